This is an optimization exercise on Yosys and OpenROAD, whose aim is small area and a short achievable clock period, not a production implementation.
Where RTL was checked, it was by simulation tests only, not by an equivalence proof against the original.
The runs stand in the order in which they began. Some may have run side by side, so a run need not build on the results above it, and the first need not be the original design.
Some runs may be left out. An edit can pass the tests and still lose a function that they never use.
The RTL of runs 2 to 4, 7, 8, 10, 13, 14 and 19 was laid out without a check of its function.

==> design.v <==
module Memristor_Infra_Booth_4bit (
    input wire clk                      ,  
    input wire rst                      ,  
    input wire start                    ,  
    input wire top                      ,  
    input wire bottom                   ,  
    input wire signed [3:0] delta_m     ,  
    output wire signed [7:0] result         
);
reg signed [7:0] phi;
assign result = phi;
always @(posedge clk) begin
    if (rst) begin
        phi <= 0                        ;
    end
    else if (start) begin
        case({top,bottom})
            2'b00: phi <= phi >>> 1  ;
            2'b11: phi <= phi >>> 1  ;
            2'b10: phi <= $signed({( ({phi[7],phi[7:4]} - {delta_m[3],delta_m})),phi[3:0]}) >>> 1  ;
            2'b01: phi <= $signed({( ({phi[7],phi[7:4]} + {delta_m[3],delta_m})),phi[3:0]}) >>> 1  ;
        endcase
    end
end
endmodule
module Memristor_Infra_multiplier_4bit (
    input wire clk                          ,  
    input wire rst                          ,  
    input wire start                        ,  
    input wire signed [3:0] multiplier      ,  
    input wire signed [3:0] multiplicand    ,  
    output wire signed [7:0] result         ,  
    output wire done                           
);
wire top, bottom                            ;  
reg enable                                  ;  
reg [2:0] bit_counter                       ;  
reg [3:0] multiplier_reg                    ;  
reg [3:0] multiplicand_reg                  ;  
reg done_reg                                ;  
assign done = done_reg                      ;
assign bottom = (bit_counter == 0) ? 1'b0 : multiplier_reg[bit_counter-1];
assign top = (bit_counter >= 4) ? 1'b0 : multiplier_reg[bit_counter]     ; 
Memristor_Infra_Booth_4bit booth_instance (
    .clk(clk)                                                           ,
    .rst(rst)                                                           ,
    .start(enable)                                                      ,
    .top(top)                                                           ,
    .bottom(bottom)                                                     ,
    .delta_m(multiplicand_reg)                                          ,
    .result(result)
)                                                                       ;
always @(posedge clk) begin
    if (rst) begin
        enable <= 1'b0                                                  ;
        bit_counter <= 3'd0                                             ;
        multiplier_reg <= 4'd0                                          ;
        multiplicand_reg <= 4'd0                                        ;
        done_reg <= 1'b0                                                ;
    end
    else if (start) begin
        if (!done_reg) begin 
            if (bit_counter == 3'd0 && !enable) begin
                multiplier_reg   <= multiplier                          ;
                multiplicand_reg <= multiplicand                        ;
                enable <= 1'b1                                          ;
                bit_counter <= 3'd0                                     ; 
            end
            else if (bit_counter < 3'd3) begin
                bit_counter <= bit_counter + 1'b1                       ;
            end
            else if (bit_counter == 3'd3) begin   
                enable <= 1'b0                                          ;
                bit_counter <= 3'd0                                     ;
                done_reg <= 1'b1                                        ;  
            end
        end
    end
end
endmodule
module Tensor_Simple_Output_Adder(
    input wire clk,
    input wire rst,
    input wire start,
    input signed [7:0] ele_0,
    input signed [7:0] ele_1,
    input signed [7:0] ele_2,
    input signed [7:0] ele_3,
    input signed [3:0] ele_k,
    output wire signed [15:0] result
);
reg signed [15:0] result_temp;
reg done;
assign result = result_temp;
always @(posedge clk) begin
    if (rst) begin
        result_temp <= 16'd0;
        done <= 0;
    end
    else if (start && !done) begin
        result_temp <= ele_0 + ele_1 + ele_2 + ele_3 + ele_k;
        done <= 1;
    end
end
endmodule
module Tensor_Crossbar_Array_4m4n4k(
    input wire clk                          ,    
    input wire rst                          ,    
    input wire start                        ,    
    input wire [15:0] cin_M_0               ,    
    input wire [15:0] cin_M_1               ,    
    input wire [15:0] cin_M_2               ,    
    input wire [15:0] cin_M_3               ,    
    input wire [15:0] cin_N_0               ,    
    input wire [15:0] cin_N_1               ,    
    input wire [15:0] cin_N_2               ,    
    input wire [15:0] cin_N_3               ,    
    input wire [15:0] cin_K_0               ,    
    input wire [15:0] cin_K_1               ,    
    input wire [15:0] cin_K_2               ,    
    input wire [15:0] cin_K_3               ,    
    output reg [15:0] data_out_col_0        ,    
    output reg [15:0] data_out_col_1        ,    
    output reg [15:0] data_out_col_2        ,    
    output reg [15:0] data_out_col_3             
);
integer i, j, k                             ;    
genvar a, b, c, d, e                        ;    
reg [3:0]   STATE                           ;    
reg [3:0]   Array_M [0:3] [0:3]             ;    
reg [3:0]   Array_N [0:3] [0:3]             ;    
reg [3:0]   Array_K [0:3] [0:3]             ;    
reg [2:0]   FLAG_OUTPUT                     ;    
reg rst_mul                                 ;    
reg start_mul                               ;    
reg done_mul                                ;    
wire done_signal [0:3][0:3][0:3]            ;    
wire [7:0] multiplier_out [0:3][0:3][0:3]   ;    
reg rst_adder                               ;    
reg start_adder                             ;    
wire [15:0] Adder_Result [0:3] [0:3]        ;    
generate     
    for(d = 0; d < 4; d = d + 1) begin: floor
        for(e = 0; e < 4; e = e + 1) begin: row
            Tensor_Simple_Output_Adder adder_inst (
                .clk(clk)                           ,
                .rst(rst_adder)                     ,
                .start(start_adder)                 ,
                .ele_0(multiplier_out[d][e][0])     ,
                .ele_1(multiplier_out[d][e][1])     ,
                .ele_2(multiplier_out[d][e][2])     ,
                .ele_3(multiplier_out[d][e][3])     ,
                .ele_k(Array_K[d][e])               ,
                .result(Adder_Result[d][e])
            );
        end
    end
endgenerate 
generate     
    for(a = 0; a < 4; a = a + 1) begin: floor_mul
        for(b = 0; b < 4; b = b + 1) begin: column_mul
            for(c = 0; c < 4; c = c + 1) begin: row_mul
                Memristor_Infra_multiplier_4bit multiplier_inst (
                    .clk(clk)                                   ,
                    .rst(rst_mul)                               ,
                    .start(start_mul)                           ,
                    .multiplier(Array_N[a][c])                  ,    
                    .multiplicand(Array_M[b][c])                ,    
                    .result(multiplier_out[a][b][c])            ,    
                    .done(done_signal[a][b][c])
                );
            end
        end
    end
endgenerate
reg temp_done;
always@(*) begin
    temp_done = 1'b1;
    for(i = 0; i < 4; i = i + 1) begin
        for(j = 0; j < 4; j = j + 1) begin
            for(k = 0; k < 4; k = k + 1) begin
                temp_done = temp_done & done_signal[i][j][k];
            end
        end
    end
end
always@(posedge clk) begin
    done_mul <= temp_done;
end
always @(posedge clk) begin
    if(STATE == 1) begin
        for(j = 0; j < 4; j = j + 1) begin
            for(i = 0; i < 4; i = i + 1) begin
                case(j)
                    0: Array_M[i][j] <= cin_M_0[15-4*i -: 4]    ;
                    1: Array_M[i][j] <= cin_M_1[15-4*i -: 4]    ;
                    2: Array_M[i][j] <= cin_M_2[15-4*i -: 4]    ;
                    3: Array_M[i][j] <= cin_M_3[15-4*i -: 4]    ;
                endcase
            end
        end
        for(i = 0; i < 4; i = i + 1) begin
            for(j = 0; j < 4; j = j + 1) begin
                case(i)
                    0: Array_N[i][j] <= cin_N_0[15-4*j -: 4]    ;
                    1: Array_N[i][j] <= cin_N_1[15-4*j -: 4]    ;
                    2: Array_N[i][j] <= cin_N_2[15-4*j -: 4]    ;
                    3: Array_N[i][j] <= cin_N_3[15-4*j -: 4]    ;
                endcase
                case(i)
                    0: Array_K[i][j] <= cin_K_0[15-4*j -: 4]    ;
                    1: Array_K[i][j] <= cin_K_1[15-4*j -: 4]    ;
                    2: Array_K[i][j] <= cin_K_2[15-4*j -: 4]    ;
                    3: Array_K[i][j] <= cin_K_3[15-4*j -: 4]    ;
                endcase
            end
        end
    end
end
always @(posedge clk) begin
    if(rst) begin
        STATE <= 0                ;
        FLAG_OUTPUT <= 'd0                  ;
        rst_mul <= 'd1                      ;
        start_mul <= 'd0                    ;
        rst_adder <= 'd1                    ;
        start_adder <= 'd0                  ;
        data_out_col_0 <= 'd0               ;
        data_out_col_1 <= 'd0               ;
        data_out_col_2 <= 'd0               ;
        data_out_col_3 <= 'd0               ;
    end
    else begin
        case(STATE)
            0: begin
                data_out_col_0 <= 'd0                                   ;
                data_out_col_1 <= 'd0                                   ;
                data_out_col_2 <= 'd0                                   ;
                data_out_col_3 <= 'd0                                   ;
            end
            2: begin
                rst_mul <= 0;
                start_mul <= 1;
            end
            3: begin
                start_mul <= 0;
                rst_adder <= 0;
                start_adder <= 1;
            end
            4: begin
                case(FLAG_OUTPUT)
                    1: begin
                        data_out_col_0 <= Adder_Result[0][0]            ;
                        data_out_col_1 <= Adder_Result[0][1]            ;
                        data_out_col_2 <= Adder_Result[0][2]            ;
                        data_out_col_3 <= Adder_Result[0][3]            ;
                    end
                    2: begin
                        data_out_col_0 <= Adder_Result[1][0]            ;
                        data_out_col_1 <= Adder_Result[1][1]            ;
                        data_out_col_2 <= Adder_Result[1][2]            ;
                        data_out_col_3 <= Adder_Result[1][3]            ;
                    end
                    3: begin
                        data_out_col_0 <= Adder_Result[2][0]            ;
                        data_out_col_1 <= Adder_Result[2][1]            ;
                        data_out_col_2 <= Adder_Result[2][2]            ;
                        data_out_col_3 <= Adder_Result[2][3]            ;
                    end
                    4: begin
                        data_out_col_0 <= Adder_Result[3][0]            ;
                        data_out_col_1 <= Adder_Result[3][1]            ;
                        data_out_col_2 <= Adder_Result[3][2]            ;
                        data_out_col_3 <= Adder_Result[3][3]            ;
                    end
                    default: ;
                endcase
            end
            default: ;
        endcase
        if(start) begin
            case(STATE)
                0: begin
                    STATE <= 1;
                end
                1: begin
                    STATE <= 2;
                end
                2: begin
                    if(done_mul) begin
                        STATE <= 3;
                    end
                end
                3: begin
                    STATE <= 4;
                end
                4: begin
                    if(FLAG_OUTPUT < 'd4) begin
                        FLAG_OUTPUT  <= FLAG_OUTPUT + 1;
                    end
                    else if(FLAG_OUTPUT == 'd4) begin
                        FLAG_OUTPUT <= 'd0;
                        STATE <= 0;    
                        start_adder <= 0;        
                        rst_mul <= 1;            
                        rst_adder <= 1;          
                    end
                end
                default: begin
                    STATE <= 0;
                end
            endcase
        end
    end
end
endmodule
==> run.sh <==
#!/bin/bash
# synth_recipe.tcl (not shown) runs the flow's synth.tcl, then flattens the netlist and writes it again
# the make line also repeats each setting of config.mk as NAME=value (left out here)
make -C /OpenROAD-flow-scripts/flow DESIGN_CONFIG=/design/flow/config.mk WORK_HOME=/design/flow/orfs CLKGATE_MAP_FILE= SYNTH_SCRIPT=/design/flow/synth_recipe.tcl finish
==> config.mk <==
export PLATFORM = sky130hd
export DESIGN_NAME = Tensor_Crossbar_Array_4m4n4k
export DESIGN_NICKNAME = Tensor_Crossbar_Array_4m4n4k
export VERILOG_FILES = /design/flow/design.v
export SDC_FILE = /design/flow/constraint.sdc
export NUM_CORES = 4
export LEC_CHECK = 0
export CAP_MARGIN = 20
export CORE_MARGIN = 2
export CORE_UTILIZATION = 40
export SLEW_MARGIN = 20
==> constraint.sdc <==
create_clock -name core_clock -period 5.0 [get_ports {clk}]
set_input_delay 1.0000 -clock core_clock [delete_from_list [all_inputs] [get_ports {clk}]]
set_output_delay 1.0000 -clock core_clock [all_outputs]
set_load 0.01 [all_outputs]
==> flow_summary.toml, run 1 <==
[synth]
synth_nets = 14100
synth_top_area_frac = 0.298
synth.area.top_cells = "dfxtp_1 30%, ha_1 10%, mux2i_1 7.8%, fa_1 6.8%, nor2_1 6.3%"
synth_top_area_cell = "dfxtp_1"
synthDistinctLibCells = 73
synth_edf_count = 192
synthFlopType = "dfxtp_1"
postSynthAreaPerCell_um2 = 9.03
async_flop_share = 0
yosysWarnings = 10
synth_cells = 12600
ys_seq_area_frac = 0.349
synth.cell_area_um2 = 113000
ys_ff_latch = 1883

[die]
start_util = 0.402
die_w_um = 537
die_y_um = 537
dieArea_um2 = 288000
core-area_um2 = 282000
io_pins = 259
row_count = 195

[setup_path]
required_ns = 5.82
cp-start-kind = "flop"
end_kind = "flop"
r2r-end = "floor[3].row[3].adder_inst.result_temp[12]$_SDFFE_PP0P_"
r2r_cells = 17
r2r_slack_ns = 0.40
crit_type = "reg2reg"
worstPathArrival_ns = 5.43
crit_path_end = "floor[3].row[3].adder_inst.result_temp[12]$_SDFFE_PP0P_"
path_max_fanout = 6

[sta]
post-route-min-period_ns = 4.60
worst_pin_slew_ns = 1.15
fmax_mhz = 217
rsz0062_at_grt = "no"
post-route-period-util = 0.920
setup_viol = 0
slew_headroom = 0.231
hold_viol_final = 0
slew_violations = 0
setup_tns_ns = 0
clock_skew_ns = 0.0738

[route]
vias_per_cell = 5.25
routed_wl_um = 319000
dr.first_iter.drc_count = 6326
dr.pass1.iters = 5
ant_nets = 0
post-route-drc-count = 0
route.detailed.wl_per_inst_um = 19.2
route.vias.total = 87000

[clocking]
cts.sinks = 1883
clk_latency_ns = 0.91
cts_buffers = 223
tritoncts = "done"
cts.clk_slew.worst_paths_ns = 0.06
clock-root-buffer = "clkbuf_16"
post-cts-setup-buffers = 0
hold_buffers = 0
cts_resized = 0
htree_levels = 4
clockBufferDepth = 4

[place]
placedInstanceArea_um2 = 120000
place_inst = 16100
hpwl_um = 243000
io_buffers = 258
gp_congestion = 0.886

[grt]
grt_pass1_wl_um = 487000
antenna_found_initial = 20
grt_max_degree = 149
globalRouteTotalUtil = 0.217
first_global_vias = 80000
grt-ovfl-total = 0

[cells_and_area]
syn2layout_area_growth_pct = 12.1
final_cells = 16600
stdcell_area_um2 = 127000
final_core_util = 0.451
nNetsFinal = 14100
drive_above_1_share = 0.0575

[flow_run]
cap_violations = 0

[status]
status = "complete, no violations"

[worst_hold_path]
hp-class = "reg2reg"
-- cells in the final DEF (no fill, tap or decap), types with 47 or more instances in the layout --
cell type        count
a2111oi_0           47
a211oi_1           202
a21o_1             186
a21oi_1           1018
a221oi_1            66
a31oi_1             95
buf_4               91
clkbuf_16          229
clkdlybuf4s50_1    257
dfxtp_1           1685
edfxtp_1           192
fa_1               384
ha_1               929
inv_1             1009
mux2_2              72
mux2i_1            887
mux4_2             110
nand2_1            824
nand2b_1           135
nand3_1            205
nand4_1             54
nor2_1            1899
nor2b_1            163
nor3_1             156
nor4_1              55
nor4bb_1            64
o211ai_1            99
o21a_1              94
o21ai_0            491
xnor2_1            186
xor2_1             277
-- synthesized netlist by cell type, types with 27 or more instances --
| master | number |
|---|---|
| a2111oi_0 | 47 |
| a211oi_1 | 202 |
| a21o_1 | 186 |
| a21oi_1 | 1019 |
| a221oi_1 | 66 |
| a31oi_1 | 95 |
| a41oi_1 | 31 |
| buf_1 | 50 |
| buf_2 | 40 |
| buf_4 | 35 |
| clkbuf_1 | 395 |
| dfxtp_1 | 1691 |
| edfxtp_1 | 192 |
| fa_1 | 384 |
| ha_1 | 932 |
| inv_1 | 1009 |
| mux2_2 | 72 |
| mux2i_1 | 887 |
| mux4_2 | 110 |
| nand2_1 | 824 |
| nand2b_1 | 135 |
| nand3_1 | 205 |
| nand4_1 | 54 |
| nor2_1 | 1899 |
| nor2b_1 | 163 |
| nor3_1 | 162 |
| nor3b_1 | 33 |
| nor4_1 | 55 |
| nor4b_1 | 38 |
| nor4bb_1 | 64 |
| o211ai_1 | 99 |
| o21a_1 | 94 |
| o21ai_0 | 491 |
| o21ba_2 | 31 |
| or3_1 | 27 |
| xnor2_1 | 186 |
| xor2_1 | 277 |
-- cells by family after synthesis --
logic type | after synthesis | synth area share
xor+xnor | 463 | 0.0358
compound gates | 2531 | 0.137
mux | 1069 | 0.107
buf+inv | 1545 | 0.0532
fa+ha+maj | 1316 | 0.171
flops | 1883 | 0.349
simple gates | 3754 | 0.147
-- metrics by stage --
step                      setup slack [ns]  hold WS (ns)
after floorplan                     -0.721         0.425
after global placement               0.413         0.438
after detailed placement             0.393         0.444
after CTS                            0.406         0.452
after global routing                0.0717         0.471
final                                0.398         0.452
-- layer usage --
metal	up-vias	routed length (um)	GRT usage
met3	374	16700	0.0270
met4	2	9480	0.0624
li1	43600	-	-
met2	1839	136000	0.328
met1	41100	156000	0.322
met5	-	12	0
-- worst max-delay path: stages (launching register included) --
cell and delay (ns):
dfxtp_1 0.34, fa_1 0.48, ha_1 0.24, fa_1 0.41, a21o_1 0.18, a21oi_1 0.23, o21bai_1 0.09, a21oi_1 0.22
xor2_1 0.10, buf_4 0.17, fa_1 0.48, inv_1 0.04, ha_1 0.36, a211o_1 0.32, o31ai_1 0.39, nor2b_1 0.09
o2111a_1 0.26, nor3_1 0.17
-- area by class of cell --
| cell class | instances | area (um^2) |
|---|---|---|
| diodes | 4 | 10.0 |
| clock buffers | 305 | 6380 |
| clock inverters | 100 | 1180 |
| fillers | 27300 | 155000 |
| inverters | 1018 | 3820 |
| multi-input cells | 9133 | 67900 |
| flip-flops and latches | 1883 | 39600 |
| well taps | 3743 | 4680 |
| repair buffers | 368 | 3630 |
-- worst min-delay path by stage --
stage | from | end | slack [ns] | cells past startpoint
after global placement | floor[3].row[2].adder_inst.result_temp[3]$_SDFFE_PP0P_ | floor[3].row[2].adder_inst.result_temp[3]$_SDFFE_PP0P_ | 0.44 | 2
after floorplan | floor[3].row[3].adder_inst.result_temp[10]$_SDFFE_PP0P_ | floor[3].row[3].adder_inst.result_temp[10]$_SDFFE_PP0P_ | 0.42 | 2
after global routing | floor[3].row[2].adder_inst.result_temp[3]$_SDFFE_PP0P_ | floor[3].row[2].adder_inst.result_temp[3]$_SDFFE_PP0P_ | 0.47 | 2
after detailed placement | floor[1].row[2].adder_inst.result_temp[10]$_SDFFE_PP0P_ | floor[1].row[2].adder_inst.result_temp[10]$_SDFFE_PP0P_ | 0.44 | 2
after CTS | floor[0].row[3].adder_inst.result_temp[3]$_SDFFE_PP0P_ | floor[0].row[3].adder_inst.result_temp[3]$_SDFFE_PP0P_ | 0.45 | 2
final | floor[3].row[2].adder_inst.result_temp[3]$_SDFFE_PP0P_ | floor[3].row[2].adder_inst.result_temp[3]$_SDFFE_PP0P_ | 0.45 | 2
Power of run 1 is not shown: the default activity estimate is doubtful for this run.
==> run 2, diff against run 1 <==
==> design.v (replaced) <==
module Tensor_Crossbar_Array_4m4n4k(
    input wire clk,
    input wire rst,
    input wire start,
    input wire [15:0] cin_M_0, input wire [15:0] cin_M_1,
    input wire [15:0] cin_M_2, input wire [15:0] cin_M_3,
    input wire [15:0] cin_N_0, input wire [15:0] cin_N_1,
    input wire [15:0] cin_N_2, input wire [15:0] cin_N_3,
    input wire [15:0] cin_K_0, input wire [15:0] cin_K_1,
    input wire [15:0] cin_K_2, input wire [15:0] cin_K_3,
    output wire [15:0] data_out_col_0,
    output wire [15:0] data_out_col_1,
    output wire [15:0] data_out_col_2,
    output wire [15:0] data_out_col_3
);
localparam [2:0] S_IDLE = 3'd0, S_LOAD = 3'd1, S_MULT = 3'd2, S_ADD = 3'd3, S_OUT = 3'd4;
reg [2:0] state;
reg [2:0] f;         
reg [2:0] cnt;       
reg [15:0] M [0:3];  
reg [15:0] N [0:3];  
reg [15:0] K [0:3];  
reg signed [9:0] o0, o1, o2, o3;
assign data_out_col_0 = {{6{o0[9]}}, o0};
assign data_out_col_1 = {{6{o1[9]}}, o1};
assign data_out_col_2 = {{6{o2[9]}}, o2};
assign data_out_col_3 = {{6{o3[9]}}, o3};
function signed [3:0] el(input [15:0] w, input integer j);
    el = w[15-4*j -: 4];
endfunction
always @(posedge clk) begin
    if (state == S_LOAD) begin
        M[0] <= cin_M_0; M[1] <= cin_M_1; M[2] <= cin_M_2; M[3] <= cin_M_3;
        N[0] <= cin_N_0; N[1] <= cin_N_1; N[2] <= cin_N_2; N[3] <= cin_N_3;
        K[0] <= cin_K_0; K[1] <= cin_K_1; K[2] <= cin_K_2; K[3] <= cin_K_3;
    end
end
wire [1:0] rsel = f[1:0] - 2'd1;
wire [15:0] arow = N[rsel];
wire [15:0] crow = K[rsel];
function [9:0] dot(input [15:0] a, input [15:0] c, input integer col);
    reg [9:0] s;
    reg [3:0] x, y, k;
    integer t, i, j;
    begin
        k = el(c, col);
        s = 10'b1000111000 + {6'd0, ~k[3], k[2:0]} ;
        for (t = 0; t < 4; t = t + 1) begin
            x = el(a, t);
            y = el(M[t], col);
            for (i = 0; i < 4; i = i + 1)
                for (j = 0; j < 4; j = j + 1)
                    if ((i == 3) == (j == 3))
                        s = s + ({9'd0, x[i] & y[j]} << (i + j));
                    else
                        s = s + ({9'd0, ~(x[i] & y[j])} << (i + j));
        end
        dot = s;
    end
endfunction
wire signed [9:0] r0 = dot(arow, crow, 0);
wire signed [9:0] r1 = dot(arow, crow, 1);
wire signed [9:0] r2 = dot(arow, crow, 2);
wire signed [9:0] r3 = dot(arow, crow, 3);
always @(posedge clk) begin
    if (rst) begin
        state <= S_IDLE;
        f <= 3'd0;
        cnt <= 3'd0;
        o0 <= 10'd0; o1 <= 10'd0; o2 <= 10'd0; o3 <= 10'd0;
    end else begin
        if (state == S_IDLE) begin
            o0 <= 10'd0; o1 <= 10'd0; o2 <= 10'd0; o3 <= 10'd0;
        end else if (state == S_OUT && f != 3'd0) begin
            o0 <= r0; o1 <= r1; o2 <= r2; o3 <= r3;
        end
        if (state == S_MULT && cnt != 3'd7)
            cnt <= cnt + 3'd1;
        if (start) begin
            case (state)
                S_IDLE: state <= S_LOAD;
                S_LOAD: begin state <= S_MULT; cnt <= 3'd0; end
                S_MULT: if (cnt == 3'd7) state <= S_ADD;
                S_ADD:  begin state <= S_OUT; f <= 3'd0; end
                S_OUT:  if (f == 3'd4) begin f <= 3'd0; state <= S_IDLE; end
                        else f <= f + 3'd1;
                default: state <= S_IDLE;
            endcase
        end
    end
end
endmodule
==> run 2 against run 1 <==
Against the previous run: the layout now fails its checks (negative setup slack); die area shrank 84%; synthesized cell count decreased by 88%; first-iteration DRC count shrank 89%; worst setup slack lost 1.3 ns; via count fell by 87%; register-to-register slack got worse by 1.3 ns; hold slack barely moved; wire length shrank 86%; global-route usage decreased by 1.6 points; critical path depth increased by 3; highest routed layer unchanged.
==> flow_summary.toml, run 2 <==
[status]
so_faults = "negative setup slack"
status = "finished with violations"

[sta]
setup_viol = 28
fin_ws_ns = -0.932
holdWs_ns = 0.451
slew_headroom = 0.310
clock_skew_ns = 0.0229
hold_viol_final = 0
slew_violations = 0
setup_tns_ns = -19.40
rsz0062_at_grt = "yes"
worst_pin_slew_ns = 1.04
post-route-min-period_ns = 5.93
post-route-period-util = 1.19
fmax_mhz = 169

[clocking]
clk_latency_ns = 0.57
cts_buffers = 27
cts.sinks = 241
tritoncts = "done"
htree_levels = 1
cts.clk_slew.worst_paths_ns = 0.06
hold_buffers = 0
clockBufferDepth = 3
clock-root-buffer = "clkbuf_16"

[synth]
synth_edf_count = 192
yosysWarnings = 4
synth_nets = 2030
yosysMostFrequentCell = "fa_1"
postSynthAreaPerCell_um2 = 11.7
synth.cell_area_um2 = 17400
synth_common_cells = "223 x fa_1, 222 x inv_1, 193 x nand2_1, 192 x edfxtp_1, 120 x ha_1"
synth_top_area_frac = 0.331
ys_seq_area_frac = 0.388
synthDistinctLibCells = 50
async_flop_share = 0
synth_cells = 1492
synth_top_area_cell = "edfxtp_1"
synth.area.top_cells = "edfxtp_1 33%, fa_1 26%, ha_1 8.6%, dfxtp_1 5.6%, inv_1 4.8%"
ys_ff_latch = 241
synthFlopType = "edfxtp_1"

[cells_and_area]
reg_top3 = "K x64, M x64, N x64"
syn2layout_area_growth_pct = 33.1
nNetsFinal = 2365
final_core_util = 0.539
fillers = 3803
n_antenna_cell = 0
final_common_cell = "clkdlybuf4s50_1"
drive_above_1_share = 0.174
mostFrequentLayoutCells = "258 x clkdlybuf4s50_1, 205 x fa_1, 204 x inv_1"

[setup_path]
r2r_slack_ns = -0.93
required_ns = 5.44
regToRegStartpoint = "f[0]$_SDFFE_PP0P_"
worstSetupStartpoint = "f[0]$_SDFFE_PP0P_"
cp-start-kind = "flop"
worstPathArrival_ns = 6.37
end_kind = "flop"
crit_type = "reg2reg"
r2r-end = "o1[8]$_SDFFE_PP0P_"
path_max_fanout = 13
r2r_cells = 20

[route]
ant_nets = 0
post-route-drc-count = 0
dr.pass1.iters = 7
vias_per_cell = 4.81
dr.first_iter.drc_count = 673
routed_wl_um = 44500
route.vias.total = 11700
route.detailed.wl_per_inst_um = 18.3

[die]
die_w_um = 213
die_y_um = 213
dieArea_um2 = 45200
io_pins = 259
start_util = 0.405
core-area_um2 = 43000
row_count = 76

[place]
gp_congestion = 0.867
hpwl_um = 35400
dp_slack_ns = -0.991
io_buffers = 258

[grt]
grt_pass1_wl_um = 69800
globalRouteMet2Util = 0.322
gr-usage-met3 = 0.0436
grt_max_degree = 169
grt_use_met1 = 0.282
antenna_found_initial = 2
first_global_vias = 12400
grt-ovfl-total = 0
globalRouteTotalUtil = 0.201
grt-busiest-layer = "met2"

[worst_hold_path]
hold_depth = 2
hp-class = "reg2reg"
hold_path_end = "o2[3]$_SDFFE_PP0P_"
hp-start = "o2[3]$_SDFFE_PP0P_"

[flow_run]
cap_violations = 0
-- run 2: cell types whose count changed after synthesis, moves of 176 or more --
cell / before / now
mux2i_1: 887 / 4
a211oi_1: 202 / 22
xor2_1: 277 / 2
clkbuf_1: 395 / 37
inv_1: 1009 / 222
dfxtp_1: 1691 / 49
o21ai_0: 491 / 36
a21oi_1: 1019 / 47
a21o_1: 186 / 10
nand3_1: 205 / 7
nor2_1: 1899 / 57
nand2_1: 824 / 193
ha_1: 932 / 120
-- run 2: worst max-delay path by stage --
stage,end
global placement,o2[8]$_SDFFE_PP0P_
global route,o1[8]$_SDFFE_PP0P_
finish,o1[8]$_SDFFE_PP0P_
detailed placement,o2[8]$_SDFFE_PP0P_
CTS,o2[8]$_SDFFE_PP0P_
floorplan,K[0][0]$_DFFE_PN_
-- run 2: worst max-delay path, stage by stage, from the launching register on --
cell,delay (ns)
dfxtp_4,0.38
inv_4,0.06
ha_4,0.21
buf_4,0.16
a222oi_1,0.21
a21oi_1,0.13
buf_6,0.18
and2_1,0.18
fa_1,0.50
fa_1,0.52
inv_1,0.06
fa_1,0.57
inv_1,0.06
fa_2,0.53
fa_1,0.44
fa_1,0.55
ha_4,0.22
a211oi_2,0.21
o21ai_1,0.13
and4bb_2,0.24
a221o_1,0.25
-- run 2: cells by family (layout without fill, tap and decap cells) --
family          after synthesis  after routing  synth area share
compound gates              180            180            0.0722
xor+xnor                     14             14           0.00705
fa+ha+maj                   343            343             0.343
buf+inv                     292            647            0.0693
flops                       241            241             0.388
mux                           8              8           0.00489
simple gates                414            414             0.116
-- run 2: per-stage QoR --
stage | cells | cell area (um^2)
floorplan | 1492 | 18000
global placement | 2373 | 21900
detailed placement | 2373 | 21900
CTS | 2430 | 22900
global route | 2432 | 23200
finish | 2432 | 23200
-- run 2: cell type report --
cell class	instances	area [um^2]	share of cell area
clock inverter	20	176	0.00762
multi-input combinational	959	10200	0.440
tap	585	732	0.0316
inverter	223	843	0.0364
timing repair buffer	375	3770	0.163
sequential	241	6760	0.292
clock buffer	29	683	0.0295
-- run 2: repair_timing --
| item | in CTS | in global routing |
|---|---|---|
| endpoints found under the setup margin | 29 | 30 |
| setup buffers | 8 | 2 |
| pin swaps | 6 | 13 |
| gates resized for setup | 13 | 64 |
-- run 2: routing by layer --
layer  vias up  routed length (um)
met5         -                  13
met1      5711               20400
met2       342               20400
met4         2                 786
li1       5590                   -
met3        53                2910
Power of run 2 is not shown: default switching activity piles up to over one toggle a cycle in this logic, so the estimate is an artifact.
==> run 3, diff against run 2 <==
==> design.v (replaced) <==
module dot9_pipe (
    input wire clk,
    input wire [15:0] a,    
    input wire [15:0] b,    
    input wire [3:0] c,
    output wire [8:0] r     
);
reg [26:0] p1;
reg [13:0] p2;
wire n_1 = (a[0] & b[0]) ^ (a[4] & b[4]) ^ (a[8] & b[8]);
wire n_2 = ((a[0] & b[0]) & (a[4] & b[4])) | ((a[0] & b[0]) & (a[8] & b[8])) | ((a[4] & b[4]) & (a[8] & b[8]));
wire n_3 = (a[0] & b[1]) ^ (a[1] & b[0]) ^ (a[4] & b[5]);
wire n_4 = ((a[0] & b[1]) & (a[1] & b[0])) | ((a[0] & b[1]) & (a[4] & b[5])) | ((a[1] & b[0]) & (a[4] & b[5]));
wire n_5 = (a[5] & b[4]) ^ (a[8] & b[9]) ^ (a[9] & b[8]);
wire n_6 = ((a[5] & b[4]) & (a[8] & b[9])) | ((a[5] & b[4]) & (a[9] & b[8])) | ((a[8] & b[9]) & (a[9] & b[8]));
wire n_7 = (a[12] & b[13]) ^ (a[13] & b[12]) ^ c[1];
wire n_8 = ((a[12] & b[13]) & (a[13] & b[12])) | ((a[12] & b[13]) & c[1]) | ((a[13] & b[12]) & c[1]);
wire n_9 = (a[0] & b[2]) ^ (a[1] & b[1]) ^ (a[2] & b[0]);
wire n_10 = ((a[0] & b[2]) & (a[1] & b[1])) | ((a[0] & b[2]) & (a[2] & b[0])) | ((a[1] & b[1]) & (a[2] & b[0]));
wire n_11 = (a[4] & b[6]) ^ (a[5] & b[5]) ^ (a[6] & b[4]);
wire n_12 = ((a[4] & b[6]) & (a[5] & b[5])) | ((a[4] & b[6]) & (a[6] & b[4])) | ((a[5] & b[5]) & (a[6] & b[4]));
wire n_13 = (a[8] & b[10]) ^ (a[9] & b[9]) ^ (a[10] & b[8]);
wire n_14 = ((a[8] & b[10]) & (a[9] & b[9])) | ((a[8] & b[10]) & (a[10] & b[8])) | ((a[9] & b[9]) & (a[10] & b[8]));
wire n_15 = (a[12] & b[14]) ^ (a[13] & b[13]) ^ (a[14] & b[12]);
wire n_16 = ((a[12] & b[14]) & (a[13] & b[13])) | ((a[12] & b[14]) & (a[14] & b[12])) | ((a[13] & b[13]) & (a[14] & b[12]));
wire n_17 = ~(a[0] & b[3]) ^ (a[1] & b[2]) ^ (a[2] & b[1]);
wire n_18 = (~(a[0] & b[3]) & (a[1] & b[2])) | (~(a[0] & b[3]) & (a[2] & b[1])) | ((a[1] & b[2]) & (a[2] & b[1]));
wire n_19 = ~(a[3] & b[0]) ^ ~(a[4] & b[7]) ^ (a[5] & b[6]);
wire n_20 = (~(a[3] & b[0]) & ~(a[4] & b[7])) | (~(a[3] & b[0]) & (a[5] & b[6])) | (~(a[4] & b[7]) & (a[5] & b[6]));
wire n_21 = (a[6] & b[5]) ^ ~(a[7] & b[4]) ^ ~(a[8] & b[11]);
wire n_22 = ((a[6] & b[5]) & ~(a[7] & b[4])) | ((a[6] & b[5]) & ~(a[8] & b[11])) | (~(a[7] & b[4]) & ~(a[8] & b[11]));
wire n_23 = (a[9] & b[10]) ^ (a[10] & b[9]) ^ ~(a[11] & b[8]);
wire n_24 = ((a[9] & b[10]) & (a[10] & b[9])) | ((a[9] & b[10]) & ~(a[11] & b[8])) | ((a[10] & b[9]) & ~(a[11] & b[8]));
wire n_25 = ~(a[12] & b[15]) ^ (a[13] & b[14]) ^ (a[14] & b[13]);
wire n_26 = (~(a[12] & b[15]) & (a[13] & b[14])) | (~(a[12] & b[15]) & (a[14] & b[13])) | ((a[13] & b[14]) & (a[14] & b[13]));
wire n_27 = ~(a[15] & b[12]) ^ ~c[3] ^ 1'b1;
wire n_28 = (~(a[15] & b[12]) & ~c[3]) | (~(a[15] & b[12]) & 1'b1) | (~c[3] & 1'b1);
wire n_29 = ~(a[1] & b[3]) ^ (a[2] & b[2]) ^ ~(a[3] & b[1]);
wire n_30 = (~(a[1] & b[3]) & (a[2] & b[2])) | (~(a[1] & b[3]) & ~(a[3] & b[1])) | ((a[2] & b[2]) & ~(a[3] & b[1]));
wire n_31 = ~(a[5] & b[7]) ^ (a[6] & b[6]) ^ ~(a[7] & b[5]);
wire n_32 = (~(a[5] & b[7]) & (a[6] & b[6])) | (~(a[5] & b[7]) & ~(a[7] & b[5])) | ((a[6] & b[6]) & ~(a[7] & b[5]));
wire n_33 = ~(a[9] & b[11]) ^ (a[10] & b[10]) ^ ~(a[11] & b[9]);
wire n_34 = (~(a[9] & b[11]) & (a[10] & b[10])) | (~(a[9] & b[11]) & ~(a[11] & b[9])) | ((a[10] & b[10]) & ~(a[11] & b[9]));
wire n_35 = ~(a[13] & b[15]) ^ (a[14] & b[14]) ^ ~(a[15] & b[13]);
wire n_36 = (~(a[13] & b[15]) & (a[14] & b[14])) | (~(a[13] & b[15]) & ~(a[15] & b[13])) | ((a[14] & b[14]) & ~(a[15] & b[13]));
wire n_37 = ~(a[2] & b[3]) ^ ~(a[3] & b[2]) ^ ~(a[6] & b[7]);
wire n_38 = (~(a[2] & b[3]) & ~(a[3] & b[2])) | (~(a[2] & b[3]) & ~(a[6] & b[7])) | (~(a[3] & b[2]) & ~(a[6] & b[7]));
wire n_39 = ~(a[7] & b[6]) ^ ~(a[10] & b[11]) ^ ~(a[11] & b[10]);
wire n_40 = (~(a[7] & b[6]) & ~(a[10] & b[11])) | (~(a[7] & b[6]) & ~(a[11] & b[10])) | (~(a[10] & b[11]) & ~(a[11] & b[10]));
wire n_41 = ~(a[14] & b[15]) ^ ~(a[15] & b[14]) ^ 1'b1;
wire n_42 = (~(a[14] & b[15]) & ~(a[15] & b[14])) | (~(a[14] & b[15]) & 1'b1) | (~(a[15] & b[14]) & 1'b1);
wire n_43 = (a[3] & b[3]) ^ (a[7] & b[7]) ^ (a[11] & b[11]);
wire n_44 = ((a[3] & b[3]) & (a[7] & b[7])) | ((a[3] & b[3]) & (a[11] & b[11])) | ((a[7] & b[7]) & (a[11] & b[11]));
wire n_45 = n_1 ^ (a[12] & b[12]) ^ c[0];
wire n_46 = (n_1 & (a[12] & b[12])) | (n_1 & c[0]) | ((a[12] & b[12]) & c[0]);
wire n_47 = n_3 ^ n_5 ^ n_7;
wire n_48 = (n_3 & n_5) | (n_3 & n_7) | (n_5 & n_7);
wire n_49 = n_9 ^ n_11 ^ n_13;
wire n_50 = (n_9 & n_11) | (n_9 & n_13) | (n_11 & n_13);
wire n_51 = n_15 ^ c[2] ^ n_4;
wire n_52 = (n_15 & c[2]) | (n_15 & n_4) | (c[2] & n_4);
wire n_53 = n_17 ^ n_19 ^ n_21;
wire n_54 = (n_17 & n_19) | (n_17 & n_21) | (n_19 & n_21);
wire n_55 = n_23 ^ n_25 ^ n_27;
wire n_56 = (n_23 & n_25) | (n_23 & n_27) | (n_25 & n_27);
wire n_57 = n_10 ^ n_12 ^ n_14;
wire n_58 = (n_10 & n_12) | (n_10 & n_14) | (n_12 & n_14);
wire n_59 = n_29 ^ n_31 ^ n_33;
wire n_60 = (n_29 & n_31) | (n_29 & n_33) | (n_31 & n_33);
wire n_61 = n_35 ^ 1'b1 ^ n_18;
wire n_62 = (n_35 & 1'b1) | (n_35 & n_18) | (1'b1 & n_18);
wire n_63 = n_20 ^ n_22 ^ n_24;
wire n_64 = (n_20 & n_22) | (n_20 & n_24) | (n_22 & n_24);
wire n_65 = n_37 ^ n_39 ^ n_41;
wire n_66 = (n_37 & n_39) | (n_37 & n_41) | (n_39 & n_41);
wire n_67 = n_30 ^ n_32 ^ n_34;
wire n_68 = (n_30 & n_32) | (n_30 & n_34) | (n_32 & n_34);
wire n_69 = n_43 ^ (a[15] & b[15]) ^ n_38;
wire n_70 = (n_43 & (a[15] & b[15])) | (n_43 & n_38) | ((a[15] & b[15]) & n_38);
wire n_71 = n_47 ^ n_2 ^ n_46;
wire n_72 = (n_47 & n_2) | (n_47 & n_46) | (n_2 & n_46);
wire n_73 = n_49 ^ n_51 ^ n_6;
wire n_74 = (n_49 & n_51) | (n_49 & n_6) | (n_51 & n_6);
wire n_75 = n_53 ^ n_55 ^ n_57;
wire n_76 = (n_53 & n_55) | (n_53 & n_57) | (n_55 & n_57);
wire n_77 = n_16 ^ n_50 ^ n_52;
wire n_78 = (n_16 & n_50) | (n_16 & n_52) | (n_50 & n_52);
wire n_79 = n_59 ^ n_61 ^ n_63;
wire n_80 = (n_59 & n_61) | (n_59 & n_63) | (n_61 & n_63);
wire n_81 = n_26 ^ n_28 ^ n_54;
wire n_82 = (n_26 & n_28) | (n_26 & n_54) | (n_28 & n_54);
wire n_83 = n_65 ^ n_67 ^ n_36;
wire n_84 = (n_65 & n_67) | (n_65 & n_36) | (n_67 & n_36);
wire n_85 = n_60 ^ n_62 ^ n_64;
wire n_86 = (n_60 & n_62) | (n_60 & n_64) | (n_62 & n_64);
wire n_87 = n_69 ^ n_40 ^ n_42;
wire n_88 = (n_69 & n_40) | (n_69 & n_42) | (n_40 & n_42);
wire n_89 = p1[2] ^ p1[3] ^ p1[4];
wire n_90 = (p1[2] & p1[3]) | (p1[2] & p1[4]) | (p1[3] & p1[4]);
wire n_91 = p1[6] ^ p1[7] ^ p1[8];
wire n_92 = (p1[6] & p1[7]) | (p1[6] & p1[8]) | (p1[7] & p1[8]);
wire n_93 = p1[9] ^ p1[10] ^ p1[11];
wire n_94 = (p1[9] & p1[10]) | (p1[9] & p1[11]) | (p1[10] & p1[11]);
wire n_95 = p1[12] ^ p1[13] ^ p1[14];
wire n_96 = (p1[12] & p1[13]) | (p1[12] & p1[14]) | (p1[13] & p1[14]);
wire n_97 = p1[15] ^ p1[16] ^ p1[17];
wire n_98 = (p1[15] & p1[16]) | (p1[15] & p1[17]) | (p1[16] & p1[17]);
wire n_99 = p1[19] ^ p1[20] ^ p1[21];
wire n_100 = (p1[19] & p1[20]) | (p1[19] & p1[21]) | (p1[20] & p1[21]);
wire n_101 = p1[24] ^ p1[25] ^ p1[26];
wire n_102 = (p1[24] & p1[25]) | (p1[24] & p1[26]) | (p1[25] & p1[26]);
wire n_103 = n_93 ^ n_95 ^ n_92;
wire n_104 = (n_93 & n_95) | (n_93 & n_92) | (n_95 & n_92);
wire n_105 = n_97 ^ p1[18] ^ n_94;
wire n_106 = (n_97 & p1[18]) | (n_97 & n_94) | (p1[18] & n_94);
wire n_107 = n_99 ^ p1[22] ^ p1[23];
wire n_108 = (n_99 & p1[22]) | (n_99 & p1[23]) | (p1[22] & p1[23]);
wire n_109 = n_105 ^ n_96 ^ n_104;
wire n_110 = (n_105 & n_96) | (n_105 & n_104) | (n_96 & n_104);
wire n_111 = n_107 ^ n_98 ^ n_106;
wire n_112 = (n_107 & n_98) | (n_107 & n_106) | (n_98 & n_106);
wire n_113 = n_101 ^ n_100 ^ n_108;
wire n_114 = (n_101 & n_100) | (n_101 & n_108) | (n_100 & n_108);
always @(posedge clk) begin
    p1[0] <= n_45;
    p1[1] <= n_71;
    p1[2] <= n_73;
    p1[3] <= n_8;
    p1[4] <= n_48;
    p1[5] <= n_72;
    p1[6] <= n_75;
    p1[7] <= n_77;
    p1[8] <= n_74;
    p1[9] <= n_79;
    p1[10] <= n_81;
    p1[11] <= n_56;
    p1[12] <= n_58;
    p1[13] <= n_76;
    p1[14] <= n_78;
    p1[15] <= n_83;
    p1[16] <= n_85;
    p1[17] <= n_80;
    p1[18] <= n_82;
    p1[19] <= n_87;
    p1[20] <= n_66;
    p1[21] <= n_68;
    p1[22] <= n_84;
    p1[23] <= n_86;
    p1[24] <= n_44;
    p1[25] <= n_70;
    p1[26] <= n_88;
    p2[0] <= p1[0];
    p2[1] <= p1[1];
    p2[2] <= n_89;
    p2[3] <= p1[5];
    p2[4] <= n_91;
    p2[5] <= n_90;
    p2[6] <= n_103;
    p2[7] <= n_109;
    p2[8] <= n_111;
    p2[9] <= n_110;
    p2[10] <= n_113;
    p2[11] <= n_112;
    p2[12] <= n_102;
    p2[13] <= n_114;
end
wire [8:0] row0 = {p2[12], p2[10], p2[8], p2[7], p2[6], p2[4], p2[2], p2[1], p2[0]};
wire [8:0] row1 = {p2[13], p2[11], p2[9], 1'b0, 1'b0, p2[5], p2[3], 1'b0, 1'b0};
assign r = row0 + row1;
endmodule
module Tensor_Crossbar_Array_4m4n4k(
    input wire clk,
    input wire rst,
    input wire start,
    input wire [15:0] cin_M_0, input wire [15:0] cin_M_1,
    input wire [15:0] cin_M_2, input wire [15:0] cin_M_3,
    input wire [15:0] cin_N_0, input wire [15:0] cin_N_1,
    input wire [15:0] cin_N_2, input wire [15:0] cin_N_3,
    input wire [15:0] cin_K_0, input wire [15:0] cin_K_1,
    input wire [15:0] cin_K_2, input wire [15:0] cin_K_3,
    output wire [15:0] data_out_col_0,
    output wire [15:0] data_out_col_1,
    output wire [15:0] data_out_col_2,
    output wire [15:0] data_out_col_3
);
localparam [2:0] S_IDLE = 3'd0, S_LOAD = 3'd1, S_MULT = 3'd2, S_ADD = 3'd3, S_OUT = 3'd4;
reg [2:0] state;
reg [2:0] f;         
reg [3:0] ec;        
wire load = (state == S_LOAD);
reg [35:0] slot [0:3];
reg [15:0] bq0, bq1, bq2, bq3;
function [15:0] bcol(input integer c);
    integer t;
    reg [15:0] m;
    begin
        for (t = 0; t < 4; t = t + 1) begin
            case (t)
                0: m = cin_M_0; 1: m = cin_M_1; 2: m = cin_M_2; default: m = cin_M_3;
            endcase
            bcol[4*t +: 4] = m[15-4*c -: 4];
        end
    end
endfunction
function [15:0] swz(input [15:0] w);
    swz = {w[3:0], w[7:4], w[11:8], w[15:12]};
endfunction
always @(posedge clk) begin
    if (load) begin
        bq0 <= bcol(0); bq1 <= bcol(1); bq2 <= bcol(2); bq3 <= bcol(3);
    end else begin
        bq0 <= bq2; bq2 <= bq0; bq1 <= bq3; bq3 <= bq1;
    end
end
reg [15:0] a_cur;
reg [7:0]  c_cur;
wire [2:0] rj = ec[2:0];
always @(posedge clk) begin
    a_cur <= slot[rj[2:1]][15:0];
    c_cur <= rj[0] ? slot[rj[2:1]][31:24] : slot[rj[2:1]][23:16];
end
wire [8:0] res0, res1;
dot9_pipe e0 (.clk(clk), .a(a_cur), .b(bq2), .c(c_cur[3:0]), .r(res0));
dot9_pipe e1 (.clk(clk), .a(a_cur), .b(bq3), .c(c_cur[7:4]), .r(res1));
wire       wr_en   = (ec >= 4'd3) && (ec <= 4'd10);
wire [3:0] wj      = ec - 4'd3;
wire [1:0] wr_row  = wj[2:1];
wire       wr_half = wj[0];
integer r;
always @(posedge clk) begin
    for (r = 0; r < 4; r = r + 1) begin
        if (load) begin
            case (r)
                0: slot[r][31:0] <= {swz(cin_K_0), swz(cin_N_0)};
                1: slot[r][31:0] <= {swz(cin_K_1), swz(cin_N_1)};
                2: slot[r][31:0] <= {swz(cin_K_2), swz(cin_N_2)};
                default: slot[r][31:0] <= {swz(cin_K_3), swz(cin_N_3)};
            endcase
        end else if (wr_en && wr_row == r) begin
            if (wr_half)
                slot[r][31:18] <= {res1[4:0], res0};
            else
                slot[r][17:0] <= {res1, res0};
        end
        if (!load && wr_en && wr_row == r && wr_half)
            slot[r][35:32] <= res1[8:5];
    end
end
reg [9:0] o0, o1, o2, o3;
assign data_out_col_0 = {{6{o0[9]}}, o0};
assign data_out_col_1 = {{6{o1[9]}}, o1};
assign data_out_col_2 = {{6{o2[9]}}, o2};
assign data_out_col_3 = {{6{o3[9]}}, o3};
function [9:0] dec(input [8:0] v);
    dec = {v[8] & (|v[7:3]), v};
endfunction
wire [1:0]  orow = f[1:0] - 2'd1;
wire [35:0] rrow = slot[orow];
always @(posedge clk) begin
    if (rst) begin
        state <= S_IDLE;
        f <= 3'd0;
        ec <= 4'd15;
        o0 <= 10'd0; o1 <= 10'd0; o2 <= 10'd0; o3 <= 10'd0;
    end else begin
        if (state == S_IDLE) begin
            o0 <= 10'd0; o1 <= 10'd0; o2 <= 10'd0; o3 <= 10'd0;
        end else if (state == S_OUT && f != 3'd0) begin
            o0 <= dec(rrow[8:0]);
            o1 <= dec(rrow[17:9]);
            o2 <= dec(rrow[26:18]);
            o3 <= dec(rrow[35:27]);
        end
        if (ec != 4'd15)
            ec <= ec + 4'd1;
        if (start) begin
            case (state)
                S_IDLE: state <= S_LOAD;
                S_LOAD: begin state <= S_MULT; ec <= 4'd0; end
                S_MULT: if (ec >= 4'd7) state <= S_ADD;
                S_ADD:  state <= S_OUT;
                S_OUT:  if (f == 3'd4) begin f <= 3'd0; state <= S_IDLE; end
                        else f <= f + 3'd1;
                default: state <= S_IDLE;
            endcase
        end
    end
end
endmodule
==> run 3 against run 2 <==
Against the previous run: the run now finishes clean; non-clock buffer count is 104 lower; sequential cell count rose by 123; via count rose by 6.3%; global-route usage rose by 1.7 points; core utilization down 3.7 points; register-to-register slack improved by 3.2 ns; first-iteration DRC count is 74% higher; cell count is 0.99% lower; synthesized cell count rose by 7.0%; clock skew grew 0.0038 ns; sequential share of layout area up 11 points.
==> flow_summary.toml, run 3 <==
[status]
status = "complete, no violations"

[setup_path]
end_kind = "flop"
r2r-end = "slot[0][18]$_DFFE_PP_"
r2r_slack_ns = 2.22
crit_path_end = "slot[0][18]$_DFFE_PP_"
regToRegStartpoint = "ec[0]$_SDFF_PP1_"
crit_type = "reg2reg"
path_max_fanout = 14
r2r_cells = 6
worstSetupStartpoint = "ec[0]$_SDFF_PP1_"
cp-start-kind = "flop"
worstPathArrival_ns = 2.95
required_ns = 5.17

[sta]
setup_viol = 0
post-route-min-period_ns = 2.78
fmax_mhz = 360
setup_tns_ns = 0
rsz0062_at_grt = "no"
slew_headroom = 0.340
worst_pin_slew_ns = 0.991
holdWs_ns = 0.319
slew_violations = 0
fin_ws_ns = 2.22
post-route-period-util = 0.556
clock_skew_ns = 0.0267
hold_viol_final = 0

[synth]
synth.area.top_cells = "dfxtp_1 25%, edfxtp_1 25%, fa_1 13%, nand2_1 8.5%, mux4_2 4.1%"
synth_edf_count = 144
synth_top_area_frac = 0.252
async_flop_share = 0
yosysMostFrequentCell = "nand2_1"
ys_seq_area_frac = 0.500
synth.cell_area_um2 = 17500
postSynthAreaPerCell_um2 = 10.9
synthDistinctLibCells = 51
yosysWarnings = 3
synth_top_area_cell = "dfxtp_1"
synthFlopType = "dfxtp_1"
synth_common_cells = "397 x nand2_1, 220 x dfxtp_1, 144 x edfxtp_1, 125 x inv_1, 110 x fa_1"
synth_nets = 1922
synth_cells = 1596
ys_ff_latch = 364

[place]
io_buffers = 258
gp_congestion = 0.902
hpwl_um = 36300
place_inst = 2339
dp_slack_ns = 2.10

[route]
route.detailed.wl_per_inst_um = 20.4
dr.pass1.iters = 7
route.vias.total = 12400
dr.first_iter.drc_count = 1169
vias_per_cell = 5.16
routed_wl_um = 49200
ant_nets = 0
post-route-drc-count = 0

[clocking]
cts.clk_slew.worst_paths_ns = 0.06
clock-root-buffer = "clkbuf_16"
htree_levels = 2
hold_buffers = 0
clk_latency_ns = 0.55
cts_buffers = 38
post-cts-setup-buffers = 0
tritoncts = "done"
clockBufferDepth = 3
cts.sinks = 364
cts_resized = 0

[grt]
grt_max_degree = 69
grt_pass1_wl_um = 73900
antenna_found_initial = 0
grt-ovfl-total = 0
globalRouteTotalUtil = 0.219
first_global_vias = 12700

[die]
row_count = 76
die_y_um = 213
core-area_um2 = 43100
die_w_um = 213
io_pins = 259
start_util = 0.405
dieArea_um2 = 45300

[cells_and_area]
final_common_cell = "nand2_1"
syn2layout_area_growth_pct = 23.9
n_antenna_cell = 0
nNetsFinal = 2121
final_cells = 2408
reg_top3 = "slot x144, e0.p1 x27, e1.p1 x27"
top_register = "slot"
drive_above_1_share = 0.0675
largest_register_ffs = 144
mostFrequentLayoutCells = "397 x nand2_1, 258 x clkdlybuf4s50_1, 219 x dfxtp_1"

[worst_hold_path]
hp-class = "reg2reg"

[flow_run]
cap_violations = 0
==> run 3: cell count changes after synthesis, sizes merged, moves of 32 or more <==
cell / before / now
ha: 120 / 21
and2: 119 / 65
dfxtp: 49 / 220
buf: 32 / 88
nor2: 57 / 14
edfxtp: 192 / 144
nand2: 193 / 398
inv: 222 / 125
fa: 223 / 110
a21o: 10 / 86
mux4: 0 / 32
==> run 3: worst min-delay path by stage <==
stage	depth (start not counted)	start	slack [ns]	endpoint
2_1_floorplan	0	e0.p1[0]$_DFF_P_	0.31	e0.p2[0]$_DFF_P_
3_3_place_gp	0	e0.p1[5]$_DFF_P_	0.32	e0.p2[3]$_DFF_P_
5_1_grt	0	e0.p1[5]$_DFF_P_	0.33	e0.p2[3]$_DFF_P_
4_1_cts	0	e0.p1[5]$_DFF_P_	0.33	e0.p2[3]$_DFF_P_
3_5_place_dp	0	e1.p1[5]$_DFF_P_	0.31	e1.p2[3]$_DFF_P_
6_report	0	e0.p1[5]$_DFF_P_	0.32	e0.p2[3]$_DFF_P_
==> run 3: area by class of cell <==
class	instances	area [um^2]
Clock inverter	12	159
Inverter	125	469
Fill cell	3858	21500
Sequential cell	364	8730
Multi-Input combinational cell	995	7690
Tap cell	585	732
Clock buffer	56	1140
Timing Repair Buffer	271	2700
==> run 3: logic make-up after synthesis <==
| group | after synthesis | share of synthesized area |
|---|---|---|
| flops | 364 | 0.500 |
| simple gates | 533 | 0.133 |
| mux | 34 | 0.0432 |
| buf+inv | 237 | 0.0628 |
| compound gates | 285 | 0.114 |
| fa+ha+maj | 131 | 0.141 |
| xor+xnor | 12 | 0.00602 |
==> run 3: critical path: stages (launching register included) <==
cell and delay, ns:
dfxtp_1 0.42, inv_1 0.32, ha_1 0.21, nor2b_1 0.05, o31ai_1 0.26, nand2_1 0.27, o21ai_2 0.85
==> run 3: per-layer routing <==
metal	vias up	global-route usage	wire length [um]
li1	5738	-	-
met1	6133	0.294	20900
met2	473	0.348	22600
met3	89	0.0500	4020
met4	0	0.0745	1630
met5	-	0	0
==> run 3: stage by stage <==
step | area (um^2) | utilization
2_1_floorplan | 17500 | -
3_3_place_gp | 20300 | 0.471
3_5_place_dp | 20300 | 0.471
4_1_cts | 21600 | 0.501
5_1_grt | 21600 | 0.502
6_report | 21600 | 0.502
Power of run 3 is not shown: the default activity estimate is doubtful for this run.
==> run 4, diff against run 3 <==
--- a/config.mk
+++ b/config.mk
@@ -10,2 +10,3 @@
 export CORE_UTILIZATION = 40
+export SETUP_SLACK_MARGIN = 3.0
 export SLEW_MARGIN = 20
==> run 4 against run 3 <==
Against the previous run: first-iteration DRC count increased by 22%; via count increased by 5.8%; cell count increased by 3.5%; synthesized cell count unchanged; non-clock buffer count increased by 82; clock skew increased by 0.0036 ns; global-route usage increased by 1.8 points; wire length increased by 11%.
==> flow_summary.toml, run 4 <==
[synth]
synth.area.top_cells = "dfxtp_1 25%, edfxtp_1 25%, fa_1 13%, nand2_1 8.5%, mux4_2 4.1%"
synth_nets = 1922
postSynthAreaPerCell_um2 = 10.9
synth_cells = 1596
synth_compound_area_frac = 0.114
synthAdderAreaFrac = 0.141
synth_top_area_cell = "dfxtp_1"
synth_top_area_frac = 0.252
synthXorXnorAreaFrac = 0.00602
synth_top_family_by_area = "adder cells"
ys_seq_area_frac = 0.500
ys_ff_latch = 364
synthDistinctLibCells = 51
yosysMostFrequentCell = "nand2_1"
synthFlopType = "dfxtp_1"
synth-simple-area-share = 0.133
async_flop_share = 0
synth.cell_area_um2 = 17500
yosysWarnings = 3
synth_edf_count = 144
synth_common_cells = "397 x nand2_1, 220 x dfxtp_1, 144 x edfxtp_1, 125 x inv_1, 110 x fa_1"
muxShareOfSynthArea = 0.0432

[clocking]
clk_latency_ns = 0.54
clockBufferDepth = 3
cts.sinks = 364
clock-root-buffer = "clkbuf_16"
hold_buffers = 0
cts_buffers = 38
cts.clk_slew.worst_paths_ns = 0.06
tritoncts = "done"
htree_levels = 2

[die]
die_y_um = 213
dieArea_um2 = 45300
io_pins = 259
die_w_um = 213
start_util = 0.405
row_count = 76
core-area_um2 = 43100

[grt]
grt-ovfl-total = 0
grt_use_met1 = 0.330
grt_max_degree = 83
gr-usage-met3 = 0.0422
antenna_found_initial = 1
first_global_vias = 13200
globalRouteTotalUtil = 0.237
grt_pass1_wl_um = 79300
globalRouteMet2Util = 0.370
grt-busiest-layer = "met2"

[route]
vias_per_cell = 5.28
route.detailed.wl_per_inst_um = 22.0
dr.first_iter.drc_count = 1422
routed_wl_um = 54700
route.vias.total = 13200
dr.pass1.iters = 9
post-route-drc-count = 0
ant_nets = 0

[sta]
rsz0062_at_grt = "yes"
worst_pin_slew_ns = 0.856
clock_skew_ns = 0.0302
hold_viol_final = 0
post-route-period-util = 0.447
slew_violations = 0
setup_viol = 0
post-route-min-period_ns = 2.24
setup_tns_ns = 0
slew_headroom = 0.425
fmax_mhz = 447

[cells_and_area]
n_antenna_cell = 0
nNetsFinal = 2205
reg_top3 = "slot x144, e0.p1 x27, e1.p1 x27"
final_common_cell = "nand2_1"
largest_register_ffs = 144
drive_above_1_share = 0.255
top_register = "slot"
mostFrequentLayoutCells = "366 x nand2_1, 193 x clkdlybuf4s50_1, 144 x edfxtp_1"
syn2layout_area_growth_pct = 34.4
fillers = 3651

[worst_hold_path]
hold_path_end = "e0.p2[3]$_DFF_P_"
hold_depth = 0
hp-start = "e0.p1[5]$_DFF_P_"
hp-class = "reg2reg"

[setup_path]
path_max_fanout = 8
worstPathArrival_ns = 2.70
crit_type = "reg2reg"
cp-start-kind = "flop"
end_kind = "flop"
required_ns = 5.47
r2r_slack_ns = 2.76
r2r-end = "e0.p1[6]$_DFF_P_"
regToRegStartpoint = "a_cur[9]$_DFF_P_"
r2r_cells = 5

[place]
gp_congestion = 0.885
hpwl_um = 37600
io_buffers = 258

[flow_run]
cap_violations = 0

[status]
status = "complete, no violations"
-- run 4: cell counts after synthesis --
No cell type changed its count.
-- run 4: worst max-delay path: stages, from the launching register on --
cell and delay, ns:
dfxtp_4 0.45, nand2_2 0.08, fa_1 0.53, inv_1 0.05, fa_1 0.51, fa_2 0.56
-- run 4: layer usage --
| layer | wire length, um | part of all wire |
|---|---|---|
| met1 | 22600 | 0.41 |
| met2 | 24800 | 0.45 |
| met3 | 5220 | 0.095 |
| met4 | 2060 | 0.038 |
| met5 | 0 | 0 |
-- run 4: per-stage QoR --
stage / instances / utilization / hold WS [ns] / setup slack, ns / instance area, um^2
2_1_floorplan: 1596 / - / 0.310 / 2.93 / 17700
3_5_place_dp: 2336 / 0.475 / 0.314 / 2.15 / 20500
6_report: 2492 / 0.544 / 0.328 / 2.76 / 23500
4_1_cts: 2459 / 0.530 / 0.332 / 2.77 / 22800
5_1_grt: 2492 / 0.544 / 0.343 / 2.69 / 23500
3_3_place_gp: 2336 / 0.475 / 0.315 / 2.21 / 20500
-- run 4: kinds of logic after synthesis --
group	count (synthesis)
AO/OA/AOI/OAI	285
XOR/XNOR	12
adder cells (fa/ha/maj)	131
buffers and inverters	237
flip-flops	364
multiplexers	34
AND/OR/NAND/NOR	533
-- run 4: final cells by class --
type,instances,area (um^2),share of cell area
Tap cell,585,732,0.0312
Clock inverter,14,129,0.00550
Multi-Input combinational cell,997,8320,0.355
Clock buffer,54,1090,0.0466
Inverter,125,485,0.0207
Sequential cell,364,8940,0.381
Timing Repair Buffer,353,3760,0.160
-- run 4: what timing repair did --
item	CTS	global route
cloned	3	4
endpoints found under the setup margin	474	309
resized for setup	525	74
pin swaps	59	34
buffers inserted	52	29
-- run 4: how the worst max path moves through the flow --
stage	startpoint	endpoint	slack [ns]	cells after the start
after floorplan	a_cur[11]$_DFF_P_	e0.p1[6]$_DFF_P_	2.93	5
after CTS	a_cur[2]$_DFF_P_	e0.p1[15]$_DFF_P_	2.77	5
final	a_cur[9]$_DFF_P_	e0.p1[6]$_DFF_P_	2.76	5
after global placement	rst	o3[9]$_SDFFE_PP0P_	2.21	3
after global routing	a_cur[2]$_DFF_P_	e0.p1[15]$_DFF_P_	2.69	5
after detailed placement	rst	o3[9]$_SDFFE_PP0P_	2.15	3
Power of run 4 is not shown: the default activity estimate is doubtful for this run.
==> run 5, diff against run 4 <==
--- a/design.v
+++ b/design.v
@@ -224,6 +224,8 @@
 dot9_pipe e1 (.clk(clk), .a(a_cur), .b(bq3), .c(c_cur[7:4]), .r(res1));
-wire       wr_en   = (ec >= 4'd3) && (ec <= 4'd10);
-wire [3:0] wj      = ec - 4'd3;
-wire [1:0] wr_row  = wj[2:1];
-wire       wr_half = wj[0];
+reg [7:0] wsel;
+always @(posedge clk) begin
+    wsel <= 8'd0;
+    if (ec >= 4'd2 && ec <= 4'd9)
+        wsel[ec - 4'd2] <= 1'b1;
+end
 integer r;
@@ -238,9 +240,9 @@
             endcase
-        end else if (wr_en && wr_row == r) begin
-            if (wr_half)
+        end else begin
+            if (wsel[2*r])
+                slot[r][17:0] <= {res1, res0};
+            if (wsel[2*r+1])
                 slot[r][31:18] <= {res1[4:0], res0};
-            else
-                slot[r][17:0] <= {res1, res0};
-        end
-        if (!load && wr_en && wr_row == r && wr_half)
+        end
+        if (!load && wsel[2*r+1])
             slot[r][35:32] <= res1[8:5];
@@ -256,3 +258,3 @@
 endfunction
-wire [1:0]  orow = f[1:0] - 2'd1;
+reg  [1:0]  orow;      
 wire [35:0] rrow = slot[orow];
@@ -262,2 +264,3 @@
         f <= 3'd0;
+        orow <= 2'd3;
         ec <= 4'd15;
@@ -281,4 +284,4 @@
                 S_ADD:  state <= S_OUT;
-                S_OUT:  if (f == 3'd4) begin f <= 3'd0; state <= S_IDLE; end
-                        else f <= f + 3'd1;
+                S_OUT:  if (f == 3'd4) begin f <= 3'd0; orow <= 2'd3; state <= S_IDLE; end
+                        else begin f <= f + 3'd1; orow <= orow + 2'd1; end
                 default: state <= S_IDLE;
==> run 5 against run 4 <==
Against the previous run: maximum frequency down 1.1%; cell count up 2.2%; count of clock-buffer cells in the layout is 4 higher; global-route usage barely moved; worst setup slack worse by 0.024 ns; wire length rose by 2.2%; non-clock buffer count down 33; still clean on timing, DRC and antenna.
==> flow_summary.toml, run 5 <==
[route]
post-route-drc-count = 0
dr.first_iter.drc_count = 1305
dr.pass1.iters = 7
vias_per_cell = 5.24
route.vias.total = 13300
route.detailed.wl_per_inst_um = 22.0
ant_nets = 0
routed_wl_um = 55900
dr_wl_met3_um = 5040
routedLengthMet1_um = 22700
highest_layer = "met4"
met2WireLength_um = 25700

[place]
hpwl_um = 37900
gp_congestion = 0.847
dp_slack_ns = 2.03
io_buffers = 258

[setup_path]
required_ns = 5.42
worstPathArrival_ns = 2.68
cp-start-kind = "flop"
crit_type = "reg2reg"
end_kind = "flop"
path_max_fanout = 8

[synth]
synth_compound_area_frac = 0.124
synth_nets = 2012
yosysMostFrequentCell = "nand2_1"
synthXorXnorAreaFrac = 0.00687
synth_top_area_frac = 0.258
synth_edf_count = 144
ys_seq_area_frac = 0.501
synth_top_family_by_area = "adder cells"
synthDistinctLibCells = 52
synth_top_area_cell = "dfxtp_1"
yosysWarnings = 3
synth_cells = 1676
synth.area.top_cells = "dfxtp_1 26%, edfxtp_1 24%, fa_1 12%, nand2_1 8.0%, a21o_1 3.8%"
async_flop_share = 0
ys_ff_latch = 374
synthAdderAreaFrac = 0.145
postSynthAreaPerCell_um2 = 10.6
muxShareOfSynthArea = 0.0286
synth-simple-area-share = 0.128
synth.cell_area_um2 = 17800
synthFlopType = "dfxtp_1"
synth_common_cells = "380 x nand2_1, 230 x dfxtp_1, 158 x inv_1, 144 x edfxtp_1, 110 x fa_1"

[die]
core-area_um2 = 44100
row_count = 77
die_y_um = 215
start_util = 0.404
dieArea_um2 = 46300
io_pins = 259
die_w_um = 215

[clocking]
clock-root-buffer = "clkbuf_16"
clockBufferDepth = 3
cts.sinks = 374
cts_buffers = 40
tritoncts = "done"
htree_levels = 2
cts.clk_slew.worst_paths_ns = 0.06
clk_latency_ns = 0.57

[cells_and_area]
drive_above_1_share = 0.223
mostFrequentLayoutCells = "349 x nand2_1, 193 x clkdlybuf4s50_1, 148 x inv_1"
top_register = "slot"
final_common_cell = "nand2_1"
reg_top3 = "slot x144, e0.p1 x27, e1.p1 x27"
largest_register_ffs = 144
syn2layout_area_growth_pct = 31.4
nNetsFinal = 2258

[sta]
clock_skew_ns = 0.0303
setup_viol = 0
setup_tns_ns = 0
post-route-period-util = 0.452
worst_pin_slew_ns = 0.686
post-route-min-period_ns = 2.26
slew_violations = 0
fin_ws_ns = 2.74
fmax_mhz = 442
hold_viol_final = 0
slew_headroom = 0.543
rsz0062_at_grt = "yes"

[grt]
grt-ovfl-total = 0
grt_pass1_wl_um = 81700
antenna_found_initial = 3
grt_max_degree = 87
first_global_vias = 13200
globalRouteTotalUtil = 0.237

[status]
status = "complete, no violations"

[worst_hold_path]
hp-class = "reg2reg"

[flow_run]
cap_violations = 0
[run 5: metrics by stage]
stage,cells,util,hold slack [ns],area [um^2]
2_1_floorplan,1676,-,0.310,18000
3_3_place_gp,2420,0.471,0.312,20800
3_5_place_dp,2420,0.471,0.312,20800
4_1_cts,2525,0.520,0.317,22900
5_1_grt,2545,0.531,0.330,23400
6_report,2546,0.531,0.327,23400
[run 5: kinds of logic after synthesis]
| kind of cell | Yosys count |
|---|---|
| AO/OA/AOI/OAI | 302 |
| XOR/XNOR | 14 |
| adder cells (fa/ha/maj) | 141 |
| buffers and inverters | 277 |
| flip-flops | 374 |
| multiplexers | 46 |
| AND/OR/NAND/NOR | 522 |
[run 5: per-layer routing]
metal	up-vias	track usage
met3	114	0.0553
met5	-	0
li1	6094	-
met4	0	0.106
met2	585	0.373
met1	6536	0.313
[run 5: layout make-up]
type / instances / area, um^2
multi-input combinational: 1028 / 8260
fill: 3880 / 20700
inverter: 158 / 603
clock buffer: 58 / 1180
sequential: 374 / 9140
antenna: 1 / 2.50
timing repair buffer: 320 / 3300
tap: 592 / 741
clock inverter: 15 / 208
[run 5: critical path, cell delays in order (launching register included)]
cell and delay, ns:
dfxtp_4 0.44, nand2_4 0.06, fa_1 0.53, inv_1 0.06
fa_2 0.58, fa_1 0.43
[run 5: worst paths after layout]
kind                          from          endpoint  slack [ns]  depth (start not counted)
setup / recovery  a_cur[2]$_DFF_P_  e0.p1[6]$_DFF_P_        2.74                          5
hold / removal    e0.p1[1]$_DFF_P_  e0.p2[1]$_DFF_P_        0.33                          0
setup reg to reg  a_cur[2]$_DFF_P_  e0.p1[6]$_DFF_P_        2.74                          5
hold reg to reg   e0.p1[1]$_DFF_P_  e0.p2[1]$_DFF_P_        0.33                          0
[run 5: timing repair]
| action | in CTS | in global routing |
|---|---|---|
| endpoints found under the hold margin | 0 | 0 |
| pin swaps | 41 | 38 |
| resized for setup | 491 | 96 |
| endpoints found under the setup margin | 499 | 189 |
| cloned | 4 | 1 |
| buffers inserted | 28 | 19 |
| hold buffers | 0 | 0 |
Power of run 5 is not shown: the default activity estimate is doubtful for this run.
==> run 6, diff against run 5 <==
--- a/config.mk
+++ b/config.mk
@@ -9,4 +9,4 @@
 export CORE_MARGIN = 2
-export CORE_UTILIZATION = 40
-export SETUP_SLACK_MARGIN = 3.0
+export CORE_UTILIZATION = 60
+export SETUP_SLACK_MARGIN = 2.8
 export SLEW_MARGIN = 20
==> run 6 against run 5 <==
Against the previous run: synthesized cell count stayed put; critical path depth is 1 higher; clock skew is 0.017 ns lower; cell count is 9.3% lower; still clean on timing, DRC and antenna; count of clock-buffer cells in the layout is 8 lower; die area is 33% lower; sequential share of layout area is 1.8 points higher; wire length is 8.4% lower; synthesized area stayed put; non-clock buffer count is 33 lower; largest cell class unchanged; sequential cell count stayed put.
==> flow_summary.toml, run 6 <==
[die]
dieArea_um2 = 31100
row_count = 63
io_pins = 259
die_w_um = 176
start_util = 0.605
core-area_um2 = 29500
die_y_um = 176

[setup_path]
required_ns = 5.40
worstPathArrival_ns = 2.65
regToRegStartpoint = "a_cur[9]$_DFF_P_"
end_kind = "flop"
r2r_cells = 6
path_max_fanout = 7
crit_path_end = "e1.p1[2]$_DFF_P_"
crit_type = "reg2reg"
cp-start-kind = "flop"
r2r_slack_ns = 2.75
r2r-end = "e1.p1[2]$_DFF_P_"
worstSetupStartpoint = "a_cur[9]$_DFF_P_"

[clocking]
hold_buffers = 0
clockBufferDepth = 3
cts.sinks = 374
tritoncts = "done"
clk_latency_ns = 0.52
clock-root-buffer = "clkbuf_16"
htree_levels = 2
cts_buffers = 39
cts.clk_slew.worst_paths_ns = 0.06

[place]
hpwl_um = 34400
io_buffers = 258
gp_congestion = 0.904

[synth]
ys_seq_area_frac = 0.501
synth.area.top_cells = "dfxtp_1 26%, edfxtp_1 24%, fa_1 12%, nand2_1 8.0%, a21o_1 3.8%"
async_flop_share = 0
synth_top_area_frac = 0.258
synth.cell_area_um2 = 17800
synthFlopType = "dfxtp_1"
synthDistinctLibCells = 52
yosysWarnings = 3
synth_nets = 2012
synth_common_cells = "380 x nand2_1, 230 x dfxtp_1, 158 x inv_1, 144 x edfxtp_1, 110 x fa_1"
synth_top_area_cell = "dfxtp_1"
postSynthAreaPerCell_um2 = 10.6
yosysMostFrequentCell = "nand2_1"
synth_cells = 1676
synth_edf_count = 144
ys_ff_latch = 374

[route]
routed_wl_um = 51200
routedLengthMet1_um = 19900
dr.pass1.iters = 9
ant_nets = 0
route.vias.total = 13500
met2WireLength_um = 24600
vias_per_cell = 5.85
post-route-drc-count = 0
dr.first_iter.drc_count = 1808
dr_wl_met3_um = 4960
highest_layer = "met4"
route.detailed.wl_per_inst_um = 22.2

[grt]
antenna_found_initial = 0
first_global_vias = 13200
globalRouteTotalUtil = 0.328
grt_pass1_wl_um = 76400
grt-ovfl-total = 0
grt_max_degree = 95

[sta]
hold_viol_final = 0
slew_headroom = 0.331
rsz0062_at_grt = "yes"
fmax_mhz = 445
worst_pin_slew_ns = 1.00
clock_skew_ns = 0.0132
post-route-period-util = 0.449
setup_tns_ns = 0
post-route-min-period_ns = 2.25
slew_violations = 0
setup_viol = 0

[flow_run]
cap_violations = 0

[cells_and_area]
mostFrequentLayoutCells = "369 x nand2_1, 194 x clkdlybuf4s50_1, 171 x dfxtp_1"
nNetsFinal = 2223
fillers = 2101
syn2layout_area_growth_pct = 24.7
final_core_util = 0.754
reg_top3 = "slot x144, e0.p1 x27, e1.p1 x27"
top_register = "slot"
largest_register_ffs = 144
final_common_cell = "nand2_1"
drive_above_1_share = 0.113

[worst_hold_path]
hp-class = "reg2reg"

[status]
status = "complete, no violations"
==> run 6: cell counts after synthesis <==
No cell type changed its count.
==> run 6: worst min path at each step <==
stage                                 from          endpoint  depth (start not counted)
after floorplan           e0.p1[0]$_DFF_P_  e0.p2[0]$_DFF_P_                          0
after global placement    e0.p1[0]$_DFF_P_  e0.p2[0]$_DFF_P_                          0
after detailed placement  e0.p1[0]$_DFF_P_  e0.p2[0]$_DFF_P_                          0
after CTS                 e0.p1[0]$_DFF_P_  e0.p2[0]$_DFF_P_                          0
after global routing      e0.p1[0]$_DFF_P_  e0.p2[0]$_DFF_P_                          0
final                     e0.p1[0]$_DFF_P_  e0.p2[0]$_DFF_P_                          0
==> run 6: logic make-up (layout without fill, tap and decap cells) <==
| family | Yosys count | in the layout | share of synthesized area |
|---|---|---|---|
| simple gates | 522 | 524 | 0.128 |
| flops | 374 | 374 | 0.501 |
| compound gates | 302 | 302 | 0.124 |
| buf+inv | 277 | 516 | 0.0675 |
| fa+ha+maj | 141 | 141 | 0.145 |
| mux | 46 | 46 | 0.0286 |
| xor+xnor | 14 | 14 | 0.00687 |
| other cells | 0 | 1 | 0 |
==> run 6: worst max-delay path, stage by stage, from the launching register on <==
cell and delay (ns):
dfxtp_4 0.43, buf_6 0.13, nand2_1 0.06, fa_1 0.48, inv_1 0.06, fa_2 0.56
fa_1 0.41
==> run 6: layer usage <==
metal	GRT usage	vias up
met4	0.112	0
met2	0.541	724
met3	0.0599	113
met5	0	-
li1	-	6031
met1	0.440	6628
==> run 6: per-stage QoR <==
step / worst slack (ns) / cells / instance area (um^2) / hold slack (ns)
CTS: 2.78 / 2297 / 22000 / 0.329
global route: 2.71 / 2307 / 22200 / 0.344
floorplan: 2.83 / 1676 / 17800 / 0.310
global placement: 2.18 / 2214 / 20400 / 0.311
finish: 2.75 / 2308 / 22200 / 0.328
detailed placement: 2.11 / 2214 / 20400 / 0.314
==> run 6: cell type report <==
| cell class | count | area [um^2] | share of cell area |
|---|---|---|---|
| Tap cell | 390 | 488 | 0.0219 |
| Clock buffer | 50 | 1090 | 0.0490 |
| Clock inverter | 21 | 148 | 0.00664 |
| Multi-Input combinational cell | 1027 | 8000 | 0.360 |
| Inverter | 158 | 597 | 0.0268 |
| Antenna cell | 1 | 2.50 | 0.000113 |
| Timing Repair Buffer | 287 | 2840 | 0.128 |
| Sequential cell | 374 | 9060 | 0.408 |
==> run 6: timing repair <==
item,in CTS,in global routing
pin swaps,23,25
gates cloned,3,0
buffers inserted,9,10
setup endpoints to repair,389,122
gates resized for setup,178,74
hold endpoints to repair,0,0
Power of run 6 is not shown: the default activity estimate is doubtful for this run.
==> run 7, diff against run 6 <==
--- a/design.v
+++ b/design.v
@@ -4,3 +4,3 @@
     input wire [15:0] b,    
-    input wire [3:0] c,
+    input wire [3:0] c,     
     output wire [8:0] r     
@@ -15,84 +15,84 @@
 wire n_6 = ((a[5] & b[4]) & (a[8] & b[9])) | ((a[5] & b[4]) & (a[9] & b[8])) | ((a[8] & b[9]) & (a[9] & b[8]));
-wire n_7 = (a[12] & b[13]) ^ (a[13] & b[12]) ^ c[1];
-wire n_8 = ((a[12] & b[13]) & (a[13] & b[12])) | ((a[12] & b[13]) & c[1]) | ((a[13] & b[12]) & c[1]);
-wire n_9 = (a[0] & b[2]) ^ (a[1] & b[1]) ^ (a[2] & b[0]);
-wire n_10 = ((a[0] & b[2]) & (a[1] & b[1])) | ((a[0] & b[2]) & (a[2] & b[0])) | ((a[1] & b[1]) & (a[2] & b[0]));
-wire n_11 = (a[4] & b[6]) ^ (a[5] & b[5]) ^ (a[6] & b[4]);
-wire n_12 = ((a[4] & b[6]) & (a[5] & b[5])) | ((a[4] & b[6]) & (a[6] & b[4])) | ((a[5] & b[5]) & (a[6] & b[4]));
-wire n_13 = (a[8] & b[10]) ^ (a[9] & b[9]) ^ (a[10] & b[8]);
-wire n_14 = ((a[8] & b[10]) & (a[9] & b[9])) | ((a[8] & b[10]) & (a[10] & b[8])) | ((a[9] & b[9]) & (a[10] & b[8]));
-wire n_15 = (a[12] & b[14]) ^ (a[13] & b[13]) ^ (a[14] & b[12]);
-wire n_16 = ((a[12] & b[14]) & (a[13] & b[13])) | ((a[12] & b[14]) & (a[14] & b[12])) | ((a[13] & b[13]) & (a[14] & b[12]));
-wire n_17 = ~(a[0] & b[3]) ^ (a[1] & b[2]) ^ (a[2] & b[1]);
-wire n_18 = (~(a[0] & b[3]) & (a[1] & b[2])) | (~(a[0] & b[3]) & (a[2] & b[1])) | ((a[1] & b[2]) & (a[2] & b[1]));
-wire n_19 = ~(a[3] & b[0]) ^ ~(a[4] & b[7]) ^ (a[5] & b[6]);
-wire n_20 = (~(a[3] & b[0]) & ~(a[4] & b[7])) | (~(a[3] & b[0]) & (a[5] & b[6])) | (~(a[4] & b[7]) & (a[5] & b[6]));
-wire n_21 = (a[6] & b[5]) ^ ~(a[7] & b[4]) ^ ~(a[8] & b[11]);
-wire n_22 = ((a[6] & b[5]) & ~(a[7] & b[4])) | ((a[6] & b[5]) & ~(a[8] & b[11])) | (~(a[7] & b[4]) & ~(a[8] & b[11]));
-wire n_23 = (a[9] & b[10]) ^ (a[10] & b[9]) ^ ~(a[11] & b[8]);
-wire n_24 = ((a[9] & b[10]) & (a[10] & b[9])) | ((a[9] & b[10]) & ~(a[11] & b[8])) | ((a[10] & b[9]) & ~(a[11] & b[8]));
-wire n_25 = ~(a[12] & b[15]) ^ (a[13] & b[14]) ^ (a[14] & b[13]);
-wire n_26 = (~(a[12] & b[15]) & (a[13] & b[14])) | (~(a[12] & b[15]) & (a[14] & b[13])) | ((a[13] & b[14]) & (a[14] & b[13]));
-wire n_27 = ~(a[15] & b[12]) ^ ~c[3] ^ 1'b1;
-wire n_28 = (~(a[15] & b[12]) & ~c[3]) | (~(a[15] & b[12]) & 1'b1) | (~c[3] & 1'b1);
-wire n_29 = ~(a[1] & b[3]) ^ (a[2] & b[2]) ^ ~(a[3] & b[1]);
-wire n_30 = (~(a[1] & b[3]) & (a[2] & b[2])) | (~(a[1] & b[3]) & ~(a[3] & b[1])) | ((a[2] & b[2]) & ~(a[3] & b[1]));
-wire n_31 = ~(a[5] & b[7]) ^ (a[6] & b[6]) ^ ~(a[7] & b[5]);
-wire n_32 = (~(a[5] & b[7]) & (a[6] & b[6])) | (~(a[5] & b[7]) & ~(a[7] & b[5])) | ((a[6] & b[6]) & ~(a[7] & b[5]));
-wire n_33 = ~(a[9] & b[11]) ^ (a[10] & b[10]) ^ ~(a[11] & b[9]);
-wire n_34 = (~(a[9] & b[11]) & (a[10] & b[10])) | (~(a[9] & b[11]) & ~(a[11] & b[9])) | ((a[10] & b[10]) & ~(a[11] & b[9]));
-wire n_35 = ~(a[13] & b[15]) ^ (a[14] & b[14]) ^ ~(a[15] & b[13]);
-wire n_36 = (~(a[13] & b[15]) & (a[14] & b[14])) | (~(a[13] & b[15]) & ~(a[15] & b[13])) | ((a[14] & b[14]) & ~(a[15] & b[13]));
-wire n_37 = ~(a[2] & b[3]) ^ ~(a[3] & b[2]) ^ ~(a[6] & b[7]);
-wire n_38 = (~(a[2] & b[3]) & ~(a[3] & b[2])) | (~(a[2] & b[3]) & ~(a[6] & b[7])) | (~(a[3] & b[2]) & ~(a[6] & b[7]));
-wire n_39 = ~(a[7] & b[6]) ^ ~(a[10] & b[11]) ^ ~(a[11] & b[10]);
-wire n_40 = (~(a[7] & b[6]) & ~(a[10] & b[11])) | (~(a[7] & b[6]) & ~(a[11] & b[10])) | (~(a[10] & b[11]) & ~(a[11] & b[10]));
-wire n_41 = ~(a[14] & b[15]) ^ ~(a[15] & b[14]) ^ 1'b1;
-wire n_42 = (~(a[14] & b[15]) & ~(a[15] & b[14])) | (~(a[14] & b[15]) & 1'b1) | (~(a[15] & b[14]) & 1'b1);
-wire n_43 = (a[3] & b[3]) ^ (a[7] & b[7]) ^ (a[11] & b[11]);
-wire n_44 = ((a[3] & b[3]) & (a[7] & b[7])) | ((a[3] & b[3]) & (a[11] & b[11])) | ((a[7] & b[7]) & (a[11] & b[11]));
-wire n_45 = n_1 ^ (a[12] & b[12]) ^ c[0];
-wire n_46 = (n_1 & (a[12] & b[12])) | (n_1 & c[0]) | ((a[12] & b[12]) & c[0]);
-wire n_47 = n_3 ^ n_5 ^ n_7;
-wire n_48 = (n_3 & n_5) | (n_3 & n_7) | (n_5 & n_7);
-wire n_49 = n_9 ^ n_11 ^ n_13;
-wire n_50 = (n_9 & n_11) | (n_9 & n_13) | (n_11 & n_13);
-wire n_51 = n_15 ^ c[2] ^ n_4;
-wire n_52 = (n_15 & c[2]) | (n_15 & n_4) | (c[2] & n_4);
-wire n_53 = n_17 ^ n_19 ^ n_21;
-wire n_54 = (n_17 & n_19) | (n_17 & n_21) | (n_19 & n_21);
-wire n_55 = n_23 ^ n_25 ^ n_27;
-wire n_56 = (n_23 & n_25) | (n_23 & n_27) | (n_25 & n_27);
-wire n_57 = n_10 ^ n_12 ^ n_14;
-wire n_58 = (n_10 & n_12) | (n_10 & n_14) | (n_12 & n_14);
-wire n_59 = n_29 ^ n_31 ^ n_33;
-wire n_60 = (n_29 & n_31) | (n_29 & n_33) | (n_31 & n_33);
-wire n_61 = n_35 ^ 1'b1 ^ n_18;
-wire n_62 = (n_35 & 1'b1) | (n_35 & n_18) | (1'b1 & n_18);
-wire n_63 = n_20 ^ n_22 ^ n_24;
-wire n_64 = (n_20 & n_22) | (n_20 & n_24) | (n_22 & n_24);
-wire n_65 = n_37 ^ n_39 ^ n_41;
-wire n_66 = (n_37 & n_39) | (n_37 & n_41) | (n_39 & n_41);
-wire n_67 = n_30 ^ n_32 ^ n_34;
-wire n_68 = (n_30 & n_32) | (n_30 & n_34) | (n_32 & n_34);
-wire n_69 = n_43 ^ (a[15] & b[15]) ^ n_38;
-wire n_70 = (n_43 & (a[15] & b[15])) | (n_43 & n_38) | ((a[15] & b[15]) & n_38);
-wire n_71 = n_47 ^ n_2 ^ n_46;
-wire n_72 = (n_47 & n_2) | (n_47 & n_46) | (n_2 & n_46);
-wire n_73 = n_49 ^ n_51 ^ n_6;
-wire n_74 = (n_49 & n_51) | (n_49 & n_6) | (n_51 & n_6);
-wire n_75 = n_53 ^ n_55 ^ n_57;
-wire n_76 = (n_53 & n_55) | (n_53 & n_57) | (n_55 & n_57);
-wire n_77 = n_16 ^ n_50 ^ n_52;
-wire n_78 = (n_16 & n_50) | (n_16 & n_52) | (n_50 & n_52);
+wire n_7 = (a[0] & b[2]) ^ (a[1] & b[1]) ^ (a[2] & b[0]);
+wire n_8 = ((a[0] & b[2]) & (a[1] & b[1])) | ((a[0] & b[2]) & (a[2] & b[0])) | ((a[1] & b[1]) & (a[2] & b[0]));
+wire n_9 = (a[4] & b[6]) ^ (a[5] & b[5]) ^ (a[6] & b[4]);
+wire n_10 = ((a[4] & b[6]) & (a[5] & b[5])) | ((a[4] & b[6]) & (a[6] & b[4])) | ((a[5] & b[5]) & (a[6] & b[4]));
+wire n_11 = (a[8] & b[10]) ^ (a[9] & b[9]) ^ (a[10] & b[8]);
+wire n_12 = ((a[8] & b[10]) & (a[9] & b[9])) | ((a[8] & b[10]) & (a[10] & b[8])) | ((a[9] & b[9]) & (a[10] & b[8]));
+wire n_13 = (a[12] & b[14]) ^ (a[13] & b[13]) ^ (a[14] & b[12]);
+wire n_14 = ((a[12] & b[14]) & (a[13] & b[13])) | ((a[12] & b[14]) & (a[14] & b[12])) | ((a[13] & b[13]) & (a[14] & b[12]));
+wire n_15 = ~(a[0] & b[3]) ^ (a[1] & b[2]) ^ (a[2] & b[1]);
+wire n_16 = (~(a[0] & b[3]) & (a[1] & b[2])) | (~(a[0] & b[3]) & (a[2] & b[1])) | ((a[1] & b[2]) & (a[2] & b[1]));
+wire n_17 = ~(a[3] & b[0]) ^ ~(a[4] & b[7]) ^ (a[5] & b[6]);
+wire n_18 = (~(a[3] & b[0]) & ~(a[4] & b[7])) | (~(a[3] & b[0]) & (a[5] & b[6])) | (~(a[4] & b[7]) & (a[5] & b[6]));
+wire n_19 = (a[6] & b[5]) ^ ~(a[7] & b[4]) ^ ~(a[8] & b[11]);
+wire n_20 = ((a[6] & b[5]) & ~(a[7] & b[4])) | ((a[6] & b[5]) & ~(a[8] & b[11])) | (~(a[7] & b[4]) & ~(a[8] & b[11]));
+wire n_21 = (a[9] & b[10]) ^ (a[10] & b[9]) ^ ~(a[11] & b[8]);
+wire n_22 = ((a[9] & b[10]) & (a[10] & b[9])) | ((a[9] & b[10]) & ~(a[11] & b[8])) | ((a[10] & b[9]) & ~(a[11] & b[8]));
+wire n_23 = ~(a[12] & b[15]) ^ (a[13] & b[14]) ^ (a[14] & b[13]);
+wire n_24 = (~(a[12] & b[15]) & (a[13] & b[14])) | (~(a[12] & b[15]) & (a[14] & b[13])) | ((a[13] & b[14]) & (a[14] & b[13]));
+wire n_25 = ~(a[1] & b[3]) ^ (a[2] & b[2]) ^ ~(a[3] & b[1]);
+wire n_26 = (~(a[1] & b[3]) & (a[2] & b[2])) | (~(a[1] & b[3]) & ~(a[3] & b[1])) | ((a[2] & b[2]) & ~(a[3] & b[1]));
+wire n_27 = ~(a[5] & b[7]) ^ (a[6] & b[6]) ^ ~(a[7] & b[5]);
+wire n_28 = (~(a[5] & b[7]) & (a[6] & b[6])) | (~(a[5] & b[7]) & ~(a[7] & b[5])) | ((a[6] & b[6]) & ~(a[7] & b[5]));
+wire n_29 = ~(a[9] & b[11]) ^ (a[10] & b[10]) ^ ~(a[11] & b[9]);
+wire n_30 = (~(a[9] & b[11]) & (a[10] & b[10])) | (~(a[9] & b[11]) & ~(a[11] & b[9])) | ((a[10] & b[10]) & ~(a[11] & b[9]));
+wire n_31 = ~(a[13] & b[15]) ^ (a[14] & b[14]) ^ ~(a[15] & b[13]);
+wire n_32 = (~(a[13] & b[15]) & (a[14] & b[14])) | (~(a[13] & b[15]) & ~(a[15] & b[13])) | ((a[14] & b[14]) & ~(a[15] & b[13]));
+wire n_33 = ~(a[2] & b[3]) ^ ~(a[3] & b[2]) ^ ~(a[6] & b[7]);
+wire n_34 = (~(a[2] & b[3]) & ~(a[3] & b[2])) | (~(a[2] & b[3]) & ~(a[6] & b[7])) | (~(a[3] & b[2]) & ~(a[6] & b[7]));
+wire n_35 = ~(a[7] & b[6]) ^ ~(a[10] & b[11]) ^ ~(a[11] & b[10]);
+wire n_36 = (~(a[7] & b[6]) & ~(a[10] & b[11])) | (~(a[7] & b[6]) & ~(a[11] & b[10])) | (~(a[10] & b[11]) & ~(a[11] & b[10]));
+wire n_37 = ~(a[14] & b[15]) ^ ~(a[15] & b[14]) ^ 1'b1;
+wire n_38 = (~(a[14] & b[15]) & ~(a[15] & b[14])) | (~(a[14] & b[15]) & 1'b1) | (~(a[15] & b[14]) & 1'b1);
+wire n_39 = (a[3] & b[3]) ^ (a[7] & b[7]) ^ (a[11] & b[11]);
+wire n_40 = ((a[3] & b[3]) & (a[7] & b[7])) | ((a[3] & b[3]) & (a[11] & b[11])) | ((a[7] & b[7]) & (a[11] & b[11]));
+wire n_41 = n_1 ^ (a[12] & b[12]) ^ c[0];
+wire n_42 = (n_1 & (a[12] & b[12])) | (n_1 & c[0]) | ((a[12] & b[12]) & c[0]);
+wire n_43 = n_3 ^ n_5 ^ (a[12] & b[13]);
+wire n_44 = (n_3 & n_5) | (n_3 & (a[12] & b[13])) | (n_5 & (a[12] & b[13]));
+wire n_45 = (a[13] & b[12]) ^ n_2 ^ c[1];
+wire n_46 = ((a[13] & b[12]) & n_2) | ((a[13] & b[12]) & c[1]) | (n_2 & c[1]);
+wire n_47 = n_7 ^ n_9 ^ n_11;
+wire n_48 = (n_7 & n_9) | (n_7 & n_11) | (n_9 & n_11);
+wire n_49 = n_13 ^ n_4 ^ n_6;
+wire n_50 = (n_13 & n_4) | (n_13 & n_6) | (n_4 & n_6);
+wire n_51 = n_15 ^ n_17 ^ n_19;
+wire n_52 = (n_15 & n_17) | (n_15 & n_19) | (n_17 & n_19);
+wire n_53 = n_21 ^ n_23 ^ ~(a[15] & b[12]);
+wire n_54 = (n_21 & n_23) | (n_21 & ~(a[15] & b[12])) | (n_23 & ~(a[15] & b[12]));
+wire n_55 = 1'b1 ^ n_8 ^ n_10;
+wire n_56 = (1'b1 & n_8) | (1'b1 & n_10) | (n_8 & n_10);
+wire n_57 = n_12 ^ n_14 ^ ~c[3];
+wire n_58 = (n_12 & n_14) | (n_12 & ~c[3]) | (n_14 & ~c[3]);
+wire n_59 = n_25 ^ n_27 ^ n_29;
+wire n_60 = (n_25 & n_27) | (n_25 & n_29) | (n_27 & n_29);
+wire n_61 = n_31 ^ 1'b1 ^ n_16;
+wire n_62 = (n_31 & 1'b1) | (n_31 & n_16) | (1'b1 & n_16);
+wire n_63 = n_18 ^ n_20 ^ n_22;
+wire n_64 = (n_18 & n_20) | (n_18 & n_22) | (n_20 & n_22);
+wire n_65 = n_33 ^ n_35 ^ n_37;
+wire n_66 = (n_33 & n_35) | (n_33 & n_37) | (n_35 & n_37);
+wire n_67 = n_26 ^ n_28 ^ n_30;
+wire n_68 = (n_26 & n_28) | (n_26 & n_30) | (n_28 & n_30);
+wire n_69 = n_39 ^ (a[15] & b[15]) ^ n_34;
+wire n_70 = (n_39 & (a[15] & b[15])) | (n_39 & n_34) | ((a[15] & b[15]) & n_34);
+wire n_71 = n_43 ^ n_45 ^ n_42;
+wire n_72 = (n_43 & n_45) | (n_43 & n_42) | (n_45 & n_42);
+wire n_73 = n_47 ^ n_49 ^ c[2];
+wire n_74 = (n_47 & n_49) | (n_47 & c[2]) | (n_49 & c[2]);
+wire n_75 = n_51 ^ n_53 ^ n_55;
+wire n_76 = (n_51 & n_53) | (n_51 & n_55) | (n_53 & n_55);
+wire n_77 = n_57 ^ n_48 ^ n_50;
+wire n_78 = (n_57 & n_48) | (n_57 & n_50) | (n_48 & n_50);
 wire n_79 = n_59 ^ n_61 ^ n_63;
 wire n_80 = (n_59 & n_61) | (n_59 & n_63) | (n_61 & n_63);
-wire n_81 = n_26 ^ n_28 ^ n_54;
-wire n_82 = (n_26 & n_28) | (n_26 & n_54) | (n_28 & n_54);
-wire n_83 = n_65 ^ n_67 ^ n_36;
-wire n_84 = (n_65 & n_67) | (n_65 & n_36) | (n_67 & n_36);
+wire n_81 = n_24 ^ n_52 ^ n_54;
+wire n_82 = (n_24 & n_52) | (n_24 & n_54) | (n_52 & n_54);
+wire n_83 = n_65 ^ n_67 ^ n_32;
+wire n_84 = (n_65 & n_67) | (n_65 & n_32) | (n_67 & n_32);
 wire n_85 = n_60 ^ n_62 ^ n_64;
 wire n_86 = (n_60 & n_62) | (n_60 & n_64) | (n_62 & n_64);
-wire n_87 = n_69 ^ n_40 ^ n_42;
-wire n_88 = (n_69 & n_40) | (n_69 & n_42) | (n_40 & n_42);
+wire n_87 = n_69 ^ n_36 ^ n_38;
+wire n_88 = (n_69 & n_36) | (n_69 & n_38) | (n_36 & n_38);
 wire n_89 = p1[2] ^ p1[3] ^ p1[4];
@@ -124,7 +124,7 @@
 always @(posedge clk) begin
-    p1[0] <= n_45;
+    p1[0] <= n_41;
     p1[1] <= n_71;
     p1[2] <= n_73;
-    p1[3] <= n_8;
-    p1[4] <= n_48;
+    p1[3] <= n_44;
+    p1[4] <= n_46;
     p1[5] <= n_72;
@@ -148,3 +148,3 @@
     p1[23] <= n_86;
-    p1[24] <= n_44;
+    p1[24] <= n_40;
     p1[25] <= n_70;
@@ -215,3 +215,3 @@
 reg [15:0] a_cur;
-reg [7:0]  c_cur;
+reg [2:0]  sj;       
 wire [2:0] rj = ec[2:0];
@@ -219,4 +219,5 @@
     a_cur <= slot[rj[2:1]][15:0];
-    c_cur <= rj[0] ? slot[rj[2:1]][31:24] : slot[rj[2:1]][23:16];
-end
+    sj <= rj;
+end
+wire [7:0] c_cur = sj[0] ? slot[sj[2:1]][31:24] : slot[sj[2:1]][23:16];
 wire [8:0] res0, res1;
==> run 7 against run 6 <==
Against the previous run: maximum frequency fell by 4.6%; sequential cell count fell by 5; clock skew fell by 0.0040 ns; via count fell by 1.3%; first-iteration DRC count fell by 6.0%; wire length fell by 1.4%; synthesized cell count fell by 2.0%; hold slack barely moved; critical path depth fell by 1; count of clock-buffer cells in the layout rose by 9; core utilization rose by 0.70 points; global-route usage fell by 0.67 points.
==> flow_summary.toml, run 7 <==
[route]
route.detailed.wl_per_inst_um = 22.0
route.vias.total = 13300
ant_nets = 0
dr.pass1.iters = 10
post-route-drc-count = 0
dr.first_iter.drc_count = 1700
vias_per_cell = 5.81
routed_wl_um = 50500

[synth]
synth_top_area_cell = "dfxtp_1"
yosysWarnings = 3
async_flop_share = 0
synth_common_cells = "371 x nand2_1, 225 x dfxtp_1, 154 x inv_1, 144 x edfxtp_1, 110 x fa_1"
synth.cell_area_um2 = 17800
synth_edf_count = 144
synth_cells = 1642
synth_top_area_frac = 0.253
yosysMostFrequentCell = "nand2_1"
ys_ff_latch = 369
postSynthAreaPerCell_um2 = 10.8
ys_seq_area_frac = 0.497
synth.area.top_cells = "dfxtp_1 25%, edfxtp_1 24%, fa_1 12%, nand2_1 7.8%, a21o_1 3.7%"
synthDistinctLibCells = 51
synthFlopType = "dfxtp_1"
synth_nets = 1979

[setup_path]
r2r_slack_ns = 2.65
worstPathArrival_ns = 2.83
crit_path_cell_trace = "buf_12, mux4_2, mux2i_4, fa_1, fa_2"
crit_path_end = "e1.p1[7]$_DFF_P_"
required_ns = 5.48
worstSetupStartpoint = "sj[1]$_DFF_P_"
critPathBufInv = 1
cpPeakStageDelay_ns = 0.53
path_max_fanout = 5
end_kind = "flop"
cp_slowest_cell = "fa_2"
r2r-end = "e1.p1[7]$_DFF_P_"
cp-start-kind = "flop"
r2r_cells = 5
path_depth = 5
crit_family = "adder cells"
regToRegStartpoint = "sj[1]$_DFF_P_"
crit_type = "reg2reg"

[cells_and_area]
n_antenna_cell = 0
nNetsFinal = 2209
syn2layout_area_growth_pct = 25.9
fillers = 1990
mostFrequentLayoutCells = "369 x nand2_1, 193 x clkdlybuf4s50_1, 169 x dfxtp_1"
reg_top3 = "slot x144, e0.p1 x27, e1.p1 x27"
final_common_cell = "nand2_1"
top_register = "slot"
drive_above_1_share = 0.136
largest_register_ffs = 144

[clocking]
clockBufferDepth = 3
tritoncts = "done"
cts_buffers = 39
cts.sinks = 369
cts.clk_slew.worst_paths_ns = 0.06
clk_latency_ns = 0.53
clock-root-buffer = "clkbuf_16"
htree_levels = 2

[sta]
holdWs_ns = 0.328
post-route-min-period_ns = 2.35
slew_violations = 0
setup_viol = 0
post-route-period-util = 0.471
rsz0062_at_grt = "yes"
worst_pin_slew_ns = 0.894
clock_skew_ns = 0.00917
slew_headroom = 0.400
hold_viol_final = 0
fmax_mhz = 425
setup_tns_ns = 0

[grt]
globalRouteTotalUtil = 0.321
first_global_vias = 13300
grt_max_degree = 92
grt_pass1_wl_um = 74600
grt-ovfl-total = 0
antenna_found_initial = 2

[status]
status = "complete, no violations"

[place]
gp_congestion = 0.874
io_buffers = 258
hpwl_um = 34400

[die]
start_util = 0.605
row_count = 63
core-area_um2 = 29400
die_y_um = 176
dieArea_um2 = 31000
io_pins = 259
die_w_um = 176

[flow_run]
cap_violations = 0

[worst_hold_path]
hold_depth = 0
hp-class = "reg2reg"
run 7: cell count changes after synthesis, moves of 5 or more:
cell / change
nand3_1: +6
a21oi_1: -5
dfxtp_1: -5
nand2_1: -9
nor2_1: -8
mux4_2: +13
a222oi_1: -16
clkbuf_1: -6
run 7: final cells by class:
class,instances,area [um^2],area share
Sequential cell,369,8960,0.400
Inverter,154,578,0.0258
Tap cell,390,488,0.0218
Clock inverter,11,129,0.00576
Timing Repair Buffer,301,2910,0.130
Clock buffer,59,1200,0.0538
Multi-Input combinational cell,1007,8110,0.362
run 7: worst min-delay path by stage:
| stage | start | to | slack, ns |
|---|---|---|---|
| 3_5_place_dp | e0.p1[1]$_DFF_P_ | e0.p2[1]$_DFF_P_ | 0.31 |
| 5_1_grt | e0.p1[1]$_DFF_P_ | e0.p2[1]$_DFF_P_ | 0.33 |
| 2_1_floorplan | e0.p1[0]$_DFF_P_ | e0.p2[0]$_DFF_P_ | 0.31 |
| 6_report | e0.p1[1]$_DFF_P_ | e0.p2[1]$_DFF_P_ | 0.33 |
| 4_1_cts | e0.p1[1]$_DFF_P_ | e0.p2[1]$_DFF_P_ | 0.33 |
| 3_3_place_gp | e1.p1[1]$_DFF_P_ | e1.p2[1]$_DFF_P_ | 0.31 |
run 7: what timing repair did:
| item | 4_1_cts | 5_1_grt |
|---|---|---|
| hold buffers | 0 | 0 |
| setup buffers | 28 | 6 |
| gates cloned | 0 | 2 |
| resized for setup | 194 | 60 |
| pin swaps | 31 | 28 |
| setup endpoints to repair | 373 | 118 |
run 7: worst register-to-register path: cells and delay by family, from the launching register on:
family	cells	cell delay [ns]
adders and majority gates	2	1.02
buffers and inverters	1	0.13
DFF	1	0.37
muxes	2	0.78
run 7: per-layer routing:
layer | track usage | wire length [um] | vias to the layer above
li1 | - | - | 5944
met1 | 0.410 | 18900 | 6461
met2 | 0.525 | 23800 | 769
met3 | 0.0922 | 5770 | 138
met4 | 0.118 | 1960 | 4
met5 | 0 | 23 | -
run 7: logic make-up (layout without fill, tap and decap cells):
logic type               Yosys count  in the layout  share of synthesized area
flip-flops                       369            369                      0.497
adder cells (fa/ha/maj)          142            142                      0.146
XOR/XNOR                          14             14                    0.00690
multiplexers                      61             61                     0.0465
buffers and inverters            268            525                     0.0652
AO/OA/AOI/OAI                    272            272                      0.110
AND/OR/NAND/NOR                  516            518                      0.128
run 7: metrics by stage:
step | cell area, um^2 | cells | util | setup WS, ns
after detailed placement | 20400 | 2185 | 0.693 | 2.02
after floorplan | 17800 | 1642 | - | 2.75
after global placement | 20400 | 2185 | 0.693 | 2.06
after global routing | 22400 | 2291 | 0.761 | 2.63
final | 22400 | 2291 | 0.761 | 2.65
after CTS | 22200 | 2283 | 0.756 | 2.69
Power of run 7 is not shown: the default activity estimate is doubtful for this run.
==> run 8, diff against run 7 <==
--- a/config.mk
+++ b/config.mk
@@ -7,2 +7,3 @@
 export LEC_CHECK = 0
+export ABC_AREA = 1
 export CAP_MARGIN = 20
==> run 8 against run 7 <==
Against the previous run: first-iteration DRC count shrank 3.9%; critical path depth is 5 higher; synthesized area up 1.8%; still clean; sequential share of layout area decreased by 0.17 points; sequential cell count stayed put; design area rose by 0.22%; critical path type unchanged.
==> flow_summary.toml, run 8 <==
[setup_path]
required_ns = 5.39
worstPathArrival_ns = 2.72
critPathBufInv = 2
crit_type = "reg2reg"
cp_slowest_cell = "fa_1"
cpPeakStageDelay_ns = 0.47
path_max_fanout = 5
crit_path_cell_trace = "nand2_4, clkinvlp_4, nand2_2, nand3_2, a21oi_2, a21oi_2, o21ai_2, fa_1, inv_2, fa_1"
r2r_slack_ns = 2.67
crit_family = "adder cells"
path_depth = 10
cp-start-kind = "flop"
r2r_cells = 10
end_kind = "flop"

[clocking]
clock-root-buffer = "clkbuf_16"
hold_buffers = 0
clockBufferDepth = 3
cts.sinks = 369
cts_buffers = 38
tritoncts = "done"
cts.clk_slew.worst_paths_ns = 0.06
clk_latency_ns = 0.53
htree_levels = 2

[grt]
antenna_found_initial = 0
globalRouteTotalUtil = 0.341
grt-busiest-layer = "met2"
grt-ovfl-total = 0
grt_max_degree = 103
grt_pass1_wl_um = 80800
globalRouteMet2Util = 0.519
grt_use_met1 = 0.455
gr-usage-met3 = 0.0934
first_global_vias = 14700

[flow_run]
cap_violations = 0

[synth]
yosysWarnings = 3
yosysMostFrequentCell = "nand2_1"
postSynthAreaPerCell_um2 = 8.79
synth.area.top_cells = "dfxtp_1 25%, edfxtp_1 24%, nand2_1 18%, fa_1 12%, inv_1 5.1%"
synth_cells = 2058
synth_edf_count = 144
synthFlopType = "dfxtp_1"
ys_seq_area_frac = 0.488
ys_ff_latch = 369
synthDistinctLibCells = 39
synth.cell_area_um2 = 18100
synth_top_area_frac = 0.249
synth_common_cells = "863 x nand2_1, 245 x inv_1, 225 x dfxtp_1, 144 x edfxtp_1, 110 x fa_1"
synth_nets = 2395
synth_top_area_cell = "dfxtp_1"
async_flop_share = 0

[sta]
setup_tns_ns = 0
rsz0062_at_grt = "yes"
slew_headroom = 0.458
post-route-period-util = 0.467
worst_pin_slew_ns = 0.812
fmax_mhz = 428
post-route-min-period_ns = 2.33
clock_skew_ns = 0.0210
setup_viol = 0
slew_violations = 0
fin_ws_ns = 2.67
hold_viol_final = 0

[cells_and_area]
nNetsFinal = 2613
n_antenna_cell = 0
final_common_cell = "nand2_1"
syn2layout_area_growth_pct = 24.0
top_register = "slot"
final_core_util = 0.757
drive_above_1_share = 0.114
mostFrequentLayoutCells = "838 x nand2_1, 231 x inv_1, 194 x clkdlybuf4s50_1"
largest_register_ffs = 144
stdcell_area_um2 = 22400
reg_top3 = "slot x144, e0.p1 x27, e1.p1 x27"

[route]
dr.first_iter.drc_count = 1633
route.detailed.wl_per_inst_um = 20.2
post-route-drc-count = 0
routed_wl_um = 54300
vias_per_cell = 5.58
dr.pass1.iters = 8
ant_nets = 0
route.vias.total = 15000

[die]
die_w_um = 178
die_y_um = 178
core-area_um2 = 29600
start_util = 0.610
dieArea_um2 = 31600
row_count = 63
io_pins = 259

[place]
io_buffers = 258
dp_slack_ns = 1.97
placedInstanceArea_um2 = 20600
gp_congestion = 0.950
hpwl_um = 37300

[status]
status = "complete, no violations"

[worst_hold_path]
hp-class = "reg2reg"
hold_depth = 0
## run 8: changes by cell type after synthesis, moves of 28 or more
cell      previous run  this run
o21ai_0             34        66
nand2_1            371       863
a222oi_1            48         0
and2_1              75         1
o21a_1              28         0
a21oi_1             55        92
a21o_1              87         0
inv_1              154       245
mux2i_1             42         0
## run 8: logic make-up (layout without fill, tap and decap cells)
family | after synthesis | in the layout | synth area share
AO/OA/AOI/OAI | 208 | 208 | 0.0646
XOR/XNOR | 9 | 9 | 0.00436
adder cells (fa/ha/maj) | 142 | 142 | 0.144
buffers and inverters | 364 | 611 | 0.0871
flip-flops | 369 | 369 | 0.488
AND/OR/NAND/NOR | 966 | 966 | 0.212
## run 8: metrics by stage
| step | hold slack [ns] | std cells |
|---|---|---|
| floorplan | 0.310 | 2058 |
| global placement | 0.311 | 2598 |
| detailed placement | 0.312 | 2598 |
| CTS | 0.327 | 2682 |
| global route | 0.333 | 2695 |
| finish | 0.323 | 2695 |
## run 8: final timing paths
path                    start               end
max             sj[1]$_DFF_P_  e0.p1[1]$_DFF_P_
min          e0.p1[1]$_DFF_P_  e0.p2[1]$_DFF_P_
max reg2reg     sj[1]$_DFF_P_  e0.p1[1]$_DFF_P_
min reg2reg  e0.p1[1]$_DFF_P_  e0.p2[1]$_DFF_P_
## run 8: routing by layer
layer	vias up	share of wire
met5	-	0.0012
met4	2	0.052
met3	164	0.12
met2	936	0.44
met1	7110	0.38
li1	6820	-
## run 8: area by class of cell
class	count	area [um^2]
clock buffer	58	1130
clock inverter	11	105
fill	2162	7210
inverter	249	957
multi-input combinational	1325	7970
sequential	369	8940
tap	390	488
timing repair buffer	291	2830
timing repair inverter	2	15.0
## run 8: worst reg2reg max path, delay by kind of cell, from the launching register on
kind / cells / cell delay [ns]
fa+ha+maj: 2 / 0.87
compound gates: 3 / 0.43
flops: 1 / 0.38
simple gates: 3 / 0.28
buf+inv: 2 / 0.24
## run 8: what timing repair did
action                     4_1_cts  5_1_grt
gates resized for setup        187      104
gates cloned                     3        1
pin swaps                       15       37
hold endpoints to repair         0        0
setup endpoints to repair      354      225
buffers inserted                12       12
Power of run 8 is not shown: the default activity estimate is doubtful for this run.
==> run 9, diff against run 8 <==
==> design.v: back to that of run 5 <==
--- a/config.mk
+++ b/config.mk
@@ -7,3 +7,2 @@
 export LEC_CHECK = 0
-export ABC_AREA = 1
 export CAP_MARGIN = 20
@@ -11,3 +10,4 @@
 export CORE_UTILIZATION = 60
-export SETUP_SLACK_MARGIN = 2.8
+export CTS_BUF_LIST = sky130_fd_sc_hd__clkbuf_8
+export SETUP_SLACK_MARGIN = 2.7
 export SLEW_MARGIN = 20
==> run 9 against run 8 <==
Against the previous run: still clean; worst setup slack improved by 0.068 ns; wire length shrank 6.2%; register-to-register slack better by 0.07 ns; clock skew is 0.0030 ns lower; design area decreased by 2.6%; sequential share of layout area increased by 1.5 points; first-iteration DRC count up 3.4%; synthesized cell count shrank 19%; synthesized area down 1.4%; count of clock-buffer cells in the layout grew 9; critical path type is now reg2out; critical endpoint is now data_out_col_0[10]; largest cell class unchanged.
==> flow_summary.toml, run 9 <==
[setup_path]
cp_slowest_cell = "dfxtp_4"
r2r_slack_ns = 2.73
cp-start-kind = "flop"
cpPeakStageDelay_ns = 0.40
crit_path_cell_trace = "dlygate4sd2_1"
path_max_fanout = 9
end_kind = "output pin"
crit_family = "flip-flops"
required_ns = 4.00
critPathBufInv = 1
crit_type = "reg2out"
worstPathArrival_ns = 1.27

[sta]
setup_viol = 0
slew_violations = 0
rsz0062_at_grt = "yes"
slew_headroom = 0.404
fin_ws_ns = 2.73
clock_skew_ns = 0.0180
post-route-min-period_ns = 2.27
worst_pin_slew_ns = 0.894
setup_tns_ns = 0
post-route-period-util = 0.453
hold_viol_final = 0
fmax_mhz = 441

[synth]
synth_top_area_cell = "dfxtp_1"
yosysWarnings = 3
synth.cell_area_um2 = 17800
ys_seq_area_frac = 0.501
synth_common_cells = "380 x nand2_1, 230 x dfxtp_1, 158 x inv_1, 144 x edfxtp_1, 110 x fa_1"
postSynthAreaPerCell_um2 = 10.6
synth_nets = 2012
synth_top_area_frac = 0.258
synthDistinctLibCells = 52
synth.area.top_cells = "dfxtp_1 26%, edfxtp_1 24%, fa_1 12%, nand2_1 8.0%, a21o_1 3.8%"
synth_edf_count = 144
yosysMostFrequentCell = "nand2_1"
ys_ff_latch = 374
async_flop_share = 0
synthFlopType = "dfxtp_1"
synth_cells = 1676

[route]
route.vias.total = 13500
post-route-drc-count = 0
route.detailed.wl_per_inst_um = 21.9
ant_nets = 0
routed_wl_um = 51000
vias_per_cell = 5.80
dr.first_iter.drc_count = 1688
dr.pass1.iters = 8

[cells_and_area]
seq_area_um2 = 9020
nNetsFinal = 2229
fillers = 2217
final_cells = 2331
stdcell_area_um2 = 21800
largest_register_ffs = 144
reg_top3 = "slot x144, e0.p1 x27, e1.p1 x27"
drive_above_1_share = 0.0887
final_common_cell = "nand2_1"
syn2layout_area_growth_pct = 22.4
multi_input_area_um2 = 7890
mostFrequentLayoutCells = "380 x nand2_1, 194 x clkdlybuf4s50_1, 189 x dfxtp_1"
top_register = "slot"

[place]
place_inst = 2214
dp_slack_ns = 2.12
hpwl_um = 35000
placedInstanceArea_um2 = 20400
gp_congestion = 0.917
io_buffers = 258

[clocking]
hold_buffers = 0
cts.clk_slew.worst_paths_ns = 0.07
cts.sinks = 374
clockBufferDepth = 3
tritoncts = "done"
cts_buffers = 59
clk_latency_ns = 0.60
htree_levels = 2
clock-root-buffer = "clkbuf_8"

[die]
io_pins = 259
start_util = 0.605
row_count = 63
die_y_um = 176
die_w_um = 176
dieArea_um2 = 31100
core-area_um2 = 29500

[grt]
grt_max_degree = 80
grt-ovfl-total = 0
first_global_vias = 13100
globalRouteTotalUtil = 0.327
grt_pass1_wl_um = 76100
antenna_found_initial = 0

[flow_run]
cap_violations = 0

[worst_hold_path]
hp-class = "reg2reg"

[status]
status = "complete, no violations"
[run 9: changes by cell type after synthesis, moves of 13 or more]
cell	before	now
nand2_1	863	380
a21o_1	0	91
inv_1	245	158
and2_1	1	72
a222oi_1	0	64
mux2i_1	0	42
a21oi_1	92	60
o21a_1	0	28
o21ai_0	66	38
nand3_1	29	8
or2_2	19	1
nand4_1	16	1
nand2b_1	0	14
buf_4	38	25
[run 9: area by class of cell]
cell class / instances / area share
clock buffer: 67 / 0.0422
tap: 390 / 0.0223
clock inverter: 41 / 0.00991
multi-input combinational: 1027 / 0.361
timing repair buffer: 273 / 0.124
antenna: 1 / 0.000115
sequential: 374 / 0.413
inverter: 158 / 0.0273
[run 9: metal layers]
layer,part of all wire,wire length (um),vias up,GRT usage
met5,0,0,-,0
met4,0.037,1870,0,0.111
met3,0.10,5120,113,0.0713
li1,-,-,6044,-
met2,0.46,23600,708,0.518
met1,0.40,20400,6645,0.450
[run 9: cell families after synthesis]
kind of cell | Yosys count | share of synthesized area
AOI/OAI and AO/OA | 302 | 0.124
adders and majority gates | 141 | 0.145
DFF | 374 | 0.501
xor gates and xnor gates | 14 | 0.00687
muxes | 46 | 0.0286
and+or+nand+nor | 522 | 0.128
buffers and inverters | 277 | 0.0675
[run 9: worst paths after layout]
check                          start            endpoint  depth (start not counted)
setup reg to reg     bq3[15]$_DFF_P_    e1.p1[6]$_DFF_P_                          5
setup / recovery  o0[9]$_SDFFE_PP0P_  data_out_col_0[10]                          1
hold / removal      e0.p1[5]$_DFF_P_    e0.p2[3]$_DFF_P_                          0
hold reg to reg     e0.p1[5]$_DFF_P_    e0.p2[3]$_DFF_P_                          0
[run 9: metrics by stage]
step / hold WS, ns / util
final: 0.324 / 0.741
after global routing: 0.334 / 0.741
after CTS: 0.322 / 0.735
after detailed placement: 0.312 / 0.693
after global placement: 0.312 / 0.692
after floorplan: 0.310 / -
[run 9: timing repair]
| item | 4_1_cts | 5_1_grt |
|---|---|---|
| buffers inserted | 3 | 2 |
| cloned | 3 | 0 |
| gates resized for setup | 111 | 53 |
| setup endpoints to repair | 286 | 161 |
| pin swaps | 2 | 7 |
Power of run 9 is not shown: the default activity estimate is doubtful for this run.
==> run 10, diff against run 9 <==
--- a/design.v
+++ b/design.v
@@ -7,4 +7,4 @@
 );
-reg [26:0] p1;
-reg [13:0] p2;
+reg [35:0] p1;
+reg [16:0] p2;
 wire n_1 = (a[0] & b[0]) ^ (a[4] & b[4]) ^ (a[8] & b[8]);
@@ -79,78 +79,87 @@
 wire n_70 = (n_43 & (a[15] & b[15])) | (n_43 & n_38) | ((a[15] & b[15]) & n_38);
-wire n_71 = n_47 ^ n_2 ^ n_46;
-wire n_72 = (n_47 & n_2) | (n_47 & n_46) | (n_2 & n_46);
-wire n_73 = n_49 ^ n_51 ^ n_6;
-wire n_74 = (n_49 & n_51) | (n_49 & n_6) | (n_51 & n_6);
-wire n_75 = n_53 ^ n_55 ^ n_57;
-wire n_76 = (n_53 & n_55) | (n_53 & n_57) | (n_55 & n_57);
-wire n_77 = n_16 ^ n_50 ^ n_52;
-wire n_78 = (n_16 & n_50) | (n_16 & n_52) | (n_50 & n_52);
-wire n_79 = n_59 ^ n_61 ^ n_63;
-wire n_80 = (n_59 & n_61) | (n_59 & n_63) | (n_61 & n_63);
-wire n_81 = n_26 ^ n_28 ^ n_54;
-wire n_82 = (n_26 & n_28) | (n_26 & n_54) | (n_28 & n_54);
-wire n_83 = n_65 ^ n_67 ^ n_36;
-wire n_84 = (n_65 & n_67) | (n_65 & n_36) | (n_67 & n_36);
-wire n_85 = n_60 ^ n_62 ^ n_64;
-wire n_86 = (n_60 & n_62) | (n_60 & n_64) | (n_62 & n_64);
-wire n_87 = n_69 ^ n_40 ^ n_42;
-wire n_88 = (n_69 & n_40) | (n_69 & n_42) | (n_40 & n_42);
-wire n_89 = p1[2] ^ p1[3] ^ p1[4];
-wire n_90 = (p1[2] & p1[3]) | (p1[2] & p1[4]) | (p1[3] & p1[4]);
-wire n_91 = p1[6] ^ p1[7] ^ p1[8];
-wire n_92 = (p1[6] & p1[7]) | (p1[6] & p1[8]) | (p1[7] & p1[8]);
-wire n_93 = p1[9] ^ p1[10] ^ p1[11];
-wire n_94 = (p1[9] & p1[10]) | (p1[9] & p1[11]) | (p1[10] & p1[11]);
-wire n_95 = p1[12] ^ p1[13] ^ p1[14];
-wire n_96 = (p1[12] & p1[13]) | (p1[12] & p1[14]) | (p1[13] & p1[14]);
-wire n_97 = p1[15] ^ p1[16] ^ p1[17];
-wire n_98 = (p1[15] & p1[16]) | (p1[15] & p1[17]) | (p1[16] & p1[17]);
-wire n_99 = p1[19] ^ p1[20] ^ p1[21];
-wire n_100 = (p1[19] & p1[20]) | (p1[19] & p1[21]) | (p1[20] & p1[21]);
-wire n_101 = p1[24] ^ p1[25] ^ p1[26];
-wire n_102 = (p1[24] & p1[25]) | (p1[24] & p1[26]) | (p1[25] & p1[26]);
+wire n_71 = p1[1] ^ p1[2] ^ p1[3];
+wire n_72 = (p1[1] & p1[2]) | (p1[1] & p1[3]) | (p1[2] & p1[3]);
+wire n_73 = p1[4] ^ p1[5] ^ p1[6];
+wire n_74 = (p1[4] & p1[5]) | (p1[4] & p1[6]) | (p1[5] & p1[6]);
+wire n_75 = p1[9] ^ p1[10] ^ p1[11];
+wire n_76 = (p1[9] & p1[10]) | (p1[9] & p1[11]) | (p1[10] & p1[11]);
+wire n_77 = p1[12] ^ p1[13] ^ p1[14];
+wire n_78 = (p1[12] & p1[13]) | (p1[12] & p1[14]) | (p1[13] & p1[14]);
+wire n_79 = p1[15] ^ p1[16] ^ p1[17];
+wire n_80 = (p1[15] & p1[16]) | (p1[15] & p1[17]) | (p1[16] & p1[17]);
+wire n_81 = p1[18] ^ p1[19] ^ p1[20];
+wire n_82 = (p1[18] & p1[19]) | (p1[18] & p1[20]) | (p1[19] & p1[20]);
+wire n_83 = p1[23] ^ p1[24] ^ p1[25];
+wire n_84 = (p1[23] & p1[24]) | (p1[23] & p1[25]) | (p1[24] & p1[25]);
+wire n_85 = p1[26] ^ p1[27] ^ p1[28];
+wire n_86 = (p1[26] & p1[27]) | (p1[26] & p1[28]) | (p1[27] & p1[28]);
+wire n_87 = p1[29] ^ p1[30] ^ p1[31];
+wire n_88 = (p1[29] & p1[30]) | (p1[29] & p1[31]) | (p1[30] & p1[31]);
+wire n_89 = n_73 ^ p1[7] ^ p1[8];
+wire n_90 = (n_73 & p1[7]) | (n_73 & p1[8]) | (p1[7] & p1[8]);
+wire n_91 = n_75 ^ n_77 ^ n_74;
+wire n_92 = (n_75 & n_77) | (n_75 & n_74) | (n_77 & n_74);
+wire n_93 = n_79 ^ n_81 ^ p1[21];
+wire n_94 = (n_79 & n_81) | (n_79 & p1[21]) | (n_81 & p1[21]);
+wire n_95 = p1[22] ^ n_76 ^ n_78;
+wire n_96 = (p1[22] & n_76) | (p1[22] & n_78) | (n_76 & n_78);
+wire n_97 = n_83 ^ n_85 ^ n_80;
+wire n_98 = (n_83 & n_85) | (n_83 & n_80) | (n_85 & n_80);
+wire n_99 = n_87 ^ p1[32] ^ p1[33];
+wire n_100 = (n_87 & p1[32]) | (n_87 & p1[33]) | (p1[32] & p1[33]);
+wire n_101 = p1[34] ^ p1[35] ^ n_88;
+wire n_102 = (p1[34] & p1[35]) | (p1[34] & n_88) | (p1[35] & n_88);
 wire n_103 = n_93 ^ n_95 ^ n_92;
 wire n_104 = (n_93 & n_95) | (n_93 & n_92) | (n_95 & n_92);
-wire n_105 = n_97 ^ p1[18] ^ n_94;
-wire n_106 = (n_97 & p1[18]) | (n_97 & n_94) | (p1[18] & n_94);
-wire n_107 = n_99 ^ p1[22] ^ p1[23];
-wire n_108 = (n_99 & p1[22]) | (n_99 & p1[23]) | (p1[22] & p1[23]);
-wire n_109 = n_105 ^ n_96 ^ n_104;
-wire n_110 = (n_105 & n_96) | (n_105 & n_104) | (n_96 & n_104);
-wire n_111 = n_107 ^ n_98 ^ n_106;
-wire n_112 = (n_107 & n_98) | (n_107 & n_106) | (n_98 & n_106);
-wire n_113 = n_101 ^ n_100 ^ n_108;
-wire n_114 = (n_101 & n_100) | (n_101 & n_108) | (n_100 & n_108);
+wire n_105 = n_97 ^ n_82 ^ n_94;
+wire n_106 = (n_97 & n_82) | (n_97 & n_94) | (n_82 & n_94);
+wire n_107 = n_99 ^ n_84 ^ n_86;
+wire n_108 = (n_99 & n_84) | (n_99 & n_86) | (n_84 & n_86);
+wire n_109 = p2[7] ^ p2[8] ^ p2[9];
+wire n_110 = (p2[7] & p2[8]) | (p2[7] & p2[9]) | (p2[8] & p2[9]);
+wire n_111 = p2[10] ^ p2[11] ^ p2[12];
+wire n_112 = (p2[10] & p2[11]) | (p2[10] & p2[12]) | (p2[11] & p2[12]);
+wire n_113 = p2[13] ^ p2[14] ^ p2[15];
+wire n_114 = (p2[13] & p2[14]) | (p2[13] & p2[15]) | (p2[14] & p2[15]);
 always @(posedge clk) begin
     p1[0] <= n_45;
-    p1[1] <= n_71;
-    p1[2] <= n_73;
-    p1[3] <= n_8;
-    p1[4] <= n_48;
-    p1[5] <= n_72;
-    p1[6] <= n_75;
-    p1[7] <= n_77;
-    p1[8] <= n_74;
-    p1[9] <= n_79;
-    p1[10] <= n_81;
-    p1[11] <= n_56;
-    p1[12] <= n_58;
-    p1[13] <= n_76;
-    p1[14] <= n_78;
-    p1[15] <= n_83;
-    p1[16] <= n_85;
-    p1[17] <= n_80;
-    p1[18] <= n_82;
-    p1[19] <= n_87;
-    p1[20] <= n_66;
-    p1[21] <= n_68;
-    p1[22] <= n_84;
-    p1[23] <= n_86;
-    p1[24] <= n_44;
-    p1[25] <= n_70;
-    p1[26] <= n_88;
+    p1[1] <= n_47;
+    p1[2] <= n_2;
+    p1[3] <= n_46;
+    p1[4] <= n_49;
+    p1[5] <= n_51;
+    p1[6] <= n_6;
+    p1[7] <= n_8;
+    p1[8] <= n_48;
+    p1[9] <= n_53;
+    p1[10] <= n_55;
+    p1[11] <= n_57;
+    p1[12] <= n_16;
+    p1[13] <= n_50;
+    p1[14] <= n_52;
+    p1[15] <= n_59;
+    p1[16] <= n_61;
+    p1[17] <= n_63;
+    p1[18] <= n_26;
+    p1[19] <= n_28;
+    p1[20] <= n_54;
+    p1[21] <= n_56;
+    p1[22] <= n_58;
+    p1[23] <= n_65;
+    p1[24] <= n_67;
+    p1[25] <= n_36;
+    p1[26] <= n_60;
+    p1[27] <= n_62;
+    p1[28] <= n_64;
+    p1[29] <= n_69;
+    p1[30] <= n_40;
+    p1[31] <= n_42;
+    p1[32] <= n_66;
+    p1[33] <= n_68;
+    p1[34] <= n_44;
+    p1[35] <= n_70;
     p2[0] <= p1[0];
-    p2[1] <= p1[1];
+    p2[1] <= n_71;
     p2[2] <= n_89;
-    p2[3] <= p1[5];
+    p2[3] <= n_72;
     p2[4] <= n_91;
@@ -158,12 +167,15 @@
     p2[6] <= n_103;
-    p2[7] <= n_109;
-    p2[8] <= n_111;
-    p2[9] <= n_110;
-    p2[10] <= n_113;
-    p2[11] <= n_112;
-    p2[12] <= n_102;
-    p2[13] <= n_114;
-end
-wire [8:0] row0 = {p2[12], p2[10], p2[8], p2[7], p2[6], p2[4], p2[2], p2[1], p2[0]};
-wire [8:0] row1 = {p2[13], p2[11], p2[9], 1'b0, 1'b0, p2[5], p2[3], 1'b0, 1'b0};
+    p2[7] <= n_105;
+    p2[8] <= n_96;
+    p2[9] <= n_104;
+    p2[10] <= n_107;
+    p2[11] <= n_98;
+    p2[12] <= n_106;
+    p2[13] <= n_101;
+    p2[14] <= n_100;
+    p2[15] <= n_108;
+    p2[16] <= n_102;
+end
+wire [8:0] row0 = {p2[16], n_113, n_111, n_109, p2[6], p2[4], p2[2], p2[1], p2[0]};
+wire [8:0] row1 = {n_114, n_112, n_110, 1'b0, 1'b0, p2[5], p2[3], 1'b0, 1'b0};
 assign r = row0 + row1;
--- a/config.mk
+++ b/config.mk
@@ -10,4 +10,3 @@
 export CORE_UTILIZATION = 60
-export CTS_BUF_LIST = sky130_fd_sc_hd__clkbuf_8
-export SETUP_SLACK_MARGIN = 2.7
+export SETUP_SLACK_MARGIN = 2.8
 export SLEW_MARGIN = 20
==> run 10 against run 9 <==
Against the previous run: clock skew grew 0.0017 ns; hold slack improved by 0.014 ns; highest routed layer unchanged; register-to-register slack improved by 0.06 ns; critical path depth increased by 5; maximum frequency rose by 2.9%; core utilization is 1.3 points higher; sequential cell count rose by 24; largest cell class unchanged; global-route usage down 0.84 points; count of clock-buffer cells in the layout down 10; critical path type is now reg2reg; die area up 3.9%; wire length increased by 1.5%; critical endpoint is now slot[2][6]$_DFFE_PP_; first-iteration DRC count is 2.5% higher.
==> flow_summary.toml, run 10 <==
[cells_and_area]
stdcell_area_um2 = 23000
n_antenna_cell = 0
mostFrequentLayoutCells = "355 x nand2_1, 242 x dfxtp_1, 194 x clkdlybuf4s50_1"
reg_top3 = "slot x144, e0.p1 x36, e1.p1 x36"
largest_register_ffs = 144
drive_above_1_share = 0.102
nNetsFinal = 2289
fillers = 2080
syn2layout_area_growth_pct = 24.0
final_common_cell = "nand2_1"
top_register = "slot"
final_core_util = 0.754

[place]
placedInstanceArea_um2 = 21100
io_buffers = 258
gp_congestion = 0.890
hpwl_um = 34600

[die]
dieArea_um2 = 32300
die_y_um = 180
row_count = 64
core-area_um2 = 30500
io_pins = 259
die_w_um = 180
start_util = 0.608

[route]
vias_per_cell = 5.84
routed_wl_um = 51700
route.vias.total = 13900
dr.pass1.iters = 9
route.detailed.wl_per_inst_um = 21.7
dr.first_iter.drc_count = 1731
ant_nets = 0
post-route-drc-count = 0

[synth]
synth.cell_area_um2 = 18500
synth_top_area_frac = 0.274
synthFlopType = "dfxtp_1"
synth_common_cells = "356 x nand2_1, 254 x dfxtp_1, 184 x inv_1, 144 x edfxtp_1, 110 x fa_1"
postSynthAreaPerCell_um2 = 10.7
synth_edf_count = 144
ys_seq_area_frac = 0.507
yosysWarnings = 3
synth_top_area_cell = "dfxtp_1"
synth.area.top_cells = "dfxtp_1 27%, edfxtp_1 23%, fa_1 12%, nand2_1 7.2%, inv_1 3.7%"
ys_ff_latch = 398
yosysMostFrequentCell = "nand2_1"
synth_nets = 2064
synth_cells = 1728
async_flop_share = 0
synthDistinctLibCells = 54

[sta]
setup_tns_ns = 0
rsz0062_at_grt = "yes"
post-route-period-util = 0.441
slew_headroom = 0.355
setup_viol = 0
clock_skew_ns = 0.0197
post-route-min-period_ns = 2.20
hold_viol_final = 0
worst_pin_slew_ns = 0.968
holdWs_ns = 0.338
fmax_mhz = 454
slew_violations = 0

[setup_path]
worstPathArrival_ns = 2.49
required_ns = 5.29
crit_path_cell_trace = "ha_1, fa_1, nand3_1, xor2_1, nor2_2, a21o_1"
cpPeakStageDelay_ns = 0.51
worstSetupStartpoint = "e0.p2[2]$_DFF_P_"
r2r-end = "slot[2][6]$_DFFE_PP_"
path_max_fanout = 8
r2r_cells = 6
crit_path_end = "slot[2][6]$_DFFE_PP_"
cp-start-kind = "flop"
crit_type = "reg2reg"
cp_slowest_cell = "fa_1"
r2r_slack_ns = 2.80
regToRegStartpoint = "e0.p2[2]$_DFF_P_"
end_kind = "flop"

[clocking]
clockBufferDepth = 3
cts.sinks = 398
cts.clk_slew.worst_paths_ns = 0.06
cts_buffers = 41
clock-root-buffer = "clkbuf_16"
htree_levels = 2
clk_latency_ns = 0.55
hold_buffers = 0
tritoncts = "done"

[status]
status = "complete, no violations"

[grt]
grt-ovfl-total = 0
grt_pass1_wl_um = 79300
globalRouteTotalUtil = 0.318
first_global_vias = 13900
antenna_found_initial = 1
grt_max_degree = 74

[worst_hold_path]
hp-class = "reg2reg"

[flow_run]
cap_violations = 0
[run 10: changes by cell type in the layout (fill, tap and decap cells not counted), moves of 5 or more]
cell,change
and2_1,+25
and2_4,-7
buf_4,+17
clkbuf_1,+7
clkbuf_16,+47
clkbuf_2,+28
clkbuf_8,-65
dfxtp_1,+53
dfxtp_2,-15
dfxtp_4,-14
dlygate4sd2_1,-28
nand2_1,-25
nand2_2,+10
nand3_1,+5
[run 10: timing repair]
item,4_1_cts,5_1_grt
cloned,1,1
resized for setup,128,65
setup endpoints to repair,282,140
pin swaps,7,10
setup buffers,13,12
[run 10: final cells by class]
type,instances,area [um^2],area share
clock buffer,57,1230,0.0537
clock inverter,18,263,0.0114
inverter,185,694,0.0302
multi-input combinational,1031,8030,0.349
sequential,398,9430,0.410
tap,396,495,0.0215
timing repair buffer,296,2840,0.124
[run 10: how the worst min path moves through the flow]
stage / from / end / slack [ns] / depth (start not counted)
after floorplan: e0.p1[0]$_DFF_P_ / e0.p2[0]$_DFF_P_ / 0.31 / 0
after global placement: e1.p1[0]$_DFF_P_ / e1.p2[0]$_DFF_P_ / 0.31 / 0
after detailed placement: e1.p1[0]$_DFF_P_ / e1.p2[0]$_DFF_P_ / 0.32 / 0
after CTS: e1.p1[0]$_DFF_P_ / e1.p2[0]$_DFF_P_ / 0.33 / 0
after global routing: e1.p1[0]$_DFF_P_ / e1.p2[0]$_DFF_P_ / 0.34 / 0
final: e1.p1[0]$_DFF_P_ / e1.p2[0]$_DFF_P_ / 0.34 / 0
[run 10: logic make-up (layout without fill, tap and decap cells)]
logic type	after synthesis	count (layout)	synth area share
simple gates	530	532	0.129
fa+ha+maj	141	141	0.140
compound gates	298	298	0.117
mux	46	46	0.0275
flops	398	398	0.507
buf+inv	301	556	0.0721
xor+xnor	14	14	0.00661
[run 10: critical path, delay by kind of cell (launching register included)]
kind	cells	cell delay (ns)
simple gates	2	0.33
xor+xnor	1	0.36
compound gates	1	0.20
flops	1	0.30
fa+ha+maj	2	0.76
[run 10: layer usage]
metal	vias up	global-route usage	part of all wire
li1	6207	-	-
met1	6758	0.438	0.40
met2	810	0.502	0.45
met3	120	0.0650	0.11
met4	0	0.121	0.039
met5	-	0	0
[run 10: stage by stage]
stage | instances | setup WS [ns]
final | 2381 | 2.80
after global routing | 2381 | 2.72
after CTS | 2368 | 2.79
after detailed placement | 2279 | 2.18
after global placement | 2279 | 2.23
after floorplan | 1728 | 2.93
Power of run 10 is not shown: the default activity estimate is doubtful for this run.
==> run 11, diff against run 10 <==
==> design.v: back to that of run 5 <==
==> flow/run.sh (new file) <==
#!/bin/bash
# Standard layout, with the port buffers made from the smallest plain buffer
# (buf_1) instead of the delay buffer buffer_ports picks on its own.
set -o pipefail
cp standard.sh standard_sh.txt
export BUFFER_PORTS_ARGS="-buffer_cell sky130_fd_sc_hd__buf_1"
bash standard.sh > standard_flow.log 2>&1
==> standard.sh (new file) <==
#!/bin/bash
# synth_recipe.tcl (not shown) runs the flow's synth.tcl, then flattens the netlist and writes it again
# the make line also repeats each setting of config.mk as NAME=value (left out here)
make -C /OpenROAD-flow-scripts/flow DESIGN_CONFIG=/design/flow/config.mk WORK_HOME=/design/flow/orfs CLKGATE_MAP_FILE= SYNTH_SCRIPT=/design/flow/synth_recipe.tcl "${@:-finish}"
--- a/config.mk
+++ b/config.mk
@@ -10,3 +10,4 @@
 export CORE_UTILIZATION = 60
-export SETUP_SLACK_MARGIN = 2.8
+export CTS_BUF_LIST = sky130_fd_sc_hd__clkbuf_8
+export SETUP_SLACK_MARGIN = 2.7
 export SLEW_MARGIN = 20
removed: run.sh
==> run 11 against run 10 <==
Against the previous run: still clean on timing, DRC and antenna; synthesized area down 3.8%; critical endpoint is now e0.p1[19]$_DFF_P_; critical path type unchanged; global-route usage up 0.074 points; clock skew up 0.0017 ns; cell count down 1.7%; sequential share of layout area up 3.5 points; register-to-register slack worse by 0.06 ns.
==> flow_summary.toml, run 11 <==
[synth]
synth_edf_count = 144
synth_cells = 1676
synth_top_family_by_area = "adder cells"
synth-simple-area-share = 0.128
async_flop_share = 0
synthAdderAreaFrac = 0.145
muxShareOfSynthArea = 0.0286
ys_ff_latch = 374
synthXorXnorAreaFrac = 0.00687
yosysMostFrequentCell = "nand2_1"
synthFlopType = "dfxtp_1"
ys_seq_area_frac = 0.501
synth_compound_area_frac = 0.124
yosysWarnings = 3
synth_top_area_cell = "dfxtp_1"
synth.area.top_cells = "dfxtp_1 26%, edfxtp_1 24%, fa_1 12%, nand2_1 8.0%, a21o_1 3.8%"
synthDistinctLibCells = 52
postSynthAreaPerCell_um2 = 10.6
synth_top_area_frac = 0.258
synth.cell_area_um2 = 17800
synth_nets = 2012
synth_common_cells = "380 x nand2_1, 230 x dfxtp_1, 158 x inv_1, 144 x edfxtp_1, 110 x fa_1"

[setup_path]
worstPathArrival_ns = 2.73
cp-start-kind = "flop"
critPathBufInv = 1
required_ns = 5.47
crit_type = "reg2reg"
crit_family = "adder cells"
path_max_fanout = 7
cp_slowest_cell = "fa_1"
crit_path_cell_trace = "buf_4, and2_1, fa_1, fa_1, fa_1"
cp_common_cell = "fa_1"
r2r_cells = 5
cpPeakStageDelay_ns = 0.51
end_kind = "flop"
path_depth = 5
r2r_slack_ns = 2.74

[worst_hold_path]
hp-class = "reg2reg"
hold_depth = 0

[place]
placedInstanceArea_um2 = 18900
gp_congestion = 0.888
io_buffers = 258
hpwl_um = 34800

[die]
io_pins = 259
row_count = 63
die_y_um = 176
die_w_um = 176
start_util = 0.605
core-area_um2 = 29500
dieArea_um2 = 31100

[route]
routed_wl_um = 50100
ant_nets = 0
dr.first_iter.drc_count = 1859
dr.pass1.iters = 7
vias_per_cell = 5.74
post-route-drc-count = 0
route.vias.total = 13400
route.detailed.wl_per_inst_um = 21.4

[clocking]
cts.clk_slew.worst_paths_ns = 0.06
clockBufferDepth = 3
clk_latency_ns = 0.61
cts_buffers = 59
clock-root-buffer = "clkbuf_8"
htree_levels = 2
cts.sinks = 374
tritoncts = "done"
hold_buffers = 0

[cells_and_area]
largest_register_ffs = 144
top_register = "slot"
syn2layout_area_growth_pct = 13.6
drive_above_1_share = 0.0918
n_antenna_cell = 0
final_common_cell = "nand2_1"
stdcell_area_um2 = 20300
reg_top3 = "slot x144, e0.p1 x27, e1.p1 x27"
mostFrequentLayoutCells = "378 x nand2_1, 258 x buf_1, 192 x dfxtp_1"
nNetsFinal = 2243

[sta]
hold_viol_final = 0
fmax_mhz = 442
setup_viol = 0
rsz0062_at_grt = "yes"
clock_skew_ns = 0.0214
slew_violations = 0
post-route-period-util = 0.452
slew_headroom = 0.256
worst_pin_slew_ns = 1.12
post-route-min-period_ns = 2.26
setup_tns_ns = 0

[grt]
grt_pass1_wl_um = 73800
grt-ovfl-total = 0
antenna_found_initial = 1
grt_max_degree = 61
globalRouteTotalUtil = 0.319
first_global_vias = 12800

[flow_run]
cap_violations = 0

[status]
status = "complete, no violations"
## run 11: logic make-up after synthesis
group | Yosys count
AND/OR/NAND/NOR | 522
XOR/XNOR | 14
AO/OA/AOI/OAI | 302
adder cells (fa/ha/maj) | 141
buffers and inverters | 277
multiplexers | 46
flip-flops | 374
## run 11: final timing paths
path	from	end
worst min-delay path	e0.p1[5]$_DFF_P_	e0.p2[3]$_DFF_P_
worst max-delay path	a_cur[7]$_DFF_P_	e0.p1[19]$_DFF_P_
worst max register to register	a_cur[7]$_DFF_P_	e0.p1[19]$_DFF_P_
worst min register to register	e0.p1[5]$_DFF_P_	e0.p2[3]$_DFF_P_
## run 11: timing repair
item | in CTS | in global routing
endpoints found under the setup margin | 325 | 86
setup buffers | 3 | 2
pin swaps | 1 | 12
hold endpoints to repair | 0 | 0
cloned | 3 | 0
resized for setup | 42 | 47
## run 11: area by class of cell
cell class	instances	area (um^2)
fill	2342	9220
sequential	374	9020
multi-input combinational	1028	7880
timing repair buffer	286	1200
clock buffer	69	950
inverter	158	593
tap	390	488
clock inverter	35	136
## run 11: per-layer routing
| layer | global-route usage | share of wire |
|---|---|---|
| met3 | 0.0564 | 0.092 |
| met5 | 0 | 0 |
| met2 | 0.513 | 0.47 |
| met4 | 0.0981 | 0.029 |
| met1 | 0.446 | 0.41 |
## run 11: through the flow
step           hold slack (ns)  utilization  setup WS (ns)  std cells
2_1_floorplan            0.310            -           2.75       1676
3_3_place_gp             0.314        0.640           2.27       2227
3_5_place_dp             0.315        0.640           2.19       2228
4_1_cts                  0.330        0.683           2.70       2338
5_1_grt                  0.335        0.687           2.67       2340
6_report                 0.329        0.687           2.74       2340
Power of run 11 is not shown: the default activity estimate is doubtful for this run.
==> run 12, diff against run 11 <==
--- a/config.mk
+++ b/config.mk
@@ -10,3 +10,3 @@
 export CORE_UTILIZATION = 60
-export CTS_BUF_LIST = sky130_fd_sc_hd__clkbuf_8
+export CTS_BUF_LIST = sky130_fd_sc_hd__clkbuf_4
 export SETUP_SLACK_MARGIN = 2.7
==> run 12 against run 11 <==
Against the previous run: still clean; sequential share of layout area fell by 0.47 points; clock skew grew 0.035 ns; synthesized area is the same; largest cell class unchanged.
==> flow_summary.toml, run 12 <==
[synth]
synth-simple-area-share = 0.128
synth_cells = 1676
async_flop_share = 0
synth.area.top_cells = "dfxtp_1 26%, edfxtp_1 24%, fa_1 12%, nand2_1 8.0%, a21o_1 3.8%"
synth_top_area_frac = 0.258
synth_top_family_by_area = "adder cells"
synthAdderAreaFrac = 0.145
yosysWarnings = 3
synth_edf_count = 144
ys_ff_latch = 374
yosysMostFrequentCell = "nand2_1"
muxShareOfSynthArea = 0.0286
synth_top_area_cell = "dfxtp_1"
ys_seq_area_frac = 0.501
synth_nets = 2012
synth_compound_area_frac = 0.124
synthDistinctLibCells = 52
synthFlopType = "dfxtp_1"
synthXorXnorAreaFrac = 0.00687
synth_common_cells = "380 x nand2_1, 230 x dfxtp_1, 158 x inv_1, 144 x edfxtp_1, 110 x fa_1"
postSynthAreaPerCell_um2 = 10.6
synth.cell_area_um2 = 17800

[route]
routed_wl_um = 50300
ant_nets = 0
post-route-drc-count = 0
route.vias.total = 13800
dr.pass1.iters = 11
dr.first_iter.drc_count = 1979
vias_per_cell = 5.72
route.detailed.wl_per_inst_um = 20.9

[sta]
slew_violations = 0
slew_headroom = 0.345
fmax_mhz = 439
setup_tns_ns = 0
rsz0062_at_grt = "yes"
hold_viol_final = 0
clock_skew_ns = 0.0568
post-route-period-util = 0.456
fin_ws_ns = 2.72
setup_viol = 0
post-route-min-period_ns = 2.28
worst_pin_slew_ns = 0.983

[worst_hold_path]
hold_depth = 0
hp-class = "reg2reg"

[place]
dp_slack_ns = 2.19
gp_congestion = 0.888
io_buffers = 258
hpwl_um = 34800
placedInstanceArea_um2 = 18900

[cells_and_area]
fillers = 2349
multi_input_area_um2 = 7880
seq_area_um2 = 9030
largest_register_ffs = 144
nNetsFinal = 2279
syn2layout_area_growth_pct = 15.0
drive_above_1_share = 0.151
final_common_cell = "nand2_1"
stdcell_area_um2 = 20500
mostFrequentLayoutCells = "377 x nand2_1, 224 x buf_1, 188 x dfxtp_1"
reg_top3 = "slot x144, e0.p1 x27, e1.p1 x27"
top_register = "slot"

[setup_path]
path_max_fanout = 2
path_depth = 1
crit_type = "reg2out"
r2r_slack_ns = 2.74
worstPathArrival_ns = 1.28
cpPeakStageDelay_ns = 0.42
crit_path_cell_trace = "buf_2"
crit_family = "flip-flops"
cp-start-kind = "flop"
required_ns = 4.00
critPathBufInv = 1
r2r_cells = 5
end_kind = "output pin"
cp_slowest_cell = "dfxtp_1"

[die]
io_pins = 259
die_w_um = 176
row_count = 63
die_y_um = 176
start_util = 0.605
dieArea_um2 = 31100
core-area_um2 = 29500

[grt]
first_global_vias = 13200
grt-ovfl-total = 0
grt_pass1_wl_um = 74700
grt_max_degree = 61
globalRouteTotalUtil = 0.321
antenna_found_initial = 1

[clocking]
tritoncts = "done"
clockBufferDepth = 3
cts_buffers = 95
htree_levels = 3
cts.clk_slew.worst_paths_ns = 0.06
cts.sinks = 374
hold_buffers = 0
clock-root-buffer = "clkbuf_4"
clk_latency_ns = 0.74

[flow_run]
cap_violations = 0

[status]
status = "complete, no violations"
## run 12: area by class of cell
cell class / count / share of cell area
clock buffers: 155 / 0.0567
repair buffers: 286 / 0.0612
flip-flops and latches: 374 / 0.440
multi-input cells: 1028 / 0.384
diodes: 1 / 0.000122
inverters: 158 / 0.0289
well taps: 390 / 0.0238
clock inverters: 17 / 0.00488
## run 12: cells by family after synthesis
group	Yosys count
simple gates	522
flops	374
compound gates	302
buf+inv	277
fa+ha+maj	141
mux	46
xor+xnor	14
## run 12: per-layer routing
layer | share of wire | global-route usage | vias up | wire length (um)
li1 | - | - | 6210 | -
met1 | 0.40 | 0.447 | 6653 | 20200
met2 | 0.47 | 0.512 | 804 | 23600
met3 | 0.10 | 0.0609 | 101 | 5110
met4 | 0.028 | 0.106 | 0 | 1430
met5 | 0 | 0 | - | 0
## run 12: path summary, 6_finish.rpt
check / from / to
worst max-delay path: o2[0]$_SDFFE_PP0P_ / data_out_col_2[0]
worst min-delay path: e0.p1[0]$_DFF_P_ / e0.p2[0]$_DFF_P_
worst max register to register: bq2[9]$_DFF_P_ / e0.p1[2]$_DFF_P_
worst min register to register: e0.p1[0]$_DFF_P_ / e0.p2[0]$_DFF_P_
## run 12: what timing repair did
item                                   in CTS  in global routing
gates resized for setup                    74                 56
buffers inserted                            4                  1
setup endpoints to repair                 356                 87
cloned                                      3                  0
endpoints found under the hold margin       0                  0
pin swaps                                   1                 15
## run 12: stage by stage
step / hold WS [ns] / util / instances
finish: 0.329 / 0.696 / 2409
global route: 0.339 / 0.696 / 2409
CTS: 0.330 / 0.691 / 2407
detailed placement: 0.315 / 0.640 / 2228
global placement: 0.314 / 0.640 / 2227
floorplan: 0.310 / - / 1676
## run 12: worst reg2reg max path: stages (launching register included)
cell,delay [ns]
dfxtp_1,0.45
nand2_1,0.11
fa_1,0.51
inv_1,0.05
fa_1,0.56
fa_1,0.44
Power of run 12 is not shown: the default activity estimate is doubtful for this run.
==> run 13, diff against run 12 <==
==> design.v (replaced) <==
module dot9_pipe (
    input wire clk,
    input wire [15:0] a,    
    input wire [15:0] b,    
    input wire [3:0] c,
    output wire [8:0] r     
);
reg [25:0] p1;
reg [13:0] p2;
wire n_1 = ~(a[0] & b[0]);
wire n_2 = ~(a[0] & b[1]);
wire n_3 = ~(a[0] & b[2]);
wire n_4 = ~(a[0] & b[3]);
wire n_5 = ~(a[1] & b[0]);
wire n_6 = ~(a[1] & b[1]);
wire n_7 = ~(a[1] & b[2]);
wire n_8 = ~(a[1] & b[3]);
wire n_9 = ~(a[2] & b[0]);
wire n_10 = ~(a[2] & b[1]);
wire n_11 = ~(a[2] & b[2]);
wire n_12 = ~(a[2] & b[3]);
wire n_13 = ~(a[3] & b[0]);
wire n_14 = ~(a[3] & b[1]);
wire n_15 = ~(a[3] & b[2]);
wire n_16 = ~(a[3] & b[3]);
wire n_17 = ~(a[4] & b[4]);
wire n_18 = ~(a[4] & b[5]);
wire n_19 = ~(a[4] & b[6]);
wire n_20 = ~(a[4] & b[7]);
wire n_21 = ~(a[5] & b[4]);
wire n_22 = ~(a[5] & b[5]);
wire n_23 = ~(a[5] & b[6]);
wire n_24 = ~(a[5] & b[7]);
wire n_25 = ~(a[6] & b[4]);
wire n_26 = ~(a[6] & b[5]);
wire n_27 = ~(a[6] & b[6]);
wire n_28 = ~(a[6] & b[7]);
wire n_29 = ~(a[7] & b[4]);
wire n_30 = ~(a[7] & b[5]);
wire n_31 = ~(a[7] & b[6]);
wire n_32 = ~(a[7] & b[7]);
wire n_33 = ~(a[8] & b[8]);
wire n_34 = ~(a[8] & b[9]);
wire n_35 = ~(a[8] & b[10]);
wire n_36 = ~(a[8] & b[11]);
wire n_37 = ~(a[9] & b[8]);
wire n_38 = ~(a[9] & b[9]);
wire n_39 = ~(a[9] & b[10]);
wire n_40 = ~(a[9] & b[11]);
wire n_41 = ~(a[10] & b[8]);
wire n_42 = ~(a[10] & b[9]);
wire n_43 = ~(a[10] & b[10]);
wire n_44 = ~(a[10] & b[11]);
wire n_45 = ~(a[11] & b[8]);
wire n_46 = ~(a[11] & b[9]);
wire n_47 = ~(a[11] & b[10]);
wire n_48 = ~(a[11] & b[11]);
wire n_49 = ~(a[12] & b[12]);
wire n_50 = ~(a[12] & b[13]);
wire n_51 = ~(a[12] & b[14]);
wire n_52 = ~(a[12] & b[15]);
wire n_53 = ~(a[13] & b[12]);
wire n_54 = ~(a[13] & b[13]);
wire n_55 = ~(a[13] & b[14]);
wire n_56 = ~(a[13] & b[15]);
wire n_57 = ~(a[14] & b[12]);
wire n_58 = ~(a[14] & b[13]);
wire n_59 = ~(a[14] & b[14]);
wire n_60 = ~(a[14] & b[15]);
wire n_61 = ~(a[15] & b[12]);
wire n_62 = ~(a[15] & b[13]);
wire n_63 = ~(a[15] & b[14]);
wire n_64 = ~(a[15] & b[15]);
wire n_65 = n_1 ^ n_17 ^ n_33;
wire n_66 = (n_1 & n_17) | (n_1 & n_33) | (n_17 & n_33);
wire n_67 = n_2 ^ n_5 ^ n_18;
wire n_68 = (n_2 & n_5) | (n_2 & n_18) | (n_5 & n_18);
wire n_69 = n_21 ^ n_34 ^ n_37;
wire n_70 = (n_21 & n_34) | (n_21 & n_37) | (n_34 & n_37);
wire n_71 = ~c[1];
wire n_72 = n_71 ^ n_50 ^ n_53;
wire n_73 = (n_71 & n_50) | (n_71 & n_53) | (n_50 & n_53);
wire n_74 = n_3 ^ n_6 ^ n_9;
wire n_75 = (n_3 & n_6) | (n_3 & n_9) | (n_6 & n_9);
wire n_76 = n_19 ^ n_22 ^ n_25;
wire n_77 = (n_19 & n_22) | (n_19 & n_25) | (n_22 & n_25);
wire n_78 = n_35 ^ n_38 ^ n_41;
wire n_79 = (n_35 & n_38) | (n_35 & n_41) | (n_38 & n_41);
wire n_80 = n_51 ^ n_54 ^ n_57;
wire n_81 = (n_51 & n_54) | (n_51 & n_57) | (n_54 & n_57);
wire n_82 = n_4 ^ n_13 ^ n_20;
wire n_83 = (n_4 & n_13) | (n_4 & n_20) | (n_13 & n_20);
wire n_84 = n_29 ^ n_36 ^ n_45;
wire n_85 = (n_29 & n_36) | (n_29 & n_45) | (n_36 & n_45);
wire n_86 = n_7 ^ n_10 ^ n_23;
wire n_87 = (n_7 & n_10) | (n_7 & n_23) | (n_10 & n_23);
wire n_88 = n_26 ^ n_39 ^ n_42;
wire n_89 = (n_26 & n_39) | (n_26 & n_42) | (n_39 & n_42);
wire n_90 = n_55 ^ n_58 ^ c[3];
wire n_91 = (n_55 & n_58) | (n_55 & c[3]) | (n_58 & c[3]);
wire n_92 = n_52 ^ n_61 ^ 1'b1;
wire n_93 = (n_52 & n_61) | (n_52 & 1'b1) | (n_61 & 1'b1);
wire n_94 = n_8 ^ n_14 ^ n_24;
wire n_95 = (n_8 & n_14) | (n_8 & n_24) | (n_14 & n_24);
wire n_96 = n_30 ^ n_40 ^ n_46;
wire n_97 = (n_30 & n_40) | (n_30 & n_46) | (n_40 & n_46);
wire n_98 = n_11 ^ n_27 ^ n_43;
wire n_99 = (n_11 & n_27) | (n_11 & n_43) | (n_27 & n_43);
wire n_100 = ~n_59;
wire n_101 = n_56 ^ n_62 ^ n_100;
wire n_102 = (n_56 & n_62) | (n_56 & n_100) | (n_62 & n_100);
wire n_103 = n_12 ^ n_15 ^ n_28;
wire n_104 = (n_12 & n_15) | (n_12 & n_28) | (n_15 & n_28);
wire n_105 = n_31 ^ n_44 ^ n_47;
wire n_106 = (n_31 & n_44) | (n_31 & n_47) | (n_44 & n_47);
wire n_107 = n_60 ^ n_63 ^ 1'b1;
wire n_108 = (n_60 & n_63) | (n_60 & 1'b1) | (n_63 & 1'b1);
wire n_109 = n_16 ^ n_32 ^ n_48;
wire n_110 = (n_16 & n_32) | (n_16 & n_48) | (n_32 & n_48);
wire n_111 = ~c[0];
wire n_112 = n_111 ^ n_65 ^ n_49;
wire n_113 = (n_111 & n_65) | (n_111 & n_49) | (n_65 & n_49);
wire n_114 = n_67 ^ n_69 ^ n_72;
wire n_115 = (n_67 & n_69) | (n_67 & n_72) | (n_69 & n_72);
wire n_116 = n_74 ^ n_76 ^ n_78;
wire n_117 = (n_74 & n_76) | (n_74 & n_78) | (n_76 & n_78);
wire n_118 = n_80 ^ n_68 ^ n_70;
wire n_119 = (n_80 & n_68) | (n_80 & n_70) | (n_68 & n_70);
wire n_120 = n_82 ^ n_84 ^ n_92;
wire n_121 = (n_82 & n_84) | (n_82 & n_92) | (n_84 & n_92);
wire n_122 = n_86 ^ n_88 ^ n_90;
wire n_123 = (n_86 & n_88) | (n_86 & n_90) | (n_88 & n_90);
wire n_124 = n_75 ^ n_77 ^ n_79;
wire n_125 = (n_75 & n_77) | (n_75 & n_79) | (n_77 & n_79);
wire n_126 = n_94 ^ n_96 ^ n_101;
wire n_127 = (n_94 & n_96) | (n_94 & n_101) | (n_96 & n_101);
wire n_128 = n_83 ^ n_85 ^ n_93;
wire n_129 = (n_83 & n_85) | (n_83 & n_93) | (n_85 & n_93);
wire n_130 = n_98 ^ n_87 ^ n_89;
wire n_131 = (n_98 & n_87) | (n_98 & n_89) | (n_87 & n_89);
wire n_132 = n_103 ^ n_105 ^ n_107;
wire n_133 = (n_103 & n_105) | (n_103 & n_107) | (n_105 & n_107);
wire n_134 = n_95 ^ n_97 ^ n_102;
wire n_135 = (n_95 & n_97) | (n_95 & n_102) | (n_97 & n_102);
wire n_136 = n_104 ^ n_106 ^ n_108;
wire n_137 = (n_104 & n_106) | (n_104 & n_108) | (n_106 & n_108);
wire n_138 = n_114 ^ n_66 ^ n_113;
wire n_139 = (n_114 & n_66) | (n_114 & n_113) | (n_66 & n_113);
wire n_140 = n_116 ^ n_118 ^ n_73;
wire n_141 = (n_116 & n_118) | (n_116 & n_73) | (n_118 & n_73);
wire n_142 = n_122 ^ n_124 ^ n_81;
wire n_143 = (n_122 & n_124) | (n_122 & n_81) | (n_124 & n_81);
wire n_144 = ~n_120;
wire n_145 = n_144 ^ n_117 ^ n_119;
wire n_146 = (n_144 & n_117) | (n_144 & n_119) | (n_117 & n_119);
wire n_147 = n_126 ^ n_128 ^ n_121;
wire n_148 = (n_126 & n_128) | (n_126 & n_121) | (n_128 & n_121);
wire n_149 = n_130 ^ n_91 ^ n_123;
wire n_150 = (n_130 & n_91) | (n_130 & n_123) | (n_91 & n_123);
wire n_151 = n_132 ^ n_134 ^ n_127;
wire n_152 = (n_132 & n_134) | (n_132 & n_127) | (n_134 & n_127);
wire n_153 = ~n_129;
wire n_154 = n_153 ^ n_99 ^ n_131;
wire n_155 = (n_153 & n_99) | (n_153 & n_131) | (n_99 & n_131);
wire n_156 = n_136 ^ n_133 ^ n_135;
wire n_157 = (n_136 & n_133) | (n_136 & n_135) | (n_133 & n_135);
wire n_158 = p1[2] ^ p1[4] ^ p1[5];
wire n_159 = (p1[2] & p1[4]) | (p1[2] & p1[5]) | (p1[4] & p1[5]);
wire n_160 = p1[6] ^ p1[7] ^ p1[8];
wire n_161 = (p1[6] & p1[7]) | (p1[6] & p1[8]) | (p1[7] & p1[8]);
wire n_162 = p1[10] ^ p1[11] ^ p1[12];
wire n_163 = (p1[10] & p1[11]) | (p1[10] & p1[12]) | (p1[11] & p1[12]);
wire n_164 = ~p1[13];
wire n_165 = p1[9] ^ n_164 ^ 1'b1;
wire n_166 = (p1[9] & n_164) | (p1[9] & 1'b1) | (n_164 & 1'b1);
wire n_167 = ~p1[15];
wire n_168 = p1[14] ^ p1[16] ^ n_167;
wire n_169 = (p1[14] & p1[16]) | (p1[14] & n_167) | (p1[16] & n_167);
wire n_170 = p1[19] ^ p1[20] ^ p1[22];
wire n_171 = (p1[19] & p1[20]) | (p1[19] & p1[22]) | (p1[20] & p1[22]);
wire n_172 = ~p1[24];
wire n_173 = p1[23] ^ p1[25] ^ n_172;
wire n_174 = (p1[23] & p1[25]) | (p1[23] & n_172) | (p1[25] & n_172);
wire n_175 = ~n_165;
wire n_176 = n_175 ^ n_162 ^ n_161;
wire n_177 = (n_175 & n_162) | (n_175 & n_161) | (n_162 & n_161);
wire n_178 = ~p1[17];
wire n_179 = n_168 ^ n_166 ^ n_178;
wire n_180 = (n_168 & n_166) | (n_168 & n_178) | (n_166 & n_178);
wire n_181 = p1[18] ^ p1[21] ^ n_169;
wire n_182 = (p1[18] & p1[21]) | (p1[18] & n_169) | (p1[21] & n_169);
wire n_183 = ~n_179;
wire n_184 = n_183 ^ n_163 ^ n_177;
wire n_185 = (n_183 & n_163) | (n_183 & n_177) | (n_163 & n_177);
wire n_186 = ~n_170;
wire n_187 = n_181 ^ n_180 ^ n_186;
wire n_188 = (n_181 & n_180) | (n_181 & n_186) | (n_180 & n_186);
wire n_189 = ~n_171;
wire n_190 = n_173 ^ n_182 ^ n_189;
wire n_191 = (n_173 & n_182) | (n_173 & n_189) | (n_182 & n_189);
always @(posedge clk) begin
    p1[0] <= n_112;
    p1[1] <= n_138;
    p1[2] <= n_140;
    p1[3] <= c[2];
    p1[4] <= n_115;
    p1[5] <= n_139;
    p1[6] <= n_142;
    p1[7] <= n_145;
    p1[8] <= n_141;
    p1[9] <= n_147;
    p1[10] <= n_149;
    p1[11] <= n_125;
    p1[12] <= n_143;
    p1[13] <= n_146;
    p1[14] <= n_151;
    p1[15] <= n_154;
    p1[16] <= n_148;
    p1[17] <= n_150;
    p1[18] <= n_156;
    p1[19] <= n_109;
    p1[20] <= n_64;
    p1[21] <= n_152;
    p1[22] <= n_155;
    p1[23] <= n_137;
    p1[24] <= n_110;
    p1[25] <= n_157;
    p2[0] <= p1[0];
    p2[1] <= p1[1];
    p2[2] <= p1[3];
    p2[3] <= n_158;
    p2[4] <= n_160;
    p2[5] <= n_159;
    p2[6] <= n_176;
    p2[7] <= n_184;
    p2[8] <= n_187;
    p2[9] <= n_185;
    p2[10] <= n_190;
    p2[11] <= n_188;
    p2[12] <= n_174;
    p2[13] <= n_191;
end
wire [8:0] row0 = {p2[12], p2[10], p2[8], ~p2[7], ~p2[6], ~p2[4], p2[2], ~p2[1], ~p2[0]};
wire [8:0] row1 = {p2[13], p2[11], ~p2[9], 1'b0, 1'b0, ~p2[5], ~p2[3], 1'b0, 1'b0};
assign r = row0 + row1;
endmodule
module Tensor_Crossbar_Array_4m4n4k(
    input wire clk,
    input wire rst,
    input wire start,
    input wire [15:0] cin_M_0, input wire [15:0] cin_M_1,
    input wire [15:0] cin_M_2, input wire [15:0] cin_M_3,
    input wire [15:0] cin_N_0, input wire [15:0] cin_N_1,
    input wire [15:0] cin_N_2, input wire [15:0] cin_N_3,
    input wire [15:0] cin_K_0, input wire [15:0] cin_K_1,
    input wire [15:0] cin_K_2, input wire [15:0] cin_K_3,
    output wire [15:0] data_out_col_0,
    output wire [15:0] data_out_col_1,
    output wire [15:0] data_out_col_2,
    output wire [15:0] data_out_col_3
);
localparam [2:0] S_IDLE = 3'd0, S_LOAD = 3'd1, S_MULT = 3'd2, S_ADD = 3'd3, S_OUT = 3'd4;
reg [2:0] state;
reg [2:0] f;         
reg [3:0] ec;        
wire load = (state == S_LOAD);
reg [35:0] slot [0:3];
reg [15:0] bq0, bq1, bq2, bq3;
function [15:0] bcol(input integer c);
    integer t;
    reg [15:0] m;
    begin
        for (t = 0; t < 4; t = t + 1) begin
            case (t)
                0: m = cin_M_0; 1: m = cin_M_1; 2: m = cin_M_2; default: m = cin_M_3;
            endcase
            bcol[4*t +: 4] = m[15-4*c -: 4];
        end
    end
endfunction
function [15:0] swz(input [15:0] w);
    swz = {w[3:0], w[7:4], w[11:8], w[15:12]};
endfunction
always @(posedge clk) begin
    if (load) begin
        bq0 <= bcol(0); bq1 <= bcol(1); bq2 <= bcol(2); bq3 <= bcol(3);
    end else begin
        bq0 <= bq2; bq2 <= bq0; bq1 <= bq3; bq3 <= bq1;
    end
end
reg [15:0] a_cur;
reg [7:0]  c_cur;
wire [2:0] rj = ec[2:0];
always @(posedge clk) begin
    a_cur <= slot[rj[2:1]][15:0];
    c_cur <= rj[0] ? slot[rj[2:1]][31:24] : slot[rj[2:1]][23:16];
end
wire [8:0] res0, res1;
dot9_pipe e0 (.clk(clk), .a(a_cur), .b(bq2), .c(c_cur[3:0]), .r(res0));
dot9_pipe e1 (.clk(clk), .a(a_cur), .b(bq3), .c(c_cur[7:4]), .r(res1));
reg [7:0] wsel;
always @(posedge clk) begin
    wsel <= 8'd0;
    if (ec >= 4'd2 && ec <= 4'd9)
        wsel[ec - 4'd2] <= 1'b1;
end
integer r;
always @(posedge clk) begin
    for (r = 0; r < 4; r = r + 1) begin
        if (load) begin
            case (r)
                0: slot[r][31:0] <= {swz(cin_K_0), swz(cin_N_0)};
                1: slot[r][31:0] <= {swz(cin_K_1), swz(cin_N_1)};
                2: slot[r][31:0] <= {swz(cin_K_2), swz(cin_N_2)};
                default: slot[r][31:0] <= {swz(cin_K_3), swz(cin_N_3)};
            endcase
        end else begin
            if (wsel[2*r])
                slot[r][17:0] <= {res1, res0};
            if (wsel[2*r+1])
                slot[r][31:18] <= {res1[4:0], res0};
        end
        if (!load && wsel[2*r+1])
            slot[r][35:32] <= res1[8:5];
    end
end
reg [9:0] o0, o1, o2, o3;
assign data_out_col_0 = {{6{o0[9]}}, o0};
assign data_out_col_1 = {{6{o1[9]}}, o1};
assign data_out_col_2 = {{6{o2[9]}}, o2};
assign data_out_col_3 = {{6{o3[9]}}, o3};
function [9:0] dec(input [8:0] v);
    dec = {v[8] & (|v[7:3]), v};
endfunction
reg  [1:0]  orow;      
wire [35:0] rrow = slot[orow];
always @(posedge clk) begin
    if (rst) begin
        state <= S_IDLE;
        f <= 3'd0;
        orow <= 2'd3;
        ec <= 4'd15;
        o0 <= 10'd0; o1 <= 10'd0; o2 <= 10'd0; o3 <= 10'd0;
    end else begin
        if (state == S_IDLE) begin
            o0 <= 10'd0; o1 <= 10'd0; o2 <= 10'd0; o3 <= 10'd0;
        end else if (state == S_OUT && f != 3'd0) begin
            o0 <= dec(rrow[8:0]);
            o1 <= dec(rrow[17:9]);
            o2 <= dec(rrow[26:18]);
            o3 <= dec(rrow[35:27]);
        end
        if (ec != 4'd15)
            ec <= ec + 4'd1;
        if (start) begin
            case (state)
                S_IDLE: state <= S_LOAD;
                S_LOAD: begin state <= S_MULT; ec <= 4'd0; end
                S_MULT: if (ec >= 4'd7) state <= S_ADD;
                S_ADD:  state <= S_OUT;
                S_OUT:  if (f == 3'd4) begin f <= 3'd0; orow <= 2'd3; state <= S_IDLE; end
                        else begin f <= f + 3'd1; orow <= orow + 2'd1; end
                default: state <= S_IDLE;
            endcase
        end
    end
end
endmodule
--- a/config.mk
+++ b/config.mk
@@ -10,3 +10,3 @@
 export CORE_UTILIZATION = 60
-export CTS_BUF_LIST = sky130_fd_sc_hd__clkbuf_4
+export CTS_BUF_LIST = sky130_fd_sc_hd__clkbuf_8
 export SETUP_SLACK_MARGIN = 2.7
==> run 13 against run 12 <==
Against the previous run: still clean; global-route usage is 0.27 points higher; critical path type is now reg2reg; core utilization up 1.2 points; die area fell by 0.39%.
==> flow_summary.toml, run 13 <==
[status]
status = "complete, no violations"

[sta]
rsz0062_at_grt = "yes"
slew_violations = 0
setup_viol = 0
fmax_mhz = 439
slew_headroom = 0.353
clock_skew_ns = 0.0256
setup_tns_ns = 0
post-route-period-util = 0.456
worst_pin_slew_ns = 0.967
hold_viol_final = 0
post-route-min-period_ns = 2.28

[die]
core-area_um2 = 28900
row_count = 62
io_pins = 259
die_y_um = 176
die_w_um = 176
start_util = 0.614
dieArea_um2 = 31000

[cells_and_area]
nNetsFinal = 2233
syn2layout_area_growth_pct = 15.2
reg_top3 = "slot x144, e0.p1 x26, e1.p1 x26"
final_core_util = 0.707
top_register = "slot"
drive_above_1_share = 0.101
largest_register_ffs = 144
fillers = 2234
multi_input_area_um2 = 7850
final_common_cell = "nand2_1"
mostFrequentLayoutCells = "367 x nand2_1, 258 x buf_1, 185 x dfxtp_1"
stdcell_area_um2 = 20500
seq_area_um2 = 8970

[clocking]
cts.clk_slew.worst_paths_ns = 0.06
cts.sinks = 372
hold_buffers = 0
cts_buffers = 60
tritoncts = "done"
clock-root-buffer = "clkbuf_8"
clockBufferDepth = 3
htree_levels = 2
clk_latency_ns = 0.61

[synth]
synth_top_area_frac = 0.257
synth.cell_area_um2 = 17800
ys_ff_latch = 372
synth_edf_count = 144
synth_common_cells = "368 x nand2_1, 228 x dfxtp_1, 159 x inv_1, 144 x edfxtp_1, 110 x fa_1"
postSynthAreaPerCell_um2 = 10.7
ys_seq_area_frac = 0.500
synthDistinctLibCells = 50
synth_top_area_cell = "dfxtp_1"
yosysMostFrequentCell = "nand2_1"
synthFlopType = "dfxtp_1"
synth_cells = 1656
yosysWarnings = 3
async_flop_share = 0
synth_nets = 1992
synth.area.top_cells = "dfxtp_1 26%, edfxtp_1 24%, fa_1 12%, nand2_1 7.8%, a222oi_1 3.6%"

[place]
gp_congestion = 0.890
io_buffers = 258
hpwl_um = 35400
placedInstanceArea_um2 = 18800

[setup_path]
crit_type = "reg2reg"
worstSetupStartpoint = "a_cur[5]$_DFF_P_"
crit_path_end = "e0.p1[1]$_DFF_P_"
r2r_slack_ns = 2.72
worstPathArrival_ns = 2.74
r2r-end = "e0.p1[1]$_DFF_P_"
end_kind = "flop"
crit_path_cell_trace = "and2_1, fa_1, inv_1, fa_1, fa_1"
cpPeakStageDelay_ns = 0.54
r2r_cells = 5
cp_common_cell = "fa_1"
path_max_fanout = 8
cp-start-kind = "flop"
required_ns = 5.46
cp_slowest_cell = "fa_1"
regToRegStartpoint = "a_cur[5]$_DFF_P_"

[route]
routed_wl_um = 51200
dr.pass1.iters = 10
vias_per_cell = 5.87
post-route-drc-count = 0
route.detailed.wl_per_inst_um = 21.9
dr.first_iter.drc_count = 2038
route.vias.total = 13700
ant_nets = 0

[flow_run]
cap_violations = 0

[grt]
grt_pass1_wl_um = 75700
antenna_found_initial = 1
grt_max_degree = 101
first_global_vias = 13300
globalRouteTotalUtil = 0.324
grt-ovfl-total = 0

[worst_hold_path]
hp-class = "reg2reg"
==> run 13: cell types whose count changed in the layout (fill, tap and decap cells not counted), sizes merged, moves of 12 or more <==
cell,change
clkbuf,-89
o21a,+13
buf,+16
o21ai,-17
o211ai,+22
mux2i,-18
nand2,-12
a21o,-15
==> run 13: area by class of cell <==
cell class | count | area share
Multi-Input combinational cell | 1013 | 0.384
Inverter | 159 | 0.0294
Clock buffer | 78 | 0.0525
Timing Repair Buffer | 290 | 0.0631
Antenna cell | 2 | 0.000245
Sequential cell | 372 | 0.438
Timing Repair inverter | 1 | 0.000245
Clock inverter | 33 | 0.00905
Tap cell | 384 | 0.0235
==> run 13: how the worst min path moves through the flow <==
stage | end | slack [ns] | startpoint | cells after the start
2_1_floorplan | e0.p1[3]$_DFF_P_ | 0.31 | c_cur[2]$_DFF_P_ | 0
3_3_place_gp | e0.p1[3]$_DFF_P_ | 0.31 | c_cur[2]$_DFF_P_ | 0
3_5_place_dp | e0.p2[2]$_DFF_P_ | 0.32 | e0.p1[3]$_DFF_P_ | 0
4_1_cts | e0.p2[2]$_DFF_P_ | 0.33 | e0.p1[3]$_DFF_P_ | 0
5_1_grt | e0.p2[1]$_DFF_P_ | 0.34 | e0.p1[1]$_DFF_P_ | 0
6_report | e0.p2[1]$_DFF_P_ | 0.32 | e0.p1[1]$_DFF_P_ | 0
==> run 13: kinds of logic after synthesis <==
group / Yosys count / synth area share
flops: 372 / 0.500
xor+xnor: 14 / 0.00690
buf+inv: 272 / 0.0654
simple gates: 518 / 0.130
fa+ha+maj: 141 / 0.146
mux: 33 / 0.0242
compound gates: 306 / 0.128
==> run 13: per-stage QoR <==
stage / instances / setup WS, ns / hold slack, ns
finish: 2332 / 2.72 / 0.320
global route: 2331 / 2.66 / 0.336
CTS: 2314 / 2.71 / 0.329
global placement: 2199 / 2.39 / 0.313
detailed placement: 2199 / 2.34 / 0.315
floorplan: 1656 / 2.80 / 0.310
==> run 13: layer usage <==
layer | vias to the layer above | routed length (um) | global-route usage
met5 | - | 0 | 0
met4 | 0 | 1790 | 0.120
met3 | 132 | 5650 | 0.0631
met2 | 855 | 23400 | 0.498
met1 | 6632 | 20400 | 0.461
li1 | 6066 | - | -
==> run 13: timing repair <==
| item | in CTS | in global routing |
|---|---|---|
| pin swaps | 5 | 11 |
| setup endpoints to repair | 258 | 88 |
| setup buffers | 2 | 15 |
| resized for setup | 42 | 39 |
| gates cloned | 2 | 1 |
==> run 13: critical path, delay by kind of cell (launching register included) <==
| family | cells | cell delay, ns |
|---|---|---|
| buf+inv | 1 | 0.05 |
| simple gates | 1 | 0.18 |
| flops | 1 | 0.39 |
| fa+ha+maj | 3 | 1.54 |
Power of run 13 is not shown: the default activity estimate is doubtful for this run.
==> run 14, diff against run 13 <==
--- a/config.mk
+++ b/config.mk
@@ -11,3 +11,3 @@
 export CTS_BUF_LIST = sky130_fd_sc_hd__clkbuf_8
-export SETUP_SLACK_MARGIN = 2.7
+export SETUP_SLACK_MARGIN = 2.9
 export SLEW_MARGIN = 20
==> run 14 against run 13 <==
Against the previous run: critical path depth up 1; sequential share of layout area shrank 2.1 points; register-to-register slack barely moved; sequential cell count unchanged; count of clock-buffer cells in the layout down 8; non-clock buffer count is 43 higher; synthesized cell count unchanged; core utilization up 4.6 points; first-iteration DRC count down 0.98%.
==> flow_summary.toml, run 14 <==
[setup_path]
required_ns = 5.47
crit_type = "reg2reg"
path_max_fanout = 5
r2r-end = "e1.p1[6]$_DFF_P_"
r2r_cells = 6
worstSetupStartpoint = "a_cur[5]$_DFF_P_"
regToRegStartpoint = "a_cur[5]$_DFF_P_"
r2r_slack_ns = 2.71
cp-start-kind = "flop"
worstPathArrival_ns = 2.76
end_kind = "flop"

[sta]
hold_viol_final = 0
worst_pin_slew_ns = 0.908
setup_tns_ns = 0
post-route-period-util = 0.458
slew_violations = 0
fmax_mhz = 437
fin_ws_ns = 2.71
post-route-min-period_ns = 2.29
rsz0062_at_grt = "yes"
setup_viol = 0
clock_skew_ns = 0.0258
slew_headroom = 0.393

[synth]
synth.cell_area_um2 = 17800
synth_top_area_cell = "dfxtp_1"
synth_common_cells = "368 x nand2_1, 228 x dfxtp_1, 159 x inv_1, 144 x edfxtp_1, 110 x fa_1"
synth_edf_count = 144
yosysWarnings = 3
synth_nets = 1992
ys_ff_latch = 372
synth_top_area_frac = 0.257
synthDistinctLibCells = 50
synthFlopType = "dfxtp_1"
ys_seq_area_frac = 0.500
async_flop_share = 0
postSynthAreaPerCell_um2 = 10.7
synth_cells = 1656
synth.area.top_cells = "dfxtp_1 26%, edfxtp_1 24%, fa_1 12%, nand2_1 7.8%, a222oi_1 3.6%"
yosysMostFrequentCell = "nand2_1"

[route]
route.vias.total = 14100
ant_nets = 0
routed_wl_um = 54000
dr.first_iter.drc_count = 2018
dr.pass1.iters = 9
post-route-drc-count = 0
vias_per_cell = 5.91
route.detailed.wl_per_inst_um = 22.7

[clocking]
cts.clk_slew.worst_paths_ns = 0.07
cts_buffers = 59
tritoncts = "done"
hold_buffers = 0
htree_levels = 2
clk_latency_ns = 0.61
clockBufferDepth = 3
cts.sinks = 372
clock-root-buffer = "clkbuf_8"

[flow_run]
cap_violations = 0

[cells_and_area]
nNetsFinal = 2276
syn2layout_area_growth_pct = 22.7
largest_register_ffs = 144
reg_top3 = "slot x144, e0.p1 x26, e1.p1 x26"
mostFrequentLayoutCells = "348 x nand2_1, 195 x buf_1, 154 x inv_1"
drive_above_1_share = 0.231
top_register = "slot"
fillers = 2050
final_common_cell = "nand2_1"

[worst_hold_path]
hp-class = "reg2reg"
hp-start = "c_cur[6]$_DFF_P_"
hold_path_end = "e1.p1[3]$_DFF_P_"
hold_depth = 0

[die]
dieArea_um2 = 31000
io_pins = 259
core-area_um2 = 28900
row_count = 62
die_w_um = 176
start_util = 0.614
die_y_um = 176

[place]
dp_slack_ns = 2.22
io_buffers = 258
hpwl_um = 35400
gp_congestion = 0.883

[grt]
grt-ovfl-total = 0
antenna_found_initial = 1
globalRouteTotalUtil = 0.339
grt_max_degree = 98
grt_pass1_wl_um = 77900
first_global_vias = 13700

[status]
status = "complete, no violations"
run 14: cell types whose count changed in the layout (fill, tap and decap cells not counted), moves of 27 or more:
cell / before / now
and2_4: 1 / 28
buf_6: 1 / 41
buf_1: 258 / 195
fa_2: 1 / 35
dfxtp_1: 185 / 145
fa_1: 109 / 75
run 14: worst max-delay path by stage:
stage / endpoint / slack (ns) / cells after the start
3_3_place_gp: slot[1][22]$_DFFE_PP_ / 2.32 / 4
6_report: e1.p1[6]$_DFF_P_ / 2.71 / 6
3_5_place_dp: slot[1][22]$_DFFE_PP_ / 2.22 / 4
2_1_floorplan: e1.p1[6]$_DFF_P_ / 2.89 / 5
5_1_grt: e1.p1[6]$_DFF_P_ / 2.69 / 6
4_1_cts: e0.p1[6]$_DFF_P_ / 2.72 / 6
run 14: cells by family after synthesis:
group | after synthesis | synth area share
AND/OR/NAND/NOR | 518 | 0.130
XOR/XNOR | 14 | 0.00690
flip-flops | 372 | 0.500
buffers and inverters | 272 | 0.0654
adder cells (fa/ha/maj) | 141 | 0.146
multiplexers | 33 | 0.0242
AO/OA/AOI/OAI | 306 | 0.128
run 14: metal layers:
layer / vias to the layer above / share of wire / wire, um / GRT usage
li1: 6167 / - / - / -
met1: 6808 / 0.38 / 20300 / 0.455
met2: 941 / 0.46 / 24900 / 0.525
met3: 136 / 0.13 / 6750 / 0.0937
met4: 0 / 0.038 / 2080 / 0.134
met5: - / 0 / 0 / 0
run 14: per-stage QoR:
step | cell area, um^2 | cells | utilization | hold WS (ns)
final | 21800 | 2376 | 0.753 | 0.326
after global routing | 21800 | 2375 | 0.753 | 0.329
after CTS | 21200 | 2339 | 0.732 | 0.322
after detailed placement | 18800 | 2196 | 0.650 | 0.312
after global placement | 18800 | 2196 | 0.650 | 0.312
after floorplan | 17800 | 1656 | - | 0.310
run 14: layout make-up:
class,instances,area [um^2],area share
antenna,2,5.00,0.000230
clock buffer,70,963,0.0442
clock inverter,41,403,0.0185
inverter,159,601,0.0276
multi-input combinational,1015,8240,0.378
sequential,372,9080,0.417
tap,384,480,0.0220
timing repair buffer,333,2020,0.0927
run 14: repair_timing:
item,in CTS,in global routing
hold endpoints to repair,0,0
resized for setup,265,114
pin swaps,59,48
setup buffers,30,32
endpoints found under the setup margin,427,178
cloned,2,2
run 14: critical path, stage by stage (launching register included):
cell and delay, ns:
dfxtp_4 0.39, buf_6 0.13, and2_4 0.13, fa_2 0.52
inv_2 0.04, fa_2 0.54, fa_2 0.41
Power of run 14 is not shown: the default activity estimate is doubtful for this run.
==> run 15, diff against run 14 <==
==> design.v: back to that of run 5 <==
--- a/config.mk
+++ b/config.mk
@@ -7,3 +7,3 @@
 export LEC_CHECK = 0
-export CAP_MARGIN = 20
+export CAP_MARGIN = 10
 export CORE_MARGIN = 2
@@ -11,3 +11,4 @@
 export CTS_BUF_LIST = sky130_fd_sc_hd__clkbuf_8
-export SETUP_SLACK_MARGIN = 2.9
-export SLEW_MARGIN = 20
+export SETUP_SLACK_MARGIN = 2.7
+export SLEW_MARGIN = 10
+export TNS_END_PERCENT = 5
==> run 15 against run 14 <==
Against the previous run: largest cell class unchanged; synthesized area grew 0.40%; sequential cell count grew 2; first-iteration DRC count shrank 7.8%; critical path depth is the same; non-clock buffer count shrank 50; still clean.
==> flow_summary.toml, run 15 <==
[sta]
rsz0062_at_grt = "yes"
slew_violations = 0
clock_skew_ns = 0.0311
hold_viol_final = 0
slew_headroom = 0.250
setup_viol = 0
fmax_mhz = 407
post-route-min-period_ns = 2.46
post-route-period-util = 0.491
setup_tns_ns = 0
worst_pin_slew_ns = 1.12

[synth]
ys_seq_area_frac = 0.501
async_flop_share = 0
ys_ff_latch = 374
synth.area.top_cells = "dfxtp_1 26%, edfxtp_1 24%, fa_1 12%, nand2_1 8.0%, a21o_1 3.8%"
synth_top_area_frac = 0.258
yosysMostFrequentCell = "nand2_1"
synth_cells = 1676
synth.cell_area_um2 = 17800
synth_common_cells = "380 x nand2_1, 230 x dfxtp_1, 158 x inv_1, 144 x edfxtp_1, 110 x fa_1"
synth_nets = 2012
synthFlopType = "dfxtp_1"
synth_top_area_cell = "dfxtp_1"
synthDistinctLibCells = 52
synth_edf_count = 144
postSynthAreaPerCell_um2 = 10.6
yosysWarnings = 3

[cells_and_area]
drive_above_1_share = 0.0844
seq_area_um2 = 8980
final_common_cell = "nand2_1"
reg_top3 = "slot x144, e0.p1 x27, e1.p1 x27"
syn2layout_area_growth_pct = 13.6
top_register = "slot"
fillers = 2371
multi_input_area_um2 = 7820
nNetsFinal = 2240
largest_register_ffs = 144
mostFrequentLayoutCells = "379 x nand2_1, 258 x buf_1, 208 x dfxtp_1"

[worst_hold_path]
hp-class = "reg2reg"

[setup_path]
worstPathArrival_ns = 2.89
end_kind = "flop"
crit_type = "reg2reg"
cp-start-kind = "flop"
path_max_fanout = 32
required_ns = 5.44

[die]
die_y_um = 176
core-area_um2 = 29500
start_util = 0.605
io_pins = 259
row_count = 63
die_w_um = 176
dieArea_um2 = 31100

[grt]
grt_max_degree = 61
first_global_vias = 12900
grt-ovfl-total = 0
globalRouteTotalUtil = 0.317
grt_pass1_wl_um = 73500
antenna_found_initial = 2

[clocking]
cts.sinks = 374
cts.clk_slew.worst_paths_ns = 0.06
clk_latency_ns = 0.61
clock-root-buffer = "clkbuf_8"
cts_buffers = 60
hold_buffers = 0
tritoncts = "done"
htree_levels = 2
clockBufferDepth = 3

[place]
io_buffers = 258
hpwl_um = 34700
gp_congestion = 0.888

[route]
dr.first_iter.drc_count = 1860
routed_wl_um = 49600
dr.pass1.iters = 10
route.vias.total = 13400
route.detailed.wl_per_inst_um = 21.1
vias_per_cell = 5.70
ant_nets = 0
post-route-drc-count = 0

[status]
status = "complete, no violations"

[flow_run]
cap_violations = 0
-- run 15: cell types whose count changed after synthesis, sizes merged, moves of 7 or more --
cell and delta:
nand2 +12, nor4 +7, o211ai -22, nor3b -11, buf +7, o21a -13
mux2i +18, o21ai +17, a21o +15
-- run 15: cell type report --
cell class | count | share of cell area
clock buffer | 71 | 0.0482
tap | 390 | 0.0241
clock inverter | 42 | 0.0116
timing repair buffer | 283 | 0.0577
multi-input combinational | 1027 | 0.386
antenna | 1 | 0.000124
inverter | 158 | 0.0293
sequential | 374 | 0.443
-- run 15: worst paths after layout --
| path | start | endpoint | slack (ns) | cells past startpoint |
|---|---|---|---|---|
| min | e0.p1[0]$_DFF_P_ | e0.p2[0]$_DFF_P_ | 0.33 | 0 |
| min reg2reg | e0.p1[0]$_DFF_P_ | e0.p2[0]$_DFF_P_ | 0.33 | 0 |
| max | ec[1]$_SDFF_PP1_ | c_cur[6]$_DFF_P_ | 2.54 | 6 |
| max reg2reg | ec[1]$_SDFF_PP1_ | c_cur[6]$_DFF_P_ | 2.54 | 6 |
-- run 15: repair_timing --
item / 4_1_cts / 5_1_grt
endpoints found under the setup margin: 341 / 288
gates cloned: 2 / 0
gates resized for setup: 2 / 43
setup buffers: 3 / 0
pin swaps: 1 / 3
-- run 15: per-layer routing --
| layer | routed length (um) | GRT usage | vias to the layer above |
|---|---|---|---|
| met4 | 1430 | 0.102 | 0 |
| met1 | 20600 | 0.449 | 6498 |
| met5 | 0 | 0 | - |
| li1 | - | - | 6061 |
| met2 | 23000 | 0.507 | 715 |
| met3 | 4570 | 0.0465 | 93 |
-- run 15: cell families (layout without fill, tap and decap cells) --
group           count (synthesis)  in the layout  share of synthesized area
fa+ha+maj                     141            141                      0.145
flops                         374            374                      0.501
other cells                     0              1                          0
buf+inv                       277            554                     0.0675
simple gates                  522            524                      0.128
compound gates                302            302                      0.124
xor+xnor                       14             14                    0.00687
mux                            46             46                     0.0286
-- run 15: metrics by stage --
stage / instances / hold slack [ns] / utilization / instance area, um^2 / worst slack [ns]
floorplan: 1676 / 0.310 / - / 17800 / 2.75
global placement: 2227 / 0.314 / 0.640 / 18900 / 2.27
detailed placement: 2227 / 0.315 / 0.640 / 18900 / 2.18
CTS: 2345 / 0.328 / 0.683 / 20100 / 2.41
global route: 2346 / 0.334 / 0.687 / 20300 / 2.45
finish: 2346 / 0.328 / 0.687 / 20300 / 2.54
-- run 15: critical path, cell delays in order (launching register included) --
cell and delay, ns:
dfxtp_1 0.39, inv_1 0.22, ha_2 0.83, a222oi_1 0.17
nor2_1 0.15, a21oi_1 0.05, o21ai_0 0.45
Power of run 15 is not shown: the default activity estimate is doubtful for this run.
==> run 16, diff against run 15 <==
--- a/config.mk
+++ b/config.mk
@@ -7,3 +7,3 @@
 export LEC_CHECK = 0
-export CAP_MARGIN = 10
+export CAP_MARGIN = 20
 export CORE_MARGIN = 2
@@ -11,4 +11,4 @@
 export CTS_BUF_LIST = sky130_fd_sc_hd__clkbuf_8
-export SETUP_SLACK_MARGIN = 2.7
-export SLEW_MARGIN = 10
+export SETUP_SLACK_MARGIN = 2.9
+export SLEW_MARGIN = 20
 export TNS_END_PERCENT = 5
==> run 16 against run 15 <==
Against the previous run: still clean on timing, DRC and antenna; non-clock buffer count is 25 higher; design area is 3.1% higher; count of clock-buffer cells in the layout up 5; sequential cell count unchanged; register-to-register slack better by 0.22 ns; maximum frequency rose by 9.0%; hold slack worse by 0.0051 ns; first-iteration DRC count up 6.4%; global-route usage up 0.18 points; critical endpoint is now data_out_col_1[0]; largest cell class unchanged.
==> flow_summary.toml, run 16 <==
[clocking]
cts_buffers = 60
cts.clk_slew.worst_paths_ns = 0.06
tritoncts = "done"
clock-root-buffer = "clkbuf_8"
clk_latency_ns = 0.60
htree_levels = 2
hold_buffers = 0
cts.sinks = 374
clockBufferDepth = 3

[cells_and_area]
mostFrequentLayoutCells = "375 x nand2_1, 258 x buf_1, 181 x dfxtp_1"
largest_register_ffs = 144
syn2layout_area_growth_pct = 17.1
seq_area_um2 = 9030
nNetsFinal = 2266
drive_above_1_share = 0.125
final_common_cell = "nand2_1"
multi_input_area_um2 = 7990
n_antenna_cell = 0
reg_top3 = "slot x144, e0.p1 x27, e1.p1 x27"
fillers = 2333
top_register = "slot"
final_core_util = 0.708

[die]
io_pins = 259
start_util = 0.605
die_w_um = 176
dieArea_um2 = 31100
core-area_um2 = 29500
row_count = 63
die_y_um = 176

[grt]
antenna_found_initial = 0
first_global_vias = 13000
grt_max_degree = 87
grt-ovfl-total = 0
grt_pass1_wl_um = 73800
globalRouteTotalUtil = 0.319

[synth]
async_flop_share = 0
synth.cell_area_um2 = 17800
synthDistinctLibCells = 52
ys_ff_latch = 374
postSynthAreaPerCell_um2 = 10.6
synth_nets = 2012
synth_top_area_cell = "dfxtp_1"
yosysWarnings = 3
synthFlopType = "dfxtp_1"
synth_top_area_frac = 0.258
synth_common_cells = "380 x nand2_1, 230 x dfxtp_1, 158 x inv_1, 144 x edfxtp_1, 110 x fa_1"
synth.area.top_cells = "dfxtp_1 26%, edfxtp_1 24%, fa_1 12%, nand2_1 8.0%, a21o_1 3.8%"
synth_cells = 1676
synth_edf_count = 144
yosysMostFrequentCell = "nand2_1"
ys_seq_area_frac = 0.501

[sta]
fmax_mhz = 444
setup_viol = 0
post-route-period-util = 0.451
hold_viol_final = 0
slew_violations = 0
setup_tns_ns = 0
rsz0062_at_grt = "yes"
post-route-min-period_ns = 2.25
clock_skew_ns = 0.0180
slew_headroom = 0.252
worst_pin_slew_ns = 1.12

[setup_path]
critPathBufInv = 1
required_ns = 4.00
path_max_fanout = 2
cp-start-kind = "flop"
crit_path_cell_trace = "buf_1"
cp_slowest_cell = "dfxtp_1"
cpPeakStageDelay_ns = 0.41
crit_family = "flip-flops"
crit_type = "reg2out"
worstPathArrival_ns = 1.25
end_kind = "output pin"

[route]
dr.pass1.iters = 13
dr.first_iter.drc_count = 1979
routed_wl_um = 51700
post-route-drc-count = 0
route.vias.total = 13600
route.detailed.wl_per_inst_um = 21.8
vias_per_cell = 5.74
ant_nets = 0

[status]
status = "complete, no violations"

[place]
io_buffers = 258
gp_congestion = 0.921
hpwl_um = 33900

[flow_run]
cap_violations = 0

[worst_hold_path]
hp-class = "reg2reg"
run 16: cell counts after synthesis:
Identical to the previous run, type by type.
run 16: final timing paths:
kind | startpoint | end | slack [ns] | cells past startpoint
max | o1[0]$_SDFFE_PP0P_ | data_out_col_1[0] | 2.75 | 1
min | e0.p1[5]$_DFF_P_ | e0.p2[3]$_DFF_P_ | 0.32 | 0
max reg2reg | state[0]$_SDFFE_PP0P_ | slot[2][26]$_DFFE_PP_ | 2.76 | 2
min reg2reg | e0.p1[5]$_DFF_P_ | e0.p2[3]$_DFF_P_ | 0.32 | 0
run 16: final cells by class:
type | instances | share of cell area
Clock inverter | 36 | 0.00989
Sequential cell | 374 | 0.433
Multi-Input combinational cell | 1028 | 0.383
Clock buffer | 76 | 0.0501
Timing Repair Buffer | 308 | 0.0726
Inverter | 158 | 0.0286
Tap cell | 390 | 0.0234
run 16: kinds of logic after synthesis:
| family | Yosys count | share of synthesized area |
|---|---|---|
| AND/OR/NAND/NOR | 522 | 0.128 |
| flip-flops | 374 | 0.501 |
| AO/OA/AOI/OAI | 302 | 0.124 |
| buffers and inverters | 277 | 0.0675 |
| adder cells (fa/ha/maj) | 141 | 0.145 |
| multiplexers | 46 | 0.0286 |
| XOR/XNOR | 14 | 0.00687 |
run 16: per-layer routing:
layer / wire (um) / track usage / vias up
met1: 20400 / 0.445 / 6562
met2: 23300 / 0.491 / 814
met4: 2000 / 0.123 / 2
li1: - / - / 6122
met5: 69 / 0.0160 / -
met3: 5930 / 0.0674 / 110
run 16: per-stage QoR:
step	cells	hold slack, ns	worst slack [ns]	instance area, um^2
2_1_floorplan	1676	0.310	2.87	17900
3_5_place_dp	2219	0.314	2.24	18800
6_report	2370	0.323	2.75	20900
4_1_cts	2335	0.325	2.69	20300
5_1_grt	2370	0.342	2.72	20900
3_3_place_gp	2219	0.315	2.35	18800
run 16: what timing repair did:
action,CTS,global route
setup endpoints to repair,425,303
gates resized for setup,42,94
cloned,2,1
buffers inserted,2,34
pin swaps,3,27
Power of run 16 is not shown: the default activity estimate is doubtful for this run.
==> run 17, diff against run 16 <==
==> flow/run.sh (replaced) <==
#!/bin/bash
# Standard layout, with the port buffers made from the smallest plain buffer
# (buf_1) instead of the delay buffer buffer_ports picks on its own, and with
# the resizer free to change a cell's footprint when it resizes it.
set -o pipefail
cp standard.sh standard_sh.txt
export BUFFER_PORTS_ARGS="-buffer_cell sky130_fd_sc_hd__buf_1"
bash standard.sh MATCH_CELL_FOOTPRINT=0 finish > standard_flow.log 2>&1
--- a/config.mk
+++ b/config.mk
@@ -11,4 +11,3 @@
 export CTS_BUF_LIST = sky130_fd_sc_hd__clkbuf_8
-export SETUP_SLACK_MARGIN = 2.9
+export SETUP_SLACK_MARGIN = 2.7
 export SLEW_MARGIN = 20
-export TNS_END_PERCENT = 5
==> run 17 against run 16 <==
Against the previous run: worst setup slack worse by 0.0086 ns; critical path type is now reg2reg; hold slack worse by 0.0020 ns; sequential share of layout area is 1.1 points higher.
==> flow_summary.toml, run 17 <==
[status]
status = "complete, no violations"

[synth]
async_flop_share = 0
yosysMostFrequentCell = "nand2_1"
synth_cells = 1676
synth.cell_area_um2 = 17800
postSynthAreaPerCell_um2 = 10.6
yosysWarnings = 3
synth.area.top_cells = "dfxtp_1 26%, edfxtp_1 24%, fa_1 12%, nand2_1 8.0%, a21o_1 3.8%"
synth_top_area_frac = 0.258
synth_top_area_cell = "dfxtp_1"
synth_common_cells = "380 x nand2_1, 230 x dfxtp_1, 158 x inv_1, 144 x edfxtp_1, 110 x fa_1"
ys_ff_latch = 374
synth_edf_count = 144
synth_nets = 2012
synthFlopType = "dfxtp_1"
ys_seq_area_frac = 0.501
synthDistinctLibCells = 52

[setup_path]
r2r_cells = 5
crit_family = "adder cells"
crit_path_cell_trace = "nand2_1, fa_1, inv_1, fa_1, fa_1"
cp_slowest_cell = "fa_1"
end_kind = "flop"
critPathBufInv = 1
required_ns = 5.46
worstPathArrival_ns = 2.72
crit_type = "reg2reg"
cp_common_cell = "fa_1"
cpPeakStageDelay_ns = 0.51
path_depth = 5
path_max_fanout = 5
cp-start-kind = "flop"

[route]
route.vias.total = 13400
routed_wl_um = 49800
dr.pass1.iters = 13
post-route-drc-count = 0
vias_per_cell = 5.72
ant_nets = 0
dr.first_iter.drc_count = 1905
route.detailed.wl_per_inst_um = 21.3

[die]
die_y_um = 176
die_w_um = 176
row_count = 63
io_pins = 259
dieArea_um2 = 31100
core-area_um2 = 29500
start_util = 0.605

[place]
gp_congestion = 0.888
io_buffers = 258
hpwl_um = 34800

[worst_hold_path]
hold_depth = 0
hp-class = "reg2reg"

[clocking]
cts.sinks = 374
clockBufferDepth = 3
tritoncts = "done"
cts_buffers = 60
hold_buffers = 0
clk_latency_ns = 0.62
clock-root-buffer = "clkbuf_8"
cts.clk_slew.worst_paths_ns = 0.06
htree_levels = 2

[grt]
first_global_vias = 12700
antenna_found_initial = 0
grt_pass1_wl_um = 73600
grt-ovfl-total = 0
globalRouteTotalUtil = 0.318
grt_max_degree = 61

[cells_and_area]
n_antenna_cell = 0
drive_above_1_share = 0.0952
top_register = "slot"
final_common_cell = "nand2_1"
mostFrequentLayoutCells = "379 x nand2_1, 258 x buf_1, 192 x dfxtp_1"
largest_register_ffs = 144
fillers = 2333
nNetsFinal = 2244
reg_top3 = "slot x144, e0.p1 x27, e1.p1 x27"
syn2layout_area_growth_pct = 14.0

[flow_run]
cap_violations = 0

[sta]
rsz0062_at_grt = "yes"
hold_viol_final = 0
clock_skew_ns = 0.0404
post-route-period-util = 0.452
slew_headroom = 0.414
worst_pin_slew_ns = 0.879
fmax_mhz = 442
post-route-min-period_ns = 2.26
slew_violations = 0
setup_tns_ns = 0
setup_viol = 0
[run 17: kinds of logic (layout without fill, tap and decap cells)]
logic type	after synthesis	after routing	synth area share
buffers and inverters	277	551	0.0675
muxes	46	46	0.0286
and+or+nand+nor	522	525	0.128
DFF	374	374	0.501
adders and majority gates	141	141	0.145
AOI/OAI and AO/OA	302	302	0.124
xor gates and xnor gates	14	14	0.00687
[run 17: final cells by class]
type	instances	area, um^2	share of cell area
clock inverters	36	148	0.00726
clock buffers	71	977	0.0480
inverters	158	593	0.0292
well taps	390	488	0.0240
flip-flops and latches	374	9020	0.443
repair buffers	286	1230	0.0603
multi-input cells	1028	7890	0.388
[run 17: timing repair]
| action | 4_1_cts | 5_1_grt |
|---|---|---|
| endpoints found under the setup margin | 329 | 104 |
| endpoints found under the hold margin | 0 | 0 |
| pin swaps | 1 | 11 |
| setup buffers | 2 | 2 |
| gates resized for setup | 39 | 55 |
| cloned | 3 | 0 |
[run 17: path summary, 6_finish.rpt]
kind                     from               end  slack, ns
max reg2reg    bq2[9]$_DFF_P_  e0.p1[2]$_DFF_P_       2.74
min          e1.p1[5]$_DFF_P_  e1.p2[3]$_DFF_P_       0.32
min reg2reg  e1.p1[5]$_DFF_P_  e1.p2[3]$_DFF_P_       0.32
max            bq2[9]$_DFF_P_  e0.p1[2]$_DFF_P_       2.74
[run 17: layer usage]
layer | vias to the layer above | track usage | wire, um
met4 | 0 | 0.0933 | 1470
met1 | 6566 | 0.454 | 20600
met5 | - | 0 | 0
met2 | 699 | 0.510 | 23300
li1 | 6064 | - | -
met3 | 83 | 0.0478 | 4410
[run 17: metrics by stage]
step / instance area [um^2] / worst slack [ns] / std cells / util / hold slack, ns
after floorplan: 17800 / 2.75 / 1676 / - / 0.310
after global placement: 18900 / 2.27 / 2227 / 0.640 / 0.314
after detailed placement: 18900 / 2.19 / 2228 / 0.640 / 0.315
after CTS: 20200 / 2.70 / 2340 / 0.684 / 0.330
after global routing: 20300 / 2.63 / 2343 / 0.690 / 0.335
final: 20300 / 2.74 / 2343 / 0.690 / 0.321
Power of run 17 is not shown: the default activity estimate is doubtful for this run.
==> run 18, diff against run 17 <==
--- a/config.mk
+++ b/config.mk
@@ -11,3 +11,3 @@
 export CTS_BUF_LIST = sky130_fd_sc_hd__clkbuf_8
-export SETUP_SLACK_MARGIN = 2.7
+export SETUP_SLACK_MARGIN = 2.85
 export SLEW_MARGIN = 20
==> run 18 against run 17 <==
Against the previous run: still clean; critical endpoint is now e1.p1[2]$_DFF_P_; highest routed layer unchanged; global-route usage rose by 0.37 points; largest cell class unchanged; wire length rose by 3.3%; register-to-register slack improved by 0.03 ns; critical path type unchanged; hold slack improved by 0.0048 ns; first-iteration DRC count fell by 14%.
==> flow_summary.toml, run 18 <==
[synth]
async_flop_share = 0
synth.cell_area_um2 = 17800
ys_ff_latch = 374
synth_top_area_cell = "dfxtp_1"
synthFlopType = "dfxtp_1"
synthDistinctLibCells = 52
ys_seq_area_frac = 0.501
yosysWarnings = 3
yosysMostFrequentCell = "nand2_1"
synth_cells = 1676
synth_edf_count = 144
synth_nets = 2012
synth_top_area_frac = 0.258
synth.area.top_cells = "dfxtp_1 26%, edfxtp_1 24%, fa_1 12%, nand2_1 8.0%, a21o_1 3.8%"
postSynthAreaPerCell_um2 = 10.6
synth_common_cells = "380 x nand2_1, 230 x dfxtp_1, 158 x inv_1, 144 x edfxtp_1, 110 x fa_1"

[place]
gp_congestion = 0.888
hpwl_um = 33500
io_buffers = 258

[route]
dr.first_iter.drc_count = 1641
route.detailed.wl_per_inst_um = 21.9
post-route-drc-count = 0
dr.pass1.iters = 10
ant_nets = 0
route.vias.total = 13600
vias_per_cell = 5.78
routed_wl_um = 51500

[grt]
grt_pass1_wl_um = 74900
antenna_found_initial = 0
globalRouteTotalUtil = 0.322
grt_max_degree = 94
first_global_vias = 13200
grt-ovfl-total = 0

[cells_and_area]
drive_above_1_share = 0.151
nNetsFinal = 2249
mostFrequentLayoutCells = "369 x nand2_1, 224 x buf_1, 183 x inv_1"
final_common_cell = "nand2_1"
syn2layout_area_growth_pct = 17.1
largest_register_ffs = 144
fillers = 2301
top_register = "slot"
reg_top3 = "slot x144, e0.p1 x27, e1.p1 x27"

[setup_path]
regToRegStartpoint = "a_cur[2]$_DFF_P_"
cpPeakStageDelay_ns = 0.53
crit_path_end = "e1.p1[2]$_DFF_P_"
cp_slowest_cell = "fa_2"
path_depth = 6
cp_common_cell = "fa_2"
end_kind = "flop"
r2r_cells = 6
critPathBufInv = 2
required_ns = 5.48
path_max_fanout = 7
crit_type = "reg2reg"
crit_path_cell_trace = "buf_6, nand2_1, fa_2, inv_1, fa_2, fa_1"
worstPathArrival_ns = 2.72
worstSetupStartpoint = "a_cur[2]$_DFF_P_"
r2r-end = "e1.p1[2]$_DFF_P_"
r2r_slack_ns = 2.76
cp-start-kind = "flop"
crit_family = "adder cells"

[sta]
slew_violations = 0
setup_tns_ns = 0
setup_viol = 0
clock_skew_ns = 0.0167
rsz0062_at_grt = "yes"
slew_headroom = 0.279
fmax_mhz = 447
post-route-period-util = 0.447
hold_viol_final = 0
post-route-min-period_ns = 2.24
worst_pin_slew_ns = 1.08

[clocking]
clk_latency_ns = 0.61
clockBufferDepth = 3
cts.sinks = 374
cts_buffers = 60
htree_levels = 2
clock-root-buffer = "clkbuf_8"
tritoncts = "done"
cts.clk_slew.worst_paths_ns = 0.06

[die]
dieArea_um2 = 31100
core-area_um2 = 29500
start_util = 0.605
io_pins = 259
die_y_um = 176
die_w_um = 176
row_count = 63

[flow_run]
cap_violations = 0

[status]
status = "complete, no violations"

[worst_hold_path]
hp-class = "reg2reg"
hp-start = "e0.p1[5]$_DFF_P_"
==> run 18: cell counts after synthesis <==
Identical to the previous run, type by type.
==> run 18: worst register-to-register path, cell delays in order, from the launching register on <==
cell     delay, ns
dfxtp_4       0.43
buf_6         0.13
nand2_1       0.06
fa_2          0.52
inv_1         0.05
fa_2          0.53
fa_1          0.41
==> run 18: routing by layer <==
layer,up-vias,wire [um],track usage
met5,-,0,0
met4,0,2060,0.135
met1,6667,20400,0.438
met3,110,5560,0.0758
li1,6084,-,-
met2,739,23500,0.500
==> run 18: worst min path at each step <==
stage,endpoint,slack (ns),cells after the start
after floorplan,e0.p2[0]$_DFF_P_,0.31,0
after global routing,e0.p2[0]$_DFF_P_,0.33,0
after detailed placement,e0.p2[3]$_DFF_P_,0.31,0
after CTS,e0.p2[0]$_DFF_P_,0.33,0
after global placement,e0.p2[0]$_DFF_P_,0.31,0
final,e0.p2[3]$_DFF_P_,0.33,0
==> run 18: timing repair <==
action,in CTS,in global routing
pin swaps,44,21
hold buffers,0,0
setup endpoints to repair,409,108
buffers inserted,9,13
cloned,4,2
gates resized for setup,164,88
==> run 18: layout make-up <==
cell class / count / area, um^2 / area share
flip-flops and latches: 374 / 9060 / 0.434
multi-input cells: 1028 / 8070 / 0.386
repair buffers: 290 / 1480 / 0.0706
clock buffers: 74 / 1020 / 0.0488
inverters: 158 / 597 / 0.0286
well taps: 390 / 488 / 0.0234
clock inverters: 36 / 168 / 0.00803
repair inverters: 1 / 5.00 / 0.000240
diodes: 1 / 2.50 / 0.000120
==> run 18: through the flow <==
| stage | area (um^2) | worst slack [ns] | utilization | hold slack, ns | instances |
|---|---|---|---|---|---|
| detailed placement | 18800 | 2.10 | 0.637 | 0.312 | 2213 |
| floorplan | 17800 | 2.85 | - | 0.310 | 1676 |
| global route | 20900 | 2.71 | 0.708 | 0.329 | 2351 |
| global placement | 18800 | 2.16 | 0.637 | 0.312 | 2213 |
| CTS | 20500 | 2.77 | 0.695 | 0.328 | 2336 |
| finish | 20900 | 2.76 | 0.708 | 0.326 | 2352 |
==> run 18: logic make-up (layout without fill, tap and decap cells) <==
logic type | after synthesis | count (layout) | share of synthesized area
xor gates and xnor gates | 14 | 14 | 0.00687
other | 0 | 1 | 0
DFF | 374 | 374 | 0.501
AOI/OAI and AO/OA | 302 | 302 | 0.124
adders and majority gates | 141 | 141 | 0.145
muxes | 46 | 46 | 0.0286
buffers and inverters | 277 | 559 | 0.0675
and+or+nand+nor | 522 | 525 | 0.128
Power of run 18 is not shown: the default activity estimate is doubtful for this run.
==> run 19, diff against run 18 <==
--- a/design.v
+++ b/design.v
@@ -7,4 +7,4 @@
 );
-reg [26:0] p1;
-reg [13:0] p2;
+reg [35:0] p1;
+reg [16:0] p2;
 wire n_1 = (a[0] & b[0]) ^ (a[4] & b[4]) ^ (a[8] & b[8]);
@@ -79,78 +79,87 @@
 wire n_70 = (n_43 & (a[15] & b[15])) | (n_43 & n_38) | ((a[15] & b[15]) & n_38);
-wire n_71 = n_47 ^ n_2 ^ n_46;
-wire n_72 = (n_47 & n_2) | (n_47 & n_46) | (n_2 & n_46);
-wire n_73 = n_49 ^ n_51 ^ n_6;
-wire n_74 = (n_49 & n_51) | (n_49 & n_6) | (n_51 & n_6);
-wire n_75 = n_53 ^ n_55 ^ n_57;
-wire n_76 = (n_53 & n_55) | (n_53 & n_57) | (n_55 & n_57);
-wire n_77 = n_16 ^ n_50 ^ n_52;
-wire n_78 = (n_16 & n_50) | (n_16 & n_52) | (n_50 & n_52);
-wire n_79 = n_59 ^ n_61 ^ n_63;
-wire n_80 = (n_59 & n_61) | (n_59 & n_63) | (n_61 & n_63);
-wire n_81 = n_26 ^ n_28 ^ n_54;
-wire n_82 = (n_26 & n_28) | (n_26 & n_54) | (n_28 & n_54);
-wire n_83 = n_65 ^ n_67 ^ n_36;
-wire n_84 = (n_65 & n_67) | (n_65 & n_36) | (n_67 & n_36);
-wire n_85 = n_60 ^ n_62 ^ n_64;
-wire n_86 = (n_60 & n_62) | (n_60 & n_64) | (n_62 & n_64);
-wire n_87 = n_69 ^ n_40 ^ n_42;
-wire n_88 = (n_69 & n_40) | (n_69 & n_42) | (n_40 & n_42);
-wire n_89 = p1[2] ^ p1[3] ^ p1[4];
-wire n_90 = (p1[2] & p1[3]) | (p1[2] & p1[4]) | (p1[3] & p1[4]);
-wire n_91 = p1[6] ^ p1[7] ^ p1[8];
-wire n_92 = (p1[6] & p1[7]) | (p1[6] & p1[8]) | (p1[7] & p1[8]);
-wire n_93 = p1[9] ^ p1[10] ^ p1[11];
-wire n_94 = (p1[9] & p1[10]) | (p1[9] & p1[11]) | (p1[10] & p1[11]);
-wire n_95 = p1[12] ^ p1[13] ^ p1[14];
-wire n_96 = (p1[12] & p1[13]) | (p1[12] & p1[14]) | (p1[13] & p1[14]);
-wire n_97 = p1[15] ^ p1[16] ^ p1[17];
-wire n_98 = (p1[15] & p1[16]) | (p1[15] & p1[17]) | (p1[16] & p1[17]);
-wire n_99 = p1[19] ^ p1[20] ^ p1[21];
-wire n_100 = (p1[19] & p1[20]) | (p1[19] & p1[21]) | (p1[20] & p1[21]);
-wire n_101 = p1[24] ^ p1[25] ^ p1[26];
-wire n_102 = (p1[24] & p1[25]) | (p1[24] & p1[26]) | (p1[25] & p1[26]);
+wire n_71 = p1[1] ^ p1[2] ^ p1[3];
+wire n_72 = (p1[1] & p1[2]) | (p1[1] & p1[3]) | (p1[2] & p1[3]);
+wire n_73 = p1[4] ^ p1[5] ^ p1[6];
+wire n_74 = (p1[4] & p1[5]) | (p1[4] & p1[6]) | (p1[5] & p1[6]);
+wire n_75 = p1[9] ^ p1[10] ^ p1[11];
+wire n_76 = (p1[9] & p1[10]) | (p1[9] & p1[11]) | (p1[10] & p1[11]);
+wire n_77 = p1[12] ^ p1[13] ^ p1[14];
+wire n_78 = (p1[12] & p1[13]) | (p1[12] & p1[14]) | (p1[13] & p1[14]);
+wire n_79 = p1[15] ^ p1[16] ^ p1[17];
+wire n_80 = (p1[15] & p1[16]) | (p1[15] & p1[17]) | (p1[16] & p1[17]);
+wire n_81 = p1[18] ^ p1[19] ^ p1[20];
+wire n_82 = (p1[18] & p1[19]) | (p1[18] & p1[20]) | (p1[19] & p1[20]);
+wire n_83 = p1[23] ^ p1[24] ^ p1[25];
+wire n_84 = (p1[23] & p1[24]) | (p1[23] & p1[25]) | (p1[24] & p1[25]);
+wire n_85 = p1[26] ^ p1[27] ^ p1[28];
+wire n_86 = (p1[26] & p1[27]) | (p1[26] & p1[28]) | (p1[27] & p1[28]);
+wire n_87 = p1[29] ^ p1[30] ^ p1[31];
+wire n_88 = (p1[29] & p1[30]) | (p1[29] & p1[31]) | (p1[30] & p1[31]);
+wire n_89 = n_73 ^ p1[7] ^ p1[8];
+wire n_90 = (n_73 & p1[7]) | (n_73 & p1[8]) | (p1[7] & p1[8]);
+wire n_91 = n_75 ^ n_77 ^ n_74;
+wire n_92 = (n_75 & n_77) | (n_75 & n_74) | (n_77 & n_74);
+wire n_93 = n_79 ^ n_81 ^ p1[21];
+wire n_94 = (n_79 & n_81) | (n_79 & p1[21]) | (n_81 & p1[21]);
+wire n_95 = p1[22] ^ n_76 ^ n_78;
+wire n_96 = (p1[22] & n_76) | (p1[22] & n_78) | (n_76 & n_78);
+wire n_97 = n_83 ^ n_85 ^ n_80;
+wire n_98 = (n_83 & n_85) | (n_83 & n_80) | (n_85 & n_80);
+wire n_99 = n_87 ^ p1[32] ^ p1[33];
+wire n_100 = (n_87 & p1[32]) | (n_87 & p1[33]) | (p1[32] & p1[33]);
+wire n_101 = p1[34] ^ p1[35] ^ n_88;
+wire n_102 = (p1[34] & p1[35]) | (p1[34] & n_88) | (p1[35] & n_88);
 wire n_103 = n_93 ^ n_95 ^ n_92;
 wire n_104 = (n_93 & n_95) | (n_93 & n_92) | (n_95 & n_92);
-wire n_105 = n_97 ^ p1[18] ^ n_94;
-wire n_106 = (n_97 & p1[18]) | (n_97 & n_94) | (p1[18] & n_94);
-wire n_107 = n_99 ^ p1[22] ^ p1[23];
-wire n_108 = (n_99 & p1[22]) | (n_99 & p1[23]) | (p1[22] & p1[23]);
-wire n_109 = n_105 ^ n_96 ^ n_104;
-wire n_110 = (n_105 & n_96) | (n_105 & n_104) | (n_96 & n_104);
-wire n_111 = n_107 ^ n_98 ^ n_106;
-wire n_112 = (n_107 & n_98) | (n_107 & n_106) | (n_98 & n_106);
-wire n_113 = n_101 ^ n_100 ^ n_108;
-wire n_114 = (n_101 & n_100) | (n_101 & n_108) | (n_100 & n_108);
+wire n_105 = n_97 ^ n_82 ^ n_94;
+wire n_106 = (n_97 & n_82) | (n_97 & n_94) | (n_82 & n_94);
+wire n_107 = n_99 ^ n_84 ^ n_86;
+wire n_108 = (n_99 & n_84) | (n_99 & n_86) | (n_84 & n_86);
+wire n_109 = p2[7] ^ p2[8] ^ p2[9];
+wire n_110 = (p2[7] & p2[8]) | (p2[7] & p2[9]) | (p2[8] & p2[9]);
+wire n_111 = p2[10] ^ p2[11] ^ p2[12];
+wire n_112 = (p2[10] & p2[11]) | (p2[10] & p2[12]) | (p2[11] & p2[12]);
+wire n_113 = p2[13] ^ p2[14] ^ p2[15];
+wire n_114 = (p2[13] & p2[14]) | (p2[13] & p2[15]) | (p2[14] & p2[15]);
 always @(posedge clk) begin
     p1[0] <= n_45;
-    p1[1] <= n_71;
-    p1[2] <= n_73;
-    p1[3] <= n_8;
-    p1[4] <= n_48;
-    p1[5] <= n_72;
-    p1[6] <= n_75;
-    p1[7] <= n_77;
-    p1[8] <= n_74;
-    p1[9] <= n_79;
-    p1[10] <= n_81;
-    p1[11] <= n_56;
-    p1[12] <= n_58;
-    p1[13] <= n_76;
-    p1[14] <= n_78;
-    p1[15] <= n_83;
-    p1[16] <= n_85;
-    p1[17] <= n_80;
-    p1[18] <= n_82;
-    p1[19] <= n_87;
-    p1[20] <= n_66;
-    p1[21] <= n_68;
-    p1[22] <= n_84;
-    p1[23] <= n_86;
-    p1[24] <= n_44;
-    p1[25] <= n_70;
-    p1[26] <= n_88;
+    p1[1] <= n_47;
+    p1[2] <= n_2;
+    p1[3] <= n_46;
+    p1[4] <= n_49;
+    p1[5] <= n_51;
+    p1[6] <= n_6;
+    p1[7] <= n_8;
+    p1[8] <= n_48;
+    p1[9] <= n_53;
+    p1[10] <= n_55;
+    p1[11] <= n_57;
+    p1[12] <= n_16;
+    p1[13] <= n_50;
+    p1[14] <= n_52;
+    p1[15] <= n_59;
+    p1[16] <= n_61;
+    p1[17] <= n_63;
+    p1[18] <= n_26;
+    p1[19] <= n_28;
+    p1[20] <= n_54;
+    p1[21] <= n_56;
+    p1[22] <= n_58;
+    p1[23] <= n_65;
+    p1[24] <= n_67;
+    p1[25] <= n_36;
+    p1[26] <= n_60;
+    p1[27] <= n_62;
+    p1[28] <= n_64;
+    p1[29] <= n_69;
+    p1[30] <= n_40;
+    p1[31] <= n_42;
+    p1[32] <= n_66;
+    p1[33] <= n_68;
+    p1[34] <= n_44;
+    p1[35] <= n_70;
     p2[0] <= p1[0];
-    p2[1] <= p1[1];
+    p2[1] <= n_71;
     p2[2] <= n_89;
-    p2[3] <= p1[5];
+    p2[3] <= n_72;
     p2[4] <= n_91;
@@ -158,12 +167,15 @@
     p2[6] <= n_103;
-    p2[7] <= n_109;
-    p2[8] <= n_111;
-    p2[9] <= n_110;
-    p2[10] <= n_113;
-    p2[11] <= n_112;
-    p2[12] <= n_102;
-    p2[13] <= n_114;
+    p2[7] <= n_105;
+    p2[8] <= n_96;
+    p2[9] <= n_104;
+    p2[10] <= n_107;
+    p2[11] <= n_98;
+    p2[12] <= n_106;
+    p2[13] <= n_101;
+    p2[14] <= n_100;
+    p2[15] <= n_108;
+    p2[16] <= n_102;
 end
-wire [8:0] row0 = {p2[12], p2[10], p2[8], p2[7], p2[6], p2[4], p2[2], p2[1], p2[0]};
-wire [8:0] row1 = {p2[13], p2[11], p2[9], 1'b0, 1'b0, p2[5], p2[3], 1'b0, 1'b0};
+wire [8:0] row0 = {p2[16], n_113, n_111, n_109, p2[6], p2[4], p2[2], p2[1], p2[0]};
+wire [8:0] row1 = {n_114, n_112, n_110, 1'b0, 1'b0, p2[5], p2[3], 1'b0, 1'b0};
 assign r = row0 + row1;
@@ -224,8 +236,13 @@
 dot9_pipe e1 (.clk(clk), .a(a_cur), .b(bq3), .c(c_cur[7:4]), .r(res1));
-reg [7:0] wsel;
+reg [8:0] rq0, rq1;
 always @(posedge clk) begin
-    wsel <= 8'd0;
-    if (ec >= 4'd2 && ec <= 4'd9)
-        wsel[ec - 4'd2] <= 1'b1;
+    rq0 <= res0;
+    rq1 <= res1;
 end
+reg [7:0] wsel;
+always @(posedge clk)
+    if (rst || load)
+        wsel <= 8'd0;
+    else
+        wsel <= {wsel[6:0], ec == 4'd3};
 integer r;
@@ -242,8 +259,8 @@
             if (wsel[2*r])
-                slot[r][17:0] <= {res1, res0};
+                slot[r][17:0] <= {rq1, rq0};
             if (wsel[2*r+1])
-                slot[r][31:18] <= {res1[4:0], res0};
+                slot[r][31:18] <= {rq1[4:0], rq0};
         end
         if (!load && wsel[2*r+1])
-            slot[r][35:32] <= res1[8:5];
+            slot[r][35:32] <= rq1[8:5];
     end
--- a/config.mk
+++ b/config.mk
@@ -11,3 +11,3 @@
 export CTS_BUF_LIST = sky130_fd_sc_hd__clkbuf_8
-export SETUP_SLACK_MARGIN = 2.85
+export SETUP_SLACK_MARGIN = 2.7
 export SLEW_MARGIN = 20
==> run 19 against run 18 <==
Against the previous run: global-route usage shrank 3.8 points; design area grew 0.67%; worst setup slack gained 0.0010 ns; clock skew grew 0.018 ns; wire length shrank 10%; critical path depth grew 1; sequential share of layout area grew 3.1 points; count of clock-buffer cells in the layout grew 7.
==> flow_summary.toml, run 19 <==
[sta]
setup_viol = 0
post-route-min-period_ns = 2.24
post-route-period-util = 0.447
fmax_mhz = 447
slew_violations = 0
rsz0062_at_grt = "yes"
setup_tns_ns = 0
clock_skew_ns = 0.0346
worst_pin_slew_ns = 1.01
slew_headroom = 0.328
hold_viol_final = 0

[status]
status = "complete, no violations"

[clocking]
clock-root-buffer = "clkbuf_8"
clk_latency_ns = 0.60
hold_buffers = 0
clockBufferDepth = 3
cts.clk_slew.worst_paths_ns = 0.06
tritoncts = "done"
cts.sinks = 416
htree_levels = 3
cts_buffers = 70

[synth]
ys_seq_area_frac = 0.521
yosysWarnings = 3
async_flop_share = 0
yosysMostFrequentCell = "nand2_1"
synth_nets = 1980
ys_ff_latch = 416
synth_edf_count = 144
synth_top_area_frac = 0.290
synth.cell_area_um2 = 18700
synth_top_area_cell = "dfxtp_1"
synth.area.top_cells = "dfxtp_1 29%, edfxtp_1 23%, fa_1 12%, nand2_1 7.5%, a21o_1 4.7%"
synthFlopType = "dfxtp_1"
synth_cells = 1654
synthDistinctLibCells = 48
synth_common_cells = "375 x nand2_1, 272 x dfxtp_1, 166 x inv_1, 144 x edfxtp_1, 118 x a21o_1"
postSynthAreaPerCell_um2 = 11.3

[setup_path]
crit_path_cell_trace = "inv_1, ha_1, buf_6, a222oi_1, mux2i_2, nor4_1, a221oi_1"
cp-start-kind = "flop"
cp_slowest_cell = "a222oi_1"
end_kind = "flop"
path_max_fanout = 36
cpPeakStageDelay_ns = 0.48
crit_type = "reg2reg"
required_ns = 5.40
worstPathArrival_ns = 2.63

[die]
start_util = 0.611
row_count = 64
core-area_um2 = 30700
die_y_um = 181
die_w_um = 181
dieArea_um2 = 32700
io_pins = 259

[route]
dr.pass1.iters = 8
route.vias.total = 12700
ant_nets = 0
dr.first_iter.drc_count = 1156
vias_per_cell = 5.46
route.detailed.wl_per_inst_um = 19.8
post-route-drc-count = 0
routed_wl_um = 46100

[cells_and_area]
largest_register_ffs = 144
final_common_cell = "nand2_1"
drive_above_1_share = 0.0941
reg_top3 = "slot x144, e0.p1 x36, e1.p1 x36"
mostFrequentLayoutCells = "375 x nand2_1, 263 x dfxtp_1, 258 x buf_1"
n_antenna_cell = 0
fillers = 2479
top_register = "slot"
nNetsFinal = 2210
syn2layout_area_growth_pct = 12.1

[place]
io_buffers = 258
hpwl_um = 32300
gp_congestion = 0.883

[grt]
antenna_found_initial = 3
first_global_vias = 12700
globalRouteTotalUtil = 0.284
grt-ovfl-total = 0
grt_max_degree = 146
grt_pass1_wl_um = 70400

[worst_hold_path]
hp-class = "reg2reg"

[flow_run]
cap_violations = 0
==> run 19: cell count changes after synthesis, moves of 13 or more <==
cell	previous run	this run
mux4_2	3	32
o21a_1	28	0
a21o_1	91	118
clkbuf_1	43	27
mux2i_1	42	21
nor2_1	19	6
dfxtp_1	230	272
buf_6	3	16
a222oi_1	64	32
o21ai_0	38	15
==> run 19: layout make-up <==
cell class | instances | area [um^2] | share of cell area
clock buffers | 81 | 1110 | 0.0530
clock inverters | 42 | 181 | 0.00863
inverters | 166 | 623 | 0.0296
multi-input cells | 959 | 7730 | 0.368
flip-flops and latches | 416 | 9780 | 0.465
well taps | 396 | 495 | 0.0236
repair buffers | 271 | 1100 | 0.0522
==> run 19: logic make-up after synthesis <==
logic type / count (synthesis) / synth area share
and+or+nand+nor: 510 / 0.122
DFF: 416 / 0.521
buffers and inverters: 281 / 0.0711
AOI/OAI and AO/OA: 241 / 0.0930
adders and majority gates: 131 / 0.131
muxes: 62 / 0.0551
xor gates and xnor gates: 13 / 0.00607
==> run 19: path summary, 6_finish.rpt <==
kind	startpoint	to	slack (ns)	cells past startpoint
hold reg to reg	e0.p1[0]$_DFF_P_	e0.p2[0]$_DFF_P_	0.33	0
hold / removal	e0.p1[0]$_DFF_P_	e0.p2[0]$_DFF_P_	0.33	0
setup / recovery	orow[1]$_SDFFE_PP1P_	o3[9]$_SDFFE_PP0P_	2.76	7
setup reg to reg	orow[1]$_SDFFE_PP1P_	o3[9]$_SDFFE_PP0P_	2.76	7
==> run 19: through the flow <==
step | hold slack, ns | area, um^2 | setup WS, ns | cells | utilization
CTS | 0.332 | 21000 | 2.69 | 2328 | 0.683
global route | 0.336 | 21000 | 2.63 | 2331 | 0.685
floorplan | 0.310 | 18700 | 2.99 | 1654 | -
global placement | 0.313 | 19600 | 2.47 | 2204 | 0.639
finish | 0.328 | 21000 | 2.76 | 2331 | 0.685
detailed placement | 0.313 | 19600 | 2.46 | 2204 | 0.639
==> run 19: worst max-delay path: cells and delay by family (launching register included) <==
kind	cells	cell delay (ns)
DFF	1	0.37
adders and majority gates	1	0.20
muxes	1	0.21
and+or+nand+nor	1	0.32
AOI/OAI and AO/OA	2	0.62
buffers and inverters	2	0.33
==> run 19: repair_timing <==
action	in CTS	in global routing
cloned	1	1
setup buffers	0	1
pin swaps	0	2
gates resized for setup	11	13
setup endpoints to repair	229	51
==> run 19: layer usage <==
layer	GRT usage	wire (um)	vias up
li1	-	-	5907
met1	0.399	19400	6143
met2	0.444	21500	591
met3	0.0609	4070	77
met4	0.0958	1190	0
met5	0	0	-
Power of run 19 is not shown: the default activity estimate is doubtful for this run.
==> run 20, diff against run 19 <==
==> design.v: back to that of run 5 <==
--- a/config.mk
+++ b/config.mk
@@ -10,3 +10,5 @@
 export CORE_UTILIZATION = 60
-export CTS_BUF_LIST = sky130_fd_sc_hd__clkbuf_8
+export CTS_BUF_LIST = sky130_fd_sc_hd__clkbuf_16
+export CTS_CLUSTER_DIAMETER = 100
+export CTS_CLUSTER_SIZE = 30
 export SETUP_SLACK_MARGIN = 2.7
==> run 20 against run 19 <==
Against the previous run: design area decreased by 6.5%; sequential cell count decreased by 42; non-clock buffer count increased by 16; largest cell class unchanged; count of clock-buffer cells in the layout decreased by 64; still clean on timing, DRC and antenna; worst setup slack got worse by 0.047 ns; critical path depth decreased by 2; wire length increased by 6.9%; first-iteration DRC count increased by 85%; hold slack improved by 0.011 ns; cell count decreased by 3.0%; core utilization decreased by 1.9 points; clock skew decreased by 0.016 ns.
==> flow_summary.toml, run 20 <==
[synth]
ys_ff_latch = 374
synthDistinctLibCells = 52
synth.area.top_cells = "dfxtp_1 26%, edfxtp_1 24%, fa_1 12%, nand2_1 8.0%, a21o_1 3.8%"
synth_common_cells = "380 x nand2_1, 230 x dfxtp_1, 158 x inv_1, 144 x edfxtp_1, 110 x fa_1"
yosysWarnings = 3
synth_nets = 2012
synthFlopType = "dfxtp_1"
ys_seq_area_frac = 0.501
yosysMostFrequentCell = "nand2_1"
synth_top_area_cell = "dfxtp_1"
synth_top_area_frac = 0.258
postSynthAreaPerCell_um2 = 10.6
synth.cell_area_um2 = 17800
synth_edf_count = 144
async_flop_share = 0
synth_cells = 1676

[clocking]
clockBufferDepth = 3
clock-root-buffer = "clkbuf_16"
clk_latency_ns = 0.53
htree_levels = 1
cts.clk_slew.worst_paths_ns = 0.12
cts.sinks = 374
cts_buffers = 16
tritoncts = "done"

[setup_path]
crit_type = "reg2reg"
cp-start-kind = "flop"
end_kind = "flop"
required_ns = 5.47
worstPathArrival_ns = 2.76
r2r-end = "e0.p1[19]$_DFF_P_"
r2r_slack_ns = 2.72
r2r_cells = 5
worstSetupStartpoint = "a_cur[7]$_DFF_P_"
regToRegStartpoint = "a_cur[7]$_DFF_P_"
path_max_fanout = 7

[sta]
post-route-period-util = 0.456
setup_tns_ns = 0
setup_viol = 0
slew_headroom = 0.255
fmax_mhz = 438
rsz0062_at_grt = "yes"
post-route-min-period_ns = 2.28
worst_pin_slew_ns = 1.12
clock_skew_ns = 0.0186
hold_viol_final = 0
slew_violations = 0

[route]
vias_per_cell = 5.83
post-route-drc-count = 0
routed_wl_um = 49300
dr.pass1.iters = 9
ant_nets = 0
route.vias.total = 13200
dr.first_iter.drc_count = 2137
route.detailed.wl_per_inst_um = 21.8

[grt]
globalRouteTotalUtil = 0.315
first_global_vias = 12300
grt_use_met1 = 0.451
antenna_found_initial = 0
gr-usage-met3 = 0.0379
grt_pass1_wl_um = 73000
grt-busiest-layer = "met2"
grt-ovfl-total = 0
globalRouteMet2Util = 0.517
grt_max_degree = 61

[place]
gp_congestion = 0.888
hpwl_um = 34800
io_buffers = 258

[worst_hold_path]
hold_depth = 0
hold_path_end = "e0.p2[3]$_DFF_P_"
hp-start = "e0.p1[5]$_DFF_P_"
hp-class = "reg2reg"

[cells_and_area]
n_antenna_cell = 0
top_register = "slot"
final_core_util = 0.667
mostFrequentLayoutCells = "377 x nand2_1, 258 x buf_1, 192 x dfxtp_1"
drive_above_1_share = 0.0678
largest_register_ffs = 144
final_common_cell = "nand2_1"
syn2layout_area_growth_pct = 10.2
nNetsFinal = 2201
reg_top3 = "slot x144, e0.p1 x27, e1.p1 x27"

[die]
die_w_um = 176
dieArea_um2 = 31100
die_y_um = 176
row_count = 63
start_util = 0.605
core-area_um2 = 29500
io_pins = 259

[status]
status = "complete, no violations"

[flow_run]
cap_violations = 0
[run 20: changes by cell type in the layout (fill, tap and decap cells not counted), sizes merged, moves of 23 or more]
cell    change
a222oi     +32
o21ai      +23
o21a       +28
clkbuf     -63
mux4       -29
inv        -34
a21o       -27
dfxtp      -42
[run 20: per-layer routing]
layer	wire, um	part of all wire
met1	20600	0.42
met2	23300	0.47
met3	4060	0.082
met4	1380	0.028
met5	0	0
[run 20: cells by family (layout without fill, tap and decap cells)]
family / Yosys count / count (layout) / synth area share
compound gates: 302 / 302 / 0.124
xor+xnor: 14 / 14 / 0.00687
fa+ha+maj: 141 / 141 / 0.145
buf+inv: 277 / 470 / 0.0675
flops: 374 / 374 / 0.501
mux: 46 / 46 / 0.0286
simple gates: 522 / 525 / 0.128
[run 20: layout make-up]
cell class / instances / area [um^2]
sequential: 374 / 9020
multi-input combinational: 1028 / 7890
tap: 390 / 488
timing repair buffer: 287 / 1210
inverter: 158 / 593
clock buffer: 17 / 425
fill: 2409 / 9820
clock inverter: 8 / 40.0
[run 20: worst max path at each step]
stage | endpoint | slack (ns) | cells past startpoint
3_3_place_gp | slot[1][21]$_DFFE_PP_ | 2.27 | 2
4_1_cts | slot[3][3]$_DFFE_PP_ | 2.69 | 4
5_1_grt | e0.p1[19]$_DFF_P_ | 2.66 | 5
6_report | e0.p1[19]$_DFF_P_ | 2.72 | 5
2_1_floorplan | e0.p1[2]$_DFF_P_ | 2.75 | 6
3_5_place_dp | slot[1][21]$_DFFE_PP_ | 2.19 | 2
[run 20: what timing repair did]
| item | 4_1_cts | 5_1_grt |
|---|---|---|
| endpoints found under the hold margin | 0 | 0 |
| endpoints found under the setup margin | 329 | 80 |
| pin swaps | 3 | 12 |
| cloned | 3 | 0 |
| gates resized for setup | 43 | 48 |
| hold buffers | 0 | 0 |
| setup buffers | 4 | 2 |
[run 20: metrics by stage]
| stage | worst slack, ns | hold WS, ns | std cells | cell area (um^2) |
|---|---|---|---|---|
| 3_5_place_dp | 2.19 | 0.315 | 2228 | 18900 |
| 6_report | 2.72 | 0.339 | 2262 | 19700 |
| 4_1_cts | 2.69 | 0.339 | 2260 | 19500 |
| 5_1_grt | 2.66 | 0.353 | 2262 | 19700 |
| 3_3_place_gp | 2.27 | 0.314 | 2227 | 18900 |
| 2_1_floorplan | 2.75 | 0.310 | 1676 | 17800 |
[run 20: critical path, cell delays in order, from the launching register on]
cell	delay [ns]
dfxtp_4	0.41
buf_4	0.15
and2_1	0.14
fa_1	0.48
fa_1	0.51
fa_1	0.53
Power of run 20 is not shown: the default activity estimate is doubtful for this run.
==> run 21, diff against run 20 <==
--- a/config.mk
+++ b/config.mk
@@ -11,4 +11,4 @@
 export CTS_BUF_LIST = sky130_fd_sc_hd__clkbuf_16
-export CTS_CLUSTER_DIAMETER = 100
-export CTS_CLUSTER_SIZE = 30
+export CTS_CLUSTER_DIAMETER = 80
+export CTS_CLUSTER_SIZE = 24
 export SETUP_SLACK_MARGIN = 2.7
==> run 21 against run 20 <==
Against the previous run: still clean on timing, DRC and antenna; clock skew up 0.0097 ns; register-to-register slack about the same; first-iteration DRC count down 5.5%; cell count up 0.40%; count of clock-buffer cells in the layout up 2; global-route usage down 0.077 points; hold slack worse by 0.0024 ns; critical path type unchanged; critical endpoint is now slot[0][26]$_DFFE_PP_.
==> flow_summary.toml, run 21 <==
[route]
routed_wl_um = 49200
vias_per_cell = 5.78
ant_nets = 0
route.detailed.wl_per_inst_um = 21.7
dr.first_iter.drc_count = 2020
post-route-drc-count = 0
dr.pass1.iters = 11
route.vias.total = 13100

[setup_path]
crit_type = "reg2reg"
cp-start-kind = "flop"
worstPathArrival_ns = 2.51
regToRegStartpoint = "e0.p2[3]$_DFF_P_"
critPathBufInv = 1
worstSetupStartpoint = "e0.p2[3]$_DFF_P_"
r2r-end = "slot[0][26]$_DFFE_PP_"
end_kind = "flop"
required_ns = 5.24
crit_path_cell_trace = "ha_1, inv_1, fa_1, nand2b_1, o21ai_1, xnor2_2, o21ai_1"
crit_path_end = "slot[0][26]$_DFFE_PP_"
cp_common_cell = "o21ai_1"
r2r_cells = 7
path_max_fanout = 8
r2r_slack_ns = 2.73
crit_family = "adder cells"
cp_slowest_cell = "fa_1"
path_depth = 7
cpPeakStageDelay_ns = 0.50

[cells_and_area]
final_common_cell = "nand2_1"
largest_register_ffs = 144
drive_above_1_share = 0.0665
mostFrequentLayoutCells = "379 x nand2_1, 258 x buf_1, 194 x dfxtp_1"
reg_top3 = "slot x144, e0.p1 x27, e1.p1 x27"
top_register = "slot"
nNetsFinal = 2205
syn2layout_area_growth_pct = 10.6
n_antenna_cell = 0

[grt]
grt_max_degree = 61
grt_pass1_wl_um = 72900
antenna_found_initial = 0
first_global_vias = 12400
globalRouteTotalUtil = 0.314
grt-ovfl-total = 0

[clocking]
cts.sinks = 374
clock-root-buffer = "clkbuf_16"
cts.clk_slew.worst_paths_ns = 0.10
clk_latency_ns = 0.55
htree_levels = 1
tritoncts = "done"
clockBufferDepth = 3
cts_buffers = 19

[place]
dp_slack_ns = 2.19
hpwl_um = 34800
gp_congestion = 0.888
io_buffers = 258

[worst_hold_path]
hp-start = "e0.p1[0]$_DFF_P_"
hp-class = "reg2reg"

[synth]
synth_cells = 1676
synth_top_area_cell = "dfxtp_1"
ys_seq_area_frac = 0.501
yosysMostFrequentCell = "nand2_1"
synth_nets = 2012
synthFlopType = "dfxtp_1"
postSynthAreaPerCell_um2 = 10.6
yosysWarnings = 3
synth_edf_count = 144
synth.area.top_cells = "dfxtp_1 26%, edfxtp_1 24%, fa_1 12%, nand2_1 8.0%, a21o_1 3.8%"
ys_ff_latch = 374
synthDistinctLibCells = 52
synth.cell_area_um2 = 17800
synth_common_cells = "380 x nand2_1, 230 x dfxtp_1, 158 x inv_1, 144 x edfxtp_1, 110 x fa_1"
synth_top_area_frac = 0.258
async_flop_share = 0

[die]
start_util = 0.605
dieArea_um2 = 31100
row_count = 63
io_pins = 259
core-area_um2 = 29500
die_w_um = 176
die_y_um = 176

[sta]
slew_violations = 0
clock_skew_ns = 0.0283
hold_viol_final = 0
slew_headroom = 0.258
setup_tns_ns = 0
setup_viol = 0
fmax_mhz = 440
rsz0062_at_grt = "yes"
post-route-period-util = 0.454
worst_pin_slew_ns = 1.11
post-route-min-period_ns = 2.27
fin_ws_ns = 2.73

[status]
status = "complete, no violations"

[flow_run]
cap_violations = 0
-- run 21: cell count changes in the layout (fill, tap and decap cells not counted), sizes merged --
cell    before  now
buf        286  287
clkbuf      18   20
clkinv       1    3
inv        165  169
-- run 21: layer usage --
layer | vias up | wire [um] | GRT usage
li1 | 5970 | - | -
met1 | 6428 | 20200 | 0.445
met2 | 651 | 23200 | 0.509
met3 | 72 | 4480 | 0.0448
met4 | 0 | 1390 | 0.0878
met5 | - | 0 | 0
-- run 21: cell type report --
cell class              count  area, um^2
well taps                 390         488
flip-flops and latches    374        9010
fillers                  2392        9750
multi-input cells        1028        7870
inverters                 158         593
clock inverters            14        62.6
repair buffers            288        1230
clock buffers              19         475
-- run 21: through the flow --
step | cell area [um^2] | hold WS, ns | std cells | utilization
6_report | 19700 | 0.337 | 2271 | 0.669
5_1_grt | 19700 | 0.350 | 2271 | 0.669
4_1_cts | 19600 | 0.337 | 2269 | 0.666
3_5_place_dp | 18900 | 0.315 | 2228 | 0.640
3_3_place_gp | 18900 | 0.314 | 2227 | 0.640
2_1_floorplan | 17800 | 0.310 | 1676 | -
-- run 21: how the worst min path moves through the flow --
stage	end	slack, ns	depth (start not counted)
detailed placement	e0.p2[3]$_DFF_P_	0.31	0
CTS	e0.p2[3]$_DFF_P_	0.34	0
floorplan	e0.p2[0]$_DFF_P_	0.31	0
finish	e0.p2[0]$_DFF_P_	0.34	0
global placement	e0.p2[0]$_DFF_P_	0.31	0
global route	e0.p2[1]$_DFF_P_	0.35	0
-- run 21: logic make-up (layout without fill, tap and decap cells) --
| group | after synthesis | after routing | share of synthesized area |
|---|---|---|---|
| and+or+nand+nor | 522 | 525 | 0.128 |
| xor gates and xnor gates | 14 | 14 | 0.00687 |
| adders and majority gates | 141 | 141 | 0.145 |
| AOI/OAI and AO/OA | 302 | 302 | 0.124 |
| DFF | 374 | 374 | 0.501 |
| muxes | 46 | 46 | 0.0286 |
| buffers and inverters | 277 | 479 | 0.0675 |
-- run 21: repair_timing --
action,in CTS,in global routing
endpoints found under the setup margin,329,82
endpoints found under the hold margin,0,0
gates cloned,3,0
pin swaps,2,12
buffers inserted,5,2
gates resized for setup,40,46
hold buffers,0,0
Power of run 21 is not shown: the default activity estimate is doubtful for this run.
==> run 22, diff against run 21 <==
--- a/config.mk
+++ b/config.mk
@@ -9,3 +9,3 @@
 export CORE_MARGIN = 2
-export CORE_UTILIZATION = 60
+export CORE_UTILIZATION = 65
 export CTS_BUF_LIST = sky130_fd_sc_hd__clkbuf_16
==> run 22 against run 21 <==
Against the previous run: synthesized cell count is the same; core utilization increased by 5.5 points; worst setup slack worse by 0.0017 ns; synthesized area is the same; non-clock buffer count shrank 19; critical path type is now reg2out; still clean on timing, DRC and antenna; critical endpoint is now data_out_col_0[12]; sequential share of layout area rose by 0.42 points; sequential cell count did not move.
==> flow_summary.toml, run 22 <==
[status]
status = "complete, no violations"

[setup_path]
cp-start-kind = "flop"
path_max_fanout = 9
crit_family = "flip-flops"
end_kind = "output pin"
cpPeakStageDelay_ns = 0.55
crit_path_cell_trace = "buf_1"
regToRegStartpoint = "a_cur[8]$_DFF_P_"
critPathBufInv = 1
required_ns = 4.00
worstSetupStartpoint = "o0[9]$_SDFFE_PP0P_"
crit_type = "reg2out"
worstPathArrival_ns = 1.27
cp_slowest_cell = "dfxtp_1"

[cells_and_area]
top_register = "slot"
nNetsFinal = 2185
mostFrequentLayoutCells = "380 x nand2_1, 258 x buf_1, 191 x dfxtp_1"
final_common_cell = "nand2_1"
syn2layout_area_growth_pct = 9.51
reg_top3 = "slot x144, e0.p1 x27, e1.p1 x27"
n_antenna_cell = 0
largest_register_ffs = 144
drive_above_1_share = 0.0564

[grt]
grt_pass1_wl_um = 70100
grt_max_degree = 95
antenna_found_initial = 0
globalRouteTotalUtil = 0.322
grt-ovfl-total = 0
first_global_vias = 12300

[route]
route.vias.total = 13100
vias_per_cell = 5.94
dr.pass1.iters = 9
dr.first_iter.drc_count = 1914
route.detailed.wl_per_inst_um = 21.3
post-route-drc-count = 0
routed_wl_um = 46900
ant_nets = 0

[sta]
post-route-period-util = 0.454
setup_tns_ns = 0
hold_viol_final = 0
post-route-min-period_ns = 2.27
setup_viol = 0
fmax_mhz = 440
slew_headroom = 0.415
rsz0062_at_grt = "yes"
slew_violations = 0
worst_pin_slew_ns = 0.877
clock_skew_ns = 0.0332

[synth]
yosysMostFrequentCell = "nand2_1"
synth_top_area_frac = 0.258
synth_top_area_cell = "dfxtp_1"
yosysWarnings = 3
postSynthAreaPerCell_um2 = 10.6
async_flop_share = 0
synth.cell_area_um2 = 17800
ys_ff_latch = 374
synth.area.top_cells = "dfxtp_1 26%, edfxtp_1 24%, fa_1 12%, nand2_1 8.0%, a21o_1 3.8%"
synthDistinctLibCells = 52
synth_edf_count = 144
synth_common_cells = "380 x nand2_1, 230 x dfxtp_1, 158 x inv_1, 144 x edfxtp_1, 110 x fa_1"
synthFlopType = "dfxtp_1"
synth_cells = 1676
synth_nets = 2012
ys_seq_area_frac = 0.501

[clocking]
cts_buffers = 19
cts.clk_slew.worst_paths_ns = 0.09
hold_buffers = 0
clockBufferDepth = 3
clk_latency_ns = 0.55
cts.sinks = 374
htree_levels = 1
tritoncts = "done"
clock-root-buffer = "clkbuf_16"

[flow_run]
cap_violations = 0

[worst_hold_path]
hp-class = "reg2reg"
hp-start = "e1.p1[5]$_DFF_P_"

[die]
start_util = 0.662
die_y_um = 170
core-area_um2 = 27000
io_pins = 259
row_count = 60
dieArea_um2 = 28800
die_w_um = 170

[place]
io_buffers = 258
hpwl_um = 32400
gp_congestion = 0.888
[run 22: layer usage]
| metal | up-vias | wire length (um) | track usage |
|---|---|---|---|
| met5 | - | 0 | 0 |
| met4 | 0 | 1350 | 0.0877 |
| met3 | 88 | 5340 | 0.0578 |
| met2 | 759 | 20900 | 0.496 |
| met1 | 6311 | 19400 | 0.475 |
| li1 | 5912 | - | - |
[run 22: final cells by class]
class | count | area [um^2]
clock inverters | 14 | 62.6
multi-input cells | 1027 | 7880
well taps | 341 | 427
inverters | 158 | 593
flip-flops and latches | 374 | 9000
fillers | 1983 | 7420
clock buffers | 19 | 475
repair buffers | 269 | 1100
[run 22: cells by family (layout without fill, tap and decap cells)]
| family | Yosys count | count (layout) | share of synthesized area |
|---|---|---|---|
| buf+inv | 277 | 460 | 0.0675 |
| simple gates | 522 | 524 | 0.128 |
| flops | 374 | 374 | 0.501 |
| xor+xnor | 14 | 14 | 0.00687 |
| compound gates | 302 | 302 | 0.124 |
| mux | 46 | 46 | 0.0286 |
| fa+ha+maj | 141 | 141 | 0.145 |
[run 22: final timing paths]
path | cells after the start | slack, ns | end
worst min register to register | 0 | 0.34 | e1.p2[3]$_DFF_P_
worst min-delay path | 0 | 0.34 | e1.p2[3]$_DFF_P_
worst max-delay path | 1 | 2.73 | data_out_col_0[12]
worst max register to register | 5 | 2.75 | e0.p1[2]$_DFF_P_
[run 22: timing repair]
action | 4_1_cts | 5_1_grt
cloned | 2 | 1
resized for setup | 34 | 42
setup buffers | 2 | 1
pin swaps | 2 | 11
setup endpoints to repair | 127 | 109
[run 22: through the flow]
stage                     hold WS, ns  cells   util  instance area (um^2)  worst slack, ns
after floorplan                 0.310   1676      -                 17800             2.75
after global placement          0.311   2162  0.694                 18700             2.48
after detailed placement        0.313   2163  0.695                 18700             2.40
after CTS                       0.335   2200  0.720                 19400             2.70
after global routing            0.342   2202  0.725                 19500             2.63
final                           0.336   2202  0.725                 19500             2.73
Power of run 22 is not shown: the default activity estimate is doubtful for this run.
==> run 23, diff against run 22 <==
--- a/config.mk
+++ b/config.mk
@@ -9,3 +9,3 @@
 export CORE_MARGIN = 2
-export CORE_UTILIZATION = 65
+export CORE_UTILIZATION = 68
 export CTS_BUF_LIST = sky130_fd_sc_hd__clkbuf_16
==> run 23 against run 22 <==
Against the previous run: critical path type unchanged; global-route usage increased by 1.1 points; critical path depth unchanged; via count increased by 1.3%; synthesized cell count unchanged; critical endpoint is now data_out_col_0[13]; core utilization increased by 3.3 points; sequential cell count unchanged; wire length increased by 0.51%.
==> flow_summary.toml, run 23 <==
[sta]
worst_pin_slew_ns = 0.956
slew_violations = 0
slew_headroom = 0.362
hold_viol_final = 0
setup_viol = 0
post-route-period-util = 0.456
rsz0062_at_grt = "yes"
post-route-min-period_ns = 2.28
setup_tns_ns = 0
fmax_mhz = 439
clock_skew_ns = 0.0234

[clocking]
cts.clk_slew.worst_paths_ns = 0.10
tritoncts = "done"
clk_latency_ns = 0.55
cts_buffers = 19
clock-root-buffer = "clkbuf_16"
clockBufferDepth = 3
htree_levels = 1
cts.sinks = 374

[place]
hpwl_um = 32500
io_buffers = 258
gp_congestion = 0.903

[cells_and_area]
reg_top3 = "slot x144, e0.p1 x27, e1.p1 x27"
largest_register_ffs = 144
syn2layout_area_growth_pct = 10.0
mostFrequentLayoutCells = "378 x nand2_1, 258 x buf_1, 189 x dfxtp_1"
n_antenna_cell = 0
fillers = 1914
nNetsFinal = 2188
final_common_cell = "nand2_1"
drive_above_1_share = 0.0623
top_register = "slot"

[die]
die_w_um = 166
dieArea_um2 = 27500
start_util = 0.688
core-area_um2 = 25900
io_pins = 259
die_y_um = 166
row_count = 59

[synth]
synth_top_area_cell = "dfxtp_1"
synthDistinctLibCells = 52
synth_edf_count = 144
synth_cells = 1676
synth_nets = 2012
yosysMostFrequentCell = "nand2_1"
ys_seq_area_frac = 0.501
synth_common_cells = "380 x nand2_1, 230 x dfxtp_1, 158 x inv_1, 144 x edfxtp_1, 110 x fa_1"
synth_top_area_frac = 0.258
async_flop_share = 0
yosysWarnings = 3
postSynthAreaPerCell_um2 = 10.6
synth.cell_area_um2 = 17800
synthFlopType = "dfxtp_1"
synth.area.top_cells = "dfxtp_1 26%, edfxtp_1 24%, fa_1 12%, nand2_1 8.0%, a21o_1 3.8%"
ys_ff_latch = 374

[route]
dr.pass1.iters = 13
route.detailed.wl_per_inst_um = 21.5
routed_wl_um = 47200
ant_nets = 0
post-route-drc-count = 0
vias_per_cell = 6.03
route.vias.total = 13200
dr.first_iter.drc_count = 1809

[setup_path]
worstSetupStartpoint = "o0[9]$_SDFFE_PP0P_"
regToRegStartpoint = "a_cur[6]$_DFF_P_"
cpPeakStageDelay_ns = 0.55
r2r_slack_ns = 2.75
cp_slowest_cell = "dfxtp_1"
crit_path_end = "data_out_col_0[13]"
path_max_fanout = 9
crit_family = "flip-flops"
critPathBufInv = 1
path_depth = 1
crit_type = "reg2out"
cp-start-kind = "flop"
end_kind = "output pin"
worstPathArrival_ns = 1.28
r2r-end = "e0.p1[15]$_DFF_P_"
required_ns = 4.00
r2r_cells = 5
crit_path_cell_trace = "buf_1"

[status]
status = "complete, no violations"

[grt]
globalRouteTotalUtil = 0.333
first_global_vias = 13000
grt_pass1_wl_um = 71300
grt-ovfl-total = 0
antenna_found_initial = 0
grt_max_degree = 96

[flow_run]
cap_violations = 0

[worst_hold_path]
hp-class = "reg2reg"
[run 23: how the worst min path moves through the flow]
stage	start	to	cells after the start
after floorplan	e0.p1[0]$_DFF_P_	e0.p2[0]$_DFF_P_	0
after global placement	e1.p1[0]$_DFF_P_	e1.p2[0]$_DFF_P_	0
after detailed placement	e0.p1[0]$_DFF_P_	e0.p2[0]$_DFF_P_	0
after CTS	e0.p1[1]$_DFF_P_	e0.p2[1]$_DFF_P_	0
after global routing	e0.p1[1]$_DFF_P_	e0.p2[1]$_DFF_P_	0
final	e0.p1[0]$_DFF_P_	e0.p2[0]$_DFF_P_	0
[run 23: stage by stage]
| stage | hold slack [ns] | cells | utilization | instance area (um^2) | setup slack (ns) |
|---|---|---|---|---|---|
| 3_3_place_gp | 0.312 | 2157 | 0.722 | 18700 | 2.41 |
| 6_report | 0.336 | 2198 | 0.758 | 19600 | 2.72 |
| 5_1_grt | 0.339 | 2198 | 0.758 | 19600 | 2.63 |
| 3_5_place_dp | 0.318 | 2157 | 0.722 | 18700 | 2.27 |
| 4_1_cts | 0.336 | 2190 | 0.748 | 19400 | 2.68 |
| 2_1_floorplan | 0.310 | 1676 | - | 17800 | 2.75 |
[run 23: cell type report]
type                            instances  area (um^2)  share of cell area
Sequential cell                       374         9010               0.459
Multi-Input combinational cell       1026         7900               0.402
Timing Repair Buffer                  273         1170              0.0596
Inverter                              158          593              0.0302
Clock buffer                           19          475              0.0242
Tap cell                              335          419              0.0214
Clock inverter                         13         61.3             0.00312
[run 23: timing repair]
item | CTS | global route
endpoints found under the hold margin | 0 | 0
setup buffers | 1 | 7
cloned | 0 | 1
gates resized for setup | 38 | 49
setup endpoints to repair | 158 | 81
hold buffers | 0 | 0
pin swaps | 2 | 15
[run 23: cell families after synthesis]
group                    after synthesis  synth area share
AND/OR/NAND/NOR                      522             0.128
adder cells (fa/ha/maj)              141             0.145
multiplexers                          46            0.0286
buffers and inverters                277            0.0675
flip-flops                           374             0.501
AO/OA/AOI/OAI                        302             0.124
XOR/XNOR                              14           0.00687
[run 23: layer usage]
metal	vias to the layer above	GRT usage	wire (um)
met5	-	0	0
li1	5929	-	-
met4	0	0.0839	1060
met1	6438	0.482	18700
met3	81	0.0658	5890
met2	797	0.526	21500
Power of run 23 is not shown: the default activity estimate is doubtful for this run.

==> separate check: timing with driven ports <==
Ports are ideal in the flow. The routed layouts listed here were re-timed in OpenROAD. Step 1, drivers: a clkbuf_16 drives clk and a buf_2 each remaining input, both assumed. Step 2, shift: input delay + t, output delay - t, t = (earliest + latest rising clock arrival at the registers) / 2. This alone moves slack from input paths to output paths. Slacks: ideal / step 1 / step 2; pairs: ideal / step 1.
| run | shift t [ns] | setup WS [ns] | worst setup path at the end |
|---|---|---|---|
| run 1 | 0.959 | 0.398 / 0.398 / 0.398 | register to register |
| run 2 | 0.610 | -0.932 / -0.932 / -0.932 | register to register |
| run 3 | 0.593 | 2.222 / 2.222 / 2.103 | input to register |
| run 4 | 0.580 | 2.763 / 2.753 / 2.549 | input to register |
| run 5 | 0.617 | 2.739 / 2.739 / 2.457 | input to register |
| run 6 | 0.572 | 2.753 / 2.753 / 2.367 | input to register |
| run 7 | 0.579 | 2.646 / 2.646 / 2.524 | input to register |
| run 8 | 0.573 | 2.665 / 2.665 / 2.208 | input to register |
| run 9 | 0.635 | 2.733 / 2.684 / 2.348 | input to register |
| run 10 | 0.589 | 2.796 / 2.778 / 2.381 | input to register |
| run 11 | 0.649 | 2.738 / 2.712 / 2.452 | input to register |
| run 12 | 0.762 | 2.722 / 2.672 / 2.458 | input to register |
| run 13 | 0.638 | 2.720 / 2.708 / 2.397 | input to register |
| run 14 | 0.645 | 2.710 / 2.710 / 2.402 | input to register |
| run 15 | 0.647 | 2.544 / 2.544 / 2.463 | input to register |
| run 16 | 0.643 | 2.746 / 2.697 / 2.407 | input to register |
| run 17 | 0.646 | 2.738 / 2.704 / 2.448 | input to register |
| run 18 | 0.651 | 2.764 / 2.764 / 2.429 | input to register |
| run 19 | 0.626 | 2.765 / 2.765 / 2.379 | input to register |
| run 20 | 0.578 | 2.718 / 2.718 / 2.474 | input to register |
| run 21 | 0.583 | 2.729 / 2.729 / 2.465 | input to register |
| run 22 | 0.585 | 2.728 / 2.674 / 2.473 | input to register |
| run 23 | 0.582 | 2.720 / 2.669 / 2.466 | input to register |
For run 8, which loses most, drivers alone change the setup slack by 0.000 ns; drivers and shift together by -0.457 ns.
